This design comes from an exercise in tuning for small area on the open sky130 flow, not from production work.
At most, simulation tests tie the RTL to the original design; equivalence was not proved.
Order is by start time. A run may have started before the one above it ended, and the first run may already hold edits.
The series may have gaps, and a smaller design here may also do less where the tests do not look.
Only the layout flow was run in runs 17 to 19, 21 and 22; the RTL was not checked for function there.
In runs 9 to 25 the design's own scripts or RTL, not TritonCTS, make the clock network.
The clock input has no modelled driver; a real chip could not lean on it and would need a root buffer or a full tree.

### flow/design.v
module stopwatch(
    input            CLOCK_50,
    input      [3:0] KEY,
    input      [9:0] SW,
    output     [6:0] HEX0, HEX1, HEX2, HEX3
);
    reg [2:0] start_stop_button_sync;
    always @(posedge CLOCK_50) begin
        start_stop_button_sync[0] <= KEY[0];
        start_stop_button_sync[1] <= start_stop_button_sync[0];
        start_stop_button_sync[2] <= start_stop_button_sync[1];
    end
    wire start_stop_was_pressed;
    assign start_stop_was_pressed = ~start_stop_button_sync[2] & start_stop_button_sync[1];
    reg [2:0] reset_button_sync;
    always @(posedge CLOCK_50) begin
        reset_button_sync[0] <= KEY[1];
        reset_button_sync[1] <= reset_button_sync[0];
        reset_button_sync[2] <= reset_button_sync[1];
    end
    wire reset;
    assign reset = ~reset_button_sync[2] & reset_button_sync[1];
    reg device_running;
    always @(posedge CLOCK_50) begin
    if (reset) device_running <= 0;
    else if (start_stop_was_pressed) device_running <= ~device_running;
    end
    reg [3:0] pulse_counter;
    wire hundredth_of_second_passed = (pulse_counter == 4'd9);
    always @(posedge CLOCK_50) begin
        if (reset) pulse_counter <= 0;
        else if (device_running | hundredth_of_second_passed)
            if (hundredth_of_second_passed) pulse_counter <= 0;
            else pulse_counter <= pulse_counter + 1;
    end
    reg [3:0] hundredths_counter;
    wire tenth_of_second_passed = ((hundredths_counter == 4'd9) & hundredth_of_second_passed);
    always @(posedge CLOCK_50) begin
        if (reset) hundredths_counter <= 0;
        else if (hundredth_of_second_passed)
            if (tenth_of_second_passed) hundredths_counter <= 0;
            else hundredths_counter <= hundredths_counter + 1;
    end
    reg [3:0] tenths_counter;
    wire second_passed = ((tenths_counter == 4'd9) & tenth_of_second_passed);
    always @(posedge CLOCK_50) begin
        if (reset) tenths_counter <= 0;
        else if (tenth_of_second_passed)
            if (second_passed) tenths_counter <= 0;
            else tenths_counter <= tenths_counter + 1;
    end
    reg [3:0] seconds_counter;
    wire ten_passed = ((seconds_counter == 4'd9) & second_passed);
    always @(posedge CLOCK_50) begin
        if (reset) seconds_counter <= 0;
        else if (second_passed)
            if (ten_passed) seconds_counter <= 0;
            else seconds_counter <= seconds_counter + 1;
    end
    reg [3:0] tens_counter;
    wire hundred_passed = ((tens_counter == 4'd9) & ten_passed);
    always @(posedge CLOCK_50) begin
        if (reset) tens_counter <= 0;
        else if (ten_passed)
            if (hundred_passed) tens_counter <= 0;
            else tens_counter <= tens_counter + 1;
    end
    reg [3:0] hundreds_counter;
    wire thousand_passed = ((hundreds_counter == 4'd9) & hundred_passed);
    always @(posedge CLOCK_50) begin
        if (reset) hundreds_counter <= 0;
        else if (hundred_passed)
            if (thousand_passed) hundreds_counter <= 0;
            else hundreds_counter <= hundreds_counter + 1;
    end
    reg [3:0] thousands_counter;
    always @(posedge CLOCK_50) begin
        if (reset) thousands_counter <= 0;
        else if (thousand_passed)
            if (thousands_counter == 4'd9) thousands_counter <= 0;
            else thousands_counter <= thousands_counter + 1;
    end
    reg [6:0] DC_thousands;
    always @(*) begin
        case (thousands_counter)
            4'h0 : DC_thousands = 7'b1000000;
            4'h1 : DC_thousands = 7'b1111001;
            4'h2 : DC_thousands = 7'b0100100;
            4'h3 : DC_thousands = 7'b0110000;
            4'h4 : DC_thousands = 7'b0011001;
            4'h5 : DC_thousands = 7'b0010010;
            4'h6 : DC_thousands = 7'b0000010;
            4'h7 : DC_thousands = 7'b1111000;
            4'h8 : DC_thousands = 7'b0000000;
            4'h9 : DC_thousands = 7'b0010000;
            default : DC_thousands = 7'b1111111;
        endcase
    end 
    reg [6:0] DC_hundreds;
    always @(*) begin
        case (hundreds_counter)
            4'h0 : DC_hundreds = 7'b1000000;
            4'h1 : DC_hundreds = 7'b1111001;
            4'h2 : DC_hundreds = 7'b0100100;
            4'h3 : DC_hundreds = 7'b0110000;
            4'h4 : DC_hundreds = 7'b0011001;
            4'h5 : DC_hundreds = 7'b0010010;
            4'h6 : DC_hundreds = 7'b0000010;
            4'h7 : DC_hundreds = 7'b1111000;
            4'h8 : DC_hundreds = 7'b0000000;
            4'h9 : DC_hundreds = 7'b0010000;
            default : DC_hundreds = 7'b1111111;
        endcase
    end 
    reg [6:0] DC_tens;
    always @(*) begin
        case (tens_counter)
            4'h0 : DC_tens = 7'b1000000;
            4'h1 : DC_tens = 7'b1111001;
            4'h2 : DC_tens = 7'b0100100;
            4'h3 : DC_tens = 7'b0110000;
            4'h4 : DC_tens = 7'b0011001;
            4'h5 : DC_tens = 7'b0010010;
            4'h6 : DC_tens = 7'b0000010;
            4'h7 : DC_tens = 7'b1111000;
            4'h8 : DC_tens = 7'b0000000;
            4'h9 : DC_tens = 7'b0010000;
            default : DC_tens = 7'b1111111;
        endcase
    end 
    reg [6:0] DC_seconds;
    always @(*) begin
        case (seconds_counter)
            4'h0 : DC_seconds = 7'b1000000;
            4'h1 : DC_seconds = 7'b1111001;
            4'h2 : DC_seconds = 7'b0100100;
            4'h3 : DC_seconds = 7'b0110000;
            4'h4 : DC_seconds = 7'b0011001;
            4'h5 : DC_seconds = 7'b0010010;
            4'h6 : DC_seconds = 7'b0000010;
            4'h7 : DC_seconds = 7'b1111000;
            4'h8 : DC_seconds = 7'b0000000;
            4'h9 : DC_seconds = 7'b0010000;
            default : DC_seconds = 7'b1111111;
        endcase
    end 
    reg [6:0] DC_tenths;
    always @(*) begin
        case (tenths_counter)
            4'h0 : DC_tenths = 7'b1000000;
            4'h1 : DC_tenths = 7'b1111001;
            4'h2 : DC_tenths = 7'b0100100;
            4'h3 : DC_tenths = 7'b0110000;
            4'h4 : DC_tenths = 7'b0011001;
            4'h5 : DC_tenths = 7'b0010010;
            4'h6 : DC_tenths = 7'b0000010;
            4'h7 : DC_tenths = 7'b1111000;
            4'h8 : DC_tenths = 7'b0000000;
            4'h9 : DC_tenths = 7'b0010000;
            default : DC_tenths = 7'b1111111;
        endcase
    end 
    reg [6:0] DC_hundredths;
    always @(*) begin
        case (hundredths_counter)
            4'h0 : DC_hundredths = 7'b1000000;
            4'h1 : DC_hundredths = 7'b1111001;
            4'h2 : DC_hundredths = 7'b0100100;
            4'h3 : DC_hundredths = 7'b0110000;
            4'h4 : DC_hundredths = 7'b0011001;
            4'h5 : DC_hundredths = 7'b0010010;
            4'h6 : DC_hundredths = 7'b0000010;
            4'h7 : DC_hundredths = 7'b1111000;
            4'h8 : DC_hundredths = 7'b0000000;
            4'h9 : DC_hundredths = 7'b0010000;
            default : DC_hundredths = 7'b1111111;
        endcase
    end 
    assign HEX3 = ~SW[0] ? DC_tens       : DC_thousands;
    assign HEX2 = ~SW[0] ? DC_seconds    : DC_hundreds;
    assign HEX1 = ~SW[0] ? DC_tenths     : DC_tens;
    assign HEX0 = ~SW[0] ? DC_hundredths : DC_seconds;
endmodule
### flow/run.sh
#!/bin/bash
# synth_recipe.tcl (not shown) runs the flow's synth.tcl, then flattens the netlist and writes it again
# the make line also repeats each setting of config.mk as NAME=value (left out here)
make -C /OpenROAD-flow-scripts/flow DESIGN_CONFIG=/design/flow/config.mk WORK_HOME=/design/flow/orfs CLKGATE_MAP_FILE= SYNTH_SCRIPT=/design/flow/synth_recipe.tcl finish
### flow/config.mk
export PLATFORM = sky130hd
export DESIGN_NAME = stopwatch
export DESIGN_NICKNAME = stopwatch
export VERILOG_FILES = /design/flow/design.v
export SDC_FILE = /design/flow/constraint.sdc
export NUM_CORES = 4
export LEC_CHECK = 0
export CAP_MARGIN = 20
export CORE_MARGIN = 2
export CORE_UTILIZATION = 40
export SLEW_MARGIN = 20
### flow/constraint.sdc
create_clock -name core_clock -period 5.0 [get_ports {CLOCK_50}]
set_input_delay 1.0000 -clock core_clock [delete_from_list [all_inputs] [get_ports {CLOCK_50}]]
set_output_delay 1.0000 -clock core_clock [all_outputs]
set_load 0.01 [all_outputs]
==> impl_metrics.csv, run 1 <==
group,metric,value,unit
outcome,status,"finished clean",
route,wl,8910,um
clock_network,numClockSinks,77,
grt,grt_max_degree,29,
worst_setup_path,cp.arrival,2.67,ns
floorplan,core,0.0104,mm2
worst_setup_path,worst-path-max-fanout,28,
hold_path,worstHoldPathType,"reg -> reg",
worst_setup_path,crit_type,"in -> out",
sta,rsz0062_at_grt,"no",
route,via_count,3360,
logic_synthesis,synth_warnings,1,
floorplan,std_cell_rows,37,
logic_synthesis,synth-seq-cells,77,
logic_synthesis,synth_top_area_share,35.9,%
worst_setup_path,critical_path.most_common_cell,"clkdlybuf4s50_1",
sta,setup-violations-final,0,
grt,grtUsageTotal,16.0,%
grt,antenna_found_initial,0,
logic_synthesis,yosysMostFrequentCell,"dfxtp_1",
logic_synthesis,async_flop_share,0,%
floorplan,dieArea,0.0116,mm2
clock_network,cts_tree,"yes",
worst_setup_path,crit_path_max_incr_delay,0.48,ns
layout,drive_above_1_share,12.1,%
logic_synthesis,synth_top_family_by_area,"simple AND/OR/NAND/NOR gates",
logic_synthesis,synth_cells,481,
sta,tns,0,ns
logic_synthesis,yosys.area_share.simple,17.7,%
logic_synthesis,netlist_area,0.00429,mm2
logic_synthesis,synth.area.top_cells,"dfxtp_1 36%, ha_1 12%, mux2_2 7.9%, a21oi_1 4.7%, nand2_1 3.1%",
route,route.detailed.drc,0,
worst_setup_path,cp_slowest_cell,"clkdlybuf4s50_1",
sta,clock.fmax,0.272,GHz
clock_network,cts_inserted_buffers,9,
route,via_per_inst,5.19,
logic_synthesis,ys_types,58,
logic_synthesis,synth-edff-count,0,
sta,fin_worst_skew,0.0121,ns
worst_setup_path,critPathBufInv,3,
worst_setup_path,crit_chain,"clkdlybuf4s50_1 -> buf_4 -> mux2_2 -> clkdlybuf4s50_1",
layout,area_delta_synth_final,15.9,%
clock_network,htreeDepth,3,
logic_synthesis,synth-compound-area-share,16.3,%
layout,fin_area,0.00498,mm2
sta,hold_viol_final,0,
logic_synthesis,synth_area_leader_cell,"dfxtp_1",
clock_network,cts_hold_buf,0,
route,drt_iter0_drc,147,
sta,fin_crit_sh,73.5,%
logic_synthesis,synthAdderAreaFrac,11.9,%
grt,gr-total-overflow,0,
clock_network,clkTransAtPathRegs,0.07,ns
clock_network,postCtsSetupBuffers,0,
sta,period_minus_slack,3.67,ns
worst_setup_path,start_kind,"primary input",
grt,grt_first_pass_wirelength,14800,um
logic_synthesis,synthTopCellsByCount,"77 x dfxtp_1, 41 x ha_1, 40 x a21oi_1, 36 x nand2_1, 32 x inv_1",
grt,grt_pass1_vias,3204,
worst_setup_path,cp.required,4.00,ns
place,numPortBuffers,31,
layout,nets,562,
sta,drv_slew,0,
clock_network,cts_resized,0,
layout,multi_input_area,0.00255,mm2
sta,holdWs,0.329,ns
sta,worst_pin_slew,0.898,ns
layout,insertedDiodeCount,0,
floorplan,die_y,108,um
place,post_dp_cell_area,0.00473,mm2
clock_network,cts_buffer_depth,2,
layout,final.fill_count,1022,
worst_setup_path,regToRegStartpoint,"hundredths_counter[0]$_SDFFE_PP0N_",
worst_setup_path,worst_setup_path_end_kind,"primary output",
floorplan,initial_core_util,41.4,%
floorplan,die_w,108,um
logic_synthesis,syn_area_per_cell,8.93,um2
place,place_hpwl,6590,um
route,firstDrtPassIters,4,
worst_setup_path,crit_path_start,"SW[0]",
sta,max_slew_margin,38.6,%
layout,ff_latch_area,0.00154,mm2
logic_synthesis,yosys.area_share.xor_xnor,3.06,%
logic_synthesis,synth.mux.area_fraction,10.2,%
logic_synthesis,synth_nets,537,
clock_network,cts_root_buffer,"clkbuf_8",
floorplan,num_io_pins,43,
route,ant_nets,0,
logic_synthesis,ys.flop_type,"dfxtp_1",
worst_setup_path,critPathTopFamily,"buffers and inverters",
place,place_congestion,0.866,
logic_synthesis,synth.yosys.seq_area_share,35.9,%
route,wl_per_cell,13.8,um
flow_run,drv_cap,0,
hold_path,min_from,"reset_button_sync[0]$_DFF_P_",
clock_network,clk_latency,0.35,ns
worst reg2reg max path, cell delays in order, from the launching register on:
cell and delay, ns:
dfxtp_1 0.41, ha_1 0.24, nand3b_4 0.14, or4_1 0.78, o21a_1 0.27, o21ai_1 0.45, inv_1 0.16, ha_1 0.27
a32o_1 0.25, a311oi_1 0.24, o21ai_0 0.11
sequential cells by signal, indices dropped and copies added, names as in the netlist, 7 cells and up:
signal / count
DC_tenths: 7
DC_tens: 7
DC_seconds: 7
DC_hundredths: 7
DC_thousands: 7
DC_hundreds: 7
routing by layer:
| metal | wire length, um | GRT usage (%) |
|---|---|---|
| met1 | 4550 | 21.8 |
| met3 | 360 | 3.45 |
| met4 | 123 | 6.32 |
| met2 | 3870 | 24.7 |
| met5 | 0 | 0 |
cell families (layout without fill, tap and decap cells):
logic type	after synthesis	in the layout
compound gates	110	110
fa+ha+maj	41	41
mux	40	40
xor+xnor	15	15
buf+inv	55	85
flops	77	77
simple gates	143	143
area by class of cell:
type	count	area share, %
Multi-Input combinational cell	349	51.2
Sequential cell	77	31.0
Timing Repair Buffer	36	6.99
Tap cell	136	3.42
Clock buffer	10	2.77
Inverter	33	2.49
Clock inverter	6	2.21
stage by stage:
stage	utilization (%)	worst slack (ns)	instances
after global routing	48.0	1.22	647
after detailed placement	45.6	1.31	631
after global placement	45.6	1.32	631
after CTS	48.0	1.31	647
after floorplan	-	1.92	481
final	48.0	1.33	647
worst paths after layout:
check                                                     to  slack, ns  depth (start not counted)
worst max-delay path                                 HEX0[1]       1.33                          4
worst min-delay path            reset_button_sync[1]$_DFF_P_       0.33                          0
worst max register to register       DC_thousands[6]$_DFF_P_       1.51                         10
worst min register to register  reset_button_sync[1]$_DFF_P_       0.33                          0
placed cells by master, fill, tap and decap left out, types with 5 or more instances in the layout:
cell	count
mux2i_1	10
nand2_1	36
or3_1	5
o21ai_0	20
clkdlybuf4s50_1	31
nor4_1	5
buf_4	5
nand3_1	15
ha_1	41
a21oi_1	40
mux2_2	30
inv_1	32
o31ai_1	5
nor2b_1	7
xnor2_1	7
and2_1	7
nor3_1	11
clkbuf_8	10
xor2_1	8
o21a_1	8
dfxtp_1	77
nor2_1	29
Power of run 1 is not shown: the default activity estimate is doubtful for this run.
==> run 2, diff against run 1 <==
==> flow/design.v (replaced) <==
module stopwatch(
    input            CLOCK_50,
    input      [3:0] KEY,
    input      [9:0] SW,
    output     [6:0] HEX0, HEX1, HEX2, HEX3
);
    function [4:0] digit_next;
        input [3:0] q;
        input en, rst;
        digit_next = {
            (~q[0] & ~q[2] & q[3] & en),
            ~((~q[3] & ~en) | (~q[0] & ~q[1] & en) | (rst)),
            ~((~q[2] & ~en) | (~q[0] & ~q[2]) | (rst) | (q[1] & q[3] & en)),
            (q[1] & ~en & ~rst) | (~q[3] & en & ~rst),
            ~((q[2] & en) | (rst) | (~q[0] & ~en) | (~q[0] & ~q[1]))};
    endfunction
    function [6:0] seg;
        input [3:0] q;
        seg = {
            (~q[2] & ~q[3]) | (q[1] & ~q[3]),
            (q[0] & ~q[2]) | (q[1] & ~q[3]),
            (q[1] & ~q[3]) | (~q[1] & q[3]),
            (q[0] & q[2]) | (q[1] & ~q[3]),
            (q[0] & q[1]),
            (~q[0] & ~q[1] & q[2]),
            (q[0] & q[2]) | (q[1] & ~q[2] & ~q[3])};
    endfunction
    reg [2:0] ss_sync;
    reg [2:0] rst_sync;
    always @(posedge CLOCK_50) begin
        ss_sync  <= {ss_sync[1:0],  KEY[0]};
        rst_sync <= {rst_sync[1:0], KEY[1]};
    end
    wire ss  = ss_sync[1]  & ~ss_sync[2];
    wire rst = rst_sync[1] & ~rst_sync[2];
    reg running;
    always @(posedge CLOCK_50)
        running <= ~rst & (running ^ ss);
    reg [3:0] pre;
    wire [3:0] q = pre;
    wire run = running;
    wire tick = (q[0] & ~q[1] & q[3]);
    always @(posedge CLOCK_50)
        pre <= {~((~q[3] & ~run) | (q[3] & run) | (rst) | (q[0] & ~q[1] & q[3])), (q[2] & ~run & ~rst) | (~q[0] & run & ~rst), (q[1] & ~run & ~rst) | (q[2] & run & ~rst), (q[0] & ~q[3] & ~run & ~rst) | (q[1] & ~rst) | (q[2] & run & ~rst)};
    reg [3:0] d0, d1, d2, d3, d4, d5;
    wire [4:0] n0 = digit_next(d0, tick, rst);
    wire [4:0] n1 = digit_next(d1, n0[4], rst);
    wire [4:0] n2 = digit_next(d2, n1[4], rst);
    wire [4:0] n3 = digit_next(d3, n2[4], rst);
    wire [4:0] n4 = digit_next(d4, n3[4], rst);
    wire [4:0] n5 = digit_next(d5, n4[4], rst);
    always @(posedge CLOCK_50) begin
        d0 <= n0[3:0];
        d1 <= n1[3:0];
        d2 <= n2[3:0];
        d3 <= n3[3:0];
        d4 <= n4[3:0];
        d5 <= n5[3:0];
    end
    assign HEX3 = seg(SW[0] ? d5 : d3);
    assign HEX2 = seg(SW[0] ? d4 : d2);
    assign HEX1 = seg(SW[0] ? d3 : d1);
    assign HEX0 = seg(SW[0] ? d2 : d0);
endmodule
--- a/flow/config.mk
+++ b/flow/config.mk
@@ -6,4 +6,5 @@
 export NUM_CORES = 4
 export LEC_CHECK = 0
+export ABC_AREA = 1
 export CAP_MARGIN = 20
 export CORE_MARGIN = 2
==> run 2 against run 1 <==
Final cell count shrank 45%. Sequential share of layout area grew 0.38 points. Global-route usage shrank 0.40 points. Register-to-register slack gained 1.9 ns. First-iteration DRC count shrank 50%. Wire length shrank 60%. Critical endpoint is now HEX2[5]. Setup slack lost 0.28 ns. Highest routed layer unchanged. Clock skew shrank 0.0047 ns. Hold slack is essentially flat.
==> impl_metrics.csv, run 2 <==
group,metric,value,unit
outcome,status,"finished clean",
logic_synthesis,ys.flop_type,"dfxtp_1",
route,route.detailed.drc,0,
clock_network,numClockSinks,35,
place,place_congestion,0.825,
logic_synthesis,synth.area.top_cells,"dfxtp_1 39%, nand2_1 12%, inv_1 10%, o21ai_0 8.6%, nor2_1 6.3%",
floorplan,core,0.00435,mm2
logic_synthesis,synth_top_area_share,39.0,%
hold_path,worstHoldPathType,"reg -> reg",
layout,instances_no_fill,353,
clock_network,cts_tree,"yes",
hold_path,hold_end,"ss_sync[1]$_DFF_P_",
logic_synthesis,synth-seq-cells,35,
worst_setup_path,worst-path-max-fanout,32,
grt,grt_pass1_vias,1542,
logic_synthesis,ys_types,25,
floorplan,num_io_pins,43,
route,wl,3600,um
sta,tns,0,ns
clock_network,cts_resized,0,
worst_setup_path,regToRegStartpoint,"pre[0]$_DFF_P_",
clock_network,postCtsSetupBuffers,0,
worst_setup_path,start_kind,"primary input",
grt,gr-total-overflow,0,
worst_setup_path,r2r-end,"d5[3]$_DFF_P_",
logic_synthesis,yosys.area_share.xor_xnor,0,%
place,place_hpwl,2630,um
logic_synthesis,syn_area_per_cell,6.75,um2
logic_synthesis,synth-edff-count,0,
hold_path,min_from,"ss_sync[0]$_DFF_P_",
clock_network,cts_inserted_buffers,5,
grt,grt_first_pass_wirelength,6290,um
floorplan,die_w,71.0,um
worst_setup_path,cp.required,4.00,ns
place,dpl.cell_count,345,
route,drt_iter0_drc,74,
worst_setup_path,r2r_slack,3.43,ns
layout,drive_above_1_share,6.31,%
route,via_per_inst,4.78,
worst_setup_path,crit_path_max_incr_delay,0.50,ns
route,via_count,1688,
logic_synthesis,synth-compound-area-share,17.1,%
layout,nets,319,
logic_synthesis,synth_area_leader_cell,"dfxtp_1",
hold_path,min_path_cells,0,
grt,grtUsageTotal,15.6,%
sta,rsz0062_at_grt,"no",
clock_network,htreeDepth,2,
sta,fin_crit_sh,79.0,%
worst_setup_path,crit_chain,"clkdlybuf4s50_1 -> buf_4 -> o21ai_0 -> inv_1 -> ha_1 -> inv_1 -> o21ai_0 -> clkdlybuf4s50_1",
worst_setup_path,worst-r2r-cell-count,7,
floorplan,die_y,71.0,um
floorplan,std_cell_rows,24,
clock_network,clk_latency,0.28,ns
floorplan,dieArea,0.00504,mm2
logic_synthesis,yosys.area_share.simple,28.8,%
clock_network,clkTransAtPathRegs,0.07,ns
worst_setup_path,worst_setup_path_end_kind,"primary output",
worst_setup_path,cp_slowest_cell,"clkdlybuf4s50_1",
worst_setup_path,cp.arrival,2.95,ns
route,firstDrtPassIters,4,
place,post_dp_cell_area,0.00215,mm2
logic_synthesis,synth.yosys.seq_area_share,39.0,%
layout,area_delta_synth_final,24.4,%
clock_network,cts_root_buffer,"clkbuf_8",
sta,max_slew_margin,69.8,%
sta,fin_worst_skew,0.00735,ns
layout,insertedDiodeCount,0,
logic_synthesis,synth_top_family_by_area,"simple AND/OR/NAND/NOR gates",
sta,clock.fmax,0.253,GHz
grt,antenna_found_initial,0,
logic_synthesis,synth_nets,285,
route,wl_per_cell,10.2,um
sta,drv_slew,0,
floorplan,initial_core_util,41.3,%
logic_synthesis,netlist_area,0.00180,mm2
worst_setup_path,crit_type,"in -> out",
clock_network,cts_hold_buf,0,
logic_synthesis,synth_cells,266,
logic_synthesis,synth_warnings,1,
sta,hold_viol_final,0,
place,pre_cts_ws,1.06,ns
logic_synthesis,async_flop_share,0,%
route,ant_nets,0,
logic_synthesis,synthAdderAreaFrac,2.79,%
logic_synthesis,synth.mux.area_fraction,0,%
place,numPortBuffers,31,
sta,setup-violations-final,0,
clock_network,cts_buffer_depth,2,
sta,worst_slack,1.05,ns
grt,grt_max_degree,33,
layout,final.fill_count,419,
flow_run,drv_cap,0,
layout,most-common-layout-cells,"57 x nand2_1, 50 x inv_1, 35 x dfxtp_1, 31 x o21ai_0, 31 x clkdlybuf4s50_1",
sta,worst_pin_slew,0.452,ns
logic_synthesis,synthTopCellsByCount,"57 x nand2_1, 50 x inv_1, 35 x dfxtp_1, 31 x o21ai_0, 30 x nor2_1",
sta,period_minus_slack,3.95,ns
layout,layout_commonest_cell,"nand2_1",
layout,fin_area,0.00223,mm2
logic_synthesis,yosysMostFrequentCell,"nand2_1",
## run 2: changes by cell type in the layout (fill, tap and decap cells not counted), moves of 10 or more
cell	delta
ha_1	-37
dfxtp_1	-42
a21oi_1	-25
o21ai_0	+11
mux2_2	-30
nand2_1	+21
mux2i_1	-10
inv_1	+18
nand3_1	-11
## run 2: cell type report
class | count | area [um2] | area share (%)
Inverter | 50 | 188 | 8.40
Tap cell | 52 | 65.1 | 2.91
Multi-Input combinational cell | 175 | 875 | 39.1
Clock inverter | 1 | 5.00 | 0.224
Timing Repair Buffer | 33 | 325 | 14.6
Clock buffer | 7 | 76.3 | 3.42
Sequential cell | 35 | 701 | 31.4
## run 2: how the worst max path moves through the flow
stage	start	endpoint	slack [ns]	cells after the start
3_3_place_gp	SW[0]	HEX0[4]	1.06	8
6_report	SW[0]	HEX2[5]	1.05	8
4_1_cts	SW[0]	HEX2[4]	1.05	7
3_5_place_dp	SW[0]	HEX2[4]	1.06	8
2_1_floorplan	SW[0]	HEX0[5]	2.13	6
5_1_grt	SW[0]	HEX1[5]	0.89	9
## run 2: cells by family (layout without fill, tap and decap cells)
| group | after synthesis | in the layout |
|---|---|---|
| flops | 35 | 35 |
| simple gates | 115 | 115 |
| fa+ha+maj | 4 | 4 |
| compound gates | 56 | 56 |
| buf+inv | 56 | 91 |
## run 2: per-layer routing
| metal | share of wire (%) | wire length, um | GRT usage (%) |
|---|---|---|---|
| met3 | 5.4 | 193 | 4.56 |
| met1 | 48 | 1710 | 18.4 |
| met4 | 1.7 | 60 | 6.92 |
| met5 | 0 | 0 | 0 |
| met2 | 45 | 1640 | 26.4 |
## run 2: through the flow
stage | hold slack, ns | util [%]
global route | 0.335 | 51.3
global placement | 0.310 | 49.5
floorplan | 0.310 | -
detailed placement | 0.316 | 49.5
finish | 0.330 | 51.3
CTS | 0.332 | 51.3
## run 2: worst max-delay path: cells and delay by family
family	cells	cell delay (ns)
compound gates	2	0.42
buf+inv	5	1.31
fa+ha+maj	1	0.21
Power of run 2 is not shown: the default activity estimate is doubtful for this run.
==> run 3, diff against run 2 <==
==> flow/flow/run.sh (new file) <==
#!/bin/bash
set -euo pipefail
W=$(pwd)
export BUFFER_PORTS_ARGS="-buffer_cell sky130_fd_sc_hd__buf_1"
make -C "$FLOW_HOME" DESIGN_CONFIG="$W/config.mk" WORK_HOME="$W/orfs" CLKGATE_MAP_FILE= \
  SYNTH_SCRIPT="$W/flow/synth.tcl" ADDER_MAP_FILE= finish > "$W/orfs_make.log" 2>&1
R="$W/orfs/results/$FLOW_PLATFORM/stopwatch/base"
: # left out here: write the final layout as DEF
==> flow/flow/abc.script (new file) <==
strash
balance -l; resub -K 6 -l; rewrite -l; resub -K 6 -N 2 -l; refactor -l; resub -K 8 -l; balance -l; resub -K 8 -N 2 -l; rewrite -l; resub -K 10 -l; rewrite -z -l; resub -K 10 -N 2 -l; balance -l; resub -K 12 -l; refactor -z -l; resub -K 12 -N 2 -l; rewrite -z -l; balance -l
balance -l; resub -K 6 -l; rewrite -l; resub -K 6 -N 2 -l; refactor -l; resub -K 8 -l; balance -l; resub -K 8 -N 2 -l; rewrite -l; resub -K 10 -l; rewrite -z -l; resub -K 10 -N 2 -l; balance -l; resub -K 12 -l; refactor -z -l; resub -K 12 -N 2 -l; rewrite -z -l; balance -l
dch -f
amap
topo
==> flow/flow/synth.tcl (new file) <==
set abc_script_own [file join [file dirname [file normalize [info script]]] abc.script]
proc synth {args} { yosys synth -nofsm -noshare {*}$args }
proc abc {args} {
  set i [lsearch -exact $args -script]
  if {$i >= 0} { set args [lreplace $args $i [expr {$i + 1}] -script $::abc_script_own] }
  set j [lsearch -exact $args -D]
  if {$j >= 0} { set args [lreplace $args $j [expr {$j + 1}]] }
  yosys abc {*}$args
}
source $::env(SCRIPTS_DIR)/synth.tcl
# left out here: clear keep_hierarchy, flatten, clean up, hide names made inside functions, write 1_2_yosys.v
==> flow/standard.sh (new file) <==
#!/bin/bash
# synth_recipe.tcl (not shown) runs the flow's synth.tcl, then flattens the netlist and writes it again
# the make line also repeats each setting of config.mk as NAME=value (left out here)
make -C /OpenROAD-flow-scripts/flow DESIGN_CONFIG=/design/flow/config.mk WORK_HOME=/design/flow/orfs CLKGATE_MAP_FILE= SYNTH_SCRIPT=/design/flow/synth_recipe.tcl "${@:-finish}"
removed: flow/run.sh
==> run 3 against run 2 <==
Setup slack improved by 0.18 ns. First-iteration DRC count shrank 2.7%. Global-route usage grew 1.4 points. Utilization shrank 2.2 points. Highest routed layer unchanged.
==> impl_metrics.csv, run 3 <==
group,metric,value,unit
outcome,status,"finished clean",
grt,gr-total-overflow,0,
worst_setup_path,worst_setup_path_end_kind,"flop",
sta,drv_slew,0,
grt,grt_first_pass_wirelength,5520,um
logic_synthesis,synth_top_area_share,47.3,%
clock_network,cts_buffer_depth,2,
logic_synthesis,synth-edff-count,0,
route,via_count,1420,
sta,setup-violations-final,0,
clock_network,numClockSinks,35,
clock_network,clkTransAtPathRegs,0.06,ns
layout,nets,241,
worst_setup_path,critPathTopFamily,"simple AND/OR/NAND/NOR gates",
hold_path,worstHoldPathType,"reg -> reg",
route,ant_nets,0,
route,firstDrtPassIters,4,
clock_network,cts_inserted_buffers,5,
floorplan,dieArea,0.00420,mm2
grt,grt_max_degree,28,
layout,most-common-layout-cells,"35 x dfxtp_1, 31 x buf_1, 26 x nor2_1, 23 x clkinv_1, 19 x nand2_1",
worst_setup_path,worst-r2r-cell-count,18,
hold_path,min_path_cells,0,
layout,area_delta_synth_final,19.7,%
route,wl,3050,um
route,drt_iter0_drc,72,
worst_setup_path,critPathBufInv,6,
layout,insertedDiodeCount,0,
route,wl_per_cell,11.1,um
worst_setup_path,crit_chain,"nand2_1 -> nor2_1 -> clkinv_1 -> nor3_1 -> clkinv_1 -> nor2_1 -> nand2_1 -> clkinv_1 -> a21oi_1 -> nand2_1 -> clkinv_1 -> a21oi_1 -> nand2_1 -> clkinv_1 -> a21oi_1 -> nand2_1 -> clkinv_1 -> a2111oi_0",
grt,antenna_found_initial,0,
worst_setup_path,worst-path-max-fanout,5,
logic_synthesis,synth_cells,186,
sta,max_slew_margin,57.7,%
logic_synthesis,ys.flop_type,"dfxtp_1",
logic_synthesis,netlist_area,0.00148,mm2
worst_setup_path,critical_path.most_common_cell,"clkinv_1",
worst_setup_path,start_kind,"flop",
clock_network,clk_latency,0.28,ns
worst_setup_path,cp.depth,18,
logic_synthesis,synthTopCellsByCount,"35 x dfxtp_1, 26 x nor2_1, 23 x clkinv_1, 19 x nand2_1, 16 x o22ai_1",
floorplan,num_io_pins,43,
place,place_congestion,0.767,
worst_setup_path,cp_slowest_cell,"nor3_1",
floorplan,die_w,64.8,um
clock_network,postCtsSetupBuffers,0,
sta,fin_worst_skew,0.00313,ns
worst_setup_path,crit_type,"reg -> reg",
floorplan,initial_core_util,41.0,%
clock_network,cts_tree,"yes",
logic_synthesis,synth_area_leader_cell,"dfxtp_1",
logic_synthesis,synth.yosys.seq_area_share,47.3,%
logic_synthesis,async_flop_share,0,%
flow_run,drv_cap,0,
route,via_per_inst,5.16,
grt,grt_pass1_vias,1285,
sta,clock.fmax,0.265,GHz
sta,period_minus_slack,3.77,ns
sta,rsz0062_at_grt,"no",
worst_setup_path,cp.required,5.17,ns
clock_network,cts_root_buffer,"clkbuf_8",
logic_synthesis,synth_nets,201,
clock_network,cts_hold_buf,0,
logic_synthesis,syn_area_per_cell,7.96,um2
logic_synthesis,synth_warnings,1,
floorplan,die_y,64.8,um
logic_synthesis,yosysMostFrequentCell,"dfxtp_1",
sta,tns,0,ns
sta,worst_pin_slew,0.630,ns
logic_synthesis,synth.area.top_cells,"dfxtp_1 47%, o22ai_1 6.8%, nor2_1 6.6%, clkinv_1 5.8%, nand2_1 4.8%",
place,place_hpwl,2250,um
sta,hold_viol_final,0,
logic_synthesis,ys_types,19,
worst_setup_path,cp.arrival,3.94,ns
route,route.detailed.drc,0,
floorplan,core,0.00361,mm2
grt,grtUsageTotal,17.1,%
logic_synthesis,synth-seq-cells,35,
sta,fin_crit_sh,75.4,%
clock_network,htreeDepth,2,
layout,drive_above_1_share,3.96,%
place,numPortBuffers,31,
worst_setup_path,crit_path_max_incr_delay,0.56,ns
floorplan,std_cell_rows,22,
clock_network,cts_resized,0,
layout,layout_commonest_cell,"dfxtp_1",
-- run 3: routing by layer --
layer	share of wire, %	up-vias	wire length (um)	track usage (%)
met3	5.6	2	171	5.90
met4	0.95	0	29	6.38
li1	-	751	-	-
met1	50	630	1520	21.7
met2	44	37	1330	26.7
met5	0	-	0	0
-- run 3: path summary, 6_finish.rpt --
kind | startpoint | end | slack, ns
setup / recovery | pre[0]$_DFF_P_ | d5[0]$_DFF_P_ | 1.23
hold / removal | rst_sync[0]$_DFF_P_ | rst_sync[1]$_DFF_P_ | 0.33
setup reg to reg | pre[0]$_DFF_P_ | d5[0]$_DFF_P_ | 1.23
hold reg to reg | rst_sync[0]$_DFF_P_ | rst_sync[1]$_DFF_P_ | 0.33
-- run 3: cell type report --
type | instances | area, um2
fillers | 375 | 1830
flip-flops and latches | 35 | 701
repair buffers | 33 | 131
multi-input cells | 128 | 693
well taps | 48 | 60.1
clock buffers | 8 | 100
inverters | 23 | 86.3
-- run 3: logic make-up after synthesis --
group	Yosys count	synth area share (%)
compound gates	59	26.1
simple gates	69	20.7
buf+inv	23	5.83
flops	35	47.3
-- run 3: metrics by stage --
step           instances  utilization [%]  hold slack [ns]  instance area, um2  setup slack, ns
6_report             275             49.1            0.327                1770             1.23
4_1_cts              275             49.1            0.330                1770             1.22
5_1_grt              275             49.1            0.341                1770            0.662
3_3_place_gp         267             46.4            0.310                1670             1.24
3_5_place_dp         267             46.4            0.314                1670             1.26
2_1_floorplan        186                -            0.310                1480             1.90
Power of run 3 is not shown: the default activity estimate is doubtful for this run.
==> run 4, diff against run 3 <==
--- a/flow/config.mk
+++ b/flow/config.mk
@@ -10,3 +10,6 @@
 export CORE_MARGIN = 2
 export CORE_UTILIZATION = 40
+export CTS_BUF_LIST = sky130_fd_sc_hd__clkbuf_4
+export CTS_CLUSTER_DIAMETER = 100
+export CTS_CLUSTER_SIZE = 40
 export SLEW_MARGIN = 20
==> run 4 against run 3 <==
Setup slack improved by 0.0040 ns. Synthesized cell count is the same. Final area is 2.7% lower. Largest cell class unchanged. Highest routed layer unchanged. Clock skew shrank 0.0016 ns.
==> impl_metrics.csv, run 4 <==
group,metric,value,unit
grt,grt_first_pass_wirelength,5700,um
worst_setup_path,crit_chain,"nand2_1 -> nor2_1 -> clkinv_1 -> nor3_1 -> clkinv_1 -> nor2_1 -> nand2_1 -> clkinv_1 -> a21oi_1 -> nand2_1 -> clkinv_1 -> a21oi_1 -> nand2_1 -> clkinv_1 -> a21oi_1 -> nand2_1 -> clkinv_1 -> a2111oi_0",
floorplan,std_cell_rows,22,
worst_setup_path,cp.arrival,3.99,ns
place,place_congestion,0.767,
grt,antenna_found_initial,0,
clock_network,htreeDepth,2,
clock_network,clk_latency,0.33,ns
sta,tns,0,ns
logic_synthesis,synth_nets,201,
sta,setup-violations-final,0,
logic_synthesis,synth_top_area_share,47.3,%
logic_synthesis,synth_cells,186,
sta,clock.fmax,0.265,GHz
grt,grtUsageTotal,17.5,%
clock_network,cts_tree,"yes",
sta,max_slew_margin,59.4,%
logic_synthesis,netlist_area,0.00148,mm2
route,via_count,1406,
worst_setup_path,critPathBufInv,6,
floorplan,num_io_pins,43,
sta,hold_viol_final,0,
logic_synthesis,synth.area.top_cells,"dfxtp_1 47%, o22ai_1 6.8%, nor2_1 6.6%, clkinv_1 5.8%, nand2_1 4.8%",
logic_synthesis,synth-edff-count,0,
route,via_per_inst,5.11,
floorplan,initial_core_util,41.0,%
floorplan,die_w,64.8,um
flow_run,drv_cap,0,
worst_setup_path,critPathTopFamily,"simple AND/OR/NAND/NOR gates",
route,firstDrtPassIters,4,
clock_network,cts_hold_buf,0,
place,numPortBuffers,31,
logic_synthesis,synth_area_leader_cell,"dfxtp_1",
grt,grt_pass1_vias,1299,
logic_synthesis,synthTopCellsByCount,"35 x dfxtp_1, 26 x nor2_1, 23 x clkinv_1, 19 x nand2_1, 16 x o22ai_1",
place,place_hpwl,2250,um
sta,worst_pin_slew,0.605,ns
sta,worst_slack,1.23,ns
logic_synthesis,synth-seq-cells,35,
route,wl,3180,um
worst_setup_path,cp.required,5.23,ns
sta,period_minus_slack,3.77,ns
logic_synthesis,async_flop_share,0,%
layout,layout_commonest_cell,"dfxtp_1",
clock_network,cts_inserted_buffers,5,
sta,fin_crit_sh,75.3,%
hold_path,worstHoldPathType,"reg -> reg",
grt,grt_max_degree,28,
layout,final.fill_count,378,
layout,insertedDiodeCount,0,
worst_setup_path,crit_path_max_incr_delay,0.54,ns
outcome,status,"finished clean",
floorplan,dieArea,0.00420,mm2
sta,drv_slew,0,
clock_network,cts_root_buffer,"clkbuf_4",
worst_setup_path,critical_path.most_common_cell,"clkinv_1",
sta,fin_worst_skew,0.00154,ns
logic_synthesis,yosysMostFrequentCell,"dfxtp_1",
grt,gr-total-overflow,0,
logic_synthesis,ys_types,19,
worst_setup_path,start_kind,"flop",
worst_setup_path,worst-path-max-fanout,5,
floorplan,core,0.00361,mm2
logic_synthesis,synth.yosys.seq_area_share,47.3,%
clock_network,clkTransAtPathRegs,0.10,ns
layout,nets,241,
layout,drive_above_1_share,3.52,%
layout,area_delta_synth_final,16.5,%
floorplan,die_y,64.8,um
route,drt_iter0_drc,68,
logic_synthesis,synth_warnings,1,
logic_synthesis,syn_area_per_cell,7.96,um2
sta,rsz0062_at_grt,"no",
route,wl_per_cell,11.6,um
worst_setup_path,worst_setup_path_end_kind,"flop",
place,pre_cts_ws,1.26,ns
clock_network,postCtsSetupBuffers,0,
clock_network,numClockSinks,35,
worst_setup_path,crit_type,"reg -> reg",
clock_network,cts_resized,0,
logic_synthesis,ys.flop_type,"dfxtp_1",
worst_setup_path,cp_slowest_cell,"nor3_1",
layout,most-common-layout-cells,"35 x dfxtp_1, 31 x buf_1, 26 x nor2_1, 25 x clkinv_1, 19 x nand2_1",
clock_network,cts_buffer_depth,2,
route,ant_nets,0,
route,route.detailed.drc,0,
[run 4: cell count changes in the layout (fill, tap and decap cells not counted), sizes merged]
cell    before  now
clkbuf       8    6
clkinv      23   25
[run 4: final timing paths]
path / from / to / slack [ns] / cells past startpoint
worst max register to register: pre[3]$_DFF_P_ / d5[0]$_DFF_P_ / 1.23 / 18
worst max-delay path: pre[3]$_DFF_P_ / d5[0]$_DFF_P_ / 1.23 / 18
worst min register to register: rst_sync[0]$_DFF_P_ / rst_sync[1]$_DFF_P_ / 0.33 / 0
worst min-delay path: rst_sync[0]$_DFF_P_ / rst_sync[1]$_DFF_P_ / 0.33 / 0
[run 4: kinds of logic (layout without fill, tap and decap cells)]
kind of cell / Yosys count / after routing / synth area share [%]
AND/OR/NAND/NOR: 69 / 69 / 20.7
AO/OA/AOI/OAI: 59 / 59 / 26.1
flip-flops: 35 / 35 / 47.3
buffers and inverters: 23 / 64 / 5.83
[run 4: worst register-to-register path, delay by kind of cell (launching register included)]
kind	cells	cell delay, ns
buffers and inverters	6	0.94
flip-flops	1	0.36
AND/OR/NAND/NOR	8	1.62
AO/OA/AOI/OAI	4	0.75
[run 4: metrics by stage]
stage	std cells	cell area, um2	hold slack (ns)	utilization, %
2_1_floorplan	186	1480	0.310	-
3_3_place_gp	267	1670	0.310	46.4
3_5_place_dp	267	1670	0.314	46.4
4_1_cts	275	1720	0.338	47.8
5_1_grt	275	1720	0.350	47.8
6_report	275	1720	0.334	47.8
[run 4: layer usage]
layer	global-route usage, %	up-vias	wire length (um)
met2	28.9	31	1420
met4	6.38	0	46
met1	21.7	617	1550
met3	4.86	5	160
li1	-	753	-
met5	0	-	0
[run 4: layout make-up]
type                            count  area [um2]  share of cell area (%)
Timing Repair Buffer               33         131                    7.62
Tap cell                           48        60.1                    3.48
Clock inverter                      2        7.51                   0.435
Sequential cell                    35         701                    40.6
Clock buffer                        6        45.0                    2.61
Inverter                           23        86.3                    5.01
Multi-Input combinational cell    128         693                    40.2
Power of run 4 is not shown: the default activity estimate is doubtful for this run.
==> run 5, diff against run 4 <==
--- a/flow/design.v
+++ b/flow/design.v
@@ -9,20 +9,20 @@
         input en, rst;
         digit_next = {
-            (~q[0] & ~q[2] & q[3] & en),
-            ~((~q[3] & ~en) | (~q[0] & ~q[1] & en) | (rst)),
-            ~((~q[2] & ~en) | (~q[0] & ~q[2]) | (rst) | (q[1] & q[3] & en)),
-            (q[1] & ~en & ~rst) | (~q[3] & en & ~rst),
-            ~((q[2] & en) | (rst) | (~q[0] & ~en) | (~q[0] & ~q[1]))};
+            (~q[1] & q[2] & ~q[3] & en),
+            ~((~q[1] & ~q[3]) | (~q[2] & en) | (rst) | (~q[3] & ~en)),
+            (q[2] & ~en & ~rst) | (q[0] & en & ~rst) | (~q[2] & q[3] & en & ~rst),
+            ~((~q[1] & ~en) | (q[2] & en) | (rst) | (q[0] & ~q[1])),
+            (q[0] & ~en & ~rst) | (q[1] & en & ~rst)};
     endfunction
     function [6:0] seg;
         input [3:0] q;
         seg = {
-            (~q[2] & ~q[3]) | (q[1] & ~q[3]),
-            (q[0] & ~q[2]) | (q[1] & ~q[3]),
-            (q[1] & ~q[3]) | (~q[1] & q[3]),
-            (q[0] & q[2]) | (q[1] & ~q[3]),
-            (q[0] & q[1]),
-            (~q[0] & ~q[1] & q[2]),
-            (q[0] & q[2]) | (q[1] & ~q[2] & ~q[3])};
+            (~q[0] & q[1]) | (~q[1] & ~q[2] & ~q[3]),
+            (q[1]),
+            (~q[0] & q[1]) | (q[2]),
+            (~q[0] & q[1]) | (q[0] & ~q[1] & q[2]),
+            (q[0] & q[1] & ~q[2]),
+            (~q[0] & q[3]),
+            (~q[0] & q[1] & ~q[2]) | (q[0] & ~q[1] & q[2])};
     endfunction
     reg [2:0] ss_sync;
--- a/flow/flow/run.sh
+++ b/flow/flow/run.sh
@@ -3,4 +3,5 @@
 W=$(pwd)
 export BUFFER_PORTS_ARGS="-buffer_cell sky130_fd_sc_hd__buf_1"
+export CTS_ARGS="-sink_clustering_enable -repair_clock_nets -buf_list sky130_fd_sc_hd__clkbuf_4 -dont_use_dummy_load"
 make -C "$FLOW_HOME" DESIGN_CONFIG="$W/config.mk" WORK_HOME="$W/orfs" CLKGATE_MAP_FILE= \
   SYNTH_SCRIPT="$W/flow/synth.tcl" ADDER_MAP_FILE= finish > "$W/orfs_make.log" 2>&1
--- a/flow/config.mk
+++ b/flow/config.mk
@@ -10,6 +10,4 @@
 export CORE_MARGIN = 2
 export CORE_UTILIZATION = 40
-export CTS_BUF_LIST = sky130_fd_sc_hd__clkbuf_4
-export CTS_CLUSTER_DIAMETER = 100
-export CTS_CLUSTER_SIZE = 40
+export GPL_TIMING_DRIVEN = 0
 export SLEW_MARGIN = 20
==> run 5 against run 4 <==
Synthesized cell count up 1.1%. Hold slack better by 0.00078 ns. Critical path depth fell by 11. Setup slack worse by 0.50 ns. Clock skew increased by 0.015 ns. Sequential share of layout area shrank 0.088 points. Utilization increased by 0.10 points. Wire length shrank 0.38%. Sequential cell count unchanged. Critical path type is now in -> out. Critical endpoint is now HEX3[3].
==> impl_metrics.csv, run 5 <==
group,metric,value,unit
outcome,status,"finished clean",
route,ant_nets,0,
logic_synthesis,async_flop_share,0,%
layout,ff_latch_area,701,um2
logic_synthesis,ys.flop_type,"dfxtp_1",
route,wl_per_cell,11.6,um
route,firstDrtPassIters,4,
floorplan,std_cell_rows,22,
layout,area_delta_synth_final,16.4,%
flow_run,drv_cap,0,
grt,grt_first_pass_wirelength,4960,um
place,place_hpwl,2280,um
worst_setup_path,crit_chain,"buf_1 -> clkinv_1 -> o22a_1 -> o21ai_0 -> clkinv_1 -> o22ai_1 -> buf_1",
logic_synthesis,synth-seq-cells,35,
logic_synthesis,synthTopCellsByCount,"35 x dfxtp_1, 33 x nor2_1, 24 x clkinv_1, 16 x o22ai_1",
clock_network,cts_tree,"yes",
grt,antenna_found_initial,0,
clock_network,clk_latency,0.33,ns
logic_synthesis,synth_nets,203,
grt,grt_pass1_vias,1123,
layout,most-common-layout-cells,"35 x dfxtp_1, 33 x nor2_1, 31 x buf_1, 24 x clkinv_1, 16 x o22ai_1",
logic_synthesis,yosysMostFrequentCell,"dfxtp_1",
route,via_per_inst,5.23,
worst_setup_path,critPathBufInv,4,
logic_synthesis,synth_top_area_share,47.2,%
sta,hold_viol_final,0,
logic_synthesis,syn_area_per_cell,7.89,um2
logic_synthesis,synth-edff-count,0,
sta,period_minus_slack,4.26,ns
sta,fin_crit_sh,85.2,%
clock_network,htreeDepth,2,
worst_setup_path,cp.required,4.00,ns
logic_synthesis,synth_area_leader_cell,"dfxtp_1",
floorplan,initial_core_util,41.2,%
clock_network,cts_inserted_buffers,5,
floorplan,core,0.00361,mm2
worst_setup_path,critPathTopFamily,"buffers and inverters",
layout,final.fill_count,378,
worst_setup_path,cp.arrival,3.26,ns
worst_setup_path,worst_setup_path_end_kind,"primary output",
sta,setup-violations-final,0,
route,route.detailed.drc,0,
clock_network,cts_root_buffer,"clkbuf_4",
layout,nets,242,
worst_setup_path,crit_path_max_incr_delay,0.59,ns
grt,gr-total-overflow,0,
logic_synthesis,ys_types,20,
grt,grtUsageTotal,15.3,%
floorplan,dieArea,0.00421,mm2
logic_synthesis,synth.yosys.seq_area_share,47.2,%
worst_setup_path,start_kind,"primary input",
sta,rsz0062_at_grt,"no",
clock_network,clkTransAtPathRegs,0.10,ns
layout,multi_input_area,708,um2
worst_setup_path,crit_type,"in -> out",
layout,insertedDiodeCount,0,
layout,drive_above_1_share,4.00,%
clock_network,numClockSinks,35,
floorplan,num_io_pins,43,
place,numPortBuffers,31,
sta,worst_pin_slew,0.705,ns
worst_setup_path,cp_slowest_cell,"clkinv_1",
hold_path,worstHoldPathType,"reg -> reg",
place,place_congestion,0.775,
sta,fin_worst_skew,0.0165,ns
worst_setup_path,worst-path-max-fanout,17,
logic_synthesis,netlist_area,0.00148,mm2
logic_synthesis,synth.area.top_cells,"dfxtp_1 47%, nor2_1 8.3%, o22ai_1 6.7%, clkinv_1 6.1%, a21oi_1 4.4%",
layout,layout_commonest_cell,"dfxtp_1",
sta,tns,0,ns
sta,drv_slew,0,
clock_network,postCtsSetupBuffers,0,
route,drt_iter0_drc,50,
logic_synthesis,synth_warnings,1,
sta,clock.fmax,0.235,GHz
logic_synthesis,synth_cells,188,
grt,grt_max_degree,18,
route,via_count,1428,
clock_network,cts_buffer_depth,2,
route,wl,3170,um
floorplan,die_y,64.9,um
sta,max_slew_margin,53.0,%
floorplan,die_w,64.9,um
-- run 5: final timing paths --
path | cells past startpoint | end | startpoint | slack [ns]
setup / recovery | 7 | HEX3[3] | SW[0] | 0.74
hold / removal | 0 | ss_sync[1]$_DFF_P_ | ss_sync[0]$_DFF_P_ | 0.34
setup reg to reg | 16 | d5[2]$_DFF_P_ | pre[0]$_DFF_P_ | 0.75
hold reg to reg | 0 | ss_sync[1]$_DFF_P_ | ss_sync[0]$_DFF_P_ | 0.34
-- run 5: cell type report --
class,count,area share (%)
clock buffers,5,2.17
inverters,24,5.21
multi-input cells,129,41.0
flip-flops and latches,35,40.6
well taps,48,3.48
repair buffers,32,7.60
-- run 5: what timing repair did --
| item | in CTS | in global routing |
|---|---|---|
| endpoints found under the setup margin | 0 | 4 |
| hold buffers | 0 | 0 |
| resized for setup | 0 | 2 |
-- run 5: routing by layer --
metal / GRT usage (%) / wire [um]
met5: 0 / 0
met4: 7.18 / 19
met3: 4.69 / 138
met2: 21.6 / 1330
met1: 21.0 / 1680
-- run 5: worst reg2reg max path: stages, from the launching register on --
cell and delay [ns]:
dfxtp_1 0.36, nand2_1 0.06, nor2_1 0.35, clkinv_1 0.19
nor4_2 0.48, clkinv_1 0.25, nor4_2 0.50, clkinv_1 0.23
nor4_1 0.42, clkinv_1 0.23, nor2_1 0.26, nand2_1 0.17
nor2_1 0.20, nand2_1 0.10, clkinv_1 0.12, nor2_1 0.05
o32ai_1 0.21
-- run 5: cell families (layout without fill, tap and decap cells) --
group | Yosys count | after routing | share of synthesized area [%]
flops | 35 | 35 | 47.2
compound gates | 64 | 64 | 27.9
simple gates | 65 | 65 | 18.8
buf+inv | 24 | 61 | 6.07
-- run 5: per-stage QoR --
step	std cells	util, %	hold slack (ns)	worst slack (ns)	instance area (um2)
3_3_place_gp	267	46.0	0.310	0.216	1660
4_1_cts	273	47.6	0.339	0.222	1720
6_report	273	47.9	0.335	0.738	1730
2_1_floorplan	188	-	0.310	1.14	1480
5_1_grt	273	47.9	0.351	0.219	1730
3_5_place_dp	268	46.5	0.314	0.232	1680
Power of run 5 is not shown: the default activity estimate is doubtful for this run.
==> run 6, diff against run 5 <==
--- a/flow/flow/run.sh
+++ b/flow/flow/run.sh
@@ -1,3 +1,6 @@
 #!/bin/bash
+# Own layout flow: the standard ORFS flow with these changes.
+#  2. Port buffers are sky130_fd_sc_hd__buf_1 (every port still gets a buffer).
+#  3. Clock tree: clkbuf_4 buffers, no dummy loads (CTS_ARGS).
 set -euo pipefail
 W=$(pwd)
==> run 6 against run 5 <==
First-iteration DRC count stayed put. Critical path depth stayed put. Utilization unchanged. Final area unchanged. Synthesized cell count unchanged. Largest cell class unchanged. Sequential share of layout area unchanged.
==> impl_metrics.csv, run 6 <==
group,metric,value,unit
outcome,status,"finished clean",
floorplan,die_w,64.9,um
sta,clock.fmax,0.235,GHz
floorplan,initial_core_util,41.2,%
floorplan,std_cell_rows,22,
place,place_congestion,0.775,
hold_path,min_from,"ss_sync[0]$_DFF_P_",
logic_synthesis,synth-seq-cells,35,
route,wl_per_cell,11.6,um
place,numPortBuffers,31,
floorplan,die_y,64.9,um
floorplan,core,0.00361,mm2
worst_setup_path,r2r_slack,0.75,ns
route,route.detailed.drc,0,
worst_setup_path,cp.required,4.00,ns
logic_synthesis,yosysMostFrequentCell,"dfxtp_1",
clock_network,clkTransAtPathRegs,0.10,ns
logic_synthesis,synth-edff-count,0,
sta,worst_pin_slew,0.705,ns
clock_network,cts_hold_buf,0,
route,wl,3170,um
logic_synthesis,synth_warnings,1,
logic_synthesis,synth_nets,203,
worst_setup_path,worst-path-max-fanout,17,
route,drt_iter0_drc,50,
place,place_hpwl,2280,um
logic_synthesis,ys_types,20,
worst_setup_path,worst-r2r-cell-count,16,
route,via_count,1428,
worst_setup_path,r2r-end,"d5[2]$_DFF_P_",
hold_path,min_path_cells,0,
clock_network,postCtsSetupBuffers,0,
worst_setup_path,worst_setup_path_end_kind,"primary output",
sta,fin_crit_sh,85.2,%
route,firstDrtPassIters,4,
logic_synthesis,synth_cells,188,
route,via_per_inst,5.23,
layout,insertedDiodeCount,0,
grt,antenna_found_initial,0,
grt,grt_max_degree,18,
hold_path,worstHoldPathType,"reg -> reg",
sta,tns,0,ns
layout,most-common-layout-cells,"35 x dfxtp_1, 33 x nor2_1, 31 x buf_1, 24 x clkinv_1, 16 x o22ai_1",
logic_synthesis,synth.area.top_cells,"dfxtp_1 47%, nor2_1 8.3%, o22ai_1 6.7%, clkinv_1 6.1%, a21oi_1 4.4%",
floorplan,num_io_pins,43,
layout,nets,242,
layout,drive_above_1_share,4.00,%
clock_network,cts_root_buffer,"clkbuf_4",
sta,setup-violations-final,0,
grt,grt_pass1_vias,1123,
logic_synthesis,synth_top_area_share,47.2,%
sta,max_slew_margin,53.0,%
sta,period_minus_slack,4.26,ns
clock_network,cts_buffer_depth,2,
logic_synthesis,synthTopCellsByCount,"35 x dfxtp_1, 33 x nor2_1, 24 x clkinv_1, 16 x o22ai_1",
clock_network,numClockSinks,35,
sta,fin_worst_skew,0.0165,ns
grt,gr-total-overflow,0,
layout,area_delta_synth_final,16.4,%
hold_path,hold_end,"ss_sync[1]$_DFF_P_",
clock_network,clk_latency,0.33,ns
grt,grtUsageTotal,15.3,%
grt,grt_first_pass_wirelength,4960,um
logic_synthesis,netlist_area,0.00148,mm2
logic_synthesis,synth.yosys.seq_area_share,47.2,%
worst_setup_path,crit_type,"in -> out",
sta,rsz0062_at_grt,"no",
worst_setup_path,cp_slowest_cell,"clkinv_1",
flow_run,drv_cap,0,
logic_synthesis,async_flop_share,0,%
route,ant_nets,0,
worst_setup_path,start_kind,"primary input",
worst_setup_path,crit_chain,"buf_1 -> clkinv_1 -> o22a_1 -> o21ai_0 -> clkinv_1 -> o22ai_1 -> buf_1",
clock_network,htreeDepth,2,
clock_network,cts_resized,0,
logic_synthesis,ys.flop_type,"dfxtp_1",
worst_setup_path,crit_path_max_incr_delay,0.59,ns
worst_setup_path,regToRegStartpoint,"pre[0]$_DFF_P_",
clock_network,cts_inserted_buffers,5,
logic_synthesis,syn_area_per_cell,7.89,um2
layout,layout_commonest_cell,"dfxtp_1",
logic_synthesis,synth_area_leader_cell,"dfxtp_1",
sta,drv_slew,0,
clock_network,cts_tree,"yes",
sta,hold_viol_final,0,
worst_setup_path,cp.arrival,3.26,ns
floorplan,dieArea,0.00421,mm2
run 6: cell counts in the layout (fill, tap and decap cells not counted):
No cell type changed its count.
run 6: final cells by class:
type                       instances  area, um2
fill                             378       1880
multi-input combinational        129        708
timing repair buffer              32        131
sequential                        35        701
tap                               48       60.1
inverter                          24       90.1
clock buffer                       5       37.5
run 6: worst max-delay path by stage:
stage | from | end | cells after the start
after global placement | pre[0]$_DFF_P_ | d5[3]$_DFF_P_ | 16
after global routing | pre[0]$_DFF_P_ | d5[2]$_DFF_P_ | 16
after floorplan | pre[3]$_DFF_P_ | d5[2]$_DFF_P_ | 16
after detailed placement | pre[0]$_DFF_P_ | d5[2]$_DFF_P_ | 16
after CTS | pre[0]$_DFF_P_ | d5[2]$_DFF_P_ | 16
final | SW[0] | HEX3[3] | 7
run 6: metal layers:
layer	track usage (%)	routed length, um
met2	21.6	1330
met1	21.0	1680
met5	0	0
met3	4.69	138
met4	7.18	19
run 6: kinds of logic (layout without fill, tap and decap cells):
family                 Yosys count  after routing  synth area share (%)
buffers and inverters           24             61                  6.07
AND/OR/NAND/NOR                 65             65                  18.8
AO/OA/AOI/OAI                   64             64                  27.9
flip-flops                      35             35                  47.2
run 6: worst max-delay path, delay by kind of cell:
| family | cells | cell delay, ns |
|---|---|---|
| buffers and inverters | 4 | 1.42 |
| AOI/OAI and AO/OA | 3 | 0.83 |
run 6: per-stage QoR:
step	util, %	cell area, um2	setup slack (ns)	cells	hold slack [ns]
detailed placement	46.5	1680	0.232	268	0.314
global placement	46.0	1660	0.216	267	0.310
global route	47.9	1730	0.219	273	0.351
finish	47.9	1730	0.738	273	0.335
CTS	47.6	1720	0.222	273	0.339
floorplan	-	1480	1.14	188	0.310
Power of run 6 is not shown: the default activity estimate is doubtful for this run.
==> run 7, diff against run 6 <==
==> flow/flow/run.sh (replaced) <==
#!/bin/bash
# Own layout flow: the standard ORFS flow with these changes.
#  2. Port buffers are sky130_fd_sc_hd__buf_1 (every port still gets a buffer).
#  3. Clock tree: flow/cts_pre.tcl replaces TritonCTS with two clkbuf_8
#     buffers, each driving the clock pins of one half of the flip-flops.
set -euo pipefail
W=$(pwd)
export BUFFER_PORTS_ARGS="-buffer_cell sky130_fd_sc_hd__buf_1"
export PRE_CTS_TCL="$W/flow/cts_pre.tcl"
export OWN_CLKBUF=sky130_fd_sc_hd__clkbuf_8
export OWN_CLKBUF_LEVELS=1
make -C "$FLOW_HOME" DESIGN_CONFIG="$W/config.mk" WORK_HOME="$W/orfs" CLKGATE_MAP_FILE= \
  SYNTH_SCRIPT="$W/flow/synth.tcl" ADDER_MAP_FILE= finish > "$W/orfs_make.log" 2>&1
R="$W/orfs/results/$FLOW_PLATFORM/stopwatch/base"
: # left out here: write the final layout as DEF
==> flow/flow/cts_pre.tcl (new file) <==
set own_clkbuf_cell sky130_fd_sc_hd__clkbuf_4
set own_clkbuf_levels 2
if {[info exists ::env(OWN_CLKBUF)]} { set own_clkbuf_cell $::env(OWN_CLKBUF) }
if {[info exists ::env(OWN_CLKBUF_LEVELS)]} { set own_clkbuf_levels $::env(OWN_CLKBUF_LEVELS) }

proc own_bisect {items level} {
  if {$level == 0 || [llength $items] < 2} { return [list $items] }
  set axis [expr {$level % 2}]
  set s [lsort -integer -index $axis $items]
  set h [expr {[llength $s] / 2}]
  return [concat [own_bisect [lrange $s 0 [expr {$h - 1}]] [expr {$level - 1}]] \
                 [own_bisect [lrange $s $h end] [expr {$level - 1}]]]
}

proc clock_tree_synthesis {args} {
  set db [ord::get_db]
  set block [ord::get_db_block]
  set master [$db findMaster $::own_clkbuf_cell]
  set clk_net [[[$block findBTerm CLOCK_50] getNet] getName]
  set clk_net [$block findNet $clk_net]
  set keyed {}
  foreach it [$clk_net getITerms] {
    if {[$it isInputSignal]} {
      set box [[$it getInst] getBBox]
      lappend keyed [list [expr {([$box xMin] + [$box xMax]) / 2}] \
                          [expr {([$box yMin] + [$box yMax]) / 2}] $it]
    }
  }
  set g 0
  foreach grp [own_bisect $keyed $::own_clkbuf_levels] {
    set sx 0; set sy 0
    foreach k $grp { incr sx [lindex $k 0]; incr sy [lindex $k 1] }
    set cx [expr {$sx / [llength $grp]}]
    set cy [expr {$sy / [llength $grp]}]
    set net [odb::dbNet_create $block "clknet_own_$g"]
    $net setSigType CLOCK
    set inst [odb::dbInst_create $block $master "clkbuf_own_$g"]
    $inst setLocation $cx $cy
    $inst setPlacementStatus PLACED
    [$inst findITerm A] connect $clk_net
    [$inst findITerm X] connect $net
    foreach k $grp {
      set it [lindex $k 2]
      $it disconnect
      $it connect $net
    }
    incr g
  }
  puts "own clock tree: $g x $::own_clkbuf_cell for [llength $keyed] flip-flops"
  set_propagated_clock [all_clocks]
}
--- a/flow/config.mk
+++ b/flow/config.mk
@@ -7,7 +7,7 @@
 export LEC_CHECK = 0
 export ABC_AREA = 1
-export CAP_MARGIN = 20
+export CAP_MARGIN = 0
 export CORE_MARGIN = 2
 export CORE_UTILIZATION = 40
 export GPL_TIMING_DRIVEN = 0
-export SLEW_MARGIN = 20
+export SLEW_MARGIN = 0
==> run 7 against run 6 <==
The run now fails in clock tree synthesis (4_1_cts). Synthesized cell count unchanged. Synthesized area unchanged.
==> impl_metrics.csv, run 7 <==
group,metric,value,unit
logic_synthesis,async_flop_share,0,%
floorplan,num_io_pins,43,
place,place_hpwl,2240,um
place,numPortBuffers,31,
logic_synthesis,synth_area_leader_cell,"dfxtp_1",
floorplan,die_y,64.9,um
logic_synthesis,syn_area_per_cell,7.89,um2
logic_synthesis,synth_cells,188,
logic_synthesis,synth-edff-count,0,
outcome,toolErrorMsg,"Error: cts.tcl, 36 can't read \"::own_clkbuf_cell\": no such variable",
logic_synthesis,synth.area.top_cells,"dfxtp_1 47%, nor2_1 8.3%, o22ai_1 6.7%, clkinv_1 6.1%, a21oi_1 4.4%",
logic_synthesis,yosysMostFrequentCell,"dfxtp_1",
logic_synthesis,netlist_area,0.00148,mm2
outcome,status,"did not finish",
logic_synthesis,synth-seq-cells,35,
logic_synthesis,ys_types,20,
logic_synthesis,ys.flop_type,"dfxtp_1",
floorplan,std_cell_rows,22,
place,place_congestion,0.775,
floorplan,die_w,64.9,um
logic_synthesis,synth_nets,203,
logic_synthesis,synthTopCellsByCount,"35 x dfxtp_1, 33 x nor2_1, 24 x clkinv_1, 16 x o22ai_1",
logic_synthesis,synth.yosys.seq_area_share,47.2,%
logic_synthesis,synth_top_area_share,47.2,%
outcome,flow.stopped_at,"clock tree synthesis (4_1_cts)",
floorplan,initial_core_util,41.2,%
logic_synthesis,synth_warnings,1,
## run 7: cell counts after synthesis
No cell type changed its count.
## run 7: worst max-delay path by stage
stage	slack, ns	to	start	cells past startpoint
global placement	0.22	d5[3]$_DFF_P_	pre[0]$_DFF_P_	16
floorplan	1.14	d5[2]$_DFF_P_	pre[3]$_DFF_P_	16
detailed placement	0.25	d5[3]$_DFF_P_	pre[0]$_DFF_P_	16
## run 7: logic make-up after synthesis
logic type | share of synthesized area, %
AOI/OAI and AO/OA | 27.9
and+or+nand+nor | 18.8
DFF | 47.2
buffers and inverters | 6.07
## run 7: per-stage QoR
step                worst slack, ns  instance area (um2)  std cells
floorplan                      1.14                 1480        188
global placement              0.216                 1660        267
detailed placement            0.255                 1660        267
==> run 8, diff against run 7 <==
--- a/flow/config.mk
+++ b/flow/config.mk
@@ -7,7 +7,7 @@
 export LEC_CHECK = 0
 export ABC_AREA = 1
-export CAP_MARGIN = 0
+export CAP_MARGIN = 20
 export CORE_MARGIN = 2
 export CORE_UTILIZATION = 40
 export GPL_TIMING_DRIVEN = 0
-export SLEW_MARGIN = 0
+export SLEW_MARGIN = 20
==> run 8 against run 7 <==
The run again fails in clock tree synthesis (4_1_cts). Synthesized cell count is the same. Synthesized area stayed put.
==> impl_metrics.csv, run 8 <==
group,metric,value,unit
place,place_congestion,0.775,
logic_synthesis,syn_area_per_cell,7.89,um2
floorplan,std_cell_rows,22,
logic_synthesis,ys_types,20,
floorplan,die_y,64.9,um
place,place_hpwl,2280,um
logic_synthesis,synth.yosys.seq_area_share,47.2,%
outcome,flow.stopped_at,"clock tree synthesis (4_1_cts)",
outcome,toolErrorMsg,"Error: cts.tcl, 36 can't read \"::own_clkbuf_cell\": no such variable",
logic_synthesis,synthTopCellsByCount,"35 x dfxtp_1, 33 x nor2_1, 24 x clkinv_1, 16 x o22ai_1",
floorplan,die_w,64.9,um
logic_synthesis,netlist_area,0.00148,mm2
floorplan,num_io_pins,43,
logic_synthesis,synth_nets,203,
logic_synthesis,synth_warnings,1,
logic_synthesis,synth-seq-cells,35,
logic_synthesis,synth.area.top_cells,"dfxtp_1 47%, nor2_1 8.3%, o22ai_1 6.7%, clkinv_1 6.1%, a21oi_1 4.4%",
logic_synthesis,yosysMostFrequentCell,"dfxtp_1",
logic_synthesis,ys.flop_type,"dfxtp_1",
logic_synthesis,async_flop_share,0,%
logic_synthesis,synth_area_leader_cell,"dfxtp_1",
place,numPortBuffers,31,
floorplan,initial_core_util,41.2,%
logic_synthesis,synth_cells,188,
outcome,status,"did not finish",
logic_synthesis,synth-edff-count,0,
logic_synthesis,synth_top_area_share,47.2,%
[run 8: cell counts after synthesis]
No cell type changed its count.
[run 8: per-stage QoR]
stage / util [%] / std cells / setup WS [ns] / area, um2
detailed placement: 46.5 / 268 / 0.232 / 1680
global placement: 46.0 / 267 / 0.216 / 1660
floorplan: - / 188 / 1.14 / 1480
[run 8: kinds of logic after synthesis]
family / share of synthesized area, %
AO/OA/AOI/OAI: 27.9
buffers and inverters: 6.07
flip-flops: 47.2
AND/OR/NAND/NOR: 18.8
[run 8: worst max path at each step]
stage | start | to | slack [ns]
floorplan | pre[3]$_DFF_P_ | d5[2]$_DFF_P_ | 1.14
global placement | pre[0]$_DFF_P_ | d5[3]$_DFF_P_ | 0.22
detailed placement | pre[0]$_DFF_P_ | d5[2]$_DFF_P_ | 0.23
==> run 9, diff against run 8 <==
--- a/flow/flow/cts_pre.tcl
+++ b/flow/flow/cts_pre.tcl
@@ -1,6 +1,6 @@
-set own_clkbuf_cell sky130_fd_sc_hd__clkbuf_4
-set own_clkbuf_levels 2
-if {[info exists ::env(OWN_CLKBUF)]} { set own_clkbuf_cell $::env(OWN_CLKBUF) }
-if {[info exists ::env(OWN_CLKBUF_LEVELS)]} { set own_clkbuf_levels $::env(OWN_CLKBUF_LEVELS) }
+set ::own_clkbuf_cell sky130_fd_sc_hd__clkbuf_4
+set ::own_clkbuf_levels 2
+if {[info exists ::env(OWN_CLKBUF)]} { set ::own_clkbuf_cell $::env(OWN_CLKBUF) }
+if {[info exists ::env(OWN_CLKBUF_LEVELS)]} { set ::own_clkbuf_levels $::env(OWN_CLKBUF_LEVELS) }
 
 proc own_bisect {items level} {
==> run 9 against run 8 <==
Now clean on timing, DRC and antenna. Synthesized cell count stayed put. Synthesized area stayed put.
==> impl_metrics.csv, run 9 <==
group,metric,value,unit
worst_setup_path,cp.required,5.08,ns
sta,hold_viol_final,0,
floorplan,core,0.00361,mm2
hold_path,worstHoldPathType,"reg -> reg",
logic_synthesis,synth-seq-cells,35,
route,via_per_inst,5.29,
grt,antenna_found_initial,0,
route,ant_nets,0,
sta,setup-violations-final,0,
floorplan,die_y,64.9,um
logic_synthesis,synth_warnings,1,
outcome,status,"finished clean",
worst_setup_path,critical_path.endpoint,"d5[2]$_DFF_P_",
logic_synthesis,synthTopCellsByCount,"35 x dfxtp_1, 33 x nor2_1, 24 x clkinv_1, 16 x o22ai_1",
clock_network,postCtsSetupBuffers,0,
worst_setup_path,worst-r2r-cell-count,16,
worst_setup_path,worst_setup_path_end_kind,"flop",
sta,period_minus_slack,4.27,ns
worst_setup_path,r2r-end,"d5[2]$_DFF_P_",
sta,drv_slew,0,
sta,tns,0,ns
clock_network,clkTransAtPathRegs,0.10,ns
clock_network,clk_latency,0.16,ns
layout,most-common-layout-cells,"35 x dfxtp_1, 33 x nor2_1, 31 x buf_1, 24 x clkinv_1, 16 x o22ai_1",
worst_setup_path,cp_slowest_cell,"nor4_2",
worst_setup_path,r2r_slack,0.73,ns
logic_synthesis,synth_top_area_share,47.2,%
place,place_hpwl,2280,um
grt,grt_max_degree,19,
route,wl,3080,um
worst_setup_path,crit_chain,"nand2_1 -> nor2_1 -> clkinv_1 -> nor4_2 -> clkinv_1 -> nor4_2 -> clkinv_1 -> nor4_1 -> clkinv_1 -> nor2_1 -> nand2_1 -> nor2_1 -> nand2_1 -> clkinv_1 -> nor2_1 -> o32ai_1",
layout,nets,239,
grt,grtUsageTotal,13.5,%
logic_synthesis,yosysMostFrequentCell,"dfxtp_1",
floorplan,std_cell_rows,22,
logic_synthesis,async_flop_share,0,%
route,wl_per_cell,11.4,um
grt,grt_pass1_vias,1091,
worst_setup_path,critical_path.most_common_cell,"clkinv_1",
floorplan,initial_core_util,41.2,%
worst_setup_path,worst-path-max-fanout,8,
logic_synthesis,synth.area.top_cells,"dfxtp_1 47%, nor2_1 8.3%, o22ai_1 6.7%, clkinv_1 6.1%, a21oi_1 4.4%",
grt,gr-total-overflow,0,
worst_setup_path,crit_path_start,"pre[0]$_DFF_P_",
sta,fin_crit_sh,85.3,%
logic_synthesis,synth_cells,188,
route,drt_iter0_drc,41,
worst_setup_path,critPathBufInv,5,
worst_setup_path,start_kind,"flop",
sta,fin_worst_skew,0.00295,ns
worst_setup_path,regToRegStartpoint,"pre[0]$_DFF_P_",
worst_setup_path,critPathTopFamily,"simple AND/OR/NAND/NOR gates",
floorplan,die_w,64.9,um
logic_synthesis,synth_area_leader_cell,"dfxtp_1",
route,route.detailed.drc,0,
worst_setup_path,cp.depth,16,
place,numPortBuffers,31,
floorplan,dieArea,0.00421,mm2
worst_setup_path,crit_path_max_incr_delay,0.50,ns
logic_synthesis,synth-edff-count,0,
place,place_congestion,0.775,
flow_run,drv_cap,0,
worst_setup_path,crit_type,"reg -> reg",
sta,worst_pin_slew,0.700,ns
logic_synthesis,ys_types,20,
route,via_count,1429,
worst_setup_path,cp.arrival,4.34,ns
grt,grt_first_pass_wirelength,4810,um
logic_synthesis,syn_area_per_cell,7.89,um2
logic_synthesis,synth_nets,203,
sta,max_slew_margin,53.3,%
logic_synthesis,synth.yosys.seq_area_share,47.2,%
sta,clock.fmax,0.234,GHz
layout,layout_commonest_cell,"dfxtp_1",
logic_synthesis,netlist_area,0.00148,mm2
layout,area_delta_synth_final,15.8,%
route,firstDrtPassIters,4,
sta,rsz0062_at_grt,"no",
layout,insertedDiodeCount,0,
layout,drive_above_1_share,2.70,%
logic_synthesis,ys.flop_type,"dfxtp_1",
floorplan,num_io_pins,43,
clock_network,cts_hold_buf,0,
clock_network,cts_resized,0,
[run 9: kinds of logic after synthesis]
family          share of synthesized area (%)
buf+inv                                  6.07
simple gates                             18.8
compound gates                           27.9
flops                                    47.2
[run 9: how the worst min path moves through the flow]
| stage | from | slack [ns] | cells past startpoint | endpoint |
|---|---|---|---|---|
| after floorplan | rst_sync[0]$_DFF_P_ | 0.31 | 0 | rst_sync[1]$_DFF_P_ |
| after global placement | rst_sync[0]$_DFF_P_ | 0.31 | 0 | rst_sync[1]$_DFF_P_ |
| after detailed placement | ss_sync[0]$_DFF_P_ | 0.31 | 0 | ss_sync[1]$_DFF_P_ |
| after CTS | ss_sync[0]$_DFF_P_ | 0.34 | 0 | ss_sync[1]$_DFF_P_ |
| after global routing | ss_sync[0]$_DFF_P_ | 0.35 | 0 | ss_sync[1]$_DFF_P_ |
| final | ss_sync[0]$_DFF_P_ | 0.34 | 0 | ss_sync[1]$_DFF_P_ |
[run 9: area by class of cell]
type                       instances  area [um2]
buffer                             2        27.5
tap                               48        60.1
inverter                          24        90.1
multi-input combinational        129         708
sequential                        35         701
timing repair buffer              32         131
fill                             375        1890
[run 9: layer usage]
metal	wire (um)	share of wire, %	global-route usage [%]	vias up
li1	-	-	-	748
met1	1620	53	20.5	648
met2	1300	42	21.8	31
met3	119	3.9	0.694	2
met4	31	1.0	1.33	0
met5	0	0	0	-
[run 9: metrics by stage]
| step | setup slack [ns] | area [um2] | utilization (%) | hold slack, ns | instances |
|---|---|---|---|---|---|
| after floorplan | 1.14 | 1480 | - | 0.310 | 188 |
| after global placement | 0.216 | 1660 | 46.0 | 0.310 | 267 |
| after detailed placement | 0.232 | 1680 | 46.5 | 0.314 | 268 |
| after CTS | 0.210 | 1710 | 47.3 | 0.341 | 270 |
| after global routing | 0.224 | 1720 | 47.6 | 0.352 | 270 |
| final | 0.735 | 1720 | 47.6 | 0.337 | 270 |
Power of run 9 is not shown: the default activity estimate is doubtful for this run.
==> run 10, diff against run 9 <==
--- a/flow/config.mk
+++ b/flow/config.mk
@@ -7,7 +7,7 @@
 export LEC_CHECK = 0
 export ABC_AREA = 1
-export CAP_MARGIN = 20
+export CAP_MARGIN = 0
 export CORE_MARGIN = 2
 export CORE_UTILIZATION = 40
 export GPL_TIMING_DRIVEN = 0
-export SLEW_MARGIN = 20
+export SLEW_MARGIN = 0
==> run 10 against run 9 <==
Synthesized cell count unchanged. Register-to-register slack improved by 0.04 ns. Critical path type is now in -> out. Global-route usage increased by 0.77 points. First-iteration DRC count increased by 54%. Synthesized area unchanged. Setup slack about the same. Final cell count decreased by 0.37%. Clock skew increased by 0.0028 ns. Final area decreased by 0.87%.
==> impl_metrics.csv, run 10 <==
group,metric,value,unit
route,drt_iter0_drc,63,
logic_synthesis,synth_nets,203,
sta,period_minus_slack,4.27,ns
clock_network,clk_latency,0.16,ns
layout,nets,238,
layout,layout_commonest_cell,"dfxtp_1",
logic_synthesis,yosysMostFrequentCell,"dfxtp_1",
sta,fin_worst_skew,0.00578,ns
sta,fin_crit_sh,85.3,%
route,ant_nets,0,
layout,ff_latch_area,701,um2
layout,drive_above_1_share,2.26,%
logic_synthesis,netlist_area,0.00148,mm2
layout,area_delta_synth_final,14.8,%
grt,use_met1,22.2,%
place,place_hpwl,2240,um
logic_synthesis,synthTopCellsByCount,"35 x dfxtp_1, 33 x nor2_1, 24 x clkinv_1, 16 x o22ai_1",
place,place_congestion,0.775,
logic_synthesis,synth-edff-count,0,
grt,grt_max_degree,24,
hold_path,worstHoldPathType,"reg -> reg",
layout,final.fill_count,386,
logic_synthesis,synth_cells,188,
place,pre_cts_ws,0.255,ns
floorplan,initial_core_util,41.2,%
sta,clock.fmax,0.234,GHz
logic_synthesis,synth-seq-cells,35,
worst_setup_path,worst-r2r-cell-count,16,
grt,gr-total-overflow,0,
logic_synthesis,synth_warnings,1,
floorplan,die_w,64.9,um
route,wl_per_cell,11.5,um
grt,met3_usage,0.694,%
worst_setup_path,cp.arrival,3.27,ns
grt,grt_first_pass_wirelength,5050,um
worst_setup_path,worst-path-max-fanout,17,
floorplan,dieArea,0.00421,mm2
worst_setup_path,crit_type,"in -> out",
sta,max_slew_margin,37.2,%
logic_synthesis,synth.area.top_cells,"dfxtp_1 47%, nor2_1 8.3%, o22ai_1 6.7%, clkinv_1 6.1%, a21oi_1 4.4%",
sta,rsz0062_at_grt,"no",
route,route.detailed.drc,0,
sta,worst_pin_slew,0.938,ns
route,via_per_inst,5.29,
sta,drv_slew,0,
logic_synthesis,async_flop_share,0,%
worst_setup_path,start_kind,"primary input",
layout,insertedDiodeCount,0,
hold_path,min_path_cells,0,
grt,grt_busiest_layer,"met2",
route,firstDrtPassIters,4,
logic_synthesis,ys.flop_type,"dfxtp_1",
logic_synthesis,synth.yosys.seq_area_share,47.2,%
floorplan,die_y,64.9,um
sta,hold_viol_final,0,
worst_setup_path,cp.required,4.00,ns
place,numPortBuffers,31,
logic_synthesis,synth_area_leader_cell,"dfxtp_1",
layout,post-route-util,47.2,%
sta,tns,0,ns
clock_network,clkTransAtPathRegs,0.10,ns
worst_setup_path,worst_setup_path_end_kind,"primary output",
floorplan,core,0.00361,mm2
sta,holdWs,0.337,ns
floorplan,std_cell_rows,22,
route,wl,3110,um
layout,most-common-layout-cells,"35 x dfxtp_1, 33 x nor2_1, 31 x buf_1, 24 x clkinv_1, 16 x o22ai_1",
outcome,status,"finished clean",
sta,setup-violations-final,0,
floorplan,num_io_pins,43,
grt,grt_pass1_vias,1132,
flow_run,drv_cap,0,
grt,grt_use_met2,22.6,%
grt,grtUsageTotal,14.3,%
logic_synthesis,ys_types,20,
clock_network,postCtsSetupBuffers,0,
logic_synthesis,syn_area_per_cell,7.89,um2
layout,multi_input_area,708,um2
grt,antenna_found_initial,0,
logic_synthesis,synth_top_area_share,47.2,%
sta,worst_slack,0.735,ns
route,via_count,1423,
run 10: what timing repair did:
item | in CTS | in global routing
resized for setup | 0 | 2
setup endpoints to repair | 0 | 4
hold buffers | 0 | 0
run 10: cell type report:
type	count	area share, %
flip-flops and latches	35	41.1
well taps	48	3.53
plain buffers	2	1.62
multi-input cells	129	41.6
repair buffers	31	6.83
inverters	24	5.29
run 10: metrics by stage:
stage / instances / area [um2]
3_3_place_gp: 267 / 1660
4_1_cts: 269 / 1690
5_1_grt: 269 / 1700
3_5_place_dp: 267 / 1660
2_1_floorplan: 188 / 1480
6_report: 269 / 1700
run 10: critical path, stage by stage:
cell and delay (ns):
buf_1 0.51, clkinv_1 0.60, o22a_1 0.39, o21ai_0 0.31
clkinv_1 0.15, o22ai_1 0.14, buf_1 0.17
run 10: final timing paths:
kind              slack, ns                from                 end
setup / recovery       0.73               SW[0]             HEX0[3]
hold / removal         0.34  ss_sync[0]$_DFF_P_  ss_sync[1]$_DFF_P_
setup reg to reg       0.77      pre[0]$_DFF_P_       d5[3]$_DFF_P_
hold reg to reg        0.34  ss_sync[0]$_DFF_P_  ss_sync[1]$_DFF_P_
run 10: kinds of logic (layout without fill, tap and decap cells):
logic type | Yosys count | in the layout | synth area share, %
buffers and inverters | 24 | 57 | 6.07
AOI/OAI and AO/OA | 64 | 64 | 27.9
DFF | 35 | 35 | 47.2
and+or+nand+nor | 65 | 65 | 18.8
run 10: layer usage:
metal  vias up  share of wire, %
met5         -                 0
met4         0               1.0
met3         3               3.8
met2        29                42
met1       634                53
li1        757                 -
Power of run 10 is not shown: the default activity estimate is doubtful for this run.
==> run 11, diff against run 10 <==
--- a/flow/config.mk
+++ b/flow/config.mk
@@ -9,5 +9,6 @@
 export CAP_MARGIN = 0
 export CORE_MARGIN = 2
-export CORE_UTILIZATION = 40
+export CORE_UTILIZATION = 75
 export GPL_TIMING_DRIVEN = 0
+export PLACE_DENSITY = 0.85
 export SLEW_MARGIN = 0
==> run 11 against run 10 <==
Hold slack hardly changed. First-iteration DRC count fell by 30%. Via count up 11%. Critical path depth unchanged.
==> impl_metrics.csv, run 11 <==
group,metric,value,unit
logic_synthesis,yosys.area_share.simple,18.8,%
floorplan,num_io_pins,43,
worst_setup_path,worst-r2r-cell-count,16,
logic_synthesis,syn_area_per_cell,7.89,um2
grt,grt_first_pass_wirelength,5900,um
hold_path,min_path_cells,0,
grt,grt_max_degree,24,
logic_synthesis,synth.mux.area_fraction,0,%
sta,setup-violations-final,0,
layout,most-common-layout-cells,"35 x dfxtp_1, 33 x nor2_1, 31 x buf_1, 24 x clkinv_1, 16 x o22ai_1",
clock_network,clkTransAtPathRegs,0.10,ns
sta,fin_worst_skew,0.00248,ns
logic_synthesis,synth.yosys.seq_area_share,47.2,%
worst_setup_path,r2r-end,"d5[2]$_DFF_P_",
logic_synthesis,synth_cells,188,
logic_synthesis,yosysMostFrequentCell,"dfxtp_1",
logic_synthesis,synth-compound-area-share,27.9,%
route,drt_iter0_drc,44,
hold_path,min_from,"rst_sync[0]$_DFF_P_",
worst_setup_path,worst-path-max-fanout,17,
grt,grtUsageTotal,30.6,%
sta,drv_slew,0,
grt,gr-total-overflow,0,
logic_synthesis,synth_area_leader_cell,"dfxtp_1",
layout,nets,238,
floorplan,std_cell_rows,16,
worst_setup_path,start_kind,"primary input",
place,numPortBuffers,31,
place,place_hpwl,2460,um
logic_synthesis,synth_top_area_share,47.2,%
logic_synthesis,netlist_area,0.00148,mm2
logic_synthesis,synthAdderAreaFrac,0,%
layout,drive_above_1_share,2.26,%
route,ant_nets,0,
route,route.detailed.drc,0,
sta,fin_crit_sh,90.9,%
logic_synthesis,async_flop_share,0,%
logic_synthesis,synth-seq-cells,35,
logic_synthesis,yosys.area_share.xor_xnor,0,%
layout,area_delta_synth_final,13.0,%
outcome,status,"finished clean",
route,wl_per_cell,14.9,um
sta,worst_pin_slew,0.940,ns
logic_synthesis,ys_types,20,
hold_path,worstHoldPathType,"reg -> reg",
sta,max_slew_margin,37.1,%
worst_setup_path,cp_slowest_cell,"clkinv_1",
route,wl,3700,um
grt,antenna_found_initial,0,
logic_synthesis,synth_top_family_by_area,"compound AO/OA/AOI/OAI gates",
sta,period_minus_slack,4.54,ns
logic_synthesis,ys.flop_type,"dfxtp_1",
worst_setup_path,r2r_slack,0.56,ns
layout,layout_commonest_cell,"dfxtp_1",
worst_setup_path,crit_chain,"buf_1 -> clkinv_1 -> o22a_1 -> o21ai_0 -> clkinv_1 -> o22ai_1 -> buf_1",
worst_setup_path,regToRegStartpoint,"pre[3]$_DFF_P_",
clock_network,clk_latency,0.16,ns
logic_synthesis,synth.area.top_cells,"dfxtp_1 47%, nor2_1 8.3%, o22ai_1 6.7%, clkinv_1 6.1%, a21oi_1 4.4%",
layout,insertedDiodeCount,0,
sta,clock.fmax,0.220,GHz
floorplan,dieArea,0.00235,mm2
sta,rsz0062_at_grt,"no",
floorplan,die_w,48.5,um
sta,hold_viol_final,0,
floorplan,core,0.00192,mm2
logic_synthesis,synth_warnings,1,
worst_setup_path,worst_setup_path_end_kind,"primary output",
sta,tns,0,ns
worst_setup_path,cp.arrival,3.54,ns
floorplan,initial_core_util,77.2,%
route,via_count,1575,
grt,grt_pass1_vias,1450,
worst_setup_path,cp.required,4.00,ns
worst_setup_path,crit_type,"in -> out",
flow_run,drv_cap,0,
route,via_per_inst,6.35,
worst_setup_path,crit_path_max_incr_delay,0.64,ns
hold_path,hold_end,"rst_sync[1]$_DFF_P_",
logic_synthesis,synth-edff-count,0,
logic_synthesis,synth_nets,203,
route,firstDrtPassIters,4,
floorplan,die_y,48.5,um
logic_synthesis,synthTopCellsByCount,"35 x dfxtp_1, 33 x nor2_1, 24 x clkinv_1, 16 x o22ai_1",
place,place_congestion,0.783,
## run 11: stage by stage
| step | cells | instance area, um2 | utilization, % | hold WS [ns] | worst slack (ns) |
|---|---|---|---|---|---|
| finish | 248 | 1680 | 87.2 | 0.337 | 0.456 |
| global route | 248 | 1680 | 87.2 | 0.354 | 0.170 |
| CTS | 248 | 1660 | 86.5 | 0.339 | 0.113 |
| detailed placement | 246 | 1630 | 85.0 | 0.314 | 0.263 |
| global placement | 246 | 1630 | 85.0 | 0.314 | 0.541 |
| floorplan | 188 | 1480 | - | 0.310 | 1.14 |
## run 11: how the worst max path moves through the flow
stage | from | to | slack (ns) | depth (start not counted)
after floorplan | pre[3]$_DFF_P_ | d5[2]$_DFF_P_ | 1.14 | 16
after global placement | pre[0]$_DFF_P_ | d5[2]$_DFF_P_ | 0.54 | 16
after detailed placement | pre[0]$_DFF_P_ | d5[2]$_DFF_P_ | 0.26 | 16
after CTS | pre[3]$_DFF_P_ | d5[2]$_DFF_P_ | 0.11 | 16
after global routing | pre[3]$_DFF_P_ | d5[1]$_DFF_P_ | 0.17 | 16
final | SW[0] | HEX3[3] | 0.46 | 7
## run 11: area by class of cell
class                      count  area, um2
multi-input combinational    129        708
sequential                    35        701
fill                         116        245
timing repair buffer          31        116
inverter                      24       90.1
tap                           27       33.8
buffer                         2       27.5
## run 11: per-layer routing
metal | global-route usage [%] | vias to the layer above | share of wire [%]
met3 | 1.54 | 14 | 7.0
met5 | 0 | - | 0
li1 | - | 748 | -
met4 | 15.7 | 0 | 3.2
met2 | 56.3 | 92 | 50
met1 | 36.3 | 721 | 39
## run 11: cell families (layout without fill, tap and decap cells)
logic type             after synthesis  count (layout)
AO/OA/AOI/OAI                       64              64
buffers and inverters               24              57
flip-flops                          35              35
AND/OR/NAND/NOR                     65              65
## run 11: timing repair
action / in CTS / in global routing
hold buffers: 0 / 0
gates resized for setup: 0 / 2
endpoints found under the setup margin: 0 / 7
setup buffers: 0 / 0
## run 11: critical path, delay by kind of cell
family	cells	cell delay [ns]
AO/OA/AOI/OAI	3	0.99
buffers and inverters	4	1.55
Power of run 11 is not shown: the default activity estimate is doubtful for this run.
==> run 12, diff against run 11 <==
--- a/flow/config.mk
+++ b/flow/config.mk
@@ -9,6 +9,5 @@
 export CAP_MARGIN = 0
 export CORE_MARGIN = 2
-export CORE_UTILIZATION = 75
+export CORE_UTILIZATION = 60
 export GPL_TIMING_DRIVEN = 0
-export PLACE_DENSITY = 0.85
 export SLEW_MARGIN = 0
==> run 12 against run 11 <==
Hold slack lost 0.00050 ns. Final area grew 0.22%. Die area increased by 23%. Setup slack improved by 0.22 ns. Synthesized area stayed put. Via count is 6.5% lower. Register-to-register slack improved by 0.13 ns. Synthesized cell count stayed put. Wire length shrank 14%. Sequential share of layout area decreased by 0.093 points.
==> impl_metrics.csv, run 12 <==
group,metric,value,unit
outcome,status,"finished clean",
logic_synthesis,ys.flop_type,"dfxtp_1",
sta,max_slew_margin,39.8,%
worst_setup_path,crit_path_max_incr_delay,0.60,ns
layout,layout_commonest_cell,"dfxtp_1",
grt,gr-total-overflow,0,
sta,hold_viol_final,0,
floorplan,die_w,53.7,um
sta,clock.fmax,0.231,GHz
grt,grt_max_degree,24,
floorplan,dieArea,0.00289,mm2
hold_path,worstHoldPathType,"reg -> reg",
sta,worst_pin_slew,0.899,ns
layout,insertedDiodeCount,0,
sta,fin_crit_sh,86.4,%
logic_synthesis,synth_top_area_share,47.2,%
worst_setup_path,worst_setup_path_end_kind,"primary output",
worst_setup_path,start_kind,"primary input",
logic_synthesis,netlist_area,0.00148,mm2
clock_network,postCtsSetupBuffers,0,
sta,period_minus_slack,4.32,ns
place,numPortBuffers,31,
route,drt_iter0_drc,58,
logic_synthesis,syn_area_per_cell,7.89,um2
logic_synthesis,yosysMostFrequentCell,"dfxtp_1",
logic_synthesis,synth_area_leader_cell,"dfxtp_1",
logic_synthesis,async_flop_share,0,%
route,via_per_inst,5.87,
floorplan,num_io_pins,43,
grt,antenna_found_initial,0,
grt,grt_pass1_vias,1148,
worst_setup_path,critPathBufInv,4,
sta,tns,0,ns
logic_synthesis,synth-seq-cells,35,
floorplan,std_cell_rows,18,
route,route.detailed.drc,0,
sta,fin_worst_skew,0.00380,ns
layout,nets,238,
floorplan,die_y,53.7,um
worst_setup_path,critPathTopFamily,"buffers and inverters",
route,firstDrtPassIters,4,
logic_synthesis,synth_warnings,1,
logic_synthesis,synth_cells,188,
logic_synthesis,synth.yosys.seq_area_share,47.2,%
clock_network,clkTransAtPathRegs,0.10,ns
route,wl,3180,um
route,via_count,1473,
layout,area_delta_synth_final,13.2,%
clock_network,cts_resized,0,
layout,drive_above_1_share,2.26,%
layout,post-route-util,69.7,%
worst_setup_path,cp.arrival,3.32,ns
grt,grt_first_pass_wirelength,4830,um
worst_setup_path,crit_chain,"buf_1 -> clkinv_1 -> o22a_1 -> o21ai_0 -> clkinv_1 -> o22ai_1 -> buf_1",
logic_synthesis,synth-edff-count,0,
worst_setup_path,crit_type,"in -> out",
logic_synthesis,synthTopCellsByCount,"35 x dfxtp_1, 33 x nor2_1, 24 x clkinv_1, 16 x o22ai_1",
sta,rsz0062_at_grt,"no",
sta,setup-violations-final,0,
route,ant_nets,0,
worst_setup_path,cp_slowest_cell,"clkinv_1",
clock_network,cts_hold_buf,0,
sta,drv_slew,0,
route,wl_per_cell,12.7,um
layout,most-common-layout-cells,"35 x dfxtp_1, 33 x nor2_1, 31 x buf_1, 24 x clkinv_1, 16 x o22ai_1",
worst_setup_path,worst-path-max-fanout,17,
floorplan,core,0.00241,mm2
worst_setup_path,cp.required,4.00,ns
floorplan,initial_core_util,61.6,%
flow_run,drv_cap,0,
place,place_hpwl,2380,um
logic_synthesis,ys_types,20,
logic_synthesis,synth.area.top_cells,"dfxtp_1 47%, nor2_1 8.3%, o22ai_1 6.7%, clkinv_1 6.1%, a21oi_1 4.4%",
grt,grtUsageTotal,21.5,%
clock_network,clk_latency,0.16,ns
logic_synthesis,synth_nets,203,
place,place_congestion,0.798,
==> run 12: layout make-up <==
cell class,count,area [um2]
Buffer,2,27.5
Sequential cell,35,701
Fill cell,214,729
Tap cell,30,37.5
Timing Repair Buffer,31,116
Multi-Input combinational cell,129,708
Inverter,24,90.1
==> run 12: final timing paths <==
check	startpoint	end	slack, ns	cells past startpoint
setup reg to reg	pre[3]$_DFF_P_	d5[3]$_DFF_P_	0.69	16
setup / recovery	SW[0]	HEX3[3]	0.68	7
hold / removal	rst_sync[0]$_DFF_P_	rst_sync[1]$_DFF_P_	0.34	0
hold reg to reg	rst_sync[0]$_DFF_P_	rst_sync[1]$_DFF_P_	0.34	0
==> run 12: kinds of logic (layout without fill, tap and decap cells) <==
group                  Yosys count  after routing  synth area share, %
AOI/OAI and AO/OA               64             64                 27.9
buffers and inverters           24             57                 6.07
and+or+nand+nor                 65             65                 18.8
DFF                             35             35                 47.2
==> run 12: through the flow <==
step                      hold WS, ns  worst slack [ns]  area (um2)  instances
final                           0.337             0.680        1680        251
after CTS                       0.337             0.214        1670        251
after detailed placement        0.312             0.266        1640        249
after global routing            0.343           0.00343        1680        251
after global placement          0.311             0.466        1640        249
after floorplan                 0.310              1.14        1480        188
==> run 12: metal layers <==
metal  vias to the layer above  share of wire [%]  track usage (%)
met5                         -                  0                0
met4                         0               0.53             1.28
met3                         2                4.9            0.833
met2                        45                 49             38.4
met1                       671                 46             30.1
li1                        755                  -                -
Power of run 12 is not shown: the default activity estimate is doubtful for this run.
==> run 13, diff against run 12 <==
--- a/flow/config.mk
+++ b/flow/config.mk
@@ -9,5 +9,6 @@
 export CAP_MARGIN = 0
 export CORE_MARGIN = 2
-export CORE_UTILIZATION = 60
+export CORE_UTILIZATION = 40
 export GPL_TIMING_DRIVEN = 0
+export SETUP_SLACK_MARGIN = -1.0
 export SLEW_MARGIN = 0
==> run 13 against run 12 <==
Wire length down 3.1%. Clock skew is 0.0029 ns higher. Final area increased by 0.60%. Die area rose by 46%. First-iteration DRC count down 5.2%. Via count is 4.1% lower. Sequential cell count did not move. Setup slack lost 0.39 ns. Synthesized cell count unchanged. Final cell count is 7.2% higher. Utilization is 23 points lower. Sequential share of layout area decreased by 0.25 points. Critical path type is now reg -> reg. Largest cell class is now sequential cells.
==> impl_metrics.csv, run 13 <==
group,metric,value,unit
logic_synthesis,yosysMostFrequentCell,"dfxtp_1",
route,wl_met2,1290,um
sta,period_minus_slack,4.71,ns
route,dr.max_layer_used,"met4",
worst_setup_path,r2r_slack,0.29,ns
grt,antenna_found_initial,0,
grt,grt_first_pass_wirelength,5050,um
logic_synthesis,ys_types,20,
sta,worst_pin_slew,0.926,ns
sta,setup-violations-final,0,
clock_network,postCtsSetupBuffers,0,
worst_setup_path,worst_setup_path_end_kind,"flop",
route,drt_iter0_drc,55,
worst_setup_path,regToRegStartpoint,"pre[0]$_DFF_P_",
worst_setup_path,r2r-end,"d5[3]$_DFF_P_",
grt,grtUsageTotal,14.3,%
grt,gr-total-overflow,0,
sta,drv_slew,0,
worst_setup_path,crit_path_start,"pre[0]$_DFF_P_",
layout,fin_area,0.00169,mm2
worst_setup_path,critical_path.endpoint,"d5[3]$_DFF_P_",
layout,insertedDiodeCount,0,
outcome,status,"finished clean",
logic_synthesis,synth_top_area_share,47.2,%
logic_synthesis,ys.flop_type,"dfxtp_1",
logic_synthesis,synth_top_family_by_area,"compound AO/OA/AOI/OAI gates",
floorplan,die_w,64.9,um
sta,tns,0,ns
logic_synthesis,yosys.area_share.simple,18.8,%
grt,grt_max_degree,24,
logic_synthesis,synth.yosys.seq_area_share,47.2,%
route,route.detailed.drc,0,
layout,most-common-layout-cells,"35 x dfxtp_1, 33 x nor2_1, 31 x buf_1, 24 x clkinv_1, 16 x o22ai_1",
route,wl,3080,um
layout,nets,238,
worst_setup_path,cp.required,5.10,ns
clock_network,clkTransAtPathRegs,0.11,ns
sta,worst_slack,0.292,ns
worst_setup_path,crit_type,"reg -> reg",
floorplan,die_y,64.9,um
flow_run,drv_cap,0,
logic_synthesis,synth_warnings,1,
layout,post-route-util,46.9,%
place,place_congestion,0.775,
clock_network,cts_resized,0,
place,post_dp_cell_area,0.00166,mm2
route,via_count,1413,
logic_synthesis,netlist_area,0.00148,mm2
logic_synthesis,synth_area_leader_cell,"dfxtp_1",
sta,clock.fmax,0.212,GHz
worst_setup_path,start_kind,"flop",
worst_setup_path,worst-r2r-cell-count,16,
route,wl_per_cell,11.4,um
route,ant_nets,0,
logic_synthesis,syn_area_per_cell,7.89,um2
route,wl_met1,1650,um
sta,hold_viol_final,0,
logic_synthesis,synth_cells,188,
layout,drive_above_1_share,1.36,%
logic_synthesis,synth-seq-cells,35,
hold_path,worstHoldPathType,"reg -> reg",
logic_synthesis,synth-compound-area-share,27.9,%
clock_network,clk_latency,0.16,ns
logic_synthesis,synth.area.top_cells,"dfxtp_1 47%, nor2_1 8.3%, o22ai_1 6.7%, clkinv_1 6.1%, a21oi_1 4.4%",
logic_synthesis,synth.mux.area_fraction,0,%
route,firstDrtPassIters,4,
floorplan,initial_core_util,41.2,%
logic_synthesis,yosys.area_share.xor_xnor,0,%
hold_path,min_from,"ss_sync[0]$_DFF_P_",
place,place_hpwl,2240,um
logic_synthesis,synthTopCellsByCount,"35 x dfxtp_1, 33 x nor2_1, 24 x clkinv_1, 16 x o22ai_1",
logic_synthesis,synth-edff-count,0,
sta,max_slew_margin,38.0,%
layout,layout_commonest_cell,"dfxtp_1",
clock_network,cts_hold_buf,0,
route,wl_met3,110,um
logic_synthesis,async_flop_share,0,%
worst_setup_path,cp.arrival,4.80,ns
place,pre_cts_ws,0.255,ns
worst_setup_path,worst-path-max-fanout,8,
place,numPortBuffers,31,
sta,fin_worst_skew,0.00673,ns
sta,fin_crit_sh,94.2,%
floorplan,std_cell_rows,22,
route,via_per_inst,5.25,
floorplan,num_io_pins,43,
logic_synthesis,synthAdderAreaFrac,0,%
layout,area_delta_synth_final,13.9,%
floorplan,core,0.00361,mm2
logic_synthesis,synth_nets,203,
floorplan,dieArea,0.00421,mm2
grt,grt_pass1_vias,1132,
-- run 13: cell types whose count changed in the layout (fill, tap and decap cells not counted) --
| cell | delta |
|---|---|
| nor4_1 | +2 |
| nor4_2 | -2 |
-- run 13: logic make-up after synthesis --
family / count (synthesis)
AOI/OAI and AO/OA: 64
buffers and inverters: 24
DFF: 35
and+or+nand+nor: 65
-- run 13: metrics by stage --
step	cells	hold slack [ns]
3_5_place_dp	267	0.314
4_1_cts	269	0.340
3_3_place_gp	267	0.310
6_report	269	0.337
2_1_floorplan	188	0.310
5_1_grt	269	0.352
-- run 13: layer usage --
layer | vias to the layer above | global-route usage [%]
li1 | 756 | -
met1 | 632 | 22.2
met2 | 22 | 22.6
met3 | 3 | 0.694
met4 | 0 | 1.33
met5 | - | 0
-- run 13: area by class of cell --
class                           count  area, um2
Buffer                              2       27.5
Fill cell                         385       1920
Inverter                           24       90.1
Multi-Input combinational cell    129        696
Sequential cell                    35        701
Tap cell                           48       60.1
Timing Repair Buffer               31        116
-- run 13: critical path, cell delays in order (launching register included) --
cell,delay (ns)
dfxtp_1,0.37
nand2_1,0.06
nor2_1,0.35
clkinv_1,0.16
nor4_1,0.70
clkinv_1,0.28
nor4_1,0.69
clkinv_1,0.29
nor4_1,0.44
clkinv_1,0.22
nor2_1,0.24
nand2_1,0.17
nor2_1,0.19
nand2_1,0.10
clkinv_1,0.11
nand3_1,0.11
a22oi_1,0.16
-- run 13: worst min-delay path by stage --
stage	endpoint	slack [ns]	cells past startpoint
5_1_grt	ss_sync[1]$_DFF_P_	0.35	0
3_5_place_dp	ss_sync[1]$_DFF_P_	0.31	0
4_1_cts	ss_sync[1]$_DFF_P_	0.34	0
6_report	ss_sync[1]$_DFF_P_	0.34	0
2_1_floorplan	rst_sync[1]$_DFF_P_	0.31	0
3_3_place_gp	rst_sync[1]$_DFF_P_	0.31	0
Power of run 13 is not shown: the default activity estimate is doubtful for this run.
==> run 14, diff against run 13 <==
--- a/flow/design.v
+++ b/flow/design.v
@@ -9,20 +9,20 @@
         input en, rst;
         digit_next = {
-            (~q[1] & q[2] & ~q[3] & en),
-            ~((~q[1] & ~q[3]) | (~q[2] & en) | (rst) | (~q[3] & ~en)),
-            (q[2] & ~en & ~rst) | (q[0] & en & ~rst) | (~q[2] & q[3] & en & ~rst),
-            ~((~q[1] & ~en) | (q[2] & en) | (rst) | (q[0] & ~q[1])),
-            (q[0] & ~en & ~rst) | (q[1] & en & ~rst)};
+            (~q[0] & ~q[2] & q[3] & en),
+            ~((~q[3] & ~en) | (~q[0] & ~q[1] & en) | (rst)),
+            ~((~q[2] & ~en) | (~q[0] & ~q[2]) | (rst) | (q[1] & q[3] & en)),
+            (q[1] & ~en & ~rst) | (~q[3] & en & ~rst),
+            ~((q[2] & en) | (rst) | (~q[0] & ~en) | (~q[0] & ~q[1]))};
     endfunction
     function [6:0] seg;
         input [3:0] q;
         seg = {
-            (~q[0] & q[1]) | (~q[1] & ~q[2] & ~q[3]),
-            (q[1]),
-            (~q[0] & q[1]) | (q[2]),
-            (~q[0] & q[1]) | (q[0] & ~q[1] & q[2]),
-            (q[0] & q[1] & ~q[2]),
-            (~q[0] & q[3]),
-            (~q[0] & q[1] & ~q[2]) | (q[0] & ~q[1] & q[2])};
+            (~q[2] & ~q[3]) | (q[1] & ~q[3]),
+            (q[0] & ~q[2]) | (q[1] & ~q[3]),
+            (q[1] & ~q[3]) | (~q[1] & q[3]),
+            (q[0] & q[2]) | (q[1] & ~q[3]),
+            (q[0] & q[1]),
+            (~q[0] & ~q[1] & q[2]),
+            (q[0] & q[2]) | (q[1] & ~q[2] & ~q[3])};
     endfunction
     reg [2:0] ss_sync;
==> run 14 against run 13 <==
Wire length shrank 4.7%. Global-route usage grew 1.1 points. First-iteration DRC count shrank 18%. Via count shrank 3.8%. Final area grew 0.67%. Utilization grew 0.31 points. Final cell count shrank 0.37%. Fmax grew 16%. Critical path type is now in -> out. Largest cell class unchanged.
==> impl_metrics.csv, run 14 <==
group,metric,value,unit
outcome,status,"finished clean",
logic_synthesis,synth-seq-cells,35,
floorplan,core,0.00361,mm2
place,place_congestion,0.769,
sta,period_minus_slack,4.05,ns
worst_setup_path,critical_path.most_common_cell,"buf_1",
sta,rsz0062_at_grt,"no",
hold_path,worstHoldPathType,"reg -> reg",
floorplan,dieArea,0.00420,mm2
layout,drive_above_1_share,1.82,%
worst_setup_path,crit_type,"in -> out",
sta,fin_worst_skew,0.00520,ns
clock_network,cts_hold_buf,0,
sta,fin_crit_sh,80.9,%
sta,worst_slack,0.954,ns
worst_setup_path,start_kind,"primary input",
logic_synthesis,netlist_area,0.00148,mm2
layout,fin_area,0.00170,mm2
grt,antenna_found_initial,0,
worst_setup_path,worst-r2r-cell-count,18,
logic_synthesis,synth_cells,186,
route,ant_nets,0,
logic_synthesis,async_flop_share,0,%
route,via_count,1360,
logic_synthesis,synth.area.top_cells,"dfxtp_1 47%, o22ai_1 6.8%, nor2_1 6.6%, clkinv_1 5.8%, nand2_1 4.8%",
floorplan,std_cell_rows,22,
logic_synthesis,ys.flop_type,"dfxtp_1",
layout,layout_commonest_cell,"dfxtp_1",
grt,grt_first_pass_wirelength,5440,um
logic_synthesis,synth_area_leader_cell,"dfxtp_1",
grt,grt_pass1_vias,1267,
worst_setup_path,cp.required,4.00,ns
logic_synthesis,yosysMostFrequentCell,"dfxtp_1",
sta,hold_viol_final,0,
layout,area_delta_synth_final,15.0,%
hold_path,min_from,"ss_sync[0]$_DFF_P_",
worst_setup_path,crit_path_max_incr_delay,0.59,ns
route,via_per_inst,5.07,
layout,ff_latch_area,701,um2
place,post_dp_cell_area,0.00167,mm2
worst_setup_path,cp_slowest_cell,"clkinv_1",
grt,gr-total-overflow,0,
hold_path,min_path_cells,0,
place,place_hpwl,2240,um
logic_synthesis,synth.yosys.seq_area_share,47.3,%
sta,worst_pin_slew,0.687,ns
flow_run,drv_cap,0,
logic_synthesis,syn_area_per_cell,7.96,um2
sta,clock.fmax,0.247,GHz
floorplan,initial_core_util,41.0,%
layout,multi_input_area,696,um2
worst_setup_path,cp.arrival,3.05,ns
worst_setup_path,worst_setup_path_end_kind,"primary output",
worst_setup_path,r2r-end,"d5[0]$_DFF_P_",
sta,tns,0,ns
floorplan,num_io_pins,43,
clock_network,clkTransAtPathRegs,0.10,ns
route,drt_iter0_drc,45,
floorplan,die_w,64.8,um
clock_network,clk_latency,0.16,ns
hold_path,hold_end,"ss_sync[1]$_DFF_P_",
clock_network,cts_resized,0,
worst_setup_path,r2r_slack,1.20,ns
logic_synthesis,synth-edff-count,0,
clock_network,postCtsSetupBuffers,0,
worst_setup_path,crit_chain,"buf_1 -> clkinv_1 -> o22ai_1 -> or2_0 -> o21ai_0 -> buf_1",
route,route.detailed.drc,0,
grt,grt_max_degree,19,
logic_synthesis,synthTopCellsByCount,"35 x dfxtp_1, 26 x nor2_1, 23 x clkinv_1, 19 x nand2_1, 16 x o22ai_1",
logic_synthesis,ys_types,19,
route,wl_per_cell,10.9,um
sta,max_slew_margin,54.2,%
place,dpl.cell_count,266,
route,wl,2930,um
worst_setup_path,regToRegStartpoint,"pre[0]$_DFF_P_",
layout,instances_no_fill,268,
route,firstDrtPassIters,4,
floorplan,die_y,64.8,um
logic_synthesis,synth_top_area_share,47.3,%
worst_setup_path,worst-path-max-fanout,17,
layout,most-common-layout-cells,"35 x dfxtp_1, 31 x buf_1, 26 x nor2_1, 23 x clkinv_1, 19 x nand2_1",
layout,insertedDiodeCount,0,
layout,nets,237,
sta,drv_slew,0,
place,numPortBuffers,31,
grt,grtUsageTotal,15.4,%
logic_synthesis,synth_nets,201,
layout,final.fill_count,362,
place,pre_cts_ws,0.969,ns
sta,setup-violations-final,0,
logic_synthesis,synth_warnings,1,
==> run 14: critical path, delay by kind of cell <==
family	cells	cell delay, ns
AO/OA/AOI/OAI	2	0.55
buffers and inverters	3	1.24
AND/OR/NAND/NOR	1	0.25
==> run 14: metal layers <==
layer	wire length, um	GRT usage (%)
met4	36	1.60
met2	1260	26.9
met5	0	0
met3	153	0.868
met1	1490	21.7
==> run 14: through the flow <==
| stage | util [%] | hold WS (ns) |
|---|---|---|
| floorplan | - | 0.310 |
| global placement | 45.9 | 0.310 |
| detailed placement | 46.4 | 0.314 |
| CTS | 47.2 | 0.340 |
| global route | 47.2 | 0.353 |
| finish | 47.2 | 0.336 |
==> run 14: layout make-up <==
| type | count | area share (%) |
|---|---|---|
| Buffer | 2 | 1.62 |
| Multi-Input combinational cell | 128 | 40.9 |
| Inverter | 23 | 5.07 |
| Tap cell | 48 | 3.53 |
| Sequential cell | 35 | 41.2 |
| Timing Repair Buffer | 32 | 7.72 |
==> run 14: worst max-delay path by stage <==
stage,cells past startpoint,to,slack [ns],from
detailed placement,6,HEX1[5],0.97,SW[0]
global placement,6,HEX2[5],0.97,SW[0]
global route,6,HEX1[5],0.61,SW[0]
floorplan,18,d5[0]$_DFF_P_,1.90,pre[3]$_DFF_P_
finish,6,HEX1[5],0.95,SW[0]
CTS,6,HEX1[5],0.96,SW[0]
==> run 14: logic make-up after synthesis <==
group                  share of synthesized area [%]
DFF                                             47.3
and+or+nand+nor                                 20.7
AOI/OAI and AO/OA                               26.1
buffers and inverters                           5.83
Power of run 14 is not shown: the default activity estimate is doubtful for this run.
==> run 15, diff against run 14 <==
--- a/flow/design.v
+++ b/flow/design.v
@@ -9,20 +9,20 @@
         input en, rst;
         digit_next = {
-            (~q[0] & ~q[2] & q[3] & en),
-            ~((~q[3] & ~en) | (~q[0] & ~q[1] & en) | (rst)),
-            ~((~q[2] & ~en) | (~q[0] & ~q[2]) | (rst) | (q[1] & q[3] & en)),
-            (q[1] & ~en & ~rst) | (~q[3] & en & ~rst),
-            ~((q[2] & en) | (rst) | (~q[0] & ~en) | (~q[0] & ~q[1]))};
+            (q[2] & ~q[3] & en),
+            ~((~q[3] & ~en) | (q[1] & ~q[3]) | (rst) | (q[2] & en)),
+            (~q[0] & ~q[2] & en & ~rst) | (q[2] & ~en & ~rst),
+            (q[1] & ~en & ~rst) | (q[3] & en & ~rst),
+            (q[0] & ~en & ~rst) | (q[0] & ~q[3] & ~rst) | (~q[1] & q[3] & en & ~rst)};
     endfunction
     function [6:0] seg;
         input [3:0] q;
         seg = {
-            (~q[2] & ~q[3]) | (q[1] & ~q[3]),
-            (q[0] & ~q[2]) | (q[1] & ~q[3]),
-            (q[1] & ~q[3]) | (~q[1] & q[3]),
-            (q[0] & q[2]) | (q[1] & ~q[3]),
-            (q[0] & q[1]),
-            (~q[0] & ~q[1] & q[2]),
-            (q[0] & q[2]) | (q[1] & ~q[2] & ~q[3])};
+            (~q[0] & ~q[1] & ~q[2]) | (q[2] & q[3]),
+            (q[0] & ~q[3]) | (q[2] & q[3]),
+            ~((~q[0] & ~q[2]) | (q[1] & ~q[3])),
+            (~q[1] & q[3]) | (q[1] & q[2]),
+            (q[0] & q[1] & ~q[3]),
+            (q[1] & ~q[2] & q[3]),
+            (~q[1] & q[3])};
     endfunction
     reg [2:0] ss_sync;
==> run 15 against run 14 <==
Clock skew grew 0.0030 ns. Via count increased by 4.0%. Fmax decreased by 4.8%. Wire length rose by 1.7%. Final area shrank 1.7%. Sequential cell count is the same.
==> impl_metrics.csv, run 15 <==
group,metric,value,unit
clock_network,postCtsSetupBuffers,0,
sta,period_minus_slack,4.25,ns
sta,hold_viol_final,0,
layout,area_delta_synth_final,13.9,%
sta,worst_pin_slew,0.815,ns
clock_network,clk_latency,0.16,ns
clock_network,cts_resized,0,
logic_synthesis,synth_nets,213,
logic_synthesis,async_flop_share,0,%
sta,fin_crit_sh,85.0,%
grt,gr-total-overflow,0,
clock_network,cts_hold_buf,0,
grt,grt_first_pass_wirelength,4750,um
grt,grtUsageTotal,13.4,%
logic_synthesis,synth.area.top_cells,"dfxtp_1 48%, nor2_1 15%, o22ai_1 10%, clkinv_1 5.6%, o21ai_0 5.1%",
logic_synthesis,synth_area_leader_cell,"dfxtp_1",
worst_setup_path,start_kind,"primary input",
place,numPortBuffers,31,
worst_setup_path,cp.arrival,3.25,ns
worst_setup_path,cp_slowest_cell,"clkinv_1",
logic_synthesis,ys.flop_type,"dfxtp_1",
logic_synthesis,synth_top_area_share,47.7,%
logic_synthesis,synth-edff-count,0,
logic_synthesis,netlist_area,0.00147,mm2
layout,nets,248,
floorplan,std_cell_rows,22,
layout,most-common-layout-cells,"60 x nor2_1, 35 x dfxtp_1, 31 x buf_1, 24 x o22ai_1, 22 x clkinv_1",
floorplan,core,0.00361,mm2
floorplan,die_y,64.6,um
logic_synthesis,yosysMostFrequentCell,"nor2_1",
route,drt_iter0_drc,91,
route,via_per_inst,5.07,
sta,tns,0,ns
layout,drive_above_1_share,0.866,%
layout,layout_commonest_cell,"nor2_1",
layout,insertedDiodeCount,0,
floorplan,num_io_pins,43,
logic_synthesis,ys_types,15,
logic_synthesis,synth.yosys.seq_area_share,47.7,%
worst_setup_path,worst-path-max-fanout,17,
floorplan,initial_core_util,40.7,%
route,via_count,1415,
floorplan,die_w,64.6,um
floorplan,dieArea,0.00417,mm2
worst_setup_path,worst_setup_path_end_kind,"primary output",
logic_synthesis,synth-seq-cells,35,
worst_setup_path,crit_path_max_incr_delay,0.59,ns
sta,setup-violations-final,0,
place,place_congestion,0.767,
logic_synthesis,synthTopCellsByCount,"60 x nor2_1, 35 x dfxtp_1, 24 x o22ai_1, 22 x clkinv_1, 15 x o21ai_0",
sta,drv_slew,0,
logic_synthesis,synth_cells,198,
grt,antenna_found_initial,0,
hold_path,worstHoldPathType,"reg -> reg",
worst_setup_path,crit_type,"in -> out",
sta,clock.fmax,0.235,GHz
flow_run,drv_cap,0,
outcome,status,"finished clean",
layout,final.fill_count,378,
sta,rsz0062_at_grt,"no",
grt,grt_pass1_vias,1157,
clock_network,clkTransAtPathRegs,0.10,ns
layout,post-route-util,46.4,%
logic_synthesis,syn_area_per_cell,7.42,um2
route,route.detailed.drc,0,
sta,max_slew_margin,45.6,%
route,wl,2990,um
grt,grt_max_degree,19,
logic_synthesis,synth_warnings,1,
sta,fin_worst_skew,0.00823,ns
route,ant_nets,0,
worst_setup_path,crit_chain,"buf_1 -> clkinv_1 -> o22ai_1 -> clkinv_1 -> nor3_1 -> buf_1",
place,place_hpwl,2190,um
route,firstDrtPassIters,4,
route,wl_per_cell,10.7,um
worst_setup_path,cp.required,4.00,ns
-- run 15: cell families (layout without fill, tap and decap cells) --
logic type / after synthesis / after routing / share of synthesized area (%)
flip-flops: 35 / 35 / 47.7
AND/OR/NAND/NOR: 81 / 81 / 22.7
buffers and inverters: 22 / 55 / 5.62
AO/OA/AOI/OAI: 60 / 60 / 24.0
-- run 15: stage by stage --
stage,area [um2],hold slack [ns],worst slack [ns],std cells
after floorplan,1470,0.310,1.82,198
after global placement,1650,0.313,0.828,277
after detailed placement,1650,0.312,0.769,277
after CTS,1670,0.337,0.764,279
after global routing,1670,0.344,0.394,279
final,1670,0.336,0.752,279
-- run 15: cell type report --
type | instances | area, um2 | area share [%]
flip-flops and latches | 35 | 701 | 41.9
multi-input cells | 141 | 686 | 41.0
well taps | 48 | 60.1 | 3.59
inverters | 22 | 82.6 | 4.94
repair buffers | 31 | 116 | 6.96
plain buffers | 2 | 27.5 | 1.65
-- run 15: metal layers --
metal | vias up | global-route usage [%] | part of all wire, %
li1 | 765 | - | -
met1 | 619 | 18.0 | 49
met2 | 29 | 24.1 | 45
met3 | 2 | 0.694 | 4.5
met4 | 0 | 2.66 | 0.90
met5 | - | 0 | 0
-- run 15: worst max-delay path: cells and delay by family --
family / cells / cell delay (ns)
compound gates: 1 / 0.56
buf+inv: 4 / 1.47
simple gates: 1 / 0.21
-- run 15: worst paths after layout --
path         depth (start not counted)  slack, ns                 end                from
max                                  6       0.75             HEX3[2]               SW[0]
min                                  0       0.34  ss_sync[1]$_DFF_P_  ss_sync[0]$_DFF_P_
max reg2reg                         13       1.75       d5[0]$_DFF_P_      pre[0]$_DFF_P_
min reg2reg                          0       0.34  ss_sync[1]$_DFF_P_  ss_sync[0]$_DFF_P_
Power of run 15 is not shown: the default activity estimate is doubtful for this run.
==> run 16, diff against run 15 <==
--- a/flow/design.v
+++ b/flow/design.v
@@ -9,20 +9,20 @@
         input en, rst;
         digit_next = {
-            (q[2] & ~q[3] & en),
-            ~((~q[3] & ~en) | (q[1] & ~q[3]) | (rst) | (q[2] & en)),
-            (~q[0] & ~q[2] & en & ~rst) | (q[2] & ~en & ~rst),
-            (q[1] & ~en & ~rst) | (q[3] & en & ~rst),
-            (q[0] & ~en & ~rst) | (q[0] & ~q[3] & ~rst) | (~q[1] & q[3] & en & ~rst)};
+            (~q[1] & q[2] & ~q[3] & en),
+            ~((~q[1] & ~q[3]) | (~q[2] & en) | (rst) | (~q[3] & ~en)),
+            (q[2] & ~en & ~rst) | (q[0] & en & ~rst) | (~q[2] & q[3] & en & ~rst),
+            ~((~q[1] & ~en) | (q[2] & en) | (rst) | (q[0] & ~q[1])),
+            (q[0] & ~en & ~rst) | (q[1] & en & ~rst)};
     endfunction
     function [6:0] seg;
         input [3:0] q;
         seg = {
-            (~q[0] & ~q[1] & ~q[2]) | (q[2] & q[3]),
-            (q[0] & ~q[3]) | (q[2] & q[3]),
-            ~((~q[0] & ~q[2]) | (q[1] & ~q[3])),
-            (~q[1] & q[3]) | (q[1] & q[2]),
-            (q[0] & q[1] & ~q[3]),
-            (q[1] & ~q[2] & q[3]),
-            (~q[1] & q[3])};
+            (~q[0] & q[1]) | (~q[1] & ~q[2] & ~q[3]),
+            (q[1]),
+            (~q[0] & q[1]) | (q[2]),
+            (~q[0] & q[1]) | (q[0] & ~q[1] & q[2]),
+            (q[0] & q[1] & ~q[2]),
+            (~q[0] & q[3]),
+            (~q[0] & q[1] & ~q[2]) | (q[0] & ~q[1] & q[2])};
     endfunction
     reg [2:0] ss_sync;
==> flow/flow/abc01.script (new file) <==
strash
balance; rewrite; refactor; balance; rewrite; rewrite -z; balance; refactor -z; rewrite -z; balance
balance -l; resub -K 6 -l; rewrite -l; resub -K 6 -N 2 -l; refactor -l; resub -K 8 -l; balance -l; resub -K 8 -N 2 -l; rewrite -l; resub -K 10 -l; rewrite -z -l; resub -K 10 -N 2 -l; balance -l; resub -K 12 -l; refactor -z -l; resub -K 12 -N 2 -l; rewrite -z -l; balance -l
balance; rewrite; refactor; balance; rewrite; rewrite -z; balance; refactor -z; rewrite -z; balance
balance -l; resub -K 6 -l; rewrite -l; resub -K 6 -N 2 -l; refactor -l; resub -K 8 -l; balance -l; resub -K 8 -N 2 -l; rewrite -l; resub -K 10 -l; rewrite -z -l; resub -K 10 -N 2 -l; balance -l; resub -K 12 -l; refactor -z -l; resub -K 12 -N 2 -l; rewrite -z -l; balance -l
dch -f
amap
topo
==> flow/flow/abc02.script (new file) <==
strash
balance -l; resub -K 6 -l; rewrite -l; resub -K 6 -N 2 -l; refactor -l; resub -K 8 -l; balance -l; resub -K 8 -N 2 -l; rewrite -l; resub -K 10 -l; rewrite -z -l; resub -K 10 -N 2 -l; balance -l; resub -K 12 -l; refactor -z -l; resub -K 12 -N 2 -l; rewrite -z -l; balance -l
balance -l; resub -K 6 -l; rewrite -l; resub -K 6 -N 2 -l; refactor -l; resub -K 8 -l; balance -l; resub -K 8 -N 2 -l; rewrite -l; resub -K 10 -l; rewrite -z -l; resub -K 10 -N 2 -l; balance -l; resub -K 12 -l; refactor -z -l; resub -K 12 -N 2 -l; rewrite -z -l; balance -l
dch -f
amap
topo
==> flow/flow/abc03.script (new file) <==
strash
fraig
balance -l; resub -K 6 -l; rewrite -l; resub -K 6 -N 2 -l; refactor -l; resub -K 8 -l; balance -l; resub -K 8 -N 2 -l; rewrite -l; resub -K 10 -l; rewrite -z -l; resub -K 10 -N 2 -l; balance -l; resub -K 12 -l; refactor -z -l; resub -K 12 -N 2 -l; rewrite -z -l; balance -l
balance -l; resub -K 6 -l; rewrite -l; resub -K 6 -N 2 -l; refactor -l; resub -K 8 -l; balance -l; resub -K 8 -N 2 -l; rewrite -l; resub -K 10 -l; rewrite -z -l; resub -K 10 -N 2 -l; balance -l; resub -K 12 -l; refactor -z -l; resub -K 12 -N 2 -l; rewrite -z -l; balance -l
dch -f
amap -m
topo
==> flow/flow/abc04.script (new file) <==
strash
balance -l; resub -K 6 -l; rewrite -l; resub -K 6 -N 2 -l; refactor -l; resub -K 8 -l; balance -l; resub -K 8 -N 2 -l; rewrite -l; resub -K 10 -l; rewrite -z -l; resub -K 10 -N 2 -l; balance -l; resub -K 12 -l; refactor -z -l; resub -K 12 -N 2 -l; rewrite -z -l; balance -l
balance -l; resub -K 6 -l; rewrite -l; resub -K 6 -N 2 -l; refactor -l; resub -K 8 -l; balance -l; resub -K 8 -N 2 -l; rewrite -l; resub -K 10 -l; rewrite -z -l; resub -K 10 -N 2 -l; balance -l; resub -K 12 -l; refactor -z -l; resub -K 12 -N 2 -l; rewrite -z -l; balance -l
balance -l; resub -K 6 -l; rewrite -l; resub -K 6 -N 2 -l; refactor -l; resub -K 8 -l; balance -l; resub -K 8 -N 2 -l; rewrite -l; resub -K 10 -l; rewrite -z -l; resub -K 10 -N 2 -l; balance -l; resub -K 12 -l; refactor -z -l; resub -K 12 -N 2 -l; rewrite -z -l; balance -l
balance -l; resub -K 6 -l; rewrite -l; resub -K 6 -N 2 -l; refactor -l; resub -K 8 -l; balance -l; resub -K 8 -N 2 -l; rewrite -l; resub -K 10 -l; rewrite -z -l; resub -K 10 -N 2 -l; balance -l; resub -K 12 -l; refactor -z -l; resub -K 12 -N 2 -l; rewrite -z -l; balance -l
dch -f
amap
topo
==> flow/flow/abc05.script (new file) <==
strash
balance -l; resub -K 6 -l; rewrite -l; resub -K 6 -N 2 -l; refactor -l; resub -K 8 -l; balance -l; resub -K 8 -N 2 -l; rewrite -l; resub -K 10 -l; rewrite -z -l; resub -K 10 -N 2 -l; balance -l; resub -K 12 -l; refactor -z -l; resub -K 12 -N 2 -l; rewrite -z -l; balance -l
&get -n
&dch -f
&nf -R 1000
&put
topo
==> flow/flow/abc06.script (new file) <==
strash
balance; rewrite; refactor; balance; rewrite; rewrite -z; balance; refactor -z; rewrite -z; balance
balance -l; resub -K 6 -l; rewrite -l; resub -K 6 -N 2 -l; refactor -l; resub -K 8 -l; balance -l; resub -K 8 -N 2 -l; rewrite -l; resub -K 10 -l; rewrite -z -l; resub -K 10 -N 2 -l; balance -l; resub -K 12 -l; refactor -z -l; resub -K 12 -N 2 -l; rewrite -z -l; balance -l
balance; rewrite; refactor; balance; rewrite; rewrite -z; balance; refactor -z; rewrite -z; balance
balance -l; resub -K 6 -l; rewrite -l; resub -K 6 -N 2 -l; refactor -l; resub -K 8 -l; balance -l; resub -K 8 -N 2 -l; rewrite -l; resub -K 10 -l; rewrite -z -l; resub -K 10 -N 2 -l; balance -l; resub -K 12 -l; refactor -z -l; resub -K 12 -N 2 -l; rewrite -z -l; balance -l
dch -f
amap
mfs -a -W 6
strash
dch -f
amap
topo
==> flow/flow/abc07.script (new file) <==
strash
dch
map -a
topo
==> flow/flow/abc08.script (new file) <==
strash
balance; rewrite; refactor; balance; rewrite; rewrite -z; balance; refactor -z; rewrite -z; balance
balance -l; resub -K 6 -l; rewrite -l; resub -K 6 -N 2 -l; refactor -l; resub -K 8 -l; balance -l; resub -K 8 -N 2 -l; rewrite -l; resub -K 10 -l; rewrite -z -l; resub -K 10 -N 2 -l; balance -l; resub -K 12 -l; refactor -z -l; resub -K 12 -N 2 -l; rewrite -z -l; balance -l
balance; rewrite; refactor; balance; rewrite; rewrite -z; balance; refactor -z; rewrite -z; balance
balance -l; resub -K 6 -l; rewrite -l; resub -K 6 -N 2 -l; refactor -l; resub -K 8 -l; balance -l; resub -K 8 -N 2 -l; rewrite -l; resub -K 10 -l; rewrite -z -l; resub -K 10 -N 2 -l; balance -l; resub -K 12 -l; refactor -z -l; resub -K 12 -N 2 -l; rewrite -z -l; balance -l
&get -n
&dch -f
&nf -R 1000 -F 8 -A 4 -p
&put
topo
==> flow/flow/abc09.script (new file) <==
strash
balance -l; resub -K 6 -l; rewrite -l; resub -K 6 -N 2 -l; refactor -l; resub -K 8 -l; balance -l; resub -K 8 -N 2 -l; rewrite -l; resub -K 10 -l; rewrite -z -l; resub -K 10 -N 2 -l; balance -l; resub -K 12 -l; refactor -z -l; resub -K 12 -N 2 -l; rewrite -z -l; balance -l
balance -l; resub -K 6 -l; rewrite -l; resub -K 6 -N 2 -l; refactor -l; resub -K 8 -l; balance -l; resub -K 8 -N 2 -l; rewrite -l; resub -K 10 -l; rewrite -z -l; resub -K 10 -N 2 -l; balance -l; resub -K 12 -l; refactor -z -l; resub -K 12 -N 2 -l; rewrite -z -l; balance -l
dch -f
amap
strash
dch -f
amap
topo
==> flow/flow/abc10.script (new file) <==
strash
balance -l; resub -K 6 -l; rewrite -l; resub -K 6 -N 2 -l; refactor -l; resub -K 8 -l; balance -l; resub -K 8 -N 2 -l; rewrite -l; resub -K 10 -l; rewrite -z -l; resub -K 10 -N 2 -l; balance -l; resub -K 12 -l; refactor -z -l; resub -K 12 -N 2 -l; rewrite -z -l; balance -l
balance -l; resub -K 6 -l; rewrite -l; resub -K 6 -N 2 -l; refactor -l; resub -K 8 -l; balance -l; resub -K 8 -N 2 -l; rewrite -l; resub -K 10 -l; rewrite -z -l; resub -K 10 -N 2 -l; balance -l; resub -K 12 -l; refactor -z -l; resub -K 12 -N 2 -l; rewrite -z -l; balance -l
amap
topo
==> flow/flow/synth.tcl (replaced) <==
set abc_scripts_own [lsort [glob [file join [file dirname [file normalize [info script]]] abc*.script]]]
proc synth {args} { yosys synth -nofsm -noshare {*}$args }
proc abc {args} {
  set j [lsearch -exact $args -D]
  if {$j >= 0} { set args [lreplace $args $j [expr {$j + 1}]] }
  set k [lsearch -exact $args -liberty]
  set lib [lindex $args [expr {$k + 1}]]
  set i [lsearch -exact $args -script]
  yosys design -save own_pre_abc
  set best ""
  set best_area 1e18
  foreach s $::abc_scripts_own {
    yosys design -load own_pre_abc
    yosys abc {*}[lreplace $args $i [expr {$i + 1}] -script $s]
    yosys opt_clean
    set st [yosys tee -q -s result.string stat -liberty $lib]
    regexp {Chip area for module[^:]*: ([0-9.]+)} $st -> area
    puts "own abc: $s area $area"
    if {$area < $best_area} {
      set best_area $area
      set best $s
      yosys design -save own_best_abc
    }
  }
  puts "own abc: kept $best area $best_area"
  yosys design -load own_best_abc
}
source $::env(SCRIPTS_DIR)/synth.tcl
# left out here: clear keep_hierarchy, flatten, clean up, hide names made inside functions, write 1_2_yosys.v
removed: flow/flow/abc.script
==> run 16 against run 15 <==
Synthesized area fell by 0.60%. Global-route usage rose by 2.3 points. Fmax fell by 2.1%. Via count rose by 1.8%. Hold slack improved by 0.0026 ns. Sequential share of layout area fell by 0.16 points. Setup slack got worse by 0.092 ns.
==> impl_metrics.csv, run 16 <==
group,metric,value,unit
logic_synthesis,synth.yosys.seq_area_share,48.0,%
logic_synthesis,synth.area.top_cells,"dfxtp_1 48%, nor2_1 7.7%, o22ai_1 6.9%, nand2_1 6.2%, clkinv_1 4.6%",
worst_setup_path,worst_setup_path_end_kind,"primary output",
place,place_congestion,0.828,
layout,nets,240,
place,post_dp_cell_area,0.00165,mm2
route,firstDrtPassIters,5,
logic_synthesis,synth_area_leader_cell,"dfxtp_1",
route,ant_nets,0,
clock_network,clkTransAtPathRegs,0.11,ns
layout,final.fill_count,335,
floorplan,initial_core_util,42.7,%
worst_setup_path,cp.required,4.00,ns
hold_path,hold_end,"ss_sync[1]$_DFF_P_",
worst_setup_path,start_kind,"primary input",
sta,fin_worst_skew,0.00825,ns
logic_synthesis,synthTopCellsByCount,"35 x dfxtp_1, 30 x nor2_1, 24 x nand2_1, 18 x clkinv_1, 16 x o22ai_1",
logic_synthesis,syn_area_per_cell,7.73,um2
hold_path,worstHoldPathType,"reg -> reg",
logic_synthesis,synth-seq-cells,35,
hold_path,min_path_cells,0,
sta,worst_slack,0.659,ns
worst_setup_path,crit_type,"in -> out",
hold_path,min_from,"ss_sync[0]$_DFF_P_",
worst_setup_path,regToRegStartpoint,"pre[1]$_DFF_P_",
logic_synthesis,netlist_area,0.00146,mm2
floorplan,dieArea,0.00415,mm2
layout,fin_area,0.00168,mm2
sta,clock.fmax,0.230,GHz
place,place_hpwl,2430,um
floorplan,num_io_pins,43,
route,route.detailed.drc,0,
floorplan,die_y,64.4,um
place,numPortBuffers,31,
floorplan,std_cell_rows,21,
sta,rsz0062_at_grt,"no",
logic_synthesis,synth_nets,204,
logic_synthesis,synth_warnings,1,
clock_network,cts_resized,0,
sta,fin_crit_sh,86.8,%
grt,grt_max_degree,19,
grt,gr-total-overflow,0,
logic_synthesis,synth-edff-count,0,
clock_network,cts_hold_buf,0,
logic_synthesis,ys.flop_type,"dfxtp_1",
grt,grtUsageTotal,15.8,%
grt,grt_pass1_vias,1296,
layout,post-route-util,49.2,%
route,drt_iter0_drc,37,
flow_run,drv_cap,0,
sta,setup-violations-final,0,
clock_network,clk_latency,0.16,ns
layout,ff_latch_area,701,um2
worst_setup_path,worst-path-max-fanout,18,
logic_synthesis,async_flop_share,0,%
route,wl_per_cell,11.9,um
outcome,status,"finished clean",
sta,hold_viol_final,0,
layout,area_delta_synth_final,15.0,%
worst_setup_path,r2r_slack,1.85,ns
layout,most-common-layout-cells,"35 x dfxtp_1, 31 x buf_1, 30 x nor2_1, 24 x nand2_1, 18 x clkinv_1",
place,pre_cts_ws,0.672,ns
layout,insertedDiodeCount,0,
sta,worst_pin_slew,0.728,ns
route,wl,3200,um
worst_setup_path,cp.arrival,3.34,ns
grt,antenna_found_initial,0,
grt,grt_first_pass_wirelength,5580,um
logic_synthesis,synth_cells,189,
sta,drv_slew,0,
logic_synthesis,ys_types,19,
logic_synthesis,synth_top_area_share,48.0,%
route,via_count,1440,
sta,max_slew_margin,51.5,%
worst_setup_path,r2r-end,"d5[3]$_DFF_P_",
floorplan,core,0.00342,mm2
floorplan,die_w,64.4,um
sta,tns,0,ns
clock_network,postCtsSetupBuffers,0,
worst_setup_path,worst-r2r-cell-count,14,
sta,period_minus_slack,4.34,ns
layout,layout_commonest_cell,"dfxtp_1",
logic_synthesis,yosysMostFrequentCell,"dfxtp_1",
layout,drive_above_1_share,1.79,%
layout,multi_input_area,694,um2
route,via_per_inst,5.35,
==> run 16: through the flow <==
step                      hold WS [ns]  cells
final                            0.338    269
after global routing             0.355    269
after CTS                        0.338    269
after detailed placement         0.313    267
after global placement           0.310    266
after floorplan                  0.310    189
==> run 16: cell type report <==
class	count	share of cell area [%]
Sequential cell	35	41.7
Multi-Input combinational cell	136	41.4
Tap cell	46	3.43
Inverter	18	4.02
Timing Repair Buffer	32	7.82
Buffer	2	1.64
==> run 16: per-layer routing <==
metal	GRT usage, %	wire [um]	up-vias	share of wire, %
li1	-	-	736	-
met1	21.1	1430	644	45
met2	28.6	1510	55	47
met3	1.04	207	5	6.5
met4	2.13	51	0	1.6
met5	0	0	-	0
==> run 16: worst max path at each step <==
stage | start | to | cells past startpoint
4_1_cts | SW[0] | HEX2[0] | 7
5_1_grt | SW[0] | HEX2[0] | 7
3_5_place_dp | SW[0] | HEX2[0] | 7
2_1_floorplan | SW[0] | HEX0[0] | 5
6_report | SW[0] | HEX2[0] | 7
3_3_place_gp | SW[0] | HEX2[0] | 7
==> run 16: cells by family (layout without fill, tap and decap cells) <==
kind of cell | count (synthesis) | in the layout | share of synthesized area, %
compound gates | 56 | 56 | 23.7
buf+inv | 18 | 52 | 4.63
flops | 35 | 35 | 48.0
simple gates | 80 | 80 | 23.7
==> run 16: critical path, cell delays in order <==
cell and delay, ns:
buf_1 0.54, clkinv_1 0.57, o22ai_1 0.46, clkinv_1 0.16, or3_1 0.34, o21ai_0 0.09
buf_1 0.17
Power of run 16 is not shown: the default activity estimate is doubtful for this run.
==> run 17, diff against run 16 <==
--- a/flow/design.v
+++ b/flow/design.v
@@ -9,20 +9,20 @@
         input en, rst;
         digit_next = {
-            (~q[1] & q[2] & ~q[3] & en),
-            ~((~q[1] & ~q[3]) | (~q[2] & en) | (rst) | (~q[3] & ~en)),
-            (q[2] & ~en & ~rst) | (q[0] & en & ~rst) | (~q[2] & q[3] & en & ~rst),
-            ~((~q[1] & ~en) | (q[2] & en) | (rst) | (q[0] & ~q[1])),
-            (q[0] & ~en & ~rst) | (q[1] & en & ~rst)};
+            (q[0] & q[2] & en),
+            (~q[1] & ~q[3] & en & ~rst) | (q[3] & ~en & ~rst),
+            (q[2] & ~en & ~rst) | (q[3] & en & ~rst),
+            ~((~q[1] & ~en) | (~q[0] & ~q[2] & ~q[3] & en) | (rst) | (~q[1] & q[3]) | (q[0] & q[2] & en)),
+            (q[0] & ~en & ~rst) | (~q[0] & en & ~rst)};
     endfunction
     function [6:0] seg;
         input [3:0] q;
         seg = {
-            (~q[0] & q[1]) | (~q[1] & ~q[2] & ~q[3]),
-            (q[1]),
-            (~q[0] & q[1]) | (q[2]),
-            (~q[0] & q[1]) | (q[0] & ~q[1] & q[2]),
-            (q[0] & q[1] & ~q[2]),
-            (~q[0] & q[3]),
-            (~q[0] & q[1] & ~q[2]) | (q[0] & ~q[1] & q[2])};
+            (~q[1] & ~q[2]),
+            ~((~q[0] & ~q[2]) | (q[1] & ~q[3])),
+            (q[0]) | (q[1] & q[2]),
+            (q[0] & ~q[1]) | (~q[0] & q[1] & q[2]),
+            (~q[1] & q[2]),
+            (q[1] & ~q[2] & ~q[3]),
+            (~q[1] & q[3]) | (~q[0] & q[1] & q[2])};
     endfunction
     reg [2:0] ss_sync;
==> run 17 against run 16 <==
Critical endpoint is now HEX2[3]. Global-route usage decreased by 0.17 points. Utilization decreased by 0.22 points. Synthesized area decreased by 0.51%. Via count decreased by 1.3%. Final cell count decreased by 3.0%. Sequential cell count unchanged. Critical path type unchanged. Clock skew decreased by 0.0052 ns. Fmax increased by 3.6%. Synthesized cell count decreased by 4.2%. Sequential share of layout area increased by 0.19 points.
==> impl_metrics.csv, run 17 <==
group,metric,value,unit
sta,setup-violations-final,0,
logic_synthesis,syn_area_per_cell,8.03,um2
floorplan,std_cell_rows,21,
logic_synthesis,synth_area_leader_cell,"dfxtp_1",
logic_synthesis,synth.yosys.seq_area_share,48.2,%
worst_setup_path,cp.required,4.00,ns
layout,ff_latch_area,701,um2
grt,antenna_found_initial,0,
floorplan,initial_core_util,42.5,%
clock_network,clkTransAtPathRegs,0.10,ns
place,numPortBuffers,31,
worst_setup_path,start_kind,"primary input",
logic_synthesis,ys_types,14,
worst_setup_path,critical_path.endpoint,"HEX2[3]",
layout,drive_above_1_share,1.86,%
layout,insertedDiodeCount,0,
worst_setup_path,worst-path-max-fanout,17,
clock_network,cts_resized,0,
route,firstDrtPassIters,4,
worst_setup_path,worst-r2r-cell-count,14,
route,route.detailed.drc,0,
floorplan,num_io_pins,43,
layout,most-common-layout-cells,"35 x dfxtp_1, 31 x nor2_1, 31 x buf_1, 22 x clkinv_1, 18 x o21ai_0",
sta,worst_pin_slew,0.729,ns
layout,area_delta_synth_final,15.1,%
logic_synthesis,yosysMostFrequentCell,"dfxtp_1",
hold_path,worstHoldPathType,"reg -> reg",
logic_synthesis,async_flop_share,0,%
clock_network,postCtsSetupBuffers,0,
logic_synthesis,synth-edff-count,0,
sta,period_minus_slack,4.19,ns
logic_synthesis,synth_warnings,1,
sta,hold_viol_final,0,
worst_setup_path,r2r-end,"d5[1]$_DFF_P_",
worst_setup_path,cp_slowest_cell,"clkinv_1",
worst_setup_path,r2r_slack,2.13,ns
logic_synthesis,synth_cells,181,
route,wl,3290,um
sta,drv_slew,0,
floorplan,die_y,64.3,um
layout,nets,232,
floorplan,dieArea,0.00413,mm2
sta,clock.fmax,0.239,GHz
sta,tns,0,ns
flow_run,drv_cap,0,
logic_synthesis,ys.flop_type,"dfxtp_1",
route,ant_nets,0,
route,via_per_inst,5.45,
sta,fin_crit_sh,83.8,%
worst_setup_path,regToRegStartpoint,"pre[3]$_DFF_P_",
worst_setup_path,crit_path_max_incr_delay,0.61,ns
logic_synthesis,netlist_area,0.00145,mm2
logic_synthesis,synth_nets,196,
clock_network,cts_hold_buf,0,
route,wl_per_cell,12.6,um
route,drt_iter0_drc,69,
route,via_count,1422,
sta,rsz0062_at_grt,"no",
grt,grt_pass1_vias,1298,
layout,final.fill_count,340,
worst_setup_path,crit_path_start,"SW[0]",
worst_setup_path,cp.arrival,3.19,ns
grt,grtUsageTotal,15.6,%
sta,max_slew_margin,51.4,%
logic_synthesis,synth.area.top_cells,"dfxtp_1 48%, nor2_1 8.0%, a211oi_1 7.2%, o22ai_1 6.9%, o21ai_0 6.2%",
logic_synthesis,synth-seq-cells,35,
grt,grt_first_pass_wirelength,5380,um
hold_path,min_from,"rst_sync[0]$_DFF_P_",
logic_synthesis,synth_top_area_share,48.2,%
floorplan,die_w,64.3,um
worst_setup_path,crit_type,"in -> out",
worst_setup_path,crit_chain,"buf_1 -> clkinv_1 -> o22ai_1 -> clkinv_1 -> o21ai_0 -> buf_1",
grt,gr-total-overflow,0,
place,place_hpwl,2500,um
grt,grt_max_degree,19,
clock_network,clk_latency,0.16,ns
sta,fin_worst_skew,0.00310,ns
floorplan,core,0.00342,mm2
worst_setup_path,worst_setup_path_end_kind,"primary output",
place,place_congestion,0.836,
outcome,status,"finished clean",
logic_synthesis,synthTopCellsByCount,"35 x dfxtp_1, 31 x nor2_1, 22 x clkinv_1, 18 x o21ai_0, 16 x o22ai_1",
layout,multi_input_area,672,um2
layout,layout_commonest_cell,"dfxtp_1",
run 17: kinds of logic (layout without fill, tap and decap cells):
kind of cell	count (synthesis)	after routing	share of synthesized area [%]
compound gates	67	67	29.3
simple gates	57	57	16.8
flops	35	35	48.2
buf+inv	22	56	5.68
run 17: worst max-delay path: cells and delay by family:
family          cells  cell delay, ns
compound gates      2            0.64
buf+inv             4            1.55
run 17: per-stage QoR:
stage | cell area [um2] | setup slack, ns | hold WS (ns) | utilization (%) | std cells
4_1_cts | 1670 | 0.869 | 0.339 | 48.9 | 261
2_1_floorplan | 1450 | 2.01 | 0.310 | - | 181
5_1_grt | 1670 | 0.533 | 0.353 | 48.9 | 261
3_5_place_dp | 1640 | 0.885 | 0.312 | 48.1 | 259
3_3_place_gp | 1630 | 1.00 | 0.311 | 47.6 | 258
6_report | 1670 | 0.809 | 0.338 | 48.9 | 261
run 17: layout make-up:
type / instances / share of cell area (%)
buffer: 2 / 1.65
sequential: 35 / 41.9
tap: 46 / 3.44
inverter: 22 / 4.94
multi-input combinational: 124 / 40.2
timing repair buffer: 32 / 7.86
run 17: worst min path at each step:
stage	cells past startpoint	endpoint	slack, ns
after floorplan	0	rst_sync[1]$_DFF_P_	0.31
after global placement	0	rst_sync[1]$_DFF_P_	0.31
after detailed placement	0	rst_sync[1]$_DFF_P_	0.31
after CTS	0	rst_sync[1]$_DFF_P_	0.34
after global routing	0	ss_sync[1]$_DFF_P_	0.35
final	0	rst_sync[1]$_DFF_P_	0.34
run 17: per-layer routing:
layer / track usage [%] / wire length, um
met5: 0 / 0
met4: 2.93 / 52
met3: 0.880 / 115
met2: 29.7 / 1580
met1: 19.4 / 1540
Power of run 17 is not shown: the default activity estimate is doubtful for this run.
==> run 18, diff against run 17 <==
--- a/flow/flow/run.sh
+++ b/flow/flow/run.sh
@@ -7,4 +7,6 @@
 W=$(pwd)
 export BUFFER_PORTS_ARGS="-buffer_cell sky130_fd_sc_hd__buf_1"
+# Large buffers are kept out so that repair picks small ones.
+export DONT_USE_CELLS="sky130_fd_sc_hd__buf_6 sky130_fd_sc_hd__buf_8 sky130_fd_sc_hd__buf_12 sky130_fd_sc_hd__buf_16 sky130_fd_sc_hd__bufbuf_8 sky130_fd_sc_hd__bufbuf_16"
 export PRE_CTS_TCL="$W/flow/cts_pre.tcl"
 export OWN_CLKBUF=sky130_fd_sc_hd__clkbuf_8
==> run 18 against run 17 <==
Sequential cell count is the same. Utilization is the same. Final cell count unchanged. Clock skew did not move. Fmax is the same. Register-to-register slack hardly changed. Die area is the same.
==> impl_metrics.csv, run 18 <==
group,metric,value,unit
hold_path,hold_end,"rst_sync[1]$_DFF_P_",
floorplan,std_cell_rows,21,
logic_synthesis,synth-edff-count,0,
hold_path,min_path_cells,0,
worst_setup_path,cp.required,4.00,ns
worst_setup_path,crit_type,"in -> out",
grt,grtUsageTotal,15.6,%
worst_setup_path,worst_setup_path_end_kind,"primary output",
layout,multi_input_area,672,um2
route,ant_nets,0,
layout,ff_latch_area,701,um2
hold_path,min_from,"rst_sync[0]$_DFF_P_",
route,via_per_inst,5.45,
layout,area_delta_synth_final,15.1,%
sta,setup-violations-final,0,
logic_synthesis,ys.flop_type,"dfxtp_1",
flow_run,drv_cap,0,
logic_synthesis,syn_area_per_cell,8.03,um2
logic_synthesis,netlist_area,0.00145,mm2
clock_network,postCtsSetupBuffers,0,
route,drt_iter0_drc,69,
logic_synthesis,synth_cells,181,
floorplan,initial_core_util,42.5,%
logic_synthesis,synth-seq-cells,35,
logic_synthesis,synth_nets,196,
clock_network,clk_latency,0.16,ns
logic_synthesis,synthTopCellsByCount,"35 x dfxtp_1, 31 x nor2_1, 22 x clkinv_1, 18 x o21ai_0, 16 x o22ai_1",
layout,drive_above_1_share,1.86,%
layout,layout_commonest_cell,"dfxtp_1",
logic_synthesis,yosysMostFrequentCell,"dfxtp_1",
clock_network,clkTransAtPathRegs,0.10,ns
logic_synthesis,synth_top_area_share,48.2,%
sta,rsz0062_at_grt,"no",
grt,grt_pass1_vias,1298,
worst_setup_path,cp.arrival,3.19,ns
route,wl_per_cell,12.6,um
sta,max_slew_margin,51.4,%
logic_synthesis,synth.area.top_cells,"dfxtp_1 48%, nor2_1 8.0%, a211oi_1 7.2%, o22ai_1 6.9%, o21ai_0 6.2%",
grt,gr-total-overflow,0,
grt,grt_first_pass_wirelength,5380,um
place,numPortBuffers,31,
grt,grt_max_degree,19,
worst_setup_path,worst-path-max-fanout,17,
worst_setup_path,r2r-end,"d5[1]$_DFF_P_",
worst_setup_path,regToRegStartpoint,"pre[3]$_DFF_P_",
logic_synthesis,ys_types,14,
place,place_hpwl,2500,um
sta,worst_pin_slew,0.729,ns
logic_synthesis,synth_area_leader_cell,"dfxtp_1",
layout,insertedDiodeCount,0,
outcome,status,"finished clean",
floorplan,dieArea,0.00413,mm2
layout,nets,232,
floorplan,num_io_pins,43,
sta,hold_viol_final,0,
sta,fin_worst_skew,0.00310,ns
worst_setup_path,start_kind,"primary input",
logic_synthesis,async_flop_share,0,%
logic_synthesis,synth.yosys.seq_area_share,48.2,%
clock_network,cts_hold_buf,0,
route,route.detailed.drc,0,
floorplan,core,0.00342,mm2
hold_path,worstHoldPathType,"reg -> reg",
route,wl,3290,um
route,firstDrtPassIters,4,
worst_setup_path,r2r_slack,2.13,ns
sta,tns,0,ns
clock_network,cts_resized,0,
sta,period_minus_slack,4.19,ns
layout,most-common-layout-cells,"35 x dfxtp_1, 31 x nor2_1, 31 x buf_1, 22 x clkinv_1, 18 x o21ai_0",
worst_setup_path,worst-r2r-cell-count,14,
floorplan,die_w,64.3,um
place,place_congestion,0.836,
logic_synthesis,synth_warnings,1,
sta,fin_crit_sh,83.8,%
layout,final.fill_count,340,
sta,drv_slew,0,
grt,antenna_found_initial,0,
sta,clock.fmax,0.239,GHz
route,via_count,1422,
floorplan,die_y,64.3,um
run 18: kinds of logic after synthesis:
group                  count (synthesis)  synth area share [%]
AOI/OAI and AO/OA                     67                  29.3
and+or+nand+nor                       57                  16.8
buffers and inverters                 22                  5.68
DFF                                   35                  48.2
run 18: worst max path at each step:
stage	startpoint	end	slack, ns	cells after the start
final	SW[0]	HEX2[3]	0.81	6
after global placement	SW[0]	HEX2[5]	1.00	6
after CTS	SW[0]	HEX2[3]	0.87	6
after floorplan	SW[0]	HEX1[0]	2.01	4
after detailed placement	SW[0]	HEX2[3]	0.89	6
after global routing	SW[0]	HEX2[3]	0.53	6
run 18: cell type report:
type                       instances  area share, %
multi-input combinational        124           40.2
tap                               46           3.44
timing repair buffer              32           7.86
sequential                        35           41.9
buffer                             2           1.65
inverter                          22           4.94
run 18: routing by layer:
layer / global-route usage, % / wire length [um]
met5: 0 / 0
met4: 2.93 / 52
met3: 0.880 / 115
met2: 29.7 / 1580
met1: 19.4 / 1540
run 18: through the flow:
| stage | instances | hold WS (ns) | cell area [um2] | setup WS, ns | util, % |
|---|---|---|---|---|---|
| after global routing | 261 | 0.353 | 1670 | 0.533 | 48.9 |
| after global placement | 258 | 0.311 | 1630 | 1.00 | 47.6 |
| final | 261 | 0.338 | 1670 | 0.809 | 48.9 |
| after CTS | 261 | 0.339 | 1670 | 0.869 | 48.9 |
| after detailed placement | 259 | 0.312 | 1640 | 0.885 | 48.1 |
| after floorplan | 181 | 0.310 | 1450 | 2.01 | - |
run 18: critical path, stage by stage:
cell and delay (ns):
buf_1 0.54, clkinv_1 0.61, o22ai_1 0.41, clkinv_1 0.23, o21ai_0 0.23, buf_1 0.17
Power of run 18 is not shown: the default activity estimate is doubtful for this run.
==> run 19, diff against run 18 <==
--- a/flow/flow/run.sh
+++ b/flow/flow/run.sh
@@ -4,10 +4,11 @@
 #  3. Clock tree: flow/cts_pre.tcl replaces TritonCTS with two clkbuf_8
 #     buffers, each driving the clock pins of one half of the flip-flops.
+#  5. flow/resize_pre.tcl keeps large buffers out of placement repair.
+# Each tool's output goes to its own log file in the work folder.
 set -euo pipefail
 W=$(pwd)
 export BUFFER_PORTS_ARGS="-buffer_cell sky130_fd_sc_hd__buf_1"
-# Large buffers are kept out so that repair picks small ones.
-export DONT_USE_CELLS="sky130_fd_sc_hd__buf_6 sky130_fd_sc_hd__buf_8 sky130_fd_sc_hd__buf_12 sky130_fd_sc_hd__buf_16 sky130_fd_sc_hd__bufbuf_8 sky130_fd_sc_hd__bufbuf_16"
 export PRE_CTS_TCL="$W/flow/cts_pre.tcl"
+export PRE_RESIZE_TCL="$W/flow/resize_pre.tcl"
 export OWN_CLKBUF=sky130_fd_sc_hd__clkbuf_8
 export OWN_CLKBUF_LEVELS=1
==> flow/flow/resize_pre.tcl (new file) <==
# PRE_RESIZE_TCL hook: keep large buffers out of repair_design, so that a
# high-fanout net is fixed with a small buffer or a resized driver.
set_dont_use {sky130_fd_sc_hd__buf_6 sky130_fd_sc_hd__buf_8 sky130_fd_sc_hd__buf_12 sky130_fd_sc_hd__buf_16 sky130_fd_sc_hd__bufbuf_8 sky130_fd_sc_hd__bufbuf_16}
==> run 19 against run 18 <==
Still clean. Wire length up 0.49%. Final area shrank 0.45%. Hold slack worse by 0.00060 ns. Critical path type unchanged. Synthesized cell count did not move.
==> impl_metrics.csv, run 19 <==
group,metric,value,unit
grt,grt_max_degree,19,
clock_network,cts_hold_buf,0,
clock_network,clk_latency,0.16,ns
clock_network,clkTransAtPathRegs,0.11,ns
route,via_per_inst,5.39,
layout,insertedDiodeCount,0,
logic_synthesis,synth_nets,196,
floorplan,dieArea,0.00413,mm2
logic_synthesis,synth_warnings,1,
sta,fin_worst_skew,0.00582,ns
sta,drv_slew,0,
sta,period_minus_slack,4.16,ns
worst_setup_path,cp_slowest_cell,"clkinv_1",
logic_synthesis,synth_top_area_share,48.2,%
floorplan,std_cell_rows,21,
floorplan,die_y,64.3,um
place,numPortBuffers,31,
layout,layout_commonest_cell,"dfxtp_1",
sta,setup-violations-final,0,
worst_setup_path,cp.arrival,3.16,ns
place,place_congestion,0.836,
logic_synthesis,ys.flop_type,"dfxtp_1",
route,wl,3300,um
layout,most-common-layout-cells,"35 x dfxtp_1, 31 x nor2_1, 31 x buf_1, 22 x clkinv_1, 18 x o21ai_0",
worst_setup_path,worst-path-max-fanout,17,
worst_setup_path,crit_chain,"buf_1 -> clkinv_1 -> o22ai_1 -> clkinv_1 -> o21ai_0 -> buf_1",
worst_setup_path,critPathBufInv,4,
route,wl_met3,124,um
route,drt_iter0_drc,78,
clock_network,postCtsSetupBuffers,0,
logic_synthesis,synth_area_leader_cell,"dfxtp_1",
floorplan,initial_core_util,42.5,%
logic_synthesis,synth.yosys.seq_area_share,48.2,%
route,wl_met1,1520,um
grt,antenna_found_initial,0,
floorplan,core,0.00342,mm2
logic_synthesis,ys_types,14,
flow_run,drv_cap,0,
route,wl_per_cell,12.7,um
worst_setup_path,critPathTopFamily,"buffers and inverters",
logic_synthesis,synth-seq-cells,35,
hold_path,worstHoldPathType,"reg -> reg",
route,wl_met2,1620,um
sta,worst_pin_slew,0.706,ns
grt,grt_pass1_vias,1379,
sta,fin_crit_sh,83.2,%
floorplan,die_w,64.3,um
logic_synthesis,synth_cells,181,
grt,gr-total-overflow,0,
logic_synthesis,syn_area_per_cell,8.03,um2
grt,grt_first_pass_wirelength,5690,um
route,route.detailed.drc,0,
clock_network,cts_resized,0,
worst_setup_path,start_kind,"primary input",
layout,nets,232,
worst_setup_path,crit_path_max_incr_delay,0.59,ns
worst_setup_path,cp.required,4.00,ns
sta,hold_viol_final,0,
logic_synthesis,synth-edff-count,0,
layout,drive_above_1_share,1.86,%
sta,max_slew_margin,52.9,%
floorplan,num_io_pins,43,
worst_setup_path,crit_type,"in -> out",
layout,area_delta_synth_final,14.6,%
outcome,status,"finished clean",
route,firstDrtPassIters,4,
logic_synthesis,synth.area.top_cells,"dfxtp_1 48%, nor2_1 8.0%, a211oi_1 7.2%, o22ai_1 6.9%, o21ai_0 6.2%",
sta,tns,0,ns
logic_synthesis,netlist_area,0.00145,mm2
sta,clock.fmax,0.240,GHz
worst_setup_path,worst_setup_path_end_kind,"primary output",
grt,grtUsageTotal,16.4,%
place,place_hpwl,2530,um
route,via_count,1406,
logic_synthesis,yosysMostFrequentCell,"dfxtp_1",
route,dr.max_layer_used,"met4",
logic_synthesis,async_flop_share,0,%
logic_synthesis,synthTopCellsByCount,"35 x dfxtp_1, 31 x nor2_1, 22 x clkinv_1, 18 x o21ai_0, 16 x o22ai_1",
route,ant_nets,0,
sta,rsz0062_at_grt,"no",
[run 19: layer usage]
metal | track usage (%) | vias up
li1 | - | 733
met1 | 20.3 | 638
met2 | 31.6 | 32
met3 | 0.704 | 3
met4 | 2.66 | 0
met5 | 0 | -
[run 19: layout make-up]
class                           count  area (um2)
Fill cell                         340        1750
Sequential cell                    35         701
Tap cell                           46        57.6
Multi-Input combinational cell    124         672
Buffer                              2        27.5
Inverter                           22        82.6
Timing Repair Buffer               32         124
[run 19: path summary, 6_finish.rpt]
path	start	end	slack [ns]	depth (start not counted)
max	SW[0]	HEX2[3]	0.84	6
min	rst_sync[0]$_DFF_P_	rst_sync[1]$_DFF_P_	0.34	0
max reg2reg	pre[1]$_DFF_P_	d5[1]$_DFF_P_	2.15	15
min reg2reg	rst_sync[0]$_DFF_P_	rst_sync[1]$_DFF_P_	0.34	0
[run 19: worst reg2reg max path, stage by stage, from the launching register on]
cell and delay (ns):
dfxtp_1 0.31, clkinv_1 0.06, nand3_1 0.19, nor2_1 0.18
nand2_1 0.18, nor2_1 0.18, nand2_1 0.18, nor2_1 0.17
nand2_1 0.17, nor2_1 0.17, nand2_1 0.17, nor2_1 0.17
nand2_1 0.17, nor2_1 0.20, o21ai_0 0.10, a311oi_1 0.18
[run 19: cell families after synthesis]
family / Yosys count / synth area share, %
AOI/OAI and AO/OA: 67 / 29.3
buffers and inverters: 22 / 5.68
DFF: 35 / 48.2
and+or+nand+nor: 57 / 16.8
[run 19: stage by stage]
step	worst slack (ns)	area (um2)	instances	utilization [%]	hold slack, ns
global placement	1.00	1630	258	47.6	0.311
floorplan	2.01	1450	181	-	0.310
detailed placement	0.851	1640	259	47.9	0.312
global route	0.463	1660	261	48.7	0.353
finish	0.842	1660	261	48.7	0.338
CTS	0.832	1660	261	48.7	0.338
Power of run 19 is not shown: the default activity estimate is doubtful for this run.
==> run 20, diff against run 19 <==
--- a/flow/design.v
+++ b/flow/design.v
@@ -9,20 +9,20 @@
         input en, rst;
         digit_next = {
-            (q[0] & q[2] & en),
-            (~q[1] & ~q[3] & en & ~rst) | (q[3] & ~en & ~rst),
-            (q[2] & ~en & ~rst) | (q[3] & en & ~rst),
-            ~((~q[1] & ~en) | (~q[0] & ~q[2] & ~q[3] & en) | (rst) | (~q[1] & q[3]) | (q[0] & q[2] & en)),
-            (q[0] & ~en & ~rst) | (~q[0] & en & ~rst)};
+            (q[2] & ~q[3] & en),
+            ~((~q[3] & ~en) | (q[1] & ~q[3]) | (rst) | (q[2] & en)),
+            (~q[0] & ~q[2] & en & ~rst) | (q[2] & ~en & ~rst),
+            (q[1] & ~en & ~rst) | (q[3] & en & ~rst),
+            (q[0] & ~en & ~rst) | (q[0] & ~q[3] & ~rst) | (~q[1] & q[3] & en & ~rst)};
     endfunction
     function [6:0] seg;
         input [3:0] q;
         seg = {
-            (~q[1] & ~q[2]),
+            (~q[0] & ~q[1] & ~q[2]) | (q[2] & q[3]),
+            (q[0] & ~q[3]) | (q[2] & q[3]),
             ~((~q[0] & ~q[2]) | (q[1] & ~q[3])),
-            (q[0]) | (q[1] & q[2]),
-            (q[0] & ~q[1]) | (~q[0] & q[1] & q[2]),
-            (~q[1] & q[2]),
-            (q[1] & ~q[2] & ~q[3]),
-            (~q[1] & q[3]) | (~q[0] & q[1] & q[2])};
+            (~q[1] & q[3]) | (q[1] & q[2]),
+            (q[0] & q[1] & ~q[3]),
+            (q[1] & ~q[2] & q[3]),
+            (~q[1] & q[3])};
     endfunction
     reg [2:0] ss_sync;
--- a/flow/flow/run.sh
+++ b/flow/flow/run.sh
@@ -4,11 +4,8 @@
 #  3. Clock tree: flow/cts_pre.tcl replaces TritonCTS with two clkbuf_8
 #     buffers, each driving the clock pins of one half of the flip-flops.
-#  5. flow/resize_pre.tcl keeps large buffers out of placement repair.
-# Each tool's output goes to its own log file in the work folder.
 set -euo pipefail
 W=$(pwd)
 export BUFFER_PORTS_ARGS="-buffer_cell sky130_fd_sc_hd__buf_1"
 export PRE_CTS_TCL="$W/flow/cts_pre.tcl"
-export PRE_RESIZE_TCL="$W/flow/resize_pre.tcl"
 export OWN_CLKBUF=sky130_fd_sc_hd__clkbuf_8
 export OWN_CLKBUF_LEVELS=1
removed: flow/flow/resize_pre.tcl
==> run 20 against run 19 <==
Setup slack got worse by 0.023 ns. Hold slack got worse by 0.0021 ns. Final area unchanged. Wire length decreased by 4.3%. Global-route usage decreased by 1.2 points. Still clean. Utilization unchanged.
==> impl_metrics.csv, run 20 <==
group,metric,value,unit
outcome,status,"finished clean",
floorplan,die_y,64.5,um
logic_synthesis,syn_area_per_cell,7.62,um2
floorplan,die_w,64.5,um
grt,grtUsageTotal,15.2,%
worst_setup_path,cp.required,4.00,ns
sta,setup-violations-final,0,
logic_synthesis,synth.area.top_cells,"dfxtp_1 48%, nor2_1 15%, o22ai_1 10%, o21ai_0 5.5%, a21oi_1 4.4%",
route,drt_iter0_drc,43,
sta,fin_worst_skew,0.00605,ns
worst_setup_path,worst-path-max-fanout,17,
route,firstDrtPassIters,4,
logic_synthesis,ys.flop_type,"dfxtp_1",
floorplan,dieArea,0.00416,mm2
place,numPortBuffers,31,
worst_setup_path,cp.arrival,3.18,ns
route,ant_nets,0,
grt,grt_max_degree,19,
flow_run,drv_cap,0,
sta,clock.fmax,0.239,GHz
floorplan,num_io_pins,43,
logic_synthesis,synth.yosys.seq_area_share,47.9,%
sta,tns,0,ns
route,route.detailed.drc,0,
sta,drv_slew,0,
worst_setup_path,crit_chain,"buf_1 -> clkinv_1 -> o22ai_1 -> clkinv_1 -> o22ai_1 -> nor2_1 -> buf_1",
grt,grt_pass1_vias,1266,
sta,worst_slack,0.819,ns
layout,final.fill_count,352,
hold_path,worstHoldPathType,"reg -> reg",
layout,layout_commonest_cell,"nor2_1",
worst_setup_path,cp_slowest_cell,"clkinv_1",
sta,fin_crit_sh,83.6,%
worst_setup_path,critPathTopFamily,"buffers and inverters",
layout,post-route-util,48.7,%
clock_network,clkTransAtPathRegs,0.10,ns
layout,insertedDiodeCount,0,
grt,gr-total-overflow,0,
clock_network,cts_resized,0,
logic_synthesis,synthTopCellsByCount,"59 x nor2_1, 35 x dfxtp_1, 24 x o22ai_1, 16 x o21ai_0",
layout,multi_input_area,713,um2
logic_synthesis,yosysMostFrequentCell,"nor2_1",
worst_setup_path,r2r_slack,1.48,ns
logic_synthesis,synth_top_area_share,47.9,%
clock_network,postCtsSetupBuffers,0,
logic_synthesis,synth-edff-count,0,
clock_network,clk_latency,0.16,ns
logic_synthesis,ys_types,16,
floorplan,initial_core_util,42.8,%
place,pre_cts_ws,0.850,ns
sta,hold_viol_final,0,
worst_setup_path,crit_type,"in -> out",
route,via_per_inst,5.23,
route,wl_per_cell,11.7,um
place,post_dp_cell_area,0.00164,mm2
layout,ff_latch_area,701,um2
layout,area_delta_synth_final,13.8,%
layout,nets,242,
worst_setup_path,worst_setup_path_end_kind,"primary output",
logic_synthesis,netlist_area,0.00146,mm2
sta,period_minus_slack,4.18,ns
sta,max_slew_margin,40.4,%
worst_setup_path,critPathBufInv,4,
logic_synthesis,synth_area_leader_cell,"dfxtp_1",
logic_synthesis,synth-seq-cells,35,
sta,worst_pin_slew,0.892,ns
layout,fin_area,0.00166,mm2
logic_synthesis,synth_warnings,1,
place,place_congestion,0.832,
place,place_hpwl,2380,um
layout,most-common-layout-cells,"59 x nor2_1, 35 x dfxtp_1, 31 x buf_1, 24 x o22ai_1, 16 x o21ai_0",
grt,grt_first_pass_wirelength,5340,um
worst_setup_path,start_kind,"primary input",
layout,drive_above_1_share,0.889,%
clock_network,cts_hold_buf,0,
grt,antenna_found_initial,0,
logic_synthesis,synth_cells,192,
route,wl,3160,um
route,via_count,1418,
logic_synthesis,async_flop_share,0,%
floorplan,core,0.00342,mm2
sta,rsz0062_at_grt,"no",
worst_setup_path,crit_path_max_incr_delay,0.60,ns
floorplan,std_cell_rows,21,
logic_synthesis,synth_nets,207,
## run 20: path summary, 6_finish.rpt
path | cells after the start | startpoint | end
worst max-delay path | 7 | SW[0] | HEX2[1]
worst min-delay path | 0 | ss_sync[0]$_DFF_P_ | ss_sync[1]$_DFF_P_
worst max register to register | 12 | pre[3]$_DFF_P_ | d5[0]$_DFF_P_
worst min register to register | 0 | ss_sync[0]$_DFF_P_ | ss_sync[1]$_DFF_P_
## run 20: per-layer routing
metal	wire length, um	global-route usage, %	part of all wire (%)
met4	21	2.39	0.66
met2	1470	27.3	46
met1	1580	20.5	50
met5	0	0	0
met3	94	1.04	3.0
## run 20: cell families (layout without fill, tap and decap cells)
logic type	after synthesis	in the layout	share of synthesized area [%]
AOI/OAI and AO/OA	60	60	24.0
DFF	35	35	47.9
and+or+nand+nor	83	83	24.1
muxes	1	1	0.684
buffers and inverters	13	46	3.34
## run 20: area by class of cell
| cell class | count | share of cell area, % |
|---|---|---|
| multi-input combinational | 144 | 42.9 |
| tap | 46 | 3.46 |
| timing repair buffer | 31 | 6.99 |
| inverter | 13 | 2.93 |
| buffer | 2 | 1.65 |
| sequential | 35 | 42.1 |
## run 20: per-stage QoR
step / instances / hold WS [ns]
global route: 271 / 0.343
floorplan: 192 / 0.310
detailed placement: 269 / 0.315
global placement: 269 / 0.312
CTS: 271 / 0.340
finish: 271 / 0.336
Power of run 20 is not shown: the default activity estimate is doubtful for this run.
==> run 21, diff against run 20 <==
--- a/flow/design.v
+++ b/flow/design.v
@@ -9,20 +9,20 @@
         input en, rst;
         digit_next = {
-            (q[2] & ~q[3] & en),
-            ~((~q[3] & ~en) | (q[1] & ~q[3]) | (rst) | (q[2] & en)),
-            (~q[0] & ~q[2] & en & ~rst) | (q[2] & ~en & ~rst),
-            (q[1] & ~en & ~rst) | (q[3] & en & ~rst),
-            (q[0] & ~en & ~rst) | (q[0] & ~q[3] & ~rst) | (~q[1] & q[3] & en & ~rst)};
+            (q[0] & q[2] & en),
+            (~q[1] & ~q[3] & en & ~rst) | (q[3] & ~en & ~rst),
+            (q[2] & ~en & ~rst) | (q[3] & en & ~rst),
+            ~((~q[1] & ~en) | (~q[0] & ~q[2] & ~q[3] & en) | (rst) | (~q[1] & q[3]) | (q[0] & q[2] & en)),
+            (q[0] & ~en & ~rst) | (~q[0] & en & ~rst)};
     endfunction
     function [6:0] seg;
         input [3:0] q;
         seg = {
-            (~q[0] & ~q[1] & ~q[2]) | (q[2] & q[3]),
-            (q[0] & ~q[3]) | (q[2] & q[3]),
+            (~q[1] & ~q[2]),
             ~((~q[0] & ~q[2]) | (q[1] & ~q[3])),
-            (~q[1] & q[3]) | (q[1] & q[2]),
-            (q[0] & q[1] & ~q[3]),
-            (q[1] & ~q[2] & q[3]),
-            (~q[1] & q[3])};
+            (q[0]) | (q[1] & q[2]),
+            (q[0] & ~q[1]) | (~q[0] & q[1] & q[2]),
+            (~q[1] & q[2]),
+            (q[1] & ~q[2] & ~q[3]),
+            (~q[1] & q[3]) | (~q[0] & q[1] & q[2])};
     endfunction
     reg [2:0] ss_sync;
--- a/flow/flow/run.sh
+++ b/flow/flow/run.sh
@@ -4,8 +4,11 @@
 #  3. Clock tree: flow/cts_pre.tcl replaces TritonCTS with two clkbuf_8
 #     buffers, each driving the clock pins of one half of the flip-flops.
+#  5. flow/resize_pre.tcl keeps large buffers out of placement repair.
+# Each tool's output goes to its own log file in the work folder.
 set -euo pipefail
 W=$(pwd)
 export BUFFER_PORTS_ARGS="-buffer_cell sky130_fd_sc_hd__buf_1"
 export PRE_CTS_TCL="$W/flow/cts_pre.tcl"
+export PRE_RESIZE_TCL="$W/flow/resize_pre.tcl"
 export OWN_CLKBUF=sky130_fd_sc_hd__clkbuf_8
 export OWN_CLKBUF_LEVELS=1
==> flow/flow/resize_pre.tcl (new file) <==
# PRE_RESIZE_TCL hook: keep large buffers out of repair_design, so that a
# high-fanout net is fixed with a small buffer or a resized driver.
set_dont_use {sky130_fd_sc_hd__buf_4 sky130_fd_sc_hd__buf_6 sky130_fd_sc_hd__buf_8 sky130_fd_sc_hd__buf_12 sky130_fd_sc_hd__buf_16 sky130_fd_sc_hd__bufbuf_8 sky130_fd_sc_hd__bufbuf_16}
==> run 21 against run 20 <==
Still clean. Critical path depth decreased by 1. Sequential share of layout area is 0.064 points higher. First-iteration DRC count is 56% higher. Wire length rose by 3.7%. Die area is 0.65% lower. Final area is 0.15% lower. Utilization is 0.073 points lower. Synthesized cell count fell by 5.7%. Clock skew is 0.0019 ns lower. Global-route usage increased by 1.1 points.
==> impl_metrics.csv, run 21 <==
group,metric,value,unit
worst_setup_path,cp_slowest_cell,"clkinv_1",
sta,hold_viol_final,0,
sta,clock.fmax,0.239,GHz
route,drt_iter0_drc,67,
grt,gr-total-overflow,0,
logic_synthesis,ys_types,14,
sta,max_slew_margin,51.3,%
grt,use_met1,20.7,%
worst_setup_path,regToRegStartpoint,"pre[1]$_DFF_P_",
layout,insertedDiodeCount,0,
logic_synthesis,netlist_area,0.00145,mm2
grt,grt_use_met2,31.0,%
worst_setup_path,crit_path_max_incr_delay,0.58,ns
logic_synthesis,synth_cells,181,
place,numPortBuffers,31,
logic_synthesis,synth_area_leader_cell,"dfxtp_1",
route,route.detailed.drc,0,
sta,drv_slew,0,
route,via_count,1432,
worst_setup_path,r2r-end,"d5[1]$_DFF_P_",
worst_setup_path,crit_chain,"buf_1 -> clkinv_1 -> o22ai_1 -> clkinv_1 -> o21ai_0 -> buf_1",
logic_synthesis,synth_nets,196,
route,ant_nets,0,
hold_path,worstHoldPathType,"reg -> reg",
logic_synthesis,synth_warnings,1,
worst_setup_path,cp.arrival,3.18,ns
worst_setup_path,crit_path_start,"SW[0]",
grt,grt_first_pass_wirelength,5640,um
place,dpl.cell_count,259,
clock_network,clk_latency,0.16,ns
outcome,status,"finished clean",
sta,fin_crit_sh,83.6,%
worst_setup_path,worst-path-max-fanout,17,
grt,grt_pass1_vias,1362,
route,via_per_inst,5.49,
worst_setup_path,r2r_slack,2.15,ns
layout,post-route-util,48.6,%
layout,most-common-layout-cells,"35 x dfxtp_1, 31 x nor2_1, 31 x buf_1, 22 x clkinv_1, 18 x o21ai_0",
logic_synthesis,synth_top_area_share,48.2,%
worst_setup_path,cp.depth,6,
grt,antenna_found_initial,0,
floorplan,initial_core_util,42.5,%
hold_path,min_from,"rst_sync[0]$_DFF_P_",
logic_synthesis,synth.area.top_cells,"dfxtp_1 48%, nor2_1 8.0%, a211oi_1 7.2%, o22ai_1 6.9%, o21ai_0 6.2%",
worst_setup_path,critPathTopFamily,"buffers and inverters",
sta,worst_pin_slew,0.730,ns
sta,rsz0062_at_grt,"no",
clock_network,cts_hold_buf,0,
route,wl_per_cell,12.6,um
floorplan,die_y,64.3,um
layout,instances_no_fill,261,
worst_setup_path,critical_path.endpoint,"HEX2[3]",
layout,layout_commonest_cell,"dfxtp_1",
logic_synthesis,synth-seq-cells,35,
floorplan,std_cell_rows,21,
floorplan,die_w,64.3,um
layout,drive_above_1_share,1.86,%
place,place_congestion,0.836,
logic_synthesis,synth.yosys.seq_area_share,48.2,%
worst_setup_path,crit_type,"in -> out",
worst_setup_path,critPathBufInv,4,
logic_synthesis,yosysMostFrequentCell,"dfxtp_1",
layout,nets,232,
sta,period_minus_slack,4.18,ns
flow_run,drv_cap,0,
place,place_hpwl,2540,um
grt,grtUsageTotal,16.3,%
sta,fin_worst_skew,0.00412,ns
grt,met3_usage,0.704,%
logic_synthesis,synth-edff-count,0,
worst_setup_path,start_kind,"primary input",
sta,setup-violations-final,0,
floorplan,core,0.00342,mm2
sta,tns,0,ns
route,wl,3280,um
clock_network,postCtsSetupBuffers,0,
floorplan,dieArea,0.00413,mm2
logic_synthesis,syn_area_per_cell,8.03,um2
logic_synthesis,ys.flop_type,"dfxtp_1",
route,firstDrtPassIters,4,
worst_setup_path,cp.required,4.00,ns
clock_network,cts_resized,0,
logic_synthesis,synthTopCellsByCount,"35 x dfxtp_1, 31 x nor2_1, 22 x clkinv_1, 18 x o21ai_0, 16 x o22ai_1",
layout,area_delta_synth_final,14.4,%
worst_setup_path,worst_setup_path_end_kind,"primary output",
logic_synthesis,async_flop_share,0,%
worst_setup_path,worst-r2r-cell-count,15,
floorplan,num_io_pins,43,
clock_network,clkTransAtPathRegs,0.10,ns
grt,grt_max_degree,19,
grt,grt_busiest_layer,"met2",
==> run 21: cell count changes after synthesis, sizes merged, moves of 2 or more <==
cell,delta
clkinv,+9
nand2b,-4
a21oi,-5
nor3,+6
nor2b,-6
o22ai,-8
o21ai,+2
or3,-4
a311oi,+6
and3,+4
nand3,+5
nor2,-28
a211oi,+13
==> run 21: per-layer routing <==
metal | part of all wire [%] | routed length, um
met5 | 0 | 0
met4 | 1.1 | 36
met3 | 4.2 | 137
met2 | 50 | 1630
met1 | 45 | 1480
==> run 21: worst min-delay path by stage <==
stage | end | slack (ns) | cells after the start
2_1_floorplan | rst_sync[1]$_DFF_P_ | 0.31 | 0
3_3_place_gp | rst_sync[1]$_DFF_P_ | 0.31 | 0
3_5_place_dp | rst_sync[1]$_DFF_P_ | 0.31 | 0
4_1_cts | rst_sync[1]$_DFF_P_ | 0.34 | 0
5_1_grt | ss_sync[1]$_DFF_P_ | 0.35 | 0
6_report | rst_sync[1]$_DFF_P_ | 0.34 | 0
==> run 21: logic make-up (layout without fill, tap and decap cells) <==
kind of cell	after synthesis	after routing	share of synthesized area [%]
AND/OR/NAND/NOR	57	57	16.8
buffers and inverters	22	56	5.68
flip-flops	35	35	48.2
AO/OA/AOI/OAI	67	67	29.3
==> run 21: worst register-to-register path, stage by stage (launching register included) <==
cell      delay (ns)
dfxtp_1         0.31
clkinv_1        0.06
nand3_1         0.19
nor2_1          0.18
nand2_1         0.18
nor2_1          0.18
nand2_1         0.18
nor2_1          0.17
nand2_1         0.17
nor2_1          0.17
nand2_1         0.17
nor2_1          0.17
nand2_1         0.17
nor2_1          0.20
o21ai_0         0.10
a311oi_1        0.18
==> run 21: layout make-up <==
cell class                 count  area, um2
buffer                         2       27.5
fill                         346       1750
inverter                      22       82.6
multi-input combinational    124        672
sequential                    35        701
tap                           46       57.6
timing repair buffer          32        121
==> run 21: per-stage QoR <==
step           area, um2  setup slack, ns  hold slack, ns
2_1_floorplan       1450             2.01           0.310
6_report            1660            0.822           0.337
3_3_place_gp        1630             1.00           0.311
3_5_place_dp        1630            0.851           0.312
5_1_grt             1660            0.466           0.353
4_1_cts             1660            0.832           0.338
Power of run 21 is not shown: the default activity estimate is doubtful for this run.
==> run 22, diff against run 21 <==
--- a/flow/config.mk
+++ b/flow/config.mk
@@ -9,6 +9,7 @@
 export CAP_MARGIN = 0
 export CORE_MARGIN = 2
-export CORE_UTILIZATION = 40
+export CORE_UTILIZATION = 70
 export GPL_TIMING_DRIVEN = 0
+export PLACE_DENSITY = 0.8
 export SETUP_SLACK_MARGIN = -1.0
 export SLEW_MARGIN = 0
==> run 22 against run 21 <==
Critical endpoint is now HEX2[4]. Critical path depth did not move. Register-to-register slack got worse by 0.02 ns. First-iteration DRC count fell by 45%. Highest routed layer unchanged. Utilization rose by 35 points.
==> impl_metrics.csv, run 22 <==
group,metric,value,unit
place,dpl.cell_count,240,
grt,antenna_found_initial,0,
route,route.detailed.drc,0,
clock_network,clk_latency,0.16,ns
worst_setup_path,crit_type,"in -> out",
sta,setup-violations-final,0,
worst_setup_path,critical_path.endpoint,"HEX2[4]",
route,via_per_inst,6.04,
route,via_count,1461,
sta,rsz0062_at_grt,"no",
layout,instances_no_fill,242,
logic_synthesis,synth_nets,196,
logic_synthesis,netlist_area,0.00145,mm2
worst_setup_path,crit_path_start,"SW[0]",
sta,clock.fmax,0.245,GHz
sta,hold_viol_final,0,
worst_setup_path,worst-r2r-cell-count,14,
floorplan,die_w,49.6,um
floorplan,num_io_pins,43,
layout,insertedDiodeCount,0,
route,drt_iter0_drc,37,
flow_run,drv_cap,0,
sta,period_minus_slack,4.09,ns
route,wl,3190,um
layout,drive_above_1_share,1.86,%
route,firstDrtPassIters,4,
layout,most-common-layout-cells,"35 x dfxtp_1, 31 x nor2_1, 31 x buf_1, 22 x clkinv_1, 18 x o21ai_0",
floorplan,std_cell_rows,16,
logic_synthesis,synth_top_area_share,48.2,%
clock_network,postCtsSetupBuffers,0,
worst_setup_path,cp.required,4.00,ns
sta,fin_worst_skew,0.00655,ns
logic_synthesis,ys.flop_type,"dfxtp_1",
logic_synthesis,synth.area.top_cells,"dfxtp_1 48%, nor2_1 8.0%, a211oi_1 7.2%, o22ai_1 6.9%, o21ai_0 6.2%",
floorplan,initial_core_util,74.0,%
hold_path,min_from,"ss_sync[0]$_DFF_P_",
sta,drv_slew,0,
logic_synthesis,ys_types,14,
worst_setup_path,r2r_slack,2.13,ns
logic_synthesis,synth-seq-cells,35,
hold_path,worstHoldPathType,"reg -> reg",
logic_synthesis,async_flop_share,0,%
logic_synthesis,synth_area_leader_cell,"dfxtp_1",
logic_synthesis,synth_warnings,1,
outcome,status,"finished clean",
grt,grt_first_pass_wirelength,5320,um
floorplan,die_y,49.6,um
grt,gr-total-overflow,0,
sta,max_slew_margin,53.8,%
route,ant_nets,0,
clock_network,cts_hold_buf,0,
clock_network,clkTransAtPathRegs,0.10,ns
worst_setup_path,start_kind,"primary input",
worst_setup_path,worst_setup_path_end_kind,"primary output",
grt,grt_max_degree,19,
route,wl_per_cell,13.2,um
floorplan,dieArea,0.00246,mm2
logic_synthesis,synth_cells,181,
sta,tns,0,ns
sta,fin_crit_sh,81.8,%
layout,post-route-util,83.5,%
logic_synthesis,synth.yosys.seq_area_share,48.2,%
worst_setup_path,worst-path-max-fanout,17,
worst_setup_path,cp.arrival,3.09,ns
floorplan,core,0.00196,mm2
place,place_congestion,0.810,
grt,grt_pass1_vias,1345,
logic_synthesis,yosysMostFrequentCell,"dfxtp_1",
place,place_hpwl,2450,um
sta,worst_pin_slew,0.693,ns
place,numPortBuffers,31,
layout,nets,232,
logic_synthesis,synth-edff-count,0,
grt,grtUsageTotal,26.2,%
worst_setup_path,regToRegStartpoint,"pre[3]$_DFF_P_",
clock_network,cts_resized,0,
layout,layout_commonest_cell,"dfxtp_1",
logic_synthesis,syn_area_per_cell,8.03,um2
worst_setup_path,r2r-end,"d5[1]$_DFF_P_",
layout,area_delta_synth_final,12.7,%
logic_synthesis,synthTopCellsByCount,"35 x dfxtp_1, 31 x nor2_1, 22 x clkinv_1, 18 x o21ai_0, 16 x o22ai_1",
## run 22: cell counts after synthesis
Identical to the previous run, type by type.
## run 22: cell families after synthesis
| family | after synthesis | share of synthesized area [%] |
|---|---|---|
| AOI/OAI and AO/OA | 67 | 29.3 |
| and+or+nand+nor | 57 | 16.8 |
| DFF | 35 | 48.2 |
| buffers and inverters | 22 | 5.68 |
## run 22: cell type report
class | instances | area [um2]
fillers | 126 | 324
inverters | 22 | 82.6
multi-input cells | 124 | 672
well taps | 27 | 33.8
repair buffers | 32 | 121
flip-flops and latches | 35 | 701
plain buffers | 2 | 27.5
## run 22: worst min path at each step
stage	endpoint	slack (ns)	depth (start not counted)
3_5_place_dp	ss_sync[1]$_DFF_P_	0.32	0
5_1_grt	ss_sync[1]$_DFF_P_	0.36	0
6_report	ss_sync[1]$_DFF_P_	0.35	0
3_3_place_gp	rst_sync[1]$_DFF_P_	0.32	0
2_1_floorplan	rst_sync[1]$_DFF_P_	0.31	0
4_1_cts	ss_sync[1]$_DFF_P_	0.35	0
## run 22: through the flow
step | worst slack, ns | instance area (um2) | hold WS (ns)
4_1_cts | 0.974 | 1640 | 0.354
5_1_grt | 0.739 | 1640 | 0.359
6_report | 0.911 | 1640 | 0.352
3_5_place_dp | 0.994 | 1610 | 0.324
3_3_place_gp | 1.07 | 1600 | 0.318
2_1_floorplan | 2.01 | 1450 | 0.310
## run 22: layer usage
layer	wire [um]	GRT usage, %
met3	180	2.73
met4	29	6.02
met2	1660	53.1
met5	0	0
met1	1320	28.5
## run 22: worst max-delay path, stage by stage
cell and delay, ns:
buf_1 0.51, clkinv_1 0.57, o22ai_1 0.42, clkinv_1 0.18
o21ai_0 0.20, buf_1 0.19
Power of run 22 is not shown: the default activity estimate is doubtful for this run.
==> run 23, diff against run 22 <==
--- a/flow/design.v
+++ b/flow/design.v
@@ -9,20 +9,20 @@
         input en, rst;
         digit_next = {
-            (q[0] & q[2] & en),
-            (~q[1] & ~q[3] & en & ~rst) | (q[3] & ~en & ~rst),
-            (q[2] & ~en & ~rst) | (q[3] & en & ~rst),
-            ~((~q[1] & ~en) | (~q[0] & ~q[2] & ~q[3] & en) | (rst) | (~q[1] & q[3]) | (q[0] & q[2] & en)),
-            (q[0] & ~en & ~rst) | (~q[0] & en & ~rst)};
+            (~q[2] & ~q[3] & en),
+            ~((~q[3] & ~en) | (q[1] & ~q[3]) | (rst) | (~q[2] & en)),
+            (q[2] & ~en) | (~q[2] & en) | (rst) | (q[0]),
+            (q[1] & ~en & ~rst) | (q[3] & en & ~rst),
+            (q[0] & ~en & ~rst) | (~q[1] & q[3] & en & ~rst) | (q[0] & ~q[3] & ~rst)};
     endfunction
     function [6:0] seg;
         input [3:0] q;
         seg = {
-            (~q[1] & ~q[2]),
-            ~((~q[0] & ~q[2]) | (q[1] & ~q[3])),
-            (q[0]) | (q[1] & q[2]),
-            (q[0] & ~q[1]) | (~q[0] & q[1] & q[2]),
-            (~q[1] & q[2]),
-            (q[1] & ~q[2] & ~q[3]),
-            (~q[1] & q[3]) | (~q[0] & q[1] & q[2])};
+            (~q[0] & ~q[1] & q[2]) | (~q[2] & q[3]),
+            (q[0] & ~q[3]) | (~q[2] & q[3]),
+            ~((~q[0] & q[2]) | (q[1] & ~q[3])),
+            (~q[1] & q[3]) | (q[1] & ~q[2]),
+            (q[0] & q[1] & ~q[3]),
+            (q[1] & q[2] & q[3]),
+            (~q[1] & q[3])};
     endfunction
     reg [2:0] ss_sync;
--- a/flow/config.mk
+++ b/flow/config.mk
@@ -9,7 +9,6 @@
 export CAP_MARGIN = 0
 export CORE_MARGIN = 2
-export CORE_UTILIZATION = 70
+export CORE_UTILIZATION = 40
 export GPL_TIMING_DRIVEN = 0
-export PLACE_DENSITY = 0.8
 export SETUP_SLACK_MARGIN = -1.0
 export SLEW_MARGIN = 0
==> run 23 against run 22 <==
Clock skew about the same. Setup slack worse by 0.17 ns. Largest cell class unchanged. Critical path depth is the same. Via count down 4.8%. Global-route usage decreased by 10 points. Synthesized area down 0.95%. Still clean. Final cell count rose by 5.0%. Synthesized cell count is 3.3% lower. Sequential cell count did not move. Final area increased by 0.15%. Critical endpoint is now HEX0[5]. Highest routed layer unchanged. Sequential share of layout area decreased by 0.065 points. Utilization decreased by 35 points.
==> impl_metrics.csv, run 23 <==
group,metric,value,unit
route,via_per_inst,5.48,
route,via_count,1391,
layout,fin_area,0.00164,mm2
worst_setup_path,critical_path.endpoint,"HEX0[5]",
worst_setup_path,crit_chain,"buf_1 -> clkinv_1 -> o22ai_1 -> clkinv_1 -> o22ai_1 -> buf_1",
worst_setup_path,crit_path_max_incr_delay,0.59,ns
worst_setup_path,cp.depth,6,
logic_synthesis,synth-edff-count,0,
floorplan,core,0.00339,mm2
worst_setup_path,r2r_slack,1.57,ns
logic_synthesis,ys.flop_type,"dfxtp_1",
hold_path,worstHoldPathType,"reg -> reg",
grt,grt_first_pass_wirelength,5640,um
logic_synthesis,synth.area.top_cells,"dfxtp_1 49%, nor2_1 9.4%, o22ai_1 8.7%, o21ai_0 5.6%, a21oi_1 5.2%",
grt,grt_max_degree,19,
route,route.detailed.drc,0,
logic_synthesis,synth-seq-cells,35,
logic_synthesis,synth_top_area_share,48.7,%
logic_synthesis,synth_nets,190,
worst_setup_path,crit_path_start,"SW[0]",
clock_network,cts_resized,0,
layout,most-common-layout-cells,"36 x nor2_1, 35 x dfxtp_1, 31 x buf_1, 20 x o22ai_1, 16 x o21ai_0",
place,place_congestion,0.770,
logic_synthesis,synth_area_leader_cell,"dfxtp_1",
sta,hold_viol_final,0,
clock_network,clkTransAtPathRegs,0.10,ns
place,pre_cts_ws,0.784,ns
place,post_dp_cell_area,0.00161,mm2
layout,area_delta_synth_final,14.0,%
grt,gr-total-overflow,0,
sta,setup-violations-final,0,
worst_setup_path,start_kind,"primary input",
worst_setup_path,worst-path-max-fanout,17,
sta,max_slew_margin,41.9,%
route,drt_iter0_drc,89,
sta,fin_worst_skew,0.00626,ns
grt,grt_pass1_vias,1301,
worst_setup_path,cp.required,4.00,ns
worst_setup_path,crit_type,"in -> out",
layout,layout_commonest_cell,"nor2_1",
route,wl_per_cell,12.7,um
worst_setup_path,worst-r2r-cell-count,10,
worst_setup_path,critPathBufInv,4,
logic_synthesis,async_flop_share,0,%
clock_network,cts_hold_buf,0,
sta,period_minus_slack,4.26,ns
worst_setup_path,cp.arrival,3.26,ns
sta,fin_crit_sh,85.2,%
route,ant_nets,0,
clock_network,clk_latency,0.16,ns
route,firstDrtPassIters,4,
sta,worst_slack,0.738,ns
worst_setup_path,worst_setup_path_end_kind,"primary output",
sta,worst_pin_slew,0.869,ns
sta,clock.fmax,0.235,GHz
worst_setup_path,regToRegStartpoint,"pre[1]$_DFF_P_",
worst_setup_path,r2r-end,"d5[0]$_DFF_P_",
place,numPortBuffers,31,
floorplan,dieArea,0.00409,mm2
worst_setup_path,cp_slowest_cell,"clkinv_1",
logic_synthesis,ys_types,17,
grt,antenna_found_initial,0,
sta,drv_slew,0,
flow_run,drv_cap,0,
floorplan,die_w,64.0,um
logic_synthesis,syn_area_per_cell,8.22,um2
worst_setup_path,critPathTopFamily,"buffers and inverters",
floorplan,num_io_pins,43,
logic_synthesis,synth_cells,175,
logic_synthesis,synth_warnings,1,
layout,post-route-util,48.4,%
layout,drive_above_1_share,0.962,%
logic_synthesis,netlist_area,0.00144,mm2
layout,nets,225,
logic_synthesis,synthTopCellsByCount,"36 x nor2_1, 35 x dfxtp_1, 20 x o22ai_1, 16 x o21ai_0, 15 x a21oi_1",
sta,tns,0,ns
grt,grtUsageTotal,16.2,%
route,wl,3230,um
outcome,status,"finished clean",
floorplan,std_cell_rows,21,
place,place_hpwl,2360,um
clock_network,postCtsSetupBuffers,0,
logic_synthesis,yosysMostFrequentCell,"nor2_1",
layout,insertedDiodeCount,0,
floorplan,initial_core_util,42.5,%
floorplan,die_y,64.0,um
hold_path,min_path_cells,0,
sta,rsz0062_at_grt,"no",
logic_synthesis,synth.yosys.seq_area_share,48.7,%
[run 23: cell types whose count changed in the layout (fill, tap and decap cells not counted), sizes merged, moves of 7 or more]
| cell | change |
|---|---|
| a211oi | -13 |
| a21oi | +7 |
| clkinv | -10 |
| nand2 | -7 |
[run 23: cell families (layout without fill, tap and decap cells)]
| family | after synthesis | after routing | synth area share (%) |
|---|---|---|---|
| and+or+nand+nor | 60 | 60 | 18.9 |
| DFF | 35 | 35 | 48.7 |
| buffers and inverters | 12 | 45 | 3.13 |
| AOI/OAI and AO/OA | 68 | 68 | 29.3 |
[run 23: layer usage]
layer	routed length (um)	track usage (%)	share of wire, %	up-vias
met4	33	2.45	1.0	0
met3	126	1.41	3.9	3
met2	1620	28.9	50	32
met5	0	0	0	-
li1	-	-	-	715
met1	1450	21.6	45	641
[run 23: how the worst min path moves through the flow]
stage	to	start
finish	rst_sync[1]$_DFF_P_	rst_sync[0]$_DFF_P_
global route	rst_sync[1]$_DFF_P_	rst_sync[0]$_DFF_P_
CTS	rst_sync[1]$_DFF_P_	rst_sync[0]$_DFF_P_
detailed placement	rst_sync[1]$_DFF_P_	rst_sync[0]$_DFF_P_
global placement	rst_sync[1]$_DFF_P_	rst_sync[0]$_DFF_P_
floorplan	rst_sync[1]$_DFF_P_	rst_sync[0]$_DFF_P_
[run 23: stage by stage]
stage	hold slack, ns	instances
floorplan	0.310	175
global placement	0.312	252
detailed placement	0.315	252
CTS	0.339	254
global route	0.343	254
finish	0.336	254
[run 23: area by class of cell]
type	instances	area, um2
multi-input combinational	128	693
inverter	12	45.0
sequential	35	701
tap	46	57.6
timing repair buffer	31	116
fill	344	1750
buffer	2	27.5
Power of run 23 is not shown: the default activity estimate is doubtful for this run.
==> run 24, diff against run 23 <==
--- a/flow/design.v
+++ b/flow/design.v
@@ -40,7 +40,7 @@
     wire [3:0] q = pre;
     wire run = running;
-    wire tick = (q[0] & ~q[1] & q[3]);
+    wire tick = (q[0] & q[1] & q[3]);
     always @(posedge CLOCK_50)
-        pre <= {~((~q[3] & ~run) | (q[3] & run) | (rst) | (q[0] & ~q[1] & q[3])), (q[2] & ~run & ~rst) | (~q[0] & run & ~rst), (q[1] & ~run & ~rst) | (q[2] & run & ~rst), (q[0] & ~q[3] & ~run & ~rst) | (q[1] & ~rst) | (q[2] & run & ~rst)};
+        pre <= {~((~q[3] & ~run) | (q[3] & run) | (rst) | (q[0] & q[1] & q[3])), (q[2] & ~run) | (rst) | (q[0] & run), (q[2] & run) | (rst) | (q[1] & ~run), (q[0] & ~q[3] & ~run & ~rst) | (~q[1] & ~rst) | (~q[2] & run & ~rst)};
     reg [3:0] d0, d1, d2, d3, d4, d5;
     wire [4:0] n0 = digit_next(d0, tick, rst);
==> run 24 against run 23 <==
Synthesized cell count did not move. Register-to-register slack barely moved. Critical endpoint is now HEX0[2]. Highest routed layer unchanged. Final cell count did not move. Synthesized area fell by 0.17%. Global-route usage rose by 0.068 points. Critical path depth did not move. Utilization fell by 0.074 points.
==> impl_metrics.csv, run 24 <==
group,metric,value,unit
sta,clock.fmax,0.232,GHz
sta,drv_slew,0,
clock_network,clk_latency,0.16,ns
floorplan,die_y,63.9,um
grt,grt_first_pass_wirelength,5640,um
worst_setup_path,cp.depth,6,
worst_setup_path,r2r-end,"d5[0]$_DFF_P_",
route,via_count,1407,
logic_synthesis,syn_area_per_cell,8.21,um2
layout,most-common-layout-cells,"36 x nor2_1, 35 x dfxtp_1, 31 x buf_1, 21 x o22ai_1, 16 x o21ai_0",
logic_synthesis,synth_area_leader_cell,"dfxtp_1",
grt,grtUsageTotal,16.3,%
logic_synthesis,ys_types,17,
route,route.detailed.drc,0,
route,firstDrtPassIters,4,
route,wl_per_cell,13.0,um
logic_synthesis,synth-edff-count,0,
grt,gr-total-overflow,0,
layout,nets,225,
route,ant_nets,0,
place,place_hpwl,2390,um
route,wl,3300,um
place,numPortBuffers,31,
clock_network,clkTransAtPathRegs,0.10,ns
worst_setup_path,r2r_slack,1.58,ns
outcome,status,"finished clean",
grt,grt_pass1_vias,1337,
worst_setup_path,worst_setup_path_end_kind,"primary output",
logic_synthesis,yosysMostFrequentCell,"nor2_1",
worst_setup_path,critical_path.endpoint,"HEX0[2]",
worst_setup_path,critPathTopFamily,"buffers and inverters",
sta,setup-violations-final,0,
logic_synthesis,synth_nets,190,
sta,fin_crit_sh,86.1,%
place,place_congestion,0.755,
layout,drive_above_1_share,0.962,%
sta,tns,0,ns
floorplan,num_io_pins,43,
logic_synthesis,synth_top_area_share,48.8,%
logic_synthesis,synth_warnings,1,
grt,grt_max_degree,19,
logic_synthesis,synth.area.top_cells,"dfxtp_1 49%, nor2_1 9.4%, o22ai_1 9.1%, o21ai_0 5.6%, a21oi_1 4.9%",
floorplan,initial_core_util,42.4,%
grt,antenna_found_initial,0,
logic_synthesis,ys.flop_type,"dfxtp_1",
logic_synthesis,netlist_area,0.00144,mm2
worst_setup_path,crit_type,"in -> out",
worst_setup_path,cp.arrival,3.30,ns
logic_synthesis,synth.yosys.seq_area_share,48.8,%
logic_synthesis,synth-seq-cells,35,
layout,area_delta_synth_final,14.0,%
floorplan,die_w,63.9,um
layout,insertedDiodeCount,0,
worst_setup_path,start_kind,"primary input",
sta,hold_viol_final,0,
worst_setup_path,critPathBufInv,4,
hold_path,worstHoldPathType,"reg -> reg",
logic_synthesis,async_flop_share,0,%
layout,layout_commonest_cell,"nor2_1",
sta,max_slew_margin,44.4,%
worst_setup_path,crit_chain,"buf_1 -> clkinv_1 -> o22ai_1 -> clkinv_1 -> nor3_1 -> buf_1",
sta,fin_worst_skew,0.00322,ns
worst_setup_path,crit_path_start,"SW[0]",
floorplan,dieArea,0.00409,mm2
clock_network,cts_hold_buf,0,
sta,period_minus_slack,4.30,ns
worst_setup_path,worst-r2r-cell-count,9,
worst_setup_path,cp.required,4.00,ns
floorplan,std_cell_rows,21,
clock_network,cts_resized,0,
worst_setup_path,crit_path_max_incr_delay,0.59,ns
clock_network,postCtsSetupBuffers,0,
route,drt_iter0_drc,97,
floorplan,core,0.00339,mm2
worst_setup_path,regToRegStartpoint,"pre[0]$_DFF_P_",
sta,worst_pin_slew,0.832,ns
logic_synthesis,synth_cells,175,
worst_setup_path,worst-path-max-fanout,17,
route,via_per_inst,5.54,
flow_run,drv_cap,0,
logic_synthesis,synthTopCellsByCount,"36 x nor2_1, 35 x dfxtp_1, 21 x o22ai_1, 16 x o21ai_0, 14 x a21oi_1",
sta,rsz0062_at_grt,"no",
worst_setup_path,cp_slowest_cell,"clkinv_1",
-- run 24: worst min path at each step --
stage,start,endpoint,slack (ns),cells after the start
after floorplan,rst_sync[0]$_DFF_P_,rst_sync[1]$_DFF_P_,0.31,0
after global placement,rst_sync[0]$_DFF_P_,rst_sync[1]$_DFF_P_,0.31,0
after detailed placement,rst_sync[0]$_DFF_P_,rst_sync[1]$_DFF_P_,0.31,0
after CTS,rst_sync[0]$_DFF_P_,rst_sync[1]$_DFF_P_,0.34,0
after global routing,ss_sync[0]$_DFF_P_,ss_sync[1]$_DFF_P_,0.36,0
final,rst_sync[0]$_DFF_P_,rst_sync[1]$_DFF_P_,0.34,0
-- run 24: area by class of cell --
| type | instances | area (um2) |
|---|---|---|
| fillers | 336 | 1750 |
| flip-flops and latches | 35 | 701 |
| multi-input cells | 128 | 691 |
| repair buffers | 31 | 116 |
| well taps | 46 | 57.6 |
| inverters | 12 | 45.0 |
| plain buffers | 2 | 27.5 |
-- run 24: cell families (layout without fill, tap and decap cells) --
kind of cell / after synthesis / in the layout / synth area share, %
buffers and inverters: 12 / 45 / 3.14
AND/OR/NAND/NOR: 61 / 61 / 19.2
AO/OA/AOI/OAI: 67 / 67 / 28.9
flip-flops: 35 / 35 / 48.8
-- run 24: metrics by stage --
step	hold WS, ns	instances	util (%)	setup WS [ns]	instance area [um2]
final	0.337	254	48.3	0.697	1640
after global routing	0.362	254	48.3	0.368	1640
after CTS	0.338	254	48.3	0.745	1640
after detailed placement	0.312	252	47.5	0.738	1610
after global placement	0.312	252	47.5	0.850	1610
after floorplan	0.310	175	-	1.86	1440
-- run 24: layer usage --
layer	track usage [%]	share of wire, %
met5	0	0
met4	2.99	0.82
met3	1.94	5.5
met2	29.2	47
met1	21.1	46
Power of run 24 is not shown: the default activity estimate is doubtful for this run.
==> run 25, diff against run 24 <==
--- a/flow/design.v
+++ b/flow/design.v
@@ -9,20 +9,20 @@
         input en, rst;
         digit_next = {
-            (~q[2] & ~q[3] & en),
-            ~((~q[3] & ~en) | (q[1] & ~q[3]) | (rst) | (~q[2] & en)),
-            (q[2] & ~en) | (~q[2] & en) | (rst) | (q[0]),
-            (q[1] & ~en & ~rst) | (q[3] & en & ~rst),
-            (q[0] & ~en & ~rst) | (~q[1] & q[3] & en & ~rst) | (q[0] & ~q[3] & ~rst)};
+            (q[1] & ~q[2] & ~q[3] & en),
+            (rst) | (~q[0] & q[3]) | (q[3] & ~en) | (~q[0] & q[1] & en),
+            (q[2] & ~en & ~rst) | (~q[0] & q[2] & ~rst) | (q[0] & ~q[3] & en & ~rst),
+            (~q[0] & en) | (rst) | (q[1] & ~en),
+            (q[0] & ~en & ~rst) | (q[0] & ~q[2] & ~rst) | (~q[0] & q[3] & en & ~rst)};
     endfunction
     function [6:0] seg;
         input [3:0] q;
         seg = {
-            (~q[0] & ~q[1] & q[2]) | (~q[2] & q[3]),
-            (q[0] & ~q[3]) | (~q[2] & q[3]),
-            ~((~q[0] & q[2]) | (q[1] & ~q[3])),
-            (~q[1] & q[3]) | (q[1] & ~q[2]),
-            (q[0] & q[1] & ~q[3]),
-            (q[1] & q[2] & q[3]),
-            (~q[1] & q[3])};
+            (~q[2] & q[3]) | (q[0] & q[1]),
+            (q[0]),
+            ~((~q[1] & ~q[2]) | (~q[0] & q[3])),
+            (~q[0] & ~q[1] & q[2]) | (q[0] & q[1]),
+            (q[0] & ~q[1] & ~q[2]),
+            (~q[0] & q[1] & q[2]),
+            (~q[0] & ~q[1] & q[2]) | (q[0] & q[1] & ~q[2])};
     endfunction
     reg [2:0] ss_sync;
@@ -40,7 +40,7 @@
     wire [3:0] q = pre;
     wire run = running;
-    wire tick = (q[0] & q[1] & q[3]);
+    wire tick = (q[0] & ~q[1] & q[3]);
     always @(posedge CLOCK_50)
-        pre <= {~((~q[3] & ~run) | (q[3] & run) | (rst) | (q[0] & q[1] & q[3])), (q[2] & ~run) | (rst) | (q[0] & run), (q[2] & run) | (rst) | (q[1] & ~run), (q[0] & ~q[3] & ~run & ~rst) | (~q[1] & ~rst) | (~q[2] & run & ~rst)};
+        pre <= {~((~q[3] & ~run) | (q[3] & run) | (rst) | (q[0] & ~q[1] & q[3])), (q[2] & ~run & ~rst) | (~q[0] & run & ~rst), (q[1] & ~run & ~rst) | (q[2] & run & ~rst), (q[0] & ~q[3] & ~run & ~rst) | (q[1] & ~rst) | (q[2] & run & ~rst)};
     reg [3:0] d0, d1, d2, d3, d4, d5;
     wire [4:0] n0 = digit_next(d0, tick, rst);
==> run 25 against run 24 <==
Via count fell by 1.1%. Global-route usage barely moved. Final cell count did not move. Final area fell by 0.53%. Clock skew barely moved. Sequential cell count did not move. Register-to-register slack got worse by 0.34 ns. Critical path depth did not move. Utilization fell by 0.26 points. Critical path type unchanged. Critical endpoint is now HEX2[1]. Largest cell class unchanged.
==> impl_metrics.csv, run 25 <==
group,metric,value,unit
worst_setup_path,cp.required,4.00,ns
route,wl_met3,95,um
sta,fin_crit_sh,83.0,%
route,route.detailed.drc,0,
logic_synthesis,synth_cells,175,
sta,tns,0,ns
grt,grt_first_pass_wirelength,5560,um
flow_run,drv_cap,0,
place,place_hpwl,2450,um
logic_synthesis,synthTopCellsByCount,"35 x dfxtp_1, 27 x o21ai_0, 19 x a21oi_1, 16 x o22ai_1, 15 x nor2_1",
logic_synthesis,syn_area_per_cell,8.16,um2
route,wl_met2,1610,um
worst_setup_path,regToRegStartpoint,"pre[0]$_DFF_P_",
logic_synthesis,synth_nets,190,
layout,drive_above_1_share,0.962,%
clock_network,clk_latency,0.16,ns
logic_synthesis,synth-edff-count,0,
logic_synthesis,netlist_area,0.00143,mm2
worst_setup_path,r2r_slack,1.24,ns
outcome,status,"finished clean",
floorplan,dieArea,0.00406,mm2
layout,layout_commonest_cell,"dfxtp_1",
layout,most-common-layout-cells,"35 x dfxtp_1, 31 x buf_1, 27 x o21ai_0, 19 x a21oi_1, 16 x o22ai_1",
hold_path,min_from,"ss_sync[0]$_DFF_P_",
sta,rsz0062_at_grt,"no",
sta,drv_slew,0,
hold_path,worstHoldPathType,"reg -> reg",
clock_network,cts_resized,0,
route,wl_met1,1510,um
floorplan,initial_core_util,42.1,%
worst_setup_path,start_kind,"primary input",
logic_synthesis,ys_types,17,
layout,insertedDiodeCount,0,
logic_synthesis,synth_top_area_share,49.1,%
route,wl_per_cell,12.8,um
clock_network,clkTransAtPathRegs,0.10,ns
sta,clock.fmax,0.241,GHz
logic_synthesis,synth-seq-cells,35,
sta,hold_viol_final,0,
worst_setup_path,worst-r2r-cell-count,15,
worst_setup_path,r2r-end,"d5[2]$_DFF_P_",
route,ant_nets,0,
worst_setup_path,crit_type,"in -> out",
floorplan,die_w,63.7,um
sta,max_slew_margin,40.2,%
floorplan,std_cell_rows,21,
place,numPortBuffers,31,
grt,gr-total-overflow,0,
logic_synthesis,yosysMostFrequentCell,"dfxtp_1",
clock_network,postCtsSetupBuffers,0,
layout,nets,225,
logic_synthesis,async_flop_share,0,%
layout,area_delta_synth_final,14.1,%
place,place_congestion,0.757,
logic_synthesis,synth.area.top_cells,"dfxtp_1 49%, o21ai_0 9.5%, o22ai_1 7.0%, a21oi_1 6.7%, nor2_1 3.9%",
hold_path,min_path_cells,0,
route,wl,3260,um
grt,grtUsageTotal,16.2,%
worst_setup_path,worst-path-max-fanout,17,
sta,worst_pin_slew,0.894,ns
grt,grt_max_degree,20,
logic_synthesis,ys.flop_type,"dfxtp_1",
route,dr.max_layer_used,"met4",
worst_setup_path,worst_setup_path_end_kind,"primary output",
sta,setup-violations-final,0,
grt,antenna_found_initial,0,
grt,grt_pass1_vias,1258,
floorplan,core,0.00339,mm2
route,drt_iter0_drc,42,
logic_synthesis,synth_area_leader_cell,"dfxtp_1",
route,via_per_inst,5.48,
route,firstDrtPassIters,4,
sta,period_minus_slack,4.15,ns
floorplan,die_y,63.7,um
logic_synthesis,synth_warnings,1,
logic_synthesis,synth.yosys.seq_area_share,49.1,%
worst_setup_path,cp.arrival,3.15,ns
hold_path,hold_end,"ss_sync[1]$_DFF_P_",
sta,fin_worst_skew,0.00318,ns
route,via_count,1391,
clock_network,cts_hold_buf,0,
floorplan,num_io_pins,43,
run 25: cell types whose count changed after synthesis, moves of 5 or more:
cell and delta:
o22ai_1 -5, or3_1 -5, nor3_1 +5, nor2_1 -21, a211o_1 -6, a211oi_1 +6, nor2b_1 -6, a21oi_1 +5
nand2_1 +12, o21ai_0 +11, and2_0 +6
run 25: logic make-up after synthesis:
group / synth area share (%)
mux: 0.701
compound gates: 30.1
simple gates: 17.4
flops: 49.1
buf+inv: 2.63
run 25: layout make-up:
| cell class | count | area, um2 |
|---|---|---|
| plain buffers | 2 | 27.5 |
| fillers | 352 | 1760 |
| inverters | 10 | 37.5 |
| multi-input cells | 130 | 689 |
| flip-flops and latches | 35 | 701 |
| well taps | 46 | 57.6 |
| repair buffers | 31 | 116 |
run 25: worst max-delay path by stage:
stage | end | startpoint
after global routing | d5[2]$_DFF_P_ | pre[0]$_DFF_P_
after CTS | HEX2[1] | SW[0]
after global placement | HEX2[1] | SW[0]
after detailed placement | HEX2[1] | SW[0]
after floorplan | HEX1[1] | SW[0]
final | HEX2[1] | SW[0]
run 25: critical path, stage by stage:
cell	delay, ns
buf_1	0.52
clkinv_1	0.59
o22ai_1	0.42
clkinv_1	0.19
nor3_1	0.26
buf_1	0.18
run 25: per-stage QoR:
| step | cells | setup slack (ns) | cell area (um2) | hold WS (ns) | utilization, % |
|---|---|---|---|---|---|
| after detailed placement | 252 | 0.849 | 1600 | 0.316 | 47.2 |
| after global routing | 254 | 0.560 | 1630 | 0.346 | 48.1 |
| final | 254 | 0.850 | 1630 | 0.337 | 48.1 |
| after global placement | 252 | 0.945 | 1600 | 0.310 | 47.2 |
| after floorplan | 175 | 1.91 | 1430 | 0.310 | - |
| after CTS | 254 | 0.838 | 1630 | 0.342 | 48.1 |
run 25: routing by layer:
layer	track usage, %	vias up
met5	0	-
met4	1.90	0
met2	28.8	27
met3	0.880	3
li1	-	708
met1	22.5	653
Power of run 25 is not shown: the default activity estimate is doubtful for this run.

-- what the ideal ports hide --
The flow's constraints put no driver on any port. The routed layouts listed below were extracted and timed again, unchanged, in two steps. Step 1: set_driving_cell puts a clkbuf_16 on CLOCK_50 and a buf_2 on each other input, an assumption about the parent block. Step 2 adds t to the input delays and takes it off the output delays; t is the mean of the earliest and latest rising clock arrival at the registers after step 1. Input paths then give back, and output paths get back, about the clock's delay inside the block. Three values: ideal, step 1, step 2; two values: the first two.
run | t, ns | slack for setup (ns) | hold slack, ns
run 1 | 0.381 | 1.327 / 1.295 / 1.295 | 0.329 / 0.329 / 0.329
run 2 | 0.306 | 1.052 / 1.029 / 1.029 | 0.330 / 0.330 / 0.330
run 3 | 0.301 | 1.229 / 1.229 / 1.229 | 0.327 / 0.327 / 0.327
run 4 | 0.353 | 1.233 / 1.233 / 1.233 | 0.334 / 0.334 / 0.334
run 5 | 0.348 | 0.738 / 0.709 / 0.709 | 0.335 / 0.335 / 0.335
run 6 | 0.348 | 0.738 / 0.709 / 0.709 | 0.335 / 0.335 / 0.335
run 9 | 0.194 | 0.735 / 0.719 / 0.719 | 0.337 / 0.337 / 0.337
run 10 | 0.194 | 0.735 / 0.707 / 0.707 | 0.337 / 0.337 / 0.337
run 11 | 0.189 | 0.456 / 0.425 / 0.425 | 0.337 / 0.337 / 0.337
run 12 | 0.185 | 0.680 / 0.655 / 0.655 | 0.337 / 0.337 / 0.337
run 13 | 0.194 | 0.292 / 0.292 / 0.292 | 0.337 / 0.337 / 0.337
run 14 | 0.194 | 0.954 / 0.923 / 0.923 | 0.336 / 0.336 / 0.336
run 15 | 0.189 | 0.752 / 0.727 / 0.727 | 0.336 / 0.336 / 0.336
run 16 | 0.194 | 0.659 / 0.627 / 0.627 | 0.338 / 0.338 / 0.338
run 17 | 0.196 | 0.809 / 0.780 / 0.780 | 0.338 / 0.338 / 0.338
run 18 | 0.196 | 0.809 / 0.780 / 0.780 | 0.338 / 0.338 / 0.338
run 19 | 0.193 | 0.842 / 0.816 / 0.816 | 0.338 / 0.338 / 0.338
run 20 | 0.191 | 0.819 / 0.786 / 0.786 | 0.336 / 0.336 / 0.336
run 21 | 0.192 | 0.822 / 0.793 / 0.793 | 0.337 / 0.337 / 0.337
run 22 | 0.188 | 0.911 / 0.886 / 0.886 | 0.352 / 0.352 / 0.352
run 23 | 0.190 | 0.738 / 0.704 / 0.704 | 0.336 / 0.336 / 0.336
run 24 | 0.192 | 0.697 / 0.664 / 0.664 | 0.337 / 0.337 / 0.337
run 25 | 0.194 | 0.850 / 0.821 / 0.821 | 0.337 / 0.337 / 0.337
After both steps setup and hold are still met in every run listed. The setup slack of run 23, which loses most, moves by -0.034 ns with the drivers and by -0.034 ns with both steps.
